Source: an optimization exercise on an open RTL-to-GDS flow (aim: small area and a short achievable clock period). Production flows keep margins and buffers that such runs may drop.
At most, simulation tests tie the RTL to the original design; equivalence was not proved.
Runs are listed by start time; runs that overlapped did not see each other's results, and the first one shown may already differ from the original design.
The series may have gaps, and a smaller design here may also do less where the tests do not look.
Function not checked in runs 2 to 6 and 8: the RTL went through the layout flow alone.
Power and IR drop assume default switching activity.

==> flow/config.mk <==
export PLATFORM = sky130hd
export DESIGN_NAME = top
export DESIGN_NICKNAME = top
export VERILOG_FILES = /design/flow/design.v
export SDC_FILE = /design/flow/constraint.sdc
export NUM_CORES = 4
export LEC_CHECK = 0
export CAP_MARGIN = 20
export CORE_MARGIN = 2
export CORE_UTILIZATION = 30
export PLACE_DENSITY = 0.5
export SLEW_MARGIN = 20
==> flow/constraint.sdc <==
create_clock -name core_clock -period 12.0 [get_ports {CLK}]
set_input_delay 2.4000 -clock core_clock [delete_from_list [all_inputs] [get_ports {CLK}]]
set_output_delay 2.4000 -clock core_clock [all_outputs]
set_load 0.01 [all_outputs]
==> flow/design.v <==
module regPC(CLK, RST_n, IN, OUT);
input CLK, RST_n;
input [31 : 0] IN;
output [31 : 0] OUT;
reg [31 : 0] aux;
assign OUT = aux;
always_ff @(posedge CLK or negedge RST_n) 
begin
	if(!RST_n)
		aux = 0;
	else 
		aux = IN;
end
endmodule 
module ALU(Op, Zero, sol, Op1, Op2);
input [3:0] Op;
input [31:0] Op1, Op2;
output Zero;
output [31:0] sol;
reg [31:0] res;
assign Zero = (res == 0) ? 1'b1 : 1'b0;
assign sol = res;
always_comb
begin
	case(Op)
		4'b0000 : res = Op1 + Op2;	 
		4'b1000 : res = Op1 - Op2;  
		4'b0001 : res = Op1 << Op2;  
		4'b0010 : res = (Op1 < Op2) ? 1 : 0;  
		4'b0011 : res = (Op1 < Op2) ? 1 : 0;  
		4'b0100 : res = Op1 ^ Op2;	 
		4'b0101 : res = Op1 >> Op2;  
		4'b1101 : res = Op1 >> Op2;  
		4'b0110 : res = Op1 | Op2;	 
		4'b0111 : res = Op1 & Op2;  
		4'b1001 : res = (Op1 == Op2) ? 1 : 0;  
		4'b1111 : res = Op2;  
		default : res = 0;
	endcase
end
endmodule 
module ALUControl(ALUOP, IN, OUT);
input [1 : 0] ALUOP;
input [3 : 0] IN;
output reg [3 : 0] OUT;
always_comb
begin
	case(ALUOP)
		2'b00 : OUT = IN;
		2'b01 : OUT = 4'b1000;
		2'b10 : OUT = 4'b0000;
		2'b11 : OUT = 4'b1111;  
		default : OUT = 0;			
	endcase
end
endmodule 
module ImmGen (IN, OUT);
input [31 : 0] IN;
output [31 : 0] OUT;
logic [31:0] OUT_a;
assign OUT = OUT_a;
always_comb
begin
	case(IN[6:2])
		5'b00100 : OUT_a = {{20{IN[31]}},IN[31:20]};  
		5'b01000 : OUT_a = {{20{IN[31]}},IN[31:25],IN[11:7]};  
		5'b11000 : OUT_a = {{20{IN[31]}},IN[7],IN[30:25],IN[11:8],1'b0};  
		5'b01101 : OUT_a = {IN[31:12],12'b0};  
		5'b00101 : OUT_a = {{12{IN[31]}},IN[31:12]};  
		5'b11011 : OUT_a = {{12{IN[31]}},IN[19:12],IN[20],IN[30:21],1'b0};  
		5'b11001 : OUT_a = {{19{IN[31]}},IN[31:20],1'b0};  
		5'b00000 : OUT_a = {{20{IN[31]}},IN[31:20]};  
		default : OUT_a = 0;
	endcase
end
endmodule 
module registers(CLK, RST_N, Rreg1, Rreg2, Wreg, Wdata, RegWrite, Read1, Read2);
input [4:0] Rreg1, Rreg2, Wreg;
input [31:0] Wdata;
input RegWrite, CLK, RST_N;
output [31:0] Read1, Read2;
reg [31:0] regis [31:0];
integer i;
assign Read1 = regis[Rreg1][31:0];
assign Read2 = regis[Rreg2][31:0];
always_ff @(posedge CLK, negedge RST_N)
begin
	if(!RST_N)
		begin
			for (i=0;i<=31;i=i+1)
				regis[i][31:0] = 0;
		end
	else
		if(RegWrite)
			if(Wreg != 0)  
				regis[Wreg][31:0] = Wdata;			
end
endmodule 
module adder(Op1, Op2, Sol);
input [31 : 0] Op1, Op2;
output logic [31 : 0] Sol;
always_comb
begin
	Sol = Op1 + Op2;
end
endmodule 
module MUX(in1, in2, ctr, out);
input [31 : 0] in1, in2;
input ctr;
output [31 : 0] out;
assign out = (ctr == 1) ? in2 : in1;
endmodule 
module control(IN, Brach, PCRead, MemtoReg, ALUOP, MemWrite, ALUSrc, RegWrite, AddPC);
input [6:0] IN;
output reg Brach, PCRead, MemtoReg, MemWrite, ALUSrc, RegWrite, AddPC;
output reg [1:0] ALUOP;
always_comb
begin
	case(IN[6:2])
		5'b00000 : 	 
			begin
				ALUOP =  2'b10;
				Brach = 1'b0;
				PCRead = 1'b0;
				MemtoReg = 1'b1;
				MemWrite = 1'b0;
				ALUSrc = 1'b1;
				RegWrite = 1'b1;
				AddPC = 1'b0;
			end
		5'b00100 : 	 
			begin
				ALUOP =  2'b00;
				Brach = 1'b0;
				PCRead = 1'b0;
				MemtoReg = 1'b0;
				MemWrite = 1'b0;
				ALUSrc = 1'b1;
				RegWrite = 1'b1;
				AddPC = 1'b0;
			end
		5'b01000 : 	 
			begin
				ALUOP =  2'b10;
				Brach = 1'b0;
				PCRead = 1'b0;
				MemtoReg = 1'b0;
				MemWrite = 1'b1;
				ALUSrc = 1'b1;
				RegWrite = 1'b0;
				AddPC = 1'b0;
			end
		5'b01100 : 	 
			begin
				ALUOP =  2'b00;
				Brach = 1'b0;
				PCRead = 1'b0;
				MemtoReg = 1'b0;
				MemWrite = 1'b0;
				ALUSrc = 1'b0;
				RegWrite = 1'b1;
				AddPC = 1'b0;
			end
		5'b11000 : 	 
			begin
				ALUOP =  2'b00;
				Brach = 1'b1;
				PCRead = 1'b0;
				MemtoReg = 1'b0;
				MemWrite = 1'b0;
				ALUSrc = 1'b0;
				RegWrite = 1'b0;
				AddPC = 1'b0;
			end
		5'b11001 : 	 
			begin
				ALUOP =  2'b10;
				Brach = 1'b0;
				PCRead = 1'b1;
				MemtoReg = 1'b0;
				MemWrite = 1'b0;
				ALUSrc = 1'b0;
				RegWrite = 1'b1;
				AddPC = 1'b1;
			end
		5'b11011	:  
			begin
				ALUOP =  2'b10;
				Brach = 1'b0;
				PCRead = 1'b1;
				MemtoReg = 1'b0;
				MemWrite = 1'b0;
				ALUSrc = 1'b1;
				RegWrite = 1'b1;
				AddPC = 1'b1;
			end
		5'b01101 :  
			begin
				ALUOP =  2'b11;
				Brach = 1'b0;
				PCRead = 1'b0;
				MemtoReg = 1'b0;
				MemWrite = 1'b0;
				ALUSrc = 1'b1;
				RegWrite = 1'b1;
				AddPC = 1'b0;
			end
		5'b00101 :  
			begin
				ALUOP =  2'b00;
				Brach = 1'b0;
				PCRead = 1'b1;
				MemtoReg = 1'b0;
				MemWrite = 1'b0;
				ALUSrc = 1'b1;
				RegWrite = 1'b1;
				AddPC = 1'b1;
			end
		default :
			begin
				ALUOP =  2'b00;
				Brach = 1'b0;
				PCRead = 1'b0;
				MemtoReg = 1'b0;
				MemWrite = 1'b0;
				ALUSrc = 1'b0;
				RegWrite = 1'b0;
				AddPC = 1'b0;
			end
	endcase
end
endmodule 
module top(CLK, RST_N, idata, ddata_r, iaddr, daddr, ddata_w, WRam);
parameter N = 1024;
localparam n = $clog2(N);
input CLK, RST_N;
input [31 : 0] idata;
input [31 : 0] ddata_r;
output [n-1 : 0] iaddr, daddr;
output [31 : 0] ddata_w;
output WRam;
wire Zero, RegWrite;
wire [3 : 0] OP;
wire [31 : 0] AluRes, AluIn1, AluIn2;
wire [31 : 0] NeoPC;
wire [31 : 0] ADRESS;
wire [31 : 0] Add1, Add2;
wire [31 : 0] OutImm;
wire [31 : 0] Reg1, Reg2, WData;
wire [1:0] AluOP;
wire ctrAddSum, ctrReg1, ctrReg2, ctrRam, ctrAddSum_aux, AddPC;
assign ctrAddSum = (AddPC || (Zero && ctrAddSum_aux)) ? 1'b1 : 1'b0;
assign daddr = AluRes;
assign ddata_w = Reg2;
assign iaddr = ADRESS[n+1 : 2];
regPC PC_a(
	.CLK(CLK), 
	.RST_n(RST_N), 
	.IN(NeoPC), 
	.OUT(ADRESS));
ALU ALU(
	.Op(OP), 
	.Zero(Zero), 
	.sol(AluRes), 
	.Op1(AluIn1), 
	.Op2(AluIn2));
registers Registers(
	.CLK(CLK), 
	.RST_N(RST_N), 
	.Rreg1(idata[19:15]), 
	.Rreg2(idata[24:20]), 
	.Wreg(idata[11:7]), 
	.Wdata(WData), 
	.RegWrite(RegWrite), 
	.Read1(Reg1), 
	.Read2(Reg2));
ImmGen ImmGen(
	.IN(idata[31:0]), 
	.OUT(OutImm));
adder	 Add(
	.Op1(ADRESS), 
	.Op2(4), 
	.Sol(Add1));
adder	AddSum(
	.Op1(ADRESS), 
	.Op2(OutImm), 
	.Sol(Add2));
MUX MUXAddSum(
	.in1(Add1), 
	.in2(Add2), 
	.ctr(ctrAddSum), 
	.out(NeoPC));
MUX MUXReg2(
	.in1(Reg2), 
	.in2(OutImm), 
	.ctr(ctrReg2), 
	.out(AluIn2));	
MUX MUXReg1(
	.in1(Reg1), 
	.in2(Add1), 
	.ctr(ctrReg1), 
	.out(AluIn1));		
MUX MUXRam(
	.in1(AluRes), 
	.in2(ddata_r), 
	.ctr(ctrRam), 
	.out(WData));		
ALUControl	ALUControl(
	.ALUOP(AluOP), 
	.IN({idata[30],idata[14:12]}), 
	.OUT(OP));
control conrtol(
	.IN(idata[6:0]), 
	.Brach(ctrAddSum_aux), 
	.PCRead(ctrReg1), 
	.MemtoReg(ctrRam), 
	.ALUOP(AluOP), 
	.MemWrite(WRam), 
	.ALUSrc(ctrReg2), 
	.RegWrite(RegWrite),
	.AddPC(AddPC));
endmodule 
==> flow/run.sh <==
#!/bin/bash
# synth_recipe.tcl (not shown) runs the flow's synth.tcl, then flattens the netlist and writes it again
# the make line also repeats each setting of config.mk as NAME=value (left out here)
make -C /OpenROAD-flow-scripts/flow DESIGN_CONFIG=/design/flow/config.mk WORK_HOME=/design/flow/orfs CLKGATE_MAP_FILE= SYNTH_SCRIPT=/design/flow/synth_recipe.tcl finish
==> results of run 1 <==
report_power, final:
| group | internal (W) | leakage (nW) | switching (W) | total [W] |
|---|---|---|---|---|
| clock network | 0.00223 | 2.00 | 0.00171 | 0.00394 |
| registers | 0.00407 | 14.4 | 0.000545 | 0.00461 |
| logic | 0.00136 | 19.0 | 0.00283 | 0.00419 |
| total | 0.00766 | 35.4 | 0.00509 | 0.0127 |
Yosys cell counts (all sizes together) (112+ instances only):
library cell,n
dfrtp,1056
o21ai,959
a22oi,362
a21oi,240
and3,506
a2111oi,154
mux2i,126
nand2,1064
clkbuf,601
nand3,365
ha,129
buf,181
inv,112
nand4,190
nor2,345
mux2,215
routing by layer:
layer	global-route usage, %	vias to the layer above	share of wire (%)
met2	55.3	5978	41
met4	30.5	52	9.8
li1	-	28818	-
met5	0.844	-	0.13
met3	14.9	1995	13
met1	46.1	35982	36
flip-flops by register name, summed over array words and instances (netlist names):
signal and cells:
Registers.regis 1024, PC_a.aux 32
stage by stage:
stage	cells	total power (W)	instance area, µm²	hold WS [ps]	setup WS [ps]
global placement	10543	0.00864	73500	377	461
finish	10797	0.0127	77800	395	160
CTS	10761	0.0126	77600	399	487
detailed placement	10543	0.00867	73600	384	505
global route	10766	0.0131	77700	404	160
floorplan	7712	0.00652	65700	439	2290
worst max-delay path, cell delays in order:
cell and delay [ps]:
buf_2 600, nand2_1 610, nor2_4 1000, a22oi_1 250, nand4_1 120, or3_1 360
o221ai_1 240, buf_4 220, inv_1 70, ha_1 250, fa_1 240, nand2b_1 70
a21oi_1 210, o21ai_0 150, a211oi_1 450, nor2_1 120, o221ai_1 200, o31ai_1 130
nand2_1 240, nor2_1 70, o31a_1 120, a31oi_1 590, clkdlybuf4s50_1 670
kinds of logic after synthesis:
group	count (synthesis)	synth area share, %
muxes	343	5.70
buffers and inverters	895	5.64
AOI/OAI and AO/OA	2332	23.3
xor gates and xnor gates	51	0.680
and+or+nand+nor	2903	21.9
DFF	1056	40.2
adders and majority gates	132	2.55
final cells by class:
| type | count | area [µm²] |
|---|---|---|
| antenna | 34 | 85.1 |
| clock buffer | 168 | 3430 |
| clock inverter | 50 | 648 |
| fill | 22532 | 140000 |
| inverter | 113 | 424 |
| multi-input combinational | 5761 | 36500 |
| sequential | 1056 | 26400 |
| tap | 2854 | 3570 |
| timing repair buffer | 761 | 6730 |
how the worst max path moves through the flow:
stage	depth (start not counted)	from	end	slack (ps)
after floorplan	28	idata[21]	daddr[0]	2290
after global routing	19	idata[18]	daddr[1]	160
final	23	idata[18]	daddr[8]	160
after CTS	20	idata[19]	daddr[1]	490
after detailed placement	20	idata[19]	daddr[1]	500
after global placement	20	idata[19]	daddr[1]	460
cells in the final DEF (no fill, tap or decap), types with 49 or more instances in the layout:
master / count
nor2_1: 284
a21oi_1: 229
buf_12: 60
mux2i_1: 108
clkdlybuf4s50_1: 105
inv_1: 104
a2111oi_0: 152
ha_1: 129
nand2_1: 1030
dfrtp_1: 1056
o21ai_0: 944
buf_4: 589
nand4_1: 190
a221oi_1: 71
mux2_2: 210
clkbuf_16: 118
nor3_1: 96
nand3_1: 365
and3_1: 503
a22oi_1: 360
nor4_1: 49
==> report_table.html, run 1 <==
<table>
<tr><th>Metric</th><th>Value</th></tr>
<tr><th colspan="2">Status</th></tr>
<tr><td>Result of the run</td><td>no timing/DRC/antenna violations</td></tr>
<tr><th colspan="2">Timing</th></tr>
<tr><td>Max-Slew Margin vs Limit</td><td>12.7%</td></tr>
<tr><td>Time the worst path needs with I/O delays and setup</td><td>11,840 ps</td></tr>
<tr><td>RSZ-0062 raised after global routing</td><td>false</td></tr>
<tr><td>Final TNS setup</td><td>0 ps</td></tr>
<tr><td>Final Slew Violations</td><td>0</td></tr>
<tr><td>Setup-failing EPs final</td><td>0</td></tr>
<tr><td>Total count of hold-check failures in the final report</td><td>0</td></tr>
<tr><td>Worst-case clock skew</td><td>60.2 ps</td></tr>
<tr><td>Transition time at the pin with the least slew margin</td><td>1310 ps</td></tr>
<tr><td>Final cycle utilization of the critical path</td><td>98.7%</td></tr>
<tr><td>Achievable frequency</td><td>84.5 MHz</td></tr>
<tr><th colspan="2">Drt</th></tr>
<tr><td>Ratio of routed vias to standard cells</td><td>6.74</td></tr>
<tr><td>TritonRoute pass-1 iters</td><td>7</td></tr>
<tr><td>Detailed-route via count</td><td>72,825</td></tr>
<tr><td>Sum of routed wire length over all layers</td><td>444 mm</td></tr>
<tr><td>Routed len/inst</td><td>41.1 µm</td></tr>
<tr><td>DR DRC count</td><td>0</td></tr>
<tr><td>Count of nets left with antenna violations after detail routing</td><td>0</td></tr>
<tr><td>Drt first-iter violations</td><td>12,136</td></tr>
<tr><th colspan="2">Min path</th></tr>
<tr><td>Kind of path behind the tightest hold check</td><td>register to register</td></tr>
<tr><td>Origin of the worst min-delay path</td><td>Registers.regis[0][18]$_DFFE_PN0P_</td></tr>
<tr><td>Count of cells along the worst hold path</td><td>0</td></tr>
<tr><td>Capture endpoint of the worst hold path</td><td>Registers.regis[0][18]$_DFFE_PN0P_</td></tr>
<tr><th colspan="2">Logic synthesis</th></tr>
<tr><td>Average cell area after synthesis</td><td>8.52 µm²</td></tr>
<tr><td>Sequential area share after synthesis</td><td>40.2%</td></tr>
<tr><td>Gate Count Post-Synth</td><td>7,712</td></tr>
<tr><td>Ys async rst share</td><td>100%</td></tr>
<tr><td>Post-synthesis instance area</td><td>65,700 µm²</td></tr>
<tr><td>Share of the synthesized area in the top cell type</td><td>40.2%</td></tr>
<tr><td>Dominant cell type by area after synthesis</td><td>dfrtp_1</td></tr>
<tr><td>EDFF count, synth</td><td>0</td></tr>
<tr><td>Number of storage elements in the synthesis netlist</td><td>1,056</td></tr>
<tr><td>Dominant cells by area after synthesis</td><td>dfrtp_1, o21ai_0, nand2_1</td></tr>
<tr><td>Number of warnings printed during yosys synthesis</td><td>8</td></tr>
<tr><td>Most used DFF post-synth</td><td>dfrtp_1</td></tr>
<tr><td>Unique masters post-synth</td><td>108</td></tr>
<tr><th colspan="2">Final layout</th></tr>
<tr><td>Final core utilization</td><td>35.8%</td></tr>
<tr><td>Ratio of cells with drive above 1 in the final layout</td><td>16.5%</td></tr>
<tr><td>Area delta synth-&gt;final</td><td>18.4%</td></tr>
<tr><td>Number of nets in the layout</td><td>8,008</td></tr>
<tr><th colspan="2">Clock tree</th></tr>
<tr><td>Insertion delay of the later-clocked pin in the worst-skew pair</td><td>820 ps</td></tr>
<tr><td>Number of sinks on the clock net</td><td>1,056</td></tr>
<tr><td>Clock buffer count from CTS</td><td>117</td></tr>
<tr><td>Maximum clock insertion buffer count</td><td>3</td></tr>
<tr><td>Count of buffers added by post-CTS timing repair for setup</td><td>0</td></tr>
<tr><td>TritonCTS clock tree</td><td>built</td></tr>
<tr><td>Post-CTS Hold Buffers</td><td>0</td></tr>
<tr><td>Number of gates resized after CTS</td><td>0</td></tr>
<tr><td>Clock tree root buffer cell</td><td>clkbuf_16</td></tr>
<tr><td>Htree depth</td><td>3</td></tr>
<tr><td>Clock-pin slew reported for the worst setup and hold paths after clock tree synthesis</td><td>60 ps</td></tr>
<tr><th colspan="2">Global routing</th></tr>
<tr><td>Antenna violations before repair</td><td>62</td></tr>
<tr><td>Leftover overflow at the end of global routing</td><td>0</td></tr>
<tr><td>Vias in the first global route</td><td>68,053</td></tr>
<tr><td>Pin count of the biggest net entering global routing</td><td>166</td></tr>
<tr><td>Global router's overall resource usage</td><td>38.6%</td></tr>
<tr><td>First-pass GRT wire length</td><td>597 mm</td></tr>
<tr><th colspan="2">Floorplan</th></tr>
<tr><td># rows</td><td>171</td></tr>
<tr><td>Die area</td><td>223,000 µm²</td></tr>
<tr><td>I/O Pins</td><td>119</td></tr>
<tr><td>Floorplan core area</td><td>217,000 µm²</td></tr>
<tr><td>Die Ht</td><td>472 µm</td></tr>
<tr><td>Starting density of the core</td><td>30.2%</td></tr>
<tr><td>Die width</td><td>472 µm</td></tr>
<tr><th colspan="2">Setup path</th></tr>
<tr><td>Signal arrival time at the worst endpoint</td><td>9440 ps</td></tr>
<tr><td>Required time at the worst-slack endpoint</td><td>9600 ps</td></tr>
<tr><td>Register-to-register setup slack</td><td>3520 ps</td></tr>
<tr><td>Capturing element type of the critical path</td><td>output port</td></tr>
<tr><td>End of the worst register-to-register path</td><td>PC_a.aux[1]$_DFFE_PN0P_</td></tr>
<tr><td>Highest fanout seen on the critical path</td><td>22</td></tr>
<tr><td>Depth of the worst register-to-register path</td><td>29</td></tr>
<tr><td>Sort of element at the start of the critical path</td><td>input port</td></tr>
<tr><td>Startpoint of the lowest-slack register-to-register path</td><td>Registers.regis[9][0]$_DFFE_PN0P_</td></tr>
<tr><td>Critical setup path kind</td><td>input port to output port</td></tr>
<tr><th colspan="2">Placed design</th></tr>
<tr><td>Port Buf Inserts</td><td>116</td></tr>
<tr><td>Routability Congestion</td><td>1.02</td></tr>
<tr><td>Post-detail-place hpwl</td><td>303 mm</td></tr>
<tr><th colspan="2">Run</th></tr>
<tr><td>Max-cap violations</td><td>0</td></tr>
<tr><th colspan="2">Power and ir drop</th></tr>
<tr><td>Ratio of total power to cell area</td><td>164 nW/µm²</td></tr>
<tr><td>Leakage Power</td><td>35.4 nW</td></tr>
<tr><td>Maximum resistive drop on vdd</td><td>0.117 mV</td></tr>
</table>
==> run 2: changes to the inputs <==
==> flow/design.v (replaced) <==
module regPC(CLK, RST_n, IN, OUT);
input CLK, RST_n;
input [31 : 0] IN;
output reg [31 : 0] OUT;
always_ff @(posedge CLK or negedge RST_n)
	if (!RST_n)
		OUT <= 0;
	else
		OUT <= IN;
endmodule
module ALU(Op, Zero, sol, Op1, Op2);
input [3:0] Op;
input [31:0] Op1, Op2;
output Zero;
output reg [31:0] sol;
wire sub = Op[3] | Op[1];
wire [32:0] sum = {1'b0, Op1} + {1'b0, Op2 ^ {32{sub}}} + {32'b0, sub};
wire ltu = ~sum[32];
wire eq = (Op1 == Op2);
wire left = ~Op[2];
wire big = |Op2[31:5];
wire [31:0] sin, sout, srev;
genvar g;
generate
	for (g = 0; g < 32; g = g + 1) begin : rev
		assign sin[g] = left ? Op1[31-g] : Op1[g];
		assign srev[g] = sout[31-g];
	end
endgenerate
assign sout = sin >> Op2[4:0];
wire [31:0] shres = big ? 32'b0 : (left ? srev : sout);
assign Zero = (sol == 0);
always_comb
begin
	case(Op)
		4'b0000, 4'b1000 : sol = sum[31:0];
		4'b0001, 4'b0101, 4'b1101 : sol = shres;
		4'b0010, 4'b0011 : sol = {31'b0, ltu};
		4'b0100 : sol = Op1 ^ Op2;
		4'b0110 : sol = Op1 | Op2;
		4'b0111 : sol = Op1 & Op2;
		4'b1001 : sol = {31'b0, eq};
		4'b1111 : sol = Op2;
		default : sol = 0;
	endcase
end
endmodule
module ALUControl(is_add, is_lui, IN, OUT);
input is_add, is_lui;
input [3 : 0] IN;
output [3 : 0] OUT;
assign OUT = is_add ? 4'b0000 : is_lui ? 4'b1111 : IN;
endmodule
module ImmGen (IN, OUT);
input [31 : 0] IN;
output reg [31 : 0] OUT;
always_comb
begin
	case(IN[6:2])
		5'b00100 : OUT = {{20{IN[31]}},IN[31:20]};  
		5'b01000 : OUT = {{20{IN[31]}},IN[31:25],IN[11:7]};  
		5'b11000 : OUT = {{20{IN[31]}},IN[7],IN[30:25],IN[11:8],1'b0};  
		5'b01101 : OUT = {IN[31:12],12'b0};  
		5'b00101 : OUT = {{12{IN[31]}},IN[31:12]};  
		5'b11011 : OUT = {{12{IN[31]}},IN[19:12],IN[20],IN[30:21],1'b0};  
		5'b11001 : OUT = {{19{IN[31]}},IN[31:20],1'b0};  
		5'b00000 : OUT = {{20{IN[31]}},IN[31:20]};  
		default : OUT = 0;
	endcase
end
endmodule
module registers(sel, data, q);
input [31:1] sel;
input [32*31-1:0] data;
output reg [31:0] q;
integer i;
always_comb
begin
	q = 0;
	for (i = 1; i < 32; i = i + 1)
		q = q | (data[32*(i-1) +: 32] & {32{sel[i]}});
end
endmodule
module adder(Op1, Op2, Sol);
input [31 : 0] Op1, Op2;
output [31 : 0] Sol;
assign Sol = Op1 + Op2;
endmodule
module MUX(in1, in2, ctr, out);
input [31 : 0] in1, in2;
input ctr;
output [31 : 0] out;
assign out = ctr ? in2 : in1;
endmodule
module control(IN, is_load, is_store, is_br, is_addpc, is_lui, selA, selB, RegWrite);
input [4:0] IN;
output is_load, is_store, is_br, is_addpc, is_lui, selA, selB, RegWrite;
wire is_alui  = (IN == 5'b00100);
wire is_alur  = (IN == 5'b01100);
wire is_jalr  = (IN == 5'b11001);
wire is_jal   = (IN == 5'b11011);
wire is_auipc = (IN == 5'b00101);
assign is_load  = (IN == 5'b00000);
assign is_store = (IN == 5'b01000);
assign is_br    = (IN == 5'b11000);
assign is_lui   = (IN == 5'b01101);
assign is_addpc = is_jalr | is_jal | is_auipc;
assign selA = is_addpc;
assign selB = is_load | is_alui | is_store | is_jal | is_lui | is_auipc;
assign RegWrite = is_load | is_alui | is_alur | is_addpc | is_lui;
endmodule
module top(CLK, RST_N, idata, ddata_r, iaddr, daddr, ddata_w, WRam);
input CLK, RST_N;
input [31 : 0] idata;
input [31 : 0] ddata_r;
output [9 : 0] iaddr, daddr;
output [31 : 0] ddata_w;
output WRam;
wire [31:0] PC, PC4, PCIMM, NeoPC;
wire [31:0] IMM, Reg1, Reg2, A, B, RES, WData;
wire [3:0]  OP;
wire is_load, is_store, is_br, is_addpc, is_lui, selA, selB, RegWrite, taken, taken_zero;
control ctrl(
	.IN(idata[6:2]),
	.is_load(is_load),
	.is_store(is_store),
	.is_br(is_br),
	.is_addpc(is_addpc),
	.is_lui(is_lui),
	.selA(selA),
	.selB(selB),
	.RegWrite(RegWrite));
ImmGen immgen(.IN(idata), .OUT(IMM));
ALUControl aluctl(
	.is_add(is_load | is_store | (is_addpc & ~idata[4])),
	.is_lui(is_lui),
	.IN({idata[30], idata[14:12]}),
	.OUT(OP));
regPC pcreg(.CLK(CLK), .RST_n(RST_N), .IN(NeoPC), .OUT(PC));
adder add4(.Op1(PC), .Op2(32'd4), .Sol(PC4));
adder addimm(.Op1(PC), .Op2(IMM), .Sol(PCIMM));
reg [31:0] regis [1:31];
reg [31:1] valid;
wire [31:1] we, sel1, sel2;
wire [32*31-1:0] flat;
genvar g;
generate
	for (g = 1; g < 32; g = g + 1) begin : wr
		assign we[g] = RegWrite && (idata[11:7] == g);
		assign sel1[g] = valid[g] && (idata[19:15] == g);
		assign sel2[g] = valid[g] && (idata[24:20] == g);
		assign flat[32*(g-1) +: 32] = regis[g];
		always_ff @(posedge CLK)
			if (we[g])
				regis[g] <= WData;
	end
endgenerate
always_ff @(posedge CLK, negedge RST_N)
	if (!RST_N)
		valid <= 0;
	else
		valid <= valid | we;
registers rd1(.sel(sel1), .data(flat), .q(Reg1));
registers rd2(.sel(sel2), .data(flat), .q(Reg2));
MUX muxA(.in1(Reg1), .in2(PC4), .ctr(selA), .out(A));
MUX muxB(.in1(Reg2), .in2(IMM), .ctr(selB), .out(B));
ALU alu(.Op(OP), .Op1(A), .Op2(B), .sol(RES), .Zero(taken_zero));
MUX muxW(.in1(RES), .in2(ddata_r), .ctr(is_load), .out(WData));
assign taken = is_addpc | (is_br & taken_zero);
assign NeoPC = taken ? PCIMM : PC4;
wire [9:0] dimm = {idata[29:25], is_store ? idata[11:7] : idata[24:20]};
assign daddr = Reg1[9:0] + dimm;
assign ddata_w = Reg2;
assign WRam = is_store;
assign iaddr = PC[11:2];
endmodule
--- a/flow/config.mk
+++ b/flow/config.mk
@@ -11,2 +11,4 @@
 export PLACE_DENSITY = 0.5
 export SLEW_MARGIN = 20
+export SYNTH_HIERARCHICAL = 1
+export SYNTH_MINIMUM_KEEP_SIZE = 1000
==> run 2 against run 1 <==
Against the previous run: maximum frequency up 8.5%; area after synthesis is 16% lower; clock power shrank 17%; clock skew is 28 ps lower; global-route usage is 13 points lower; worst setup slack better by 930 ps; clock-buffer cell count decreased by 24; hold slack improved by 87 ps; critical path type is now input port to register; largest power group unchanged.
==> report_table.html, run 2 <==
<table>
<tr><th>Metric</th><th>Value</th></tr>
<tr><th colspan="2">Status</th></tr>
<tr><td>Result of the run</td><td>no timing/DRC/antenna violations (unchanged)</td></tr>
<tr><th colspan="2">Global routing</th></tr>
<tr><td>Leftover overflow at the end of global routing</td><td>0 (unchanged)</td></tr>
<tr><td>Pin count of the biggest net entering global routing</td><td>64 (was 166)</td></tr>
<tr><td>First-pass GRT wire length</td><td>342 mm (was 597 mm)</td></tr>
<tr><td>Vias in the first global route</td><td>42,785 (was 68,053)</td></tr>
<tr><td>Global router's overall resource usage</td><td>26.0% (was 38.6%)</td></tr>
<tr><td>Antenna violations before repair</td><td>33 (was 62)</td></tr>
<tr><th colspan="2">Drt</th></tr>
<tr><td>Detailed-route via count</td><td>45,124 (was 72,825)</td></tr>
<tr><td>Ratio of routed vias to standard cells</td><td>6.36 (was 6.74)</td></tr>
<tr><td>Routed len/inst</td><td>35.3 µm (was 41.1 µm)</td></tr>
<tr><td>Sum of routed wire length over all layers</td><td>251 mm (was 444 mm)</td></tr>
<tr><td>DR DRC count</td><td>0 (unchanged)</td></tr>
<tr><td>TritonRoute pass-1 iters</td><td>12 (was 7)</td></tr>
<tr><td>Count of nets left with antenna violations after detail routing</td><td>0 (unchanged)</td></tr>
<tr><td>Drt first-iter violations</td><td>6,542 (was 12,136)</td></tr>
<tr><th colspan="2">Timing</th></tr>
<tr><td>Time the worst path needs with I/O delays and setup</td><td>10,910 ps (was 11,840 ps)</td></tr>
<tr><td>Final cycle utilization of the critical path</td><td>90.9% (was 98.7%)</td></tr>
<tr><td>Worst-case clock skew</td><td>32.6 ps (was 60.2 ps)</td></tr>
<tr><td>Transition time at the pin with the least slew margin</td><td>1230 ps (was 1310 ps)</td></tr>
<tr><td>Max-Slew Margin vs Limit</td><td>18.3% (was 12.7%)</td></tr>
<tr><td>Total count of hold-check failures in the final report</td><td>0 (unchanged)</td></tr>
<tr><td>Final Slew Violations</td><td>0 (unchanged)</td></tr>
<tr><td>Achievable frequency</td><td>91.6 MHz (was 84.5 MHz)</td></tr>
<tr><td>Final TNS setup</td><td>0 ps (unchanged)</td></tr>
<tr><td>RSZ-0062 raised after global routing</td><td>false (unchanged)</td></tr>
<tr><td>Setup-failing EPs final</td><td>0 (unchanged)</td></tr>
<tr><th colspan="2">Logic synthesis</th></tr>
<tr><td>Dominant cell type by area after synthesis</td><td>edfxtp_1 (was dfrtp_1)</td></tr>
<tr><td>Unique masters post-synth</td><td>101 (was 108)</td></tr>
<tr><td>Dominant cells by area after synthesis</td><td>edfxtp_1, a22oi_1, ha_1 (was dfrtp_1, o21ai_0, nand2_1)</td></tr>
<tr><td>Most used DFF post-synth</td><td>edfxtp_1 (was dfrtp_1)</td></tr>
<tr><td>Synth cell count leaders</td><td>edfxtp_1, a22oi_1, clkbuf_1 (was nand2_1, dfrtp_1, o21ai_0)</td></tr>
<tr><td>Share of the synthesized area in the top cell type</td><td>53.8% (was 40.2%)</td></tr>
<tr><td>Gate Count Post-Synth</td><td>4,398 (was 7,712)</td></tr>
<tr><td>Average cell area after synthesis</td><td>12.6 µm² (was 8.52 µm²)</td></tr>
<tr><td>Sequential area share after synthesis</td><td>56.7% (was 40.2%)</td></tr>
<tr><td>Post-synthesis instance area</td><td>55,300 µm² (was 65,700 µm²)</td></tr>
<tr><td>EDFF count, synth</td><td>992 (was 0)</td></tr>
<tr><td>Number of warnings printed during yosys synthesis</td><td>12 (was 8)</td></tr>
<tr><td>Number of storage elements in the synthesis netlist</td><td>1,055 (was 1,056)</td></tr>
<tr><td>Ys async rst share</td><td>5.97% (was 100%)</td></tr>
<tr><td>Dominant cell by count in the synthesized netlist</td><td>edfxtp_1 (was nand2_1)</td></tr>
<tr><th colspan="2">Floorplan</th></tr>
<tr><td>Die width</td><td>434 µm (was 472 µm)</td></tr>
<tr><td>Die Ht</td><td>434 µm (was 472 µm)</td></tr>
<tr><td>I/O Pins</td><td>119 (unchanged)</td></tr>
<tr><td>Floorplan core area</td><td>183,000 µm² (was 217,000 µm²)</td></tr>
<tr><td>Starting density of the core</td><td>30.2% (about the same)</td></tr>
<tr><td># rows</td><td>157 (was 171)</td></tr>
<tr><td>Die area</td><td>188,000 µm² (was 223,000 µm²)</td></tr>
<tr><th colspan="2">Final layout</th></tr>
<tr><td>Area delta synth-&gt;final</td><td>15.0% (was 18.4%)</td></tr>
<tr><td>Ratio of cells with drive above 1 in the final layout</td><td>15.5% (was 16.5%)</td></tr>
<tr><td>Top library cells by usage in the layout, fill and taps aside</td><td>edfxtp_1, a22oi_1, buf_4, nand2_1, nand3_1 (was dfrtp_1, nand2_1, o21ai_0, buf_4, and3_1)</td></tr>
<tr><td>Fin area</td><td>63,700 µm² (was 77,800 µm²)</td></tr>
<tr><td>Number of nets in the layout</td><td>4,732 (was 8,008)</td></tr>
<tr><td>Max reg flops</td><td>992 (was 1,024)</td></tr>
<tr><td>Filler-free cell count of the finished design</td><td>7,093 (was 10,797)</td></tr>
<tr><td>Fill cells</td><td>17,907 (was 22,532)</td></tr>
<tr><td>Most common cell after layout, fill and taps aside</td><td>edfxtp_1 (was dfrtp_1)</td></tr>
<tr><th colspan="2">Setup path</th></tr>
<tr><td>Register-to-register setup slack</td><td>3630 ps (was 3520 ps)</td></tr>
<tr><td>Capturing element type of the critical path</td><td>register (was output port)</td></tr>
<tr><td>Required time at the worst-slack endpoint</td><td>12,630 ps (was 9600 ps)</td></tr>
<tr><td>Highest fanout seen on the critical path</td><td>18 (was 22)</td></tr>
<tr><td>Family with the most delay on the worst path</td><td>compound AO/OA/AOI/OAI gates (was simple AND/OR/NAND/NOR gates)</td></tr>
<tr><td>Critical setup path kind</td><td>input port to register (was input port to output port)</td></tr>
<tr><td>Sort of element at the start of the critical path</td><td>input port (unchanged)</td></tr>
<tr><td>Most prevalent standard cell on the critical path</td><td>buf_4</td></tr>
<tr><td>End of the worst register-to-register path</td><td>pcreg.OUT[10]$_DFF_PN0_ (was PC_a.aux[1]$_DFFE_PN0P_)</td></tr>
<tr><td>Signal arrival time at the worst endpoint</td><td>11,540 ps (was 9440 ps)</td></tr>
<tr><td>Standard cell with the maximum stage delay on the critical path</td><td>clkdlybuf4s50_1 (was nor2_4)</td></tr>
<tr><td>Peak per-stage delay on the critical path</td><td>990 ps (was 1000 ps)</td></tr>
<tr><td>Startpoint of the lowest-slack register-to-register path</td><td>valid[7]$_DFF_PN0_ (was Registers.regis[9][0]$_DFFE_PN0P_)</td></tr>
<tr><td>Count of buffering cells on the critical path with inverters included</td><td>6 (was 4)</td></tr>
<tr><td>Depth of the worst register-to-register path</td><td>26 (was 29)</td></tr>
<tr><th colspan="2">Run</th></tr>
<tr><td>Max-cap violations</td><td>0 (unchanged)</td></tr>
<tr><th colspan="2">Clock tree</th></tr>
<tr><td>Insertion delay of the later-clocked pin in the worst-skew pair</td><td>760 ps (was 820 ps)</td></tr>
<tr><td>Clock buffer count from CTS</td><td>110 (was 117)</td></tr>
<tr><td>Maximum clock insertion buffer count</td><td>3 (unchanged)</td></tr>
<tr><td>Clock tree root buffer cell</td><td>clkbuf_16 (unchanged)</td></tr>
<tr><td>Post-CTS Hold Buffers</td><td>0 (unchanged)</td></tr>
<tr><td>TritonCTS clock tree</td><td>built (unchanged)</td></tr>
<tr><td>Htree depth</td><td>3 (unchanged)</td></tr>
<tr><td>Number of gates resized after CTS</td><td>0 (unchanged)</td></tr>
<tr><td>Clock-pin slew reported for the worst setup and hold paths after clock tree synthesis</td><td>60 ps (about the same)</td></tr>
<tr><td>Number of sinks on the clock net</td><td>1,055 (was 1,056)</td></tr>
<tr><td>Count of buffers added by post-CTS timing repair for setup</td><td>0 (unchanged)</td></tr>
<tr><th colspan="2">Placed design</th></tr>
<tr><td>Post-detailed-placement cell area</td><td>60,300 µm² (was 73,600 µm²)</td></tr>
<tr><td>Number of placed instances, taps included</td><td>6,876 (was 10,543)</td></tr>
<tr><td>Post-detail-place hpwl</td><td>171 mm (was 303 mm)</td></tr>
<tr><td>Routability Congestion</td><td>1.00 (was 1.02)</td></tr>
<tr><td>Port Buf Inserts</td><td>116 (unchanged)</td></tr>
<tr><th colspan="2">Power and ir drop</th></tr>
<tr><td>Leakage Power</td><td>21.6 nW (was 35.4 nW)</td></tr>
<tr><td>Maximum resistive drop on vdd</td><td>0.139 mV (was 0.117 mV)</td></tr>
<tr><td>Ratio of total power to cell area</td><td>162 nW/µm² (was 164 nW/µm²)</td></tr>
<tr><td>Overall power of the completed layout</td><td>0.0103 W (was 0.0127 W)</td></tr>
<tr><th colspan="2">Min path</th></tr>
<tr><td>Capture endpoint of the worst hold path</td><td>valid[12]$_DFF_PN0_ (was Registers.regis[0][18]$_DFFE_PN0P_)</td></tr>
<tr><td>Count of cells along the worst hold path</td><td>1 (was 0)</td></tr>
<tr><td>Origin of the worst min-delay path</td><td>valid[12]$_DFF_PN0_ (was Registers.regis[0][18]$_DFFE_PN0P_)</td></tr>
<tr><td>Kind of path behind the tightest hold check</td><td>register to register (unchanged)</td></tr>
</table>
[run 2: cell count changes in the layout (fill, tap and decap cells not counted), moves of 174 or more]
cell | previous run | this run
a22oi_1 | 360 | 779
nand2_1 | 1030 | 186
edfxtp_1 | 0 | 992
buf_4 | 589 | 204
o21ai_0 | 944 | 101
dfrtp_1 | 1056 | 63
and3_1 | 503 | 16
nand3_1 | 365 | 181
nor2_1 | 284 | 110
[run 2: report_power, final]
| group | internal (W) | switching, W | total, W | leakage [nW] |
|---|---|---|---|---|
| Combinational | 0.000861 | 0.00173 | 0.00259 | 10.1 |
| Clock | 0.00178 | 0.00149 | 0.00327 | 1.63 |
| Sequential | 0.00432 | 0.000126 | 0.00445 | 9.88 |
| Total | 0.00696 | 0.00335 | 0.0103 | 21.6 |
[run 2: cell type report]
type                       instances  area (µm²)  share of cell area [%]
antenna                           14        35.0                  0.0550
clock buffer                     144        2890                    4.54
clock inverter                    58         458                   0.719
inverter                          94         353                   0.554
multi-input combinational       2940       22700                    35.7
sequential                      1055       31400                    49.3
tap                             2464        3080                    4.84
timing repair buffer             324        2770                    4.35
[run 2: logic make-up (layout without fill, tap and decap cells)]
group           after synthesis  count (layout)  synth area share (%)
buf+inv                     403             620                  3.12
compound gates             1486            1486                  21.0
xor+xnor                    101             101                  1.60
other cells                   0              14                     0
fa+ha+maj                   141             141                  3.23
mux                         169             169                  4.13
simple gates               1043            1043                  10.2
flops                      1055            1055                  56.7
[run 2: how the worst max path moves through the flow]
stage	start	end	depth (start not counted)	slack, ps
2_1_floorplan	idata[24]	pcreg.OUT[31]$_DFF_PN0_	32	2410
3_3_place_gp	idata[23]	pcreg.OUT[10]$_DFF_PN0_	30	750
3_5_place_dp	idata[23]	pcreg.OUT[10]$_DFF_PN0_	30	680
4_1_cts	idata[23]	pcreg.OUT[10]$_DFF_PN0_	30	1430
5_1_grt	idata[23]	pcreg.OUT[27]$_DFF_PN0_	31	830
6_report	idata[23]	pcreg.OUT[10]$_DFF_PN0_	30	1090
[run 2: stage by stage]
stage,setup WS [ps],hold slack [ps],util (%)
6_report,1090,481,34.7
5_1_grt,834,497,34.7
4_1_cts,1430,477,34.7
3_5_place_dp,681,463,32.9
3_3_place_gp,751,457,32.9
2_1_floorplan,2410,439,-
[run 2: metal layers]
layer	track usage [%]	vias up	wire, µm
met4	13.3	16	14500
li1	-	18553	-
met2	41.4	2950	115000
met5	0	-	94
met1	32.5	22915	93900
met3	6.88	690	27200
[run 2: Yosys stat by module, one instance, submodules excluded]
module | cells inside | copies in the design
registers | 733 | 2
top | 1953 | 1
ALU | 979 | 1
==> run 3: changes to the inputs <==
--- a/flow/config.mk
+++ b/flow/config.mk
@@ -10,4 +10,5 @@
 export CORE_UTILIZATION = 30
 export PLACE_DENSITY = 0.5
+export SETUP_SLACK_MARGIN = 5
 export SLEW_MARGIN = 20
 export SYNTH_HIERARCHICAL = 1
==> run 3 against run 2 <==
Against the previous run: the layout now fails its checks (capacitance limit, slew limit); utilization up 4.6 points; synthesized cell count unchanged; clock power up 1%; clock-buffer cell count down 2; non-clock buffer count up 383; critical path depth up 7; via count up 12%; maximum frequency up 20%; global-route usage up 4.9 points; critical endpoint is now regis[4][10]$_DFFE_PP_; highest routed layer unchanged.
==> report_table.html, run 3 <==
<table>
<tr><th>Metric</th><th>Value</th></tr>
<tr><th colspan="2">Timing</th></tr>
<tr><td>Final hold slack</td><td>527 ps (was 481 ps)</td></tr>
<tr><td>Final cycle utilization of the critical path</td><td>75.8% (was 90.9%)</td></tr>
<tr><td>Time the worst path needs with I/O delays and setup</td><td>9100 ps (was 10,910 ps)</td></tr>
<tr><td>Worst-case clock skew</td><td>41.8 ps (was 32.6 ps)</td></tr>
<tr><td>Transition time at the pin with the least slew margin</td><td>1560 ps (was 1230 ps)</td></tr>
<tr><td>Achievable frequency</td><td>110 MHz (was 91.6 MHz)</td></tr>
<tr><td>Final TNS setup</td><td>0 ps (unchanged)</td></tr>
<tr><td>RSZ-0062 raised after global routing</td><td>true (was false)</td></tr>
<tr><td>Setup-failing EPs final</td><td>0 (unchanged)</td></tr>
<tr><td>Max-Slew Margin vs Limit</td><td>-4.11% (was 18.3%)</td></tr>
<tr><td>Final Slew Violations</td><td>21 (was 0)</td></tr>
<tr><td>Total count of hold-check failures in the final report</td><td>0 (unchanged)</td></tr>
<tr><th colspan="2">Final layout</th></tr>
<tr><td>Most common cell after layout, fill and taps aside</td><td>edfxtp_1 (unchanged)</td></tr>
<tr><td>Max reg flops</td><td>992 (unchanged)</td></tr>
<tr><td>Number of nets in the layout</td><td>5,228 (was 4,732)</td></tr>
<tr><td>Top library cells by usage in the layout, fill and taps aside</td><td>edfxtp_1, a22oi_1, buf_4, nand3_1, nand2_1 (was edfxtp_1, a22oi_1, buf_4, nand2_1, nand3_1)</td></tr>
<tr><td>Area delta synth-&gt;final</td><td>30.2% (was 15.0%)</td></tr>
<tr><td>Ratio of cells with drive above 1 in the final layout</td><td>31.3% (was 15.5%)</td></tr>
<tr><td>Final core utilization</td><td>39.3% (was 34.7%)</td></tr>
<tr><th colspan="2">Logic synthesis</th></tr>
<tr><td>Portion of netlist area occupied by mux cells</td><td>4.13% (unchanged)</td></tr>
<tr><td>Dominant cell by count in the synthesized netlist</td><td>edfxtp_1 (unchanged)</td></tr>
<tr><td>Compound-Gate Fraction of Synth Area</td><td>21.0% (unchanged)</td></tr>
<tr><td>Post-synthesis instance area</td><td>55,300 µm² (unchanged)</td></tr>
<tr><td>Gate Count Post-Synth</td><td>4,398 (unchanged)</td></tr>
<tr><td>Number of storage elements in the synthesis netlist</td><td>1,055 (unchanged)</td></tr>
<tr><td>Number of warnings printed during yosys synthesis</td><td>12 (unchanged)</td></tr>
<tr><td>Unique masters post-synth</td><td>101 (unchanged)</td></tr>
<tr><td>EDFF count, synth</td><td>992 (unchanged)</td></tr>
<tr><td>Adder and majority cell fraction of the synthesized area</td><td>3.23% (unchanged)</td></tr>
<tr><td>Post-synthesis share of cell area spent on xor and xnor gates</td><td>1.60% (unchanged)</td></tr>
<tr><td>Ys async rst share</td><td>5.97% (unchanged)</td></tr>
<tr><td>Basic-gate share of the synthesized area counting and, or, nand and nor cells</td><td>10.2% (unchanged)</td></tr>
<tr><td>Share of the synthesized area in the top cell type</td><td>53.8% (unchanged)</td></tr>
<tr><td>Dominant cells by area after synthesis</td><td>edfxtp_1, a22oi_1, ha_1 (unchanged)</td></tr>
<tr><td>Dominant cell type by area after synthesis</td><td>edfxtp_1 (unchanged)</td></tr>
<tr><td>Most used DFF post-synth</td><td>edfxtp_1 (unchanged)</td></tr>
<tr><td>Largest family of logic cells by synthesized area</td><td>compound AO/OA/AOI/OAI gates (unchanged)</td></tr>
<tr><td>Sequential area share after synthesis</td><td>56.7% (unchanged)</td></tr>
<tr><td>Average cell area after synthesis</td><td>12.6 µm² (unchanged)</td></tr>
<tr><td>Synth cell count leaders</td><td>edfxtp_1, a22oi_1, clkbuf_1 (unchanged)</td></tr>
<tr><th colspan="2">Floorplan</th></tr>
<tr><td>Die width</td><td>434 µm (unchanged)</td></tr>
<tr><td>Floorplan core area</td><td>183,000 µm² (unchanged)</td></tr>
<tr><td>Die Ht</td><td>434 µm (unchanged)</td></tr>
<tr><td>I/O Pins</td><td>119 (unchanged)</td></tr>
<tr><td>Die area</td><td>188,000 µm² (unchanged)</td></tr>
<tr><td># rows</td><td>157 (unchanged)</td></tr>
<tr><td>Starting density of the core</td><td>30.2% (unchanged)</td></tr>
<tr><th colspan="2">Placed design</th></tr>
<tr><td>Post-detail-place hpwl</td><td>176 mm (was 171 mm)</td></tr>
<tr><td>Routability Congestion</td><td>0.971 (was 1.00)</td></tr>
<tr><td>Port Buf Inserts</td><td>116 (unchanged)</td></tr>
<tr><th colspan="2">Global routing</th></tr>
<tr><td>Global router's overall resource usage</td><td>31.0% (was 26.0%)</td></tr>
<tr><td>Pin count of the biggest net entering global routing</td><td>68 (was 64)</td></tr>
<tr><td>Antenna violations before repair</td><td>50 (was 33)</td></tr>
<tr><td>First-pass GRT wire length</td><td>398 mm (was 342 mm)</td></tr>
<tr><td>Vias in the first global route</td><td>46,147 (was 42,785)</td></tr>
<tr><td>Leftover overflow at the end of global routing</td><td>0 (unchanged)</td></tr>
<tr><th colspan="2">Clock tree</th></tr>
<tr><td>Clock-pin slew reported for the worst setup and hold paths after clock tree synthesis</td><td>60 ps (about the same)</td></tr>
<tr><td>Insertion delay of the later-clocked pin in the worst-skew pair</td><td>750 ps (was 760 ps)</td></tr>
<tr><td>Clock buffer count from CTS</td><td>107 (was 110)</td></tr>
<tr><td>Maximum clock insertion buffer count</td><td>3 (unchanged)</td></tr>
<tr><td>Number of sinks on the clock net</td><td>1,055 (unchanged)</td></tr>
<tr><td>Htree depth</td><td>3 (unchanged)</td></tr>
<tr><td>Post-CTS Hold Buffers</td><td>0 (unchanged)</td></tr>
<tr><td>TritonCTS clock tree</td><td>built (unchanged)</td></tr>
<tr><td>Clock tree root buffer cell</td><td>clkbuf_16 (unchanged)</td></tr>
<tr><th colspan="2">Drt</th></tr>
<tr><td>Sum of routed wire length over all layers</td><td>305 mm (was 251 mm)</td></tr>
<tr><td>DR DRC count</td><td>0 (unchanged)</td></tr>
<tr><td>Drt first-iter violations</td><td>8,908 (was 6,542)</td></tr>
<tr><td>Count of nets left with antenna violations after detail routing</td><td>0 (unchanged)</td></tr>
<tr><td>Detailed-route via count</td><td>50,637 (was 45,124)</td></tr>
<tr><td>Ratio of routed vias to standard cells</td><td>6.67 (was 6.36)</td></tr>
<tr><td>Routed len/inst</td><td>40.2 µm (was 35.3 µm)</td></tr>
<tr><td>TritonRoute pass-1 iters</td><td>11 (was 12)</td></tr>
<tr><th colspan="2">Power and ir drop</th></tr>
<tr><td>Leakage Power</td><td>25.2 nW (was 21.6 nW)</td></tr>
<tr><td>Maximum resistive drop on vdd</td><td>0.127 mV (was 0.139 mV)</td></tr>
<tr><td>Ratio of total power to cell area</td><td>158 nW/µm² (was 162 nW/µm²)</td></tr>
<tr><th colspan="2">Status</th></tr>
<tr><td>Failing layout criteria</td><td>capacitance limit, slew limit</td></tr>
<tr><td>Result of the run</td><td>failed layout checks (was no timing/DRC/antenna violations)</td></tr>
<tr><th colspan="2">Setup path</th></tr>
<tr><td>Required time at the worst-slack endpoint</td><td>12,420 ps (was 12,630 ps)</td></tr>
<tr><td>Standard cell with the maximum stage delay on the critical path</td><td>or4_4 (was clkdlybuf4s50_1)</td></tr>
<tr><td>Peak per-stage delay on the critical path</td><td>750 ps (was 990 ps)</td></tr>
<tr><td>Most prevalent standard cell on the critical path</td><td>buf_4 (unchanged)</td></tr>
<tr><td>Capturing element type of the critical path</td><td>register (unchanged)</td></tr>
<tr><td>Highest fanout seen on the critical path</td><td>24 (was 18)</td></tr>
<tr><td>Critical setup path kind</td><td>input port to register (unchanged)</td></tr>
<tr><td>Sort of element at the start of the critical path</td><td>input port (unchanged)</td></tr>
<tr><td>Signal arrival time at the worst endpoint</td><td>9520 ps (was 11,540 ps)</td></tr>
<tr><th colspan="2">Min path</th></tr>
<tr><td>Kind of path behind the tightest hold check</td><td>register to register (unchanged)</td></tr>
<tr><th colspan="2">Run</th></tr>
<tr><td>Max-cap violations</td><td>1 (was 0)</td></tr>
</table>
==> run 3: cell count changes in the layout (fill, tap and decap cells not counted), moves of 63 or more <==
cell / before / now
and3_4: 0 / 85
mux2_4: 0 / 115
buf_12: 4 / 67
buf_6: 0 / 139
buf_4: 204 / 392
==> run 3: Yosys stat by module, one instance, submodules excluded <==
module	cells inside	times used
ALU	979	1
top	1953	1
registers	733	2
==> run 3: where the power goes <==
part	internal, W	switching [W]
Sequential	0.00431	0.000179
Clock	0.00182	0.00149
Combinational	0.00136	0.00225
Total	0.00749	0.00392
==> run 3: timing repair <==
item,CTS,global route
gates cloned,95,29
setup endpoints to repair,1067,1066
buffers inserted,280,110
resized for setup,711,307
pin swaps,193,149
==> run 3: layout make-up <==
cell class	count	area, µm²
fill	17211	111000
clock buffer	142	2870
tap	2464	3080
antenna	24	60.1
clock inverter	50	440
multi-input combinational	3056	26700
timing repair buffer	707	7160
inverter	94	365
sequential	1055	31400
==> run 3: metal layers <==
layer  vias to the layer above  track usage [%]  wire, µm
met3                      1118             10.6     41000
met5                         -                0       219
met1                     25397             37.4    107000
met4                        26             22.7     26900
li1                      19818                -         -
met2                      4278             45.8    130000
==> run 3: stage by stage <==
stage / instances / instance area, µm² / setup slack, ps / total power (W)
global route: 7577 / 72000 / 2880 / 0.0117
finish: 7592 / 72100 / 2900 / 0.0114
detailed placement: 6860 / 60600 / 555 / 0.00715
floorplan: 4398 / 56200 / 3440 / 0.00607
global placement: 6860 / 60600 / 584 / 0.00714
CTS: 7427 / 69500 / 3160 / 0.0110
==> run 3: worst paths after layout <==
| check | start | endpoint | slack [ps] | cells past startpoint |
|---|---|---|---|---|
| max reg2reg | valid[18]$_DFF_PN0_ | regis[4][10]$_DFFE_PP_ | 4300 | 31 |
| max | idata[22] | regis[4][10]$_DFFE_PP_ | 2900 | 37 |
| min in group asynchronous | RST_N | pcreg.OUT[26]$_DFF_PN0_ | 1490 | 1 |
| min | valid[13]$_DFF_PN0_ | valid[13]$_DFF_PN0_ | 530 | 1 |
| max in group asynchronous | RST_N | valid[3]$_DFF_PN0_ | 9410 | 2 |
| min reg2reg | valid[13]$_DFF_PN0_ | valid[13]$_DFF_PN0_ | 530 | 1 |
==> run 3: critical path: cells and delay by family <==
kind / cells / cell delay (ps)
multiplexers: 2 / 700
buffers and inverters: 23 / 3020
AO/OA/AOI/OAI: 5 / 980
AND/OR/NAND/NOR: 7 / 2310
==> run 3: cells by family (layout without fill, tap and decap cells) <==
family / count (synthesis) / count (layout)
xor+xnor: 101 / 101
buf+inv: 403 / 993
fa+ha+maj: 141 / 141
flops: 1055 / 1055
simple gates: 1043 / 1073
mux: 169 / 254
compound gates: 1486 / 1487
other cells: 0 / 24
==> run 4: changes to the inputs <==
--- a/flow/design.v
+++ b/flow/design.v
@@ -12,10 +12,13 @@
 input [3:0] Op;
 input [31:0] Op1, Op2;
-output Zero;
+output reg Zero;
 output reg [31:0] sol;
 wire sub = Op[3] | Op[1];
 wire [32:0] sum = {1'b0, Op1} + {1'b0, Op2 ^ {32{sub}}} + {32'b0, sub};
 wire ltu = ~sum[32];
-wire eq = (Op1 == Op2);
+wire [31:0] x = Op1 ^ Op2;
+wire [31:0] o = Op1 | Op2;
+wire [31:0] a = Op1 & Op2;
+wire eq = ~|x;
 wire left = ~Op[2];
 wire big = |Op2[31:5];
@@ -30,5 +33,4 @@
 assign sout = sin >> Op2[4:0];
 wire [31:0] shres = big ? 32'b0 : (left ? srev : sout);
-assign Zero = (sol == 0);
 always_comb
 begin
@@ -37,10 +39,27 @@
 		4'b0001, 4'b0101, 4'b1101 : sol = shres;
 		4'b0010, 4'b0011 : sol = {31'b0, ltu};
-		4'b0100 : sol = Op1 ^ Op2;
-		4'b0110 : sol = Op1 | Op2;
-		4'b0111 : sol = Op1 & Op2;
+		4'b0100 : sol = x;
+		4'b0110 : sol = o;
+		4'b0111 : sol = a;
 		4'b1001 : sol = {31'b0, eq};
 		4'b1111 : sol = Op2;
 		default : sol = 0;
+	endcase
+end
+wire [31:0] lmask = 32'hffffffff >> Op2[4:0];	 
+wire [31:0] rmask = 32'hffffffff << Op2[4:0];	 
+always_comb
+begin
+	case(Op)
+		4'b0000 : Zero = (x == {o[30:0], 1'b0});	 
+		4'b1000, 4'b0100 : Zero = eq;
+		4'b0001 : Zero = big | ~|(Op1 & lmask);
+		4'b0101, 4'b1101 : Zero = big | ~|(Op1 & rmask);
+		4'b0010, 4'b0011 : Zero = ~ltu;
+		4'b0110 : Zero = ~|o;
+		4'b0111 : Zero = ~|a;
+		4'b1001 : Zero = ~eq;
+		4'b1111 : Zero = ~|Op2;
+		default : Zero = 1'b1;
 	endcase
 end
@@ -70,12 +89,14 @@
 end
 endmodule
-module registers(sel, data, q);
+module registers(sel, data, ext, extsel, q);
 input [31:1] sel;
 input [32*31-1:0] data;
+input [31:0] ext;
+input extsel;
 output reg [31:0] q;
 integer i;
 always_comb
 begin
-	q = 0;
+	q = ext & {32{extsel}};
 	for (i = 1; i < 32; i = i + 1)
 		q = q | (data[32*(i-1) +: 32] & {32{sel[i]}});
@@ -93,7 +114,7 @@
 assign out = ctr ? in2 : in1;
 endmodule
-module control(IN, is_load, is_store, is_br, is_addpc, is_lui, selA, selB, RegWrite);
+module control(IN, is_load, is_store, is_br, is_addpc, is_lui, foldB, RegWrite);
 input [4:0] IN;
-output is_load, is_store, is_br, is_addpc, is_lui, selA, selB, RegWrite;
+output is_load, is_store, is_br, is_addpc, is_lui, foldB, RegWrite;
 wire is_alui  = (IN == 5'b00100);
 wire is_alur  = (IN == 5'b01100);
@@ -106,6 +127,5 @@
 assign is_lui   = (IN == 5'b01101);
 assign is_addpc = is_jalr | is_jal | is_auipc;
-assign selA = is_addpc;
-assign selB = is_load | is_alui | is_store | is_jal | is_lui | is_auipc;
+assign foldB = is_alui | is_jal | is_lui | is_auipc;
 assign RegWrite = is_load | is_alui | is_alur | is_addpc | is_lui;
 endmodule
@@ -118,7 +138,7 @@
 output WRam;
 wire [31:0] PC, PC4, PCIMM, NeoPC;
-wire [31:0] IMM, Reg1, Reg2, A, B, RES, WData;
+wire [31:0] IMM, A, B, RES, WData;
 wire [3:0]  OP;
-wire is_load, is_store, is_br, is_addpc, is_lui, selA, selB, RegWrite, taken, taken_zero;
+wire is_load, is_store, is_br, is_addpc, is_lui, foldB, RegWrite, br_taken;
 control ctrl(
 	.IN(idata[6:2]),
@@ -128,6 +148,5 @@
 	.is_addpc(is_addpc),
 	.is_lui(is_lui),
-	.selA(selA),
-	.selB(selB),
+	.foldB(foldB),
 	.RegWrite(RegWrite));
 ImmGen immgen(.IN(idata), .OUT(IMM));
@@ -148,6 +167,6 @@
 	for (g = 1; g < 32; g = g + 1) begin : wr
 		assign we[g] = RegWrite && (idata[11:7] == g);
-		assign sel1[g] = valid[g] && (idata[19:15] == g);
-		assign sel2[g] = valid[g] && (idata[24:20] == g);
+		assign sel1[g] = valid[g] && !is_addpc && (idata[19:15] == g);
+		assign sel2[g] = valid[g] && !foldB && (idata[24:20] == g);
 		assign flat[32*(g-1) +: 32] = regis[g];
 		always_ff @(posedge CLK)
@@ -161,15 +180,12 @@
 	else
 		valid <= valid | we;
-registers rd1(.sel(sel1), .data(flat), .q(Reg1));
-registers rd2(.sel(sel2), .data(flat), .q(Reg2));
-MUX muxA(.in1(Reg1), .in2(PC4), .ctr(selA), .out(A));
-MUX muxB(.in1(Reg2), .in2(IMM), .ctr(selB), .out(B));
-ALU alu(.Op(OP), .Op1(A), .Op2(B), .sol(RES), .Zero(taken_zero));
+registers rdA(.sel(sel1), .data(flat), .ext(PC4), .extsel(is_addpc), .q(A));
+registers rdB(.sel(sel2), .data(flat), .ext(IMM), .extsel(foldB), .q(B));
+ALU alu(.Op(OP), .Op1(A), .Op2(B), .sol(RES), .Zero(br_taken));
 MUX muxW(.in1(RES), .in2(ddata_r), .ctr(is_load), .out(WData));
-assign taken = is_addpc | (is_br & taken_zero);
-assign NeoPC = taken ? PCIMM : PC4;
+assign NeoPC = (is_addpc | (is_br & br_taken)) ? PCIMM : PC4;
 wire [9:0] dimm = {idata[29:25], is_store ? idata[11:7] : idata[24:20]};
-assign daddr = Reg1[9:0] + dimm;
-assign ddata_w = Reg2;
+assign daddr = A[9:0] + dimm;
+assign ddata_w = B;
 assign WRam = is_store;
 assign iaddr = PC[11:2];
==> run 4 against run 3 <==
Against the previous run: first-iteration DRC count rose by 13%; critical path type is now input port to output port; cell count increased by 0.91%; non-clock buffer count increased by 50; critical endpoint is now daddr[9]; combinational power up 12%; hold slack got worse by 32 ps; die area fell by 0.82%; total power grew 4.7%; design area rose by 0.49%; the run now finishes clean; clock skew up 41 ps.
==> report_table.html, run 4 <==
<table>
<tr><th>Metric</th><th>Value</th></tr>
<tr><th colspan="2">Placed design</th></tr>
<tr><td>Post-detail-place hpwl</td><td>167 mm (was 176 mm)</td></tr>
<tr><td>Port Buf Inserts</td><td>116 (unchanged)</td></tr>
<tr><td>Routability Congestion</td><td>1.00 (was 0.971)</td></tr>
<tr><td>Worst setup slack after placement</td><td>1210 ps (was 555 ps)</td></tr>
<tr><td>Number of placed instances, taps included</td><td>6,785 (was 6,860)</td></tr>
<tr><th colspan="2">Global routing</th></tr>
<tr><td>Vias in the first global route</td><td>47,025 (was 46,147)</td></tr>
<tr><td>Pin count of the biggest net entering global routing</td><td>106 (was 68)</td></tr>
<tr><td>Antenna violations before repair</td><td>55 (was 50)</td></tr>
<tr><td>Global router's overall resource usage</td><td>32.4% (was 31.0%)</td></tr>
<tr><td>First-pass GRT wire length</td><td>414 mm (was 398 mm)</td></tr>
<tr><td>Leftover overflow at the end of global routing</td><td>0 (unchanged)</td></tr>
<tr><th colspan="2">Drt</th></tr>
<tr><td>DR DRC count</td><td>0 (unchanged)</td></tr>
<tr><td>TritonRoute pass-1 iters</td><td>9 (was 11)</td></tr>
<tr><td>Drt first-iter violations</td><td>10,072 (was 8,908)</td></tr>
<tr><td>Count of nets left with antenna violations after detail routing</td><td>0 (unchanged)</td></tr>
<tr><td>Ratio of routed vias to standard cells</td><td>6.81 (was 6.67)</td></tr>
<tr><td>Routed len/inst</td><td>41.5 µm (was 40.2 µm)</td></tr>
<tr><td>Detailed-route via count</td><td>52,158 (was 50,637)</td></tr>
<tr><td>Sum of routed wire length over all layers</td><td>318 mm (was 305 mm)</td></tr>
<tr><th colspan="2">Floorplan</th></tr>
<tr><td>I/O Pins</td><td>119 (unchanged)</td></tr>
<tr><td>Die width</td><td>432 µm (was 434 µm)</td></tr>
<tr><td># rows</td><td>156 (was 157)</td></tr>
<tr><td>Starting density of the core</td><td>30.3% (was 30.2%)</td></tr>
<tr><td>Floorplan core area</td><td>181,000 µm² (was 183,000 µm²)</td></tr>
<tr><td>Die Ht</td><td>432 µm (was 434 µm)</td></tr>
<tr><td>Die area</td><td>186,000 µm² (was 188,000 µm²)</td></tr>
<tr><th colspan="2">Clock tree</th></tr>
<tr><td>Maximum clock insertion buffer count</td><td>3 (unchanged)</td></tr>
<tr><td>Htree depth</td><td>3 (unchanged)</td></tr>
<tr><td>Number of sinks on the clock net</td><td>1,055 (unchanged)</td></tr>
<tr><td>Clock-pin slew reported for the worst setup and hold paths after clock tree synthesis</td><td>70 ps (was 60 ps)</td></tr>
<tr><td>Insertion delay of the later-clocked pin in the worst-skew pair</td><td>800 ps (was 750 ps)</td></tr>
<tr><td>TritonCTS clock tree</td><td>built (unchanged)</td></tr>
<tr><td>Clock tree root buffer cell</td><td>clkbuf_16 (unchanged)</td></tr>
<tr><td>Clock buffer count from CTS</td><td>111 (was 107)</td></tr>
<tr><th colspan="2">Logic synthesis</th></tr>
<tr><td>EDFF count, synth</td><td>992 (unchanged)</td></tr>
<tr><td>Gate Count Post-Synth</td><td>4,477 (was 4,398)</td></tr>
<tr><td>Dominant cell type by area after synthesis</td><td>edfxtp_1 (unchanged)</td></tr>
<tr><td>Ys async rst share</td><td>5.97% (unchanged)</td></tr>
<tr><td>Most used DFF post-synth</td><td>edfxtp_1 (unchanged)</td></tr>
<tr><td>Dominant cell by count in the synthesized netlist</td><td>a22oi_1 (was edfxtp_1)</td></tr>
<tr><td>Unique masters post-synth</td><td>92 (was 101)</td></tr>
<tr><td>Number of warnings printed during yosys synthesis</td><td>12 (unchanged)</td></tr>
<tr><td>Post-synthesis instance area</td><td>54,900 µm² (was 55,300 µm²)</td></tr>
<tr><td>Synth cell count leaders</td><td>a22oi_1, edfxtp_1, nand4_1 (was edfxtp_1, a22oi_1, clkbuf_1)</td></tr>
<tr><td>Number of storage elements in the synthesis netlist</td><td>1,055 (unchanged)</td></tr>
<tr><td>Dominant cells by area after synthesis</td><td>edfxtp_1, a22oi_1, nand4_1 (was edfxtp_1, a22oi_1, ha_1)</td></tr>
<tr><td>Average cell area after synthesis</td><td>12.3 µm² (was 12.6 µm²)</td></tr>
<tr><td>Share of the synthesized area in the top cell type</td><td>54.3% (was 53.8%)</td></tr>
<tr><td>Sequential area share after synthesis</td><td>57.1% (was 56.7%)</td></tr>
<tr><th colspan="2">Final layout</th></tr>
<tr><td>Number of nets in the layout</td><td>5,364 (was 5,228)</td></tr>
<tr><td>Ratio of cells with drive above 1 in the final layout</td><td>30.1% (was 31.3%)</td></tr>
<tr><td>Max reg flops</td><td>992 (unchanged)</td></tr>
<tr><td>Top library cells by usage in the layout, fill and taps aside</td><td>edfxtp_1, a22oi_1, buf_4, nand4_1, nand2_1 (was edfxtp_1, a22oi_1, buf_4, nand3_1, nand2_1)</td></tr>
<tr><td>Fill cells</td><td>16,902 (was 17,211)</td></tr>
<tr><td>Final core utilization</td><td>39.9% (was 39.3%)</td></tr>
<tr><td>Area delta synth-&gt;final</td><td>32.0% (was 30.2%)</td></tr>
<tr><td>Combined area of the multi-input logic cells</td><td>26,200 µm² (was 26,700 µm²)</td></tr>
<tr><td>Filler-free cell count of the finished design</td><td>7,661 (was 7,592)</td></tr>
<tr><td>Combined flip-flop and latch cell area</td><td>31,400 µm² (unchanged)</td></tr>
<tr><td>Most common cell after layout, fill and taps aside</td><td>edfxtp_1 (unchanged)</td></tr>
<tr><th colspan="2">Timing</th></tr>
<tr><td>Total count of hold-check failures in the final report</td><td>0 (unchanged)</td></tr>
<tr><td>Worst-case clock skew</td><td>82.9 ps (was 41.8 ps)</td></tr>
<tr><td>Transition time at the pin with the least slew margin</td><td>1170 ps (was 1560 ps)</td></tr>
<tr><td>RSZ-0062 raised after global routing</td><td>true (unchanged)</td></tr>
<tr><td>Time the worst path needs with I/O delays and setup</td><td>9190 ps (was 9100 ps)</td></tr>
<tr><td>Final cycle utilization of the critical path</td><td>76.6% (was 75.8%)</td></tr>
<tr><td>Achievable frequency</td><td>109 MHz (was 110 MHz)</td></tr>
<tr><td>Final TNS setup</td><td>0 ps (unchanged)</td></tr>
<tr><td>Max-Slew Margin vs Limit</td><td>21.6% (was -4.11%)</td></tr>
<tr><td>Final worst slack</td><td>2810 ps (was 2900 ps)</td></tr>
<tr><td>Setup-failing EPs final</td><td>0 (unchanged)</td></tr>
<tr><td>Final Slew Violations</td><td>0 (was 21)</td></tr>
<tr><th colspan="2">Power and ir drop</th></tr>
<tr><td>Ratio of total power to cell area</td><td>165 nW/µm² (was 158 nW/µm²)</td></tr>
<tr><td>Power share of the combinational group</td><td>33.9% (was 31.6%)</td></tr>
<tr><td>Internal cell power</td><td>0.00766 W (was 0.00749 W)</td></tr>
<tr><td>Sequential cell fraction of total power</td><td>37.4% (was 39.4%)</td></tr>
<tr><td>Net switching power</td><td>0.00428 W (was 0.00392 W)</td></tr>
<tr><td>Clock power share</td><td>28.7% (was 29.0%)</td></tr>
<tr><td>Sw Ratio</td><td>35.8% (was 34.3%)</td></tr>
<tr><td>Maximum resistive drop on vdd</td><td>0.150 mV (was 0.127 mV)</td></tr>
<tr><td>Leakage Power</td><td>25.1 nW (was 25.2 nW)</td></tr>
<tr><th colspan="2">Setup path</th></tr>
<tr><td>Required time at the worst-slack endpoint</td><td>9600 ps (was 12,420 ps)</td></tr>
<tr><td>Worst path cell trace</td><td>buf_12, nand2b_4, nor3_4, o21ai_4, and3_4, and3_4, buf_8, a22oi_2, nand4_1, or4_4, ha_4, a21o_1, a21oi_4, o21bai_1, a21oi_2, nor2b_1, o21a_1, o21ai_1, nand2b_1, a21oi_2, xnor2_2, buf_2</td></tr>
<tr><td>Sort of element at the start of the critical path</td><td>input port (unchanged)</td></tr>
<tr><td>Standard cell with the maximum stage delay on the critical path</td><td>or4_4 (unchanged)</td></tr>
<tr><td>Peak per-stage delay on the critical path</td><td>790 ps (was 750 ps)</td></tr>
<tr><td>Capturing element type of the critical path</td><td>output port (was register)</td></tr>
<tr><td>Critical setup path kind</td><td>input port to output port (was input port to register)</td></tr>
<tr><td>Highest fanout seen on the critical path</td><td>7 (was 24)</td></tr>
<tr><td>Depth of the worst register-to-register path</td><td>27 (was 31)</td></tr>
<tr><td>Signal arrival time at the worst endpoint</td><td>6790 ps (was 9520 ps)</td></tr>
<tr><th colspan="2">Min path</th></tr>
<tr><td>Count of cells along the worst hold path</td><td>1 (unchanged)</td></tr>
<tr><td>Kind of path behind the tightest hold check</td><td>register to register (unchanged)</td></tr>
<tr><th colspan="2">Status</th></tr>
<tr><td>Result of the run</td><td>no timing/DRC/antenna violations (was failed layout checks)</td></tr>
<tr><th colspan="2">Run</th></tr>
<tr><td>Max-cap violations</td><td>0 (was 1)</td></tr>
</table>
==> run 4: metal layers <==
layer / routed length [µm] / part of all wire (%) / global-route usage (%) / vias to the layer above
met2: 126000 / 40 / 45.1 / 4834
met1: 110000 / 35 / 40.0 / 26021
met3: 49600 / 16 / 13.6 / 1183
met5: 361 / 0.11 / 0.338 / -
met4: 31000 / 9.8 / 23.5 / 20
li1: - / - / - / 20100
==> run 4: area by class of cell <==
class	instances	area share, %
clock buffer	137	4.00
timing repair buffer	757	10.9
sequential	1055	43.3
clock inverter	74	0.867
inverter	102	0.534
multi-input combinational	3130	36.2
antenna	36	0.124
tap	2370	4.09
==> run 4: metrics by stage <==
stage                     area (µm²)  power (W)  hold slack, ps
after global routing           72400     0.0121             516
after global placement         59400    0.00718             458
after floorplan                56000    0.00606             445
final                          72400     0.0119             495
after CTS                      69900     0.0114             489
after detailed placement       59400    0.00719             466
==> run 4: cell families after synthesis <==
logic type               synth area share, %
AO/OA/AOI/OAI                           20.8
XOR/XNOR                                2.38
adder cells (fa/ha/maj)                 3.26
buffers and inverters                   3.50
flip-flops                              57.1
multiplexers                            2.77
AND/OR/NAND/NOR                         10.1
==> run 4: timing repair <==
item / CTS / global route
buffers inserted: 378 / 111
resized for setup: 754 / 279
gates cloned: 126 / 12
endpoints found under the setup margin: 1067 / 1067
hold buffers: 0 / 0
pin swaps: 193 / 170
==> run 4: path summary, 6_finish.rpt <==
path / endpoint / from / slack (ps)
worst min-delay path: pcreg.OUT[31]$_DFF_PN0_ / pcreg.OUT[31]$_DFF_PN0_ / 490
worst max-delay path: daddr[9] / idata[6] / 2810
min in group asynchronous: pcreg.OUT[19]$_DFF_PN0_ / RST_N / 1790
worst max register to register: pcreg.OUT[30]$_DFF_PN0_ / pcreg.OUT[2]$_DFF_PN0_ / 4220
worst min register to register: pcreg.OUT[31]$_DFF_PN0_ / pcreg.OUT[31]$_DFF_PN0_ / 490
max in group asynchronous: pcreg.OUT[21]$_DFF_PN0_ / RST_N / 9540
==> run 4: power by group through the flow <==
stage,Sequential (W),Clock (W),Combinational (W)
final,0.00447,0.00343,0.00405
after global routing,0.00447,0.00356,0.00408
after CTS,0.00446,0.00343,0.00353
after detailed placement,0.00451,0,0.00269
after global placement,0.00450,0,0.00268
after floorplan,0.00447,0,0.00159
==> run 4: critical path: cells and delay by family <==
family	cells	cell delay, ps
simple gates	8	2260
compound gates	9	1290
xor+xnor	1	130
fa+ha+maj	1	250
buf+inv	3	400
==> run 4: Yosys stat by module (local to each module, per instance) <==
module | flops+latches | copies in the design
ALU | 0 | 1
registers | 0 | 2
top | 1055 | 1
==> run 5: changes to the inputs <==
==> flow/design.v (replaced) <==
module regPC(CLK, RST_n, IN, OUT);
input CLK, RST_n;
input [31 : 0] IN;
output reg [31 : 0] OUT;
always_ff @(posedge CLK or negedge RST_n)
	if (!RST_n)
		OUT <= 32'hfffffffc;
	else
		OUT <= IN;
endmodule
module ALU(Op, sol, Op1, Op2);
input [3:0] Op;
input [31:0] Op1, Op2;
output reg [31:0] sol;
wire sub = Op[3] | Op[1];
wire [31:0] sum;
wire cout;
ksadd add(.a(Op1), .b(Op2 ^ {32{sub}}), .cin(sub), .s(sum), .cout(cout));
wire ltu = ~cout;
wire left = ~Op[2];
wire big = |Op2[31:5];
wire [31:0] sin, sout, srev;
genvar g;
generate
	for (g = 0; g < 32; g = g + 1) begin : rev
		assign sin[g] = left ? Op1[31-g] : Op1[g];
		assign srev[g] = sout[31-g];
	end
endgenerate
assign sout = sin >> Op2[4:0];
wire [31:0] shres = big ? 32'b0 : (left ? srev : sout);
always_comb
begin
	case(Op)
		4'b0000, 4'b1000 : sol = sum;
		4'b0001, 4'b0101, 4'b1101 : sol = shres;
		4'b0010, 4'b0011 : sol = {31'b0, ltu};
		4'b0100 : sol = Op1 ^ Op2;
		4'b0110 : sol = Op1 | Op2;
		4'b0111 : sol = Op1 & Op2;
		4'b1001 : sol = {31'b0, Op1 == Op2};
		4'b1111 : sol = Op2;
		default : sol = 0;
	endcase
end
endmodule
module Branch(Op, R1, R2, Zero);
input [3:0] Op;
input [31:0] R1, R2;
output reg Zero;
wire [31:0] x = R1 ^ R2;
wire [31:0] o = R1 | R2;
wire eq = ~|x;
wire big = |R2[31:5];
wire [31:0] lmask = 32'hffffffff >> R2[4:0];	 
wire [31:0] rmask = 32'hffffffff << R2[4:0];	 
always_comb
begin
	case(Op)
		4'b0000 : Zero = (x == {o[30:0], 1'b0});	 
		4'b1000, 4'b0100 : Zero = eq;
		4'b0001 : Zero = big | ~|(R1 & lmask);
		4'b0101, 4'b1101 : Zero = big | ~|(R1 & rmask);
		4'b0010, 4'b0011 : Zero = ~(R1 < R2);
		4'b0110 : Zero = ~|o;
		4'b0111 : Zero = ~|(R1 & R2);
		4'b1001 : Zero = ~eq;
		4'b1111 : Zero = ~|R2;
		default : Zero = 1'b1;
	endcase
end
endmodule
module ksadd(a, b, cin, s, cout);
input [31:0] a, b;
input cin;
output [31:0] s;
output cout;
wire [31:0] p = a ^ b;
wire [32:0] g0 = {a & b, cin};
wire [32:0] p0 = {p, 1'b0};
wire [32:0] g1, p1, g2, p2, g3, p3, g4, p4, g5, p5;
kslevel #(1)  k1(.gi(g0), .pi(p0), .go(g1), .po(p1));
kslevel #(2)  k2(.gi(g1), .pi(p1), .go(g2), .po(p2));
kslevel #(4)  k3(.gi(g2), .pi(p2), .go(g3), .po(p3));
kslevel #(8)  k4(.gi(g3), .pi(p3), .go(g4), .po(p4));
kslevel #(16) k5(.gi(g4), .pi(p4), .go(g5), .po(p5));
assign s = p ^ g5[31:0];
assign cout = g5[32] | (p5[32] & cin);
endmodule
module kslevel #(parameter D = 1) (gi, pi, go, po);
input [32:0] gi, pi;
output [32:0] go, po;
assign go = gi | (pi & {gi[32-D:0], {D{1'b0}}});
assign po = pi & {pi[32-D:0], {D{1'b0}}};
endmodule
module ALUControl(is_add, is_passB, IN, OUT);
input is_add, is_passB;
input [3 : 0] IN;
output [3 : 0] OUT;
assign OUT = is_add ? 4'b0000 : is_passB ? 4'b1111 : IN;
endmodule
module ImmGen (IN, OUT);
input [31 : 0] IN;
output reg [31 : 0] OUT;
always_comb
begin
	case(IN[6:2])
		5'b00100 : OUT = {{20{IN[31]}},IN[31:20]};  
		5'b01000 : OUT = {{20{IN[31]}},IN[31:25],IN[11:7]};  
		5'b11000 : OUT = {{20{IN[31]}},IN[7],IN[30:25],IN[11:8],1'b0};  
		5'b01101 : OUT = {IN[31:12],12'b0};  
		5'b00101 : OUT = {{12{IN[31]}},IN[31:12]};  
		5'b11011 : OUT = {{12{IN[31]}},IN[19:12],IN[20],IN[30:21],1'b0};  
		5'b11001 : OUT = {{19{IN[31]}},IN[31:20],1'b0};  
		5'b00000 : OUT = {{20{IN[31]}},IN[31:20]};  
		default : OUT = 0;
	endcase
end
endmodule
module registers(sel, data, ext, extsel, q);
input [31:1] sel;
input [32*31-1:0] data;
input [31:0] ext;
input extsel;
output reg [31:0] q;
integer i;
always_comb
begin
	q = ext & {32{extsel}};
	for (i = 1; i < 32; i = i + 1)
		q = q | (data[32*(i-1) +: 32] & {32{sel[i]}});
end
endmodule
module adder(Op1, Op2, Sol);
input [31 : 0] Op1, Op2;
output [31 : 0] Sol;
assign Sol = Op1 + Op2;
endmodule
module MUX(in1, in2, ctr, out);
input [31 : 0] in1, in2;
input ctr;
output [31 : 0] out;
assign out = ctr ? in2 : in1;
endmodule
module control(IN, is_load, is_store, is_br, is_addpc, is_lui, selB, RegWrite);
input [4:0] IN;
output is_load, is_store, is_br, is_addpc, is_lui, selB, RegWrite;
wire is_alui  = (IN == 5'b00100);
wire is_alur  = (IN == 5'b01100);
wire is_jalr  = (IN == 5'b11001);
wire is_jal   = (IN == 5'b11011);
wire is_auipc = (IN == 5'b00101);
assign is_load  = (IN == 5'b00000);
assign is_store = (IN == 5'b01000);
assign is_br    = (IN == 5'b11000);
assign is_lui   = (IN == 5'b01101);
assign is_addpc = is_jalr | is_jal | is_auipc;
assign selB = is_alui | is_store | is_jal | is_lui | is_auipc;
assign RegWrite = is_load | is_alui | is_alur | is_addpc | is_lui;
endmodule
module top(CLK, RST_N, idata, ddata_r, iaddr, daddr, ddata_w, WRam);
input CLK, RST_N;
input [31 : 0] idata;
input [31 : 0] ddata_r;
output [9 : 0] iaddr, daddr;
output [31 : 0] ddata_w;
output WRam;
wire [4:0] rs1 = idata[19:15];
wire [4:0] rs2 = idata[24:20];
wire [4:0] rd  = idata[11:7];
wire [31:0] PC, PC4, PCIMM, PCSEQ, PCPREV;
wire [31:0] IMM, Reg1, Reg2, A, B, RES;
wire [3:0]  OP;
wire is_load, is_store, is_br, is_addpc, is_lui, selB, RegWrite, zero;
control ctrl(
	.IN(idata[6:2]),
	.is_load(is_load),
	.is_store(is_store),
	.is_br(is_br),
	.is_addpc(is_addpc),
	.is_lui(is_lui),
	.selB(selB),
	.RegWrite(RegWrite));
ImmGen immgen(.IN(idata), .OUT(IMM));
ALUControl aluctl(
	.is_add(is_store | (is_addpc & ~idata[4])),
	.is_passB(is_lui | is_load),
	.IN({idata[30], idata[14:12]}),
	.OUT(OP));
reg [31:0] Areg, Breg, tgt;
reg [3:0]  opreg;
reg [4:0]  prd;
reg        pvalid, pjmp, pbr;
always_ff @(posedge CLK)
begin
	Areg  <= A;
	Breg  <= B;
	opreg <= OP;
	prd   <= rd;
	tgt   <= PCIMM;
end
always_ff @(posedge CLK or negedge RST_N)
	if (!RST_N) begin
		pvalid <= 1'b0;
		pjmp   <= 1'b0;
		pbr    <= 1'b0;
	end else begin
		pvalid <= RegWrite && (rd != 0);
		pjmp   <= is_addpc;
		pbr    <= is_br;
	end
regPC pcreg(.CLK(CLK), .RST_n(RST_N), .IN(PC), .OUT(PCPREV));
ALU alu(.Op(opreg), .Op1(Areg), .Op2(Breg), .sol(RES));
Branch br(.Op(opreg), .R1(Areg), .R2(Breg), .Zero(zero));
adder addseq(.Op1(PCPREV), .Op2(32'd4), .Sol(PCSEQ));
MUX muxPC(.in1(PCSEQ), .in2(tgt), .ctr(pjmp | (pbr & zero)), .out(PC));
adder add4(.Op1(PC), .Op2(32'd4), .Sol(PC4));
adder addimm(.Op1(PC), .Op2(IMM), .Sol(PCIMM));
reg [31:0] regis [1:31];
reg [31:1] valid;
wire [31:1] cap, com, sel1, sel2;
wire [32*31-1:0] flat;
genvar g;
generate
	for (g = 1; g < 32; g = g + 1) begin : rf
		assign cap[g] = RegWrite && (rd == g);
		assign com[g] = pvalid && (prd == g);
		assign sel1[g] = valid[g] && (rs1 == g);
		assign sel2[g] = valid[g] && (rs2 == g);
		assign flat[32*(g-1) +: 32] = regis[g];
		always_ff @(posedge CLK)
			if (com[g])
				regis[g] <= RES;
	end
endgenerate
always_ff @(posedge CLK, negedge RST_N)
	if (!RST_N)
		valid <= 0;
	else
		valid <= (valid | com) & ~cap;
wire byp1 = pvalid && (prd == rs1);
wire byp2 = pvalid && (prd == rs2);
registers rd1(.sel(sel1), .data(flat), .ext(RES), .extsel(byp1), .q(Reg1));
registers rd2(.sel(sel2), .data(flat), .ext(RES), .extsel(byp2), .q(Reg2));
assign A = is_addpc ? PC4 : Reg1;
assign B = is_load ? ddata_r : selB ? IMM : Reg2;
wire [9:0] dimm = {idata[29:25], is_store ? idata[11:7] : idata[24:20]};
assign daddr = Reg1[9:0] + dimm;
assign ddata_w = Reg2;
assign WRam = is_store;
assign iaddr = PC[11:2];
endmodule
==> run 5 against run 4 <==
Against the previous run: clock skew decreased by 50 ps; cell count rose by 8.1%; via count fell by 0.37%; worst setup slack improved by 260 ps; largest power group unchanged; clock-buffer cell count is 29 higher; flip-flop and latch count up 108; non-clock buffer count fell by 173; largest cell class unchanged; synthesized cell count is 14% higher; area after synthesis rose by 11%; utilization fell by 2.5 points; die area rose by 11%; sequential share of layout area up 1.2 points.
==> report_table.html, run 5 <==
<table>
<tr><th>Metric</th><th>Value</th></tr>
<tr><th colspan="2">Clock tree</th></tr>
<tr><td>TritonCTS clock tree</td><td>built (unchanged)</td></tr>
<tr><td>Insertion delay of the later-clocked pin in the worst-skew pair</td><td>790 ps (was 800 ps)</td></tr>
<tr><td>Number of sinks on the clock net</td><td>1,163 (was 1,055)</td></tr>
<tr><td>Htree depth</td><td>4 (was 3)</td></tr>
<tr><td>Clock buffer count from CTS</td><td>130 (was 111)</td></tr>
<tr><td>Clock-pin slew reported for the worst setup and hold paths after clock tree synthesis</td><td>60 ps (was 70 ps)</td></tr>
<tr><td>Maximum clock insertion buffer count</td><td>3 (unchanged)</td></tr>
<tr><td>Clock tree root buffer cell</td><td>clkbuf_16 (unchanged)</td></tr>
<tr><th colspan="2">Global routing</th></tr>
<tr><td>Pin count of the biggest net entering global routing</td><td>67 (was 106)</td></tr>
<tr><td>Leftover overflow at the end of global routing</td><td>0 (unchanged)</td></tr>
<tr><td>Antenna violations before repair</td><td>29 (was 55)</td></tr>
<tr><td>First-pass GRT wire length</td><td>388 mm (was 414 mm)</td></tr>
<tr><td>Vias in the first global route</td><td>48,241 (was 47,025)</td></tr>
<tr><td>Global router's overall resource usage</td><td>26.5% (was 32.4%)</td></tr>
<tr><th colspan="2">Placed design</th></tr>
<tr><td>Number of placed instances, taps included</td><td>7,742 (was 6,785)</td></tr>
<tr><td>Post-detail-place hpwl</td><td>179 mm (was 167 mm)</td></tr>
<tr><td>Routability Congestion</td><td>0.973 (was 1.00)</td></tr>
<tr><td>Port Buf Inserts</td><td>116 (unchanged)</td></tr>
<tr><th colspan="2">Final layout</th></tr>
<tr><td>Filler-free cell count of the finished design</td><td>8,285 (was 7,661)</td></tr>
<tr><td>Max reg flops</td><td>992 (unchanged)</td></tr>
<tr><td>Top library cells by usage in the layout, fill and taps aside</td><td>a22oi_1, edfxtp_1, buf_4, nand4_1, nand2_1 (was edfxtp_1, a22oi_1, buf_4, nand4_1, nand2_1)</td></tr>
<tr><td>Fill cells</td><td>19,556 (was 16,902)</td></tr>
<tr><td>Most common cell after layout, fill and taps aside</td><td>a22oi_1 (was edfxtp_1)</td></tr>
<tr><td>Number of nets in the layout</td><td>5,806 (was 5,364)</td></tr>
<tr><td>Ratio of cells with drive above 1 in the final layout</td><td>22.2% (was 30.1%)</td></tr>
<tr><td>Area delta synth-&gt;final</td><td>23.8% (was 32.0%)</td></tr>
<tr><th colspan="2">Power and ir drop</th></tr>
<tr><td>Ratio of total power to cell area</td><td>170 nW/µm² (was 165 nW/µm²)</td></tr>
<tr><td>Power share of the combinational group</td><td>31.1% (was 33.9%)</td></tr>
<tr><td>Maximum resistive drop on vdd</td><td>0.118 mV (was 0.150 mV)</td></tr>
<tr><td>Sw Ratio</td><td>33.9% (was 35.8%)</td></tr>
<tr><td>Net switching power</td><td>0.00436 W (was 0.00428 W)</td></tr>
<tr><td>Clock power share</td><td>29.8% (was 28.7%)</td></tr>
<tr><td>Internal cell power</td><td>0.00850 W (was 0.00766 W)</td></tr>
<tr><td>Leakage Power</td><td>25.8 nW (was 25.1 nW)</td></tr>
<tr><td>Sequential cell fraction of total power</td><td>39.0% (was 37.4%)</td></tr>
<tr><th colspan="2">Drt</th></tr>
<tr><td>Count of nets left with antenna violations after detail routing</td><td>0 (unchanged)</td></tr>
<tr><td>Ratio of routed vias to standard cells</td><td>6.27 (was 6.81)</td></tr>
<tr><td>Routed len/inst</td><td>34.7 µm (was 41.5 µm)</td></tr>
<tr><td>Sum of routed wire length over all layers</td><td>288 mm (was 318 mm)</td></tr>
<tr><td>Drt first-iter violations</td><td>7,781 (was 10,072)</td></tr>
<tr><td>TritonRoute pass-1 iters</td><td>8 (was 9)</td></tr>
<tr><td>DR DRC count</td><td>0 (unchanged)</td></tr>
<tr><td>Detailed-route via count</td><td>51,966 (was 52,158)</td></tr>
<tr><th colspan="2">Logic synthesis</th></tr>
<tr><td>Ys async rst share</td><td>5.67% (was 5.97%)</td></tr>
<tr><td>Share of the synthesized area in the top cell type</td><td>48.8% (was 54.3%)</td></tr>
<tr><td>Number of warnings printed during yosys synthesis</td><td>13 (was 12)</td></tr>
<tr><td>Dominant cells by area after synthesis</td><td>edfxtp_1, a22oi_1, ha_1 (was edfxtp_1, a22oi_1, nand4_1)</td></tr>
<tr><td>Unique masters post-synth</td><td>118 (was 92)</td></tr>
<tr><td>Most used DFF post-synth</td><td>edfxtp_1 (unchanged)</td></tr>
<tr><td>Number of storage elements in the synthesis netlist</td><td>1,163 (was 1,055)</td></tr>
<tr><td>Post-synthesis instance area</td><td>61,100 µm² (was 54,900 µm²)</td></tr>
<tr><td>Sequential area share after synthesis</td><td>55.0% (was 57.1%)</td></tr>
<tr><td>Gate Count Post-Synth</td><td>5,113 (was 4,477)</td></tr>
<tr><td>Synth cell count leaders</td><td>a22oi_1, edfxtp_1, nand4_1 (unchanged)</td></tr>
<tr><td>Dominant cell by count in the synthesized netlist</td><td>a22oi_1 (unchanged)</td></tr>
<tr><td>Dominant cell type by area after synthesis</td><td>edfxtp_1 (unchanged)</td></tr>
<tr><td>Average cell area after synthesis</td><td>12.0 µm² (was 12.3 µm²)</td></tr>
<tr><td>EDFF count, synth</td><td>992 (unchanged)</td></tr>
<tr><th colspan="2">Floorplan</th></tr>
<tr><td>I/O Pins</td><td>119 (unchanged)</td></tr>
<tr><td>Die width</td><td>455 µm (was 432 µm)</td></tr>
<tr><td>Floorplan core area</td><td>202,000 µm² (was 181,000 µm²)</td></tr>
<tr><td>Die area</td><td>207,000 µm² (was 186,000 µm²)</td></tr>
<tr><td>Starting density of the core</td><td>30.2% (was 30.3%)</td></tr>
<tr><td>Die Ht</td><td>455 µm (was 432 µm)</td></tr>
<tr><td># rows</td><td>165 (was 156)</td></tr>
<tr><th colspan="2">Timing</th></tr>
<tr><td>Max-Slew Margin vs Limit</td><td>32.3% (was 21.6%)</td></tr>
<tr><td>Final TNS setup</td><td>0 ps (unchanged)</td></tr>
<tr><td>Time the worst path needs with I/O delays and setup</td><td>8930 ps (was 9190 ps)</td></tr>
<tr><td>RSZ-0062 raised after global routing</td><td>true (unchanged)</td></tr>
<tr><td>Transition time at the pin with the least slew margin</td><td>1020 ps (was 1170 ps)</td></tr>
<tr><td>Total count of hold-check failures in the final report</td><td>0 (unchanged)</td></tr>
<tr><td>Worst-case clock skew</td><td>33.2 ps (was 82.9 ps)</td></tr>
<tr><td>Final Slew Violations</td><td>0 (unchanged)</td></tr>
<tr><td>Setup-failing EPs final</td><td>0 (unchanged)</td></tr>
<tr><td>Achievable frequency</td><td>112 MHz (was 109 MHz)</td></tr>
<tr><td>Final cycle utilization of the critical path</td><td>74.4% (was 76.6%)</td></tr>
<tr><th colspan="2">Setup path</th></tr>
<tr><td>Standard cell with the maximum stage delay on the critical path</td><td>or4_4 (unchanged)</td></tr>
<tr><td>Startpoint of the lowest-slack register-to-register path</td><td>Areg[7]$_DFF_P_ (was pcreg.OUT[2]$_DFF_PN0_)</td></tr>
<tr><td>Signal arrival time at the worst endpoint</td><td>6530 ps (was 6790 ps)</td></tr>
<tr><td>Register-to-register setup slack</td><td>5230 ps (was 4220 ps)</td></tr>
<tr><td>Depth of the worst register-to-register path</td><td>24 (was 27)</td></tr>
<tr><td>Peak per-stage delay on the critical path</td><td>580 ps (was 790 ps)</td></tr>
<tr><td>Required time at the worst-slack endpoint</td><td>9600 ps (about the same)</td></tr>
<tr><td>Sort of element at the start of the critical path</td><td>register (was input port)</td></tr>
<tr><td>Highest fanout seen on the critical path</td><td>7 (unchanged)</td></tr>
<tr><td>Critical setup path kind</td><td>register to output port (was input port to output port)</td></tr>
<tr><td>Critical path startpoint</td><td>opreg[1]$_SDFF_PP0_ (was idata[6])</td></tr>
<tr><td>Capturing element type of the critical path</td><td>output port (unchanged)</td></tr>
<tr><th colspan="2">Status</th></tr>
<tr><td>Result of the run</td><td>no timing/DRC/antenna violations (unchanged)</td></tr>
<tr><th colspan="2">Min path</th></tr>
<tr><td>Origin of the worst min-delay path</td><td>tgt[10]$_DFF_P_ (was pcreg.OUT[31]$_DFF_PN0_)</td></tr>
<tr><td>Count of cells along the worst hold path</td><td>2 (was 1)</td></tr>
<tr><td>Kind of path behind the tightest hold check</td><td>register to register (unchanged)</td></tr>
<tr><th colspan="2">Run</th></tr>
<tr><td>Max-cap violations</td><td>0 (unchanged)</td></tr>
</table>
-- run 5: changes by cell type in the layout (fill, tap and decap cells not counted), sizes merged, moves of 30 or more --
| cell | before | now |
|---|---|---|
| xnor2 | 74 | 104 |
| o21ai | 159 | 214 |
| dfstp | 0 | 30 |
| buf | 676 | 484 |
| ha | 138 | 234 |
| inv | 101 | 190 |
| nor2 | 165 | 207 |
| or2 | 37 | 5 |
| mux2 | 129 | 12 |
| clkbuf | 142 | 177 |
| dfxtp | 0 | 105 |
-- run 5: layout make-up --
| cell class | instances | area, µm² | area share (%) |
|---|---|---|---|
| Sequential cell | 1163 | 33600 | 44.5 |
| Clock inverter | 65 | 561 | 0.741 |
| Multi-Input combinational cell | 3432 | 27400 | 36.2 |
| Timing Repair Buffer | 584 | 6490 | 8.58 |
| Clock buffer | 166 | 3440 | 4.55 |
| Tap cell | 2672 | 3340 | 4.42 |
| Antenna cell | 10 | 25.0 | 0.0331 |
| Inverter | 192 | 756 | 0.999 |
| Timing Repair inverter | 1 | 5.00 | 0.00661 |
-- run 5: worst paths after layout --
kind	end
max reg2reg	tgt[28]$_DFF_P_
min reg2reg	pcreg.OUT[10]$_DFF_PN1_
max in group asynchronous	valid[25]$_DFF_PN0_
min in group asynchronous	pcreg.OUT[1]$_DFF_PN0_
max	daddr[8]
min	pcreg.OUT[10]$_DFF_PN1_
-- run 5: logic make-up after synthesis --
kind of cell,Yosys count,share of synthesized area (%)
adder cells (fa/ha/maj),237,4.87
buffers and inverters,533,4.05
XOR/XNOR,178,2.55
multiplexers,108,2.72
flip-flops,1163,55.0
AND/OR/NAND/NOR,1174,10.5
AO/OA/AOI/OAI,1720,20.3
-- run 5: layer usage --
layer / vias up / GRT usage (%) / share of wire, %
met4: 22 / 16.9 / 7.6
met5: - / 0 / 0.048
met1: 26363 / 33.9 / 38
met2: 3357 / 40.8 / 44
li1: 21524 / - / -
met3: 700 / 5.59 / 10
-- run 5: repair_timing --
action / CTS / global route
gates resized for setup: 640 / 261
pin swaps: 142 / 134
setup endpoints to repair: 64 / 56
setup buffers: 154 / 96
gates cloned: 43 / 9
endpoints found under the hold margin: 0 / 0
hold buffers: 0 / 0
-- run 5: worst max-delay path: cells and delay by family (launching register included) --
| kind | cells | cell delay [ps] |
|---|---|---|
| AOI/OAI and AO/OA | 12 | 2290 |
| and+or+nand+nor | 8 | 1360 |
| adders and majority gates | 3 | 860 |
| buffers and inverters | 4 | 620 |
| DFF | 1 | 320 |
| xor gates and xnor gates | 2 | 260 |
-- run 5: through the flow --
| stage | area [µm²] | power, W | worst slack (ps) | util [%] | hold slack [ps] |
|---|---|---|---|---|---|
| final | 75700 | 0.0129 | 3070 | 37.4 | 424 |
| after global routing | 75700 | 0.0132 | 2880 | 37.4 | 470 |
| after CTS | 73600 | 0.0124 | 3060 | 36.4 | 424 |
| after detailed placement | 65800 | 0.00807 | 1870 | 32.5 | 442 |
| after global placement | 65800 | 0.00805 | 1860 | 32.5 | 434 |
| after floorplan | 61300 | 0.00683 | 4180 | - | 436 |
-- run 5: power groups by stage --
stage	combinational (W)	clock [W]	sequential, W
floorplan	0.00180	0	0.00504
global placement	0.00298	0	0.00506
detailed placement	0.00300	0	0.00507
CTS	0.00357	0.00387	0.00501
global route	0.00418	0.00402	0.00503
finish	0.00400	0.00384	0.00501
-- run 5: modules after synthesis, one instance, submodules excluded --
module     cell area (µm²)  cells inside  copies in the design
top                  40300          2249                     1
Branch                3260           436                     1
registers             5380           768                     2
ALU                   6750           892                     1
==> run 6: changes to the inputs <==
--- a/flow/design.v
+++ b/flow/design.v
@@ -1,15 +1,13 @@
-module regPC(CLK, RST_n, IN, OUT);
-input CLK, RST_n;
-input [31 : 0] IN;
-output reg [31 : 0] OUT;
-always_ff @(posedge CLK or negedge RST_n)
-	if (!RST_n)
-		OUT <= 32'hfffffffc;
-	else
-		OUT <= IN;
-endmodule
-module ALU(Op, sol, Op1, Op2);
+module regPC(PCPREV, TGT, taken, PC);
+input [31 : 0] PCPREV, TGT;
+input taken;
+output [31 : 0] PC;
+wire [31 : 0] PCSEQ = PCPREV + 32'd4;
+assign PC = taken ? TGT : PCSEQ;
+endmodule
+module ALU(Op, Zero, sol, Op1, Op2);
 input [3:0] Op;
 input [31:0] Op1, Op2;
+output reg Zero;
 output reg [31:0] sol;
 wire sub = Op[3] | Op[1];
@@ -18,4 +16,8 @@
 ksadd add(.a(Op1), .b(Op2 ^ {32{sub}}), .cin(sub), .s(sum), .cout(cout));
 wire ltu = ~cout;
+wire [31:0] x = Op1 ^ Op2;
+wire [31:0] o = Op1 | Op2;
+wire [31:0] a = Op1 & Op2;
+wire eq = ~|x;
 wire left = ~Op[2];
 wire big = |Op2[31:5];
@@ -36,23 +38,12 @@
 		4'b0001, 4'b0101, 4'b1101 : sol = shres;
 		4'b0010, 4'b0011 : sol = {31'b0, ltu};
-		4'b0100 : sol = Op1 ^ Op2;
-		4'b0110 : sol = Op1 | Op2;
-		4'b0111 : sol = Op1 & Op2;
-		4'b1001 : sol = {31'b0, Op1 == Op2};
+		4'b0100 : sol = x;
+		4'b0110 : sol = o;
+		4'b0111 : sol = a;
+		4'b1001 : sol = {31'b0, eq};
 		4'b1111 : sol = Op2;
 		default : sol = 0;
 	endcase
 end
-endmodule
-module Branch(Op, R1, R2, Zero);
-input [3:0] Op;
-input [31:0] R1, R2;
-output reg Zero;
-wire [31:0] x = R1 ^ R2;
-wire [31:0] o = R1 | R2;
-wire eq = ~|x;
-wire big = |R2[31:5];
-wire [31:0] lmask = 32'hffffffff >> R2[4:0];	 
-wire [31:0] rmask = 32'hffffffff << R2[4:0];	 
 always_comb
 begin
@@ -60,11 +51,10 @@
 		4'b0000 : Zero = (x == {o[30:0], 1'b0});	 
 		4'b1000, 4'b0100 : Zero = eq;
-		4'b0001 : Zero = big | ~|(R1 & lmask);
-		4'b0101, 4'b1101 : Zero = big | ~|(R1 & rmask);
-		4'b0010, 4'b0011 : Zero = ~(R1 < R2);
+		4'b0001, 4'b0101, 4'b1101 : Zero = ~|shres;
+		4'b0010, 4'b0011 : Zero = ~ltu;
 		4'b0110 : Zero = ~|o;
-		4'b0111 : Zero = ~|(R1 & R2);
+		4'b0111 : Zero = ~|a;
 		4'b1001 : Zero = ~eq;
-		4'b1111 : Zero = ~|R2;
+		4'b1111 : Zero = ~|Op2;
 		default : Zero = 1'b1;
 	endcase
@@ -79,18 +69,16 @@
 wire [32:0] g0 = {a & b, cin};
 wire [32:0] p0 = {p, 1'b0};
-wire [32:0] g1, p1, g2, p2, g3, p3, g4, p4, g5, p5;
-kslevel #(1)  k1(.gi(g0), .pi(p0), .go(g1), .po(p1));
-kslevel #(2)  k2(.gi(g1), .pi(p1), .go(g2), .po(p2));
-kslevel #(4)  k3(.gi(g2), .pi(p2), .go(g3), .po(p3));
-kslevel #(8)  k4(.gi(g3), .pi(p3), .go(g4), .po(p4));
-kslevel #(16) k5(.gi(g4), .pi(p4), .go(g5), .po(p5));
+wire [32:0] g1 = g0 | (p0 & {g0[31:0], 1'b0});
+wire [32:0] p1 = p0 & {p0[31:0], 1'b0};
+wire [32:0] g2 = g1 | (p1 & {g1[30:0], 2'b0});
+wire [32:0] p2 = p1 & {p1[30:0], 2'b0};
+wire [32:0] g3 = g2 | (p2 & {g2[28:0], 4'b0});
+wire [32:0] p3 = p2 & {p2[28:0], 4'b0};
+wire [32:0] g4 = g3 | (p3 & {g3[24:0], 8'b0});
+wire [32:0] p4 = p3 & {p3[24:0], 8'b0};
+wire [32:0] g5 = g4 | (p4 & {g4[16:0], 16'b0});
+wire [32:0] p5 = p4 & {p4[16:0], 16'b0};
 assign s = p ^ g5[31:0];
 assign cout = g5[32] | (p5[32] & cin);
-endmodule
-module kslevel #(parameter D = 1) (gi, pi, go, po);
-input [32:0] gi, pi;
-output [32:0] go, po;
-assign go = gi | (pi & {gi[32-D:0], {D{1'b0}}});
-assign po = pi & {pi[32-D:0], {D{1'b0}}};
 endmodule
 module ALUControl(is_add, is_passB, IN, OUT);
@@ -136,4 +124,18 @@
 output [31 : 0] Sol;
 assign Sol = Op1 + Op2;
+endmodule
+module adder10(Op1, Op2, Sol);
+input [9:0] Op1, Op2;
+output [9:0] Sol;
+wire [9:0] p = Op1 ^ Op2;
+wire [9:0] g0 = Op1 & Op2;
+wire [9:0] g1 = g0 | (p  & {g0[8:0], 1'b0});
+wire [9:0] p1 = p  & {p[8:0], 1'b0};
+wire [9:0] g2 = g1 | (p1 & {g1[7:0], 2'b0});
+wire [9:0] p2 = p1 & {p1[7:0], 2'b0};
+wire [9:0] g3 = g2 | (p2 & {g2[5:0], 4'b0});
+wire [9:0] p3 = p2 & {p2[5:0], 4'b0};
+wire [9:0] g4 = g3 | (p3 & {g3[1:0], 8'b0});
+assign Sol = p ^ {g4[8:0], 1'b0};
 endmodule
 module MUX(in1, in2, ctr, out);
@@ -169,6 +171,6 @@
 wire [4:0] rs2 = idata[24:20];
 wire [4:0] rd  = idata[11:7];
-wire [31:0] PC, PC4, PCIMM, PCSEQ, PCPREV;
-wire [31:0] IMM, Reg1, Reg2, A, B, RES;
+wire [31:0] PC, PC4, PCIMM, PCPREV;
+wire [31:0] IMM, Reg1, Reg1a, Reg2, A, B, RES;
 wire [3:0]  OP;
 wire is_load, is_store, is_br, is_addpc, is_lui, selB, RegWrite, zero;
@@ -210,10 +212,14 @@
 		pbr    <= is_br;
 	end
-regPC pcreg(.CLK(CLK), .RST_n(RST_N), .IN(PC), .OUT(PCPREV));
-ALU alu(.Op(opreg), .Op1(Areg), .Op2(Breg), .sol(RES));
-Branch br(.Op(opreg), .R1(Areg), .R2(Breg), .Zero(zero));
-adder addseq(.Op1(PCPREV), .Op2(32'd4), .Sol(PCSEQ));
-MUX muxPC(.in1(PCSEQ), .in2(tgt), .ctr(pjmp | (pbr & zero)), .out(PC));
-adder add4(.Op1(PC), .Op2(32'd4), .Sol(PC4));
+reg [31:0] pcprev;
+always_ff @(posedge CLK or negedge RST_N)
+	if (!RST_N)
+		pcprev <= 32'hfffffffc;
+	else
+		pcprev <= PC;
+assign PCPREV = pcprev;
+ALU alu(.Op(opreg), .Op1(Areg), .Op2(Breg), .sol(RES), .Zero(zero));
+regPC pcsel(.PCPREV(PCPREV), .TGT(tgt), .taken(pjmp | (pbr & zero)), .PC(PC));
+assign PC4 = PC + 32'd4;
 adder addimm(.Op1(PC), .Op2(IMM), .Sol(PCIMM));
 reg [31:0] regis [1:31];
@@ -241,10 +247,14 @@
 wire byp1 = pvalid && (prd == rs1);
 wire byp2 = pvalid && (prd == rs2);
-registers rd1(.sel(sel1), .data(flat), .ext(RES), .extsel(byp1), .q(Reg1));
+registers rd1(.sel(sel1), .data(flat), .ext(32'b0), .extsel(1'b0), .q(Reg1a));
+assign Reg1 = Reg1a | (RES & {32{byp1}});
 registers rd2(.sel(sel2), .data(flat), .ext(RES), .extsel(byp2), .q(Reg2));
-assign A = is_addpc ? PC4 : Reg1;
+MUX muxA(.in1(Reg1), .in2(PC4), .ctr(is_addpc), .out(A));
 assign B = is_load ? ddata_r : selB ? IMM : Reg2;
 wire [9:0] dimm = {idata[29:25], is_store ? idata[11:7] : idata[24:20]};
-assign daddr = Reg1[9:0] + dimm;
+wire [9:0] daddr_rf, daddr_byp;
+adder10 adrf(.Op1(Reg1a[9:0]), .Op2(dimm), .Sol(daddr_rf));
+adder10 adbyp(.Op1(RES[9:0]), .Op2(dimm), .Sol(daddr_byp));
+assign daddr = byp1 ? daddr_byp : daddr_rf;
 assign ddata_w = Reg2;
 assign WRam = is_store;
==> flow/flow/run.sh (new file) <==
#!/bin/bash
# The standard layout, with two changes: the port buffers are buf_4
# (the default pick is a delay cell), and timing repair may resize cells
# across footprints.
set -euo pipefail
bash standard.sh MATCH_CELL_FOOTPRINT=0 "BUFFER_PORTS_ARGS=-buffer_cell sky130_fd_sc_hd__buf_4" finish > standard.log 2>&1
==> flow/standard.sh (new file) <==
#!/bin/bash
# synth_recipe.tcl (not shown) runs the flow's synth.tcl, then flattens the netlist and writes it again
# the make line also repeats each setting of config.mk as NAME=value (left out here)
make -C /OpenROAD-flow-scripts/flow DESIGN_CONFIG=/design/flow/config.mk WORK_HOME=/design/flow/orfs CLKGATE_MAP_FILE= SYNTH_SCRIPT=/design/flow/synth_recipe.tcl "${@:-finish}"
==> flow/config.mk (replaced) <==
export PLATFORM = sky130hd
export DESIGN_NAME = top
export DESIGN_NICKNAME = top
export VERILOG_FILES = /design/flow/design.v
export SDC_FILE = /design/flow/constraint.sdc
export NUM_CORES = 4
export LEC_CHECK = 0
export CAP_MARGIN = 30
export CORE_MARGIN = 2
export CORE_UTILIZATION = 50
export PLACE_DENSITY = 0.6
export SETUP_SLACK_MARGIN = 3
export SLEW_MARGIN = 30
export SYNTH_HIERARCHICAL = 1
export SYNTH_MINIMUM_KEEP_SIZE = 0
removed: flow/run.sh
==> run 6 against run 5 <==
Against the previous run: critical path depth shrank 15; clock skew up 58 ps; worst setup slack got worse by 24 ps; largest cell class unchanged; highest routed layer unchanged.
==> report_table.html, run 6 <==
<table>
<tr><th>Metric</th><th>Value</th></tr>
<tr><th colspan="2">Status</th></tr>
<tr><td>Result of the run</td><td>no timing/DRC/antenna violations (unchanged)</td></tr>
<tr><th colspan="2">Logic synthesis</th></tr>
<tr><td>Most used DFF post-synth</td><td>edfxtp_1 (unchanged)</td></tr>
<tr><td>Unique masters post-synth</td><td>103 (was 118)</td></tr>
<tr><td>Gate Count Post-Synth</td><td>4,894 (was 5,113)</td></tr>
<tr><td>Dominant cell type by area after synthesis</td><td>edfxtp_1 (unchanged)</td></tr>
<tr><td>Average cell area after synthesis</td><td>12.3 µm² (was 12.0 µm²)</td></tr>
<tr><td>Number of warnings printed during yosys synthesis</td><td>11 (was 13)</td></tr>
<tr><td>Share of the synthesized area in the top cell type</td><td>49.6% (was 48.8%)</td></tr>
<tr><td>Post-synthesis instance area</td><td>60,100 µm² (was 61,100 µm²)</td></tr>
<tr><td>Number of storage elements in the synthesis netlist</td><td>1,163 (unchanged)</td></tr>
<tr><td>Sequential area share after synthesis</td><td>55.9% (was 55.0%)</td></tr>
<tr><td>Dominant cell by count in the synthesized netlist</td><td>a22oi_1 (unchanged)</td></tr>
<tr><td>EDFF count, synth</td><td>992 (unchanged)</td></tr>
<tr><td>Synth cell count leaders</td><td>a22oi_1, edfxtp_1, nand4_1 (unchanged)</td></tr>
<tr><td>Ys async rst share</td><td>5.67% (unchanged)</td></tr>
<tr><td>Dominant cells by area after synthesis</td><td>edfxtp_1, a22oi_1, dfxtp_1 (was edfxtp_1, a22oi_1, ha_1)</td></tr>
<tr><th colspan="2">Clock tree</th></tr>
<tr><td>Insertion delay of the later-clocked pin in the worst-skew pair</td><td>810 ps (was 790 ps)</td></tr>
<tr><td>Clock-pin slew reported for the worst setup and hold paths after clock tree synthesis</td><td>60 ps (about the same)</td></tr>
<tr><td>TritonCTS clock tree</td><td>built (unchanged)</td></tr>
<tr><td>Post-CTS Hold Buffers</td><td>0 (unchanged)</td></tr>
<tr><td>Htree depth</td><td>3 (was 4)</td></tr>
<tr><td>Clock buffer count from CTS</td><td>120 (was 130)</td></tr>
<tr><td>Number of sinks on the clock net</td><td>1,163 (unchanged)</td></tr>
<tr><td>Maximum clock insertion buffer count</td><td>3 (unchanged)</td></tr>
<tr><td>Clock tree root buffer cell</td><td>clkbuf_16 (unchanged)</td></tr>
<tr><th colspan="2">Timing</th></tr>
<tr><td>Time the worst path needs with I/O delays and setup</td><td>8950 ps (was 8930 ps)</td></tr>
<tr><td>Transition time at the pin with the least slew margin</td><td>1030 ps (was 1020 ps)</td></tr>
<tr><td>Final worst slack</td><td>3050 ps (was 3070 ps)</td></tr>
<tr><td>RSZ-0062 raised after global routing</td><td>true (unchanged)</td></tr>
<tr><td>Worst-case clock skew</td><td>90.9 ps (was 33.2 ps)</td></tr>
<tr><td>Final cycle utilization of the critical path</td><td>74.6% (was 74.4%)</td></tr>
<tr><td>Max-Slew Margin vs Limit</td><td>31.1% (was 32.3%)</td></tr>
<tr><td>Achievable frequency</td><td>112 MHz (about the same)</td></tr>
<tr><td>Setup-failing EPs final</td><td>0 (unchanged)</td></tr>
<tr><td>Final TNS setup</td><td>0 ps (unchanged)</td></tr>
<tr><td>Final Slew Violations</td><td>0 (unchanged)</td></tr>
<tr><td>Total count of hold-check failures in the final report</td><td>0 (unchanged)</td></tr>
<tr><th colspan="2">Global routing</th></tr>
<tr><td>Leftover overflow at the end of global routing</td><td>0 (unchanged)</td></tr>
<tr><td>Global router's overall resource usage</td><td>42.3% (was 26.5%)</td></tr>
<tr><td>First-pass GRT wire length</td><td>361 mm (was 388 mm)</td></tr>
<tr><td>Pin count of the biggest net entering global routing</td><td>67 (unchanged)</td></tr>
<tr><td>Antenna violations before repair</td><td>21 (was 29)</td></tr>
<tr><td>Vias in the first global route</td><td>46,534 (was 48,241)</td></tr>
<tr><th colspan="2">Drt</th></tr>
<tr><td>Drt first-iter violations</td><td>8,359 (was 7,781)</td></tr>
<tr><td>Sum of routed wire length over all layers</td><td>266 mm (was 288 mm)</td></tr>
<tr><td>Count of nets left with antenna violations after detail routing</td><td>0 (unchanged)</td></tr>
<tr><td>Routed len/inst</td><td>39.3 µm (was 34.7 µm)</td></tr>
<tr><td>TritonRoute pass-1 iters</td><td>8 (unchanged)</td></tr>
<tr><td>Detailed-route via count</td><td>50,385 (was 51,966)</td></tr>
<tr><td>Ratio of routed vias to standard cells</td><td>7.46 (was 6.27)</td></tr>
<tr><td>DR DRC count</td><td>0 (unchanged)</td></tr>
<tr><th colspan="2">Setup path</th></tr>
<tr><td>Critical setup path kind</td><td>input port to output port (was register to output port)</td></tr>
<tr><td>Sort of element at the start of the critical path</td><td>input port (was register)</td></tr>
<tr><td>Worst path cell trace</td><td>buf_4, and2_1, and3_2, buf_4, a22oi_1, nand4_1, or4_4, ha_1, a21o_1, a2111oi_4, o211a_1, nor3_2, mux2_2, buf_4</td></tr>
<tr><td>Standard cell with the maximum stage delay on the critical path</td><td>or4_4 (unchanged)</td></tr>
<tr><td>Signal arrival time at the worst endpoint</td><td>6550 ps (was 6530 ps)</td></tr>
<tr><td>Family with the most delay on the worst path</td><td>simple AND/OR/NAND/NOR gates (was compound AO/OA/AOI/OAI gates)</td></tr>
<tr><td>Highest fanout seen on the critical path</td><td>20 (was 7)</td></tr>
<tr><td>Capturing element type of the critical path</td><td>output port (unchanged)</td></tr>
<tr><td>Most prevalent standard cell on the critical path</td><td>buf_4</td></tr>
<tr><td>Required time at the worst-slack endpoint</td><td>9600 ps (about the same)</td></tr>
<tr><td>Peak per-stage delay on the critical path</td><td>650 ps (was 580 ps)</td></tr>
<tr><td>Count of buffering cells on the critical path with inverters included</td><td>3 (was 4)</td></tr>
<tr><th colspan="2">Final layout</th></tr>
<tr><td>Top library cells by usage in the layout, fill and taps aside</td><td>a22oi_1, edfxtp_1, nand4_1, buf_4, nand2_1 (was a22oi_1, edfxtp_1, buf_4, nand4_1, nand2_1)</td></tr>
<tr><td>Fill cells</td><td>9,943 (was 19,556)</td></tr>
<tr><td>Fin area</td><td>67,400 µm² (was 75,700 µm²)</td></tr>
<tr><td>Most common cell after layout, fill and taps aside</td><td>a22oi_1 (unchanged)</td></tr>
<tr><td>Max reg flops</td><td>992 (unchanged)</td></tr>
<tr><td>Area delta synth-&gt;final</td><td>12.1% (was 23.8%)</td></tr>
<tr><td>Number of nets in the layout</td><td>5,238 (was 5,806)</td></tr>
<tr><td>Ratio of cells with drive above 1 in the final layout</td><td>15.0% (was 22.2%)</td></tr>
<tr><td>Final core utilization</td><td>56.3% (was 37.4%)</td></tr>
<tr><th colspan="2">Floorplan</th></tr>
<tr><td>Starting density of the core</td><td>50.2% (was 30.2%)</td></tr>
<tr><td>Die width</td><td>351 µm (was 455 µm)</td></tr>
<tr><td>Die area</td><td>123,000 µm² (was 207,000 µm²)</td></tr>
<tr><td>Die Ht</td><td>351 µm (was 455 µm)</td></tr>
<tr><td>Floorplan core area</td><td>120,000 µm² (was 202,000 µm²)</td></tr>
<tr><td># rows</td><td>127 (was 165)</td></tr>
<tr><td>I/O Pins</td><td>119 (unchanged)</td></tr>
<tr><th colspan="2">Power and ir drop</th></tr>
<tr><td>Overall power of the completed layout</td><td>0.0118 W (was 0.0129 W)</td></tr>
<tr><td>Ratio of total power to cell area</td><td>176 nW/µm² (was 170 nW/µm²)</td></tr>
<tr><td>Maximum resistive drop on vdd</td><td>0.149 mV (was 0.118 mV)</td></tr>
<tr><td>Leakage Power</td><td>23.1 nW (was 25.8 nW)</td></tr>
<tr><th colspan="2">Placed design</th></tr>
<tr><td>Post-detail-place hpwl</td><td>173 mm (was 179 mm)</td></tr>
<tr><td>Worst setup slack after placement</td><td>2750 ps (was 1870 ps)</td></tr>
<tr><td>Routability Congestion</td><td>1.05 (was 0.973)</td></tr>
<tr><td>Port Buf Inserts</td><td>116 (unchanged)</td></tr>
<tr><td>Post-detailed-placement cell area</td><td>63,000 µm² (was 65,800 µm²)</td></tr>
<tr><th colspan="2">Min path</th></tr>
<tr><td>Kind of path behind the tightest hold check</td><td>register to register (unchanged)</td></tr>
<tr><th colspan="2">Run</th></tr>
<tr><td>Max-cap violations</td><td>0 (unchanged)</td></tr>
</table>
[run 6: final timing paths]
check	to	startpoint	depth (start not counted)	slack, ps
worst max-delay path	daddr[9]	idata[18]	14	3050
worst min-delay path	pcprev[28]$_DFF_PN1_	tgt[28]$_DFF_P_	2	500
worst max register to register	tgt[28]$_DFF_P_	opreg[2]$_DFF_P_	20	3650
worst min register to register	pcprev[28]$_DFF_PN1_	tgt[28]$_DFF_P_	2	500
max in group asynchronous	valid[18]$_DFF_PN0_	RST_N	1	9810
min in group asynchronous	valid[31]$_DFF_PN0_	RST_N	1	1690
[run 6: layout make-up]
type / instances / area (µm²) / share of cell area [%]
diodes: 16 / 40.0 / 0.0594
clock buffers: 147 / 3140 / 4.65
clock inverters: 79 / 828 / 1.23
inverters: 95 / 357 / 0.529
multi-input cells: 3350 / 25200 / 37.3
flip-flops and latches: 1163 / 33600 / 49.8
well taps: 1612 / 2020 / 2.99
repair buffers: 291 / 2280 / 3.38
[run 6: routing by layer]
metal | track usage (%) | vias up | routed length [µm]
met5 | 0 | - | 107
met4 | 28.7 | 16 | 21600
met3 | 12.5 | 1002 | 35700
met2 | 61.4 | 4060 | 112000
met1 | 54.8 | 24979 | 96300
li1 | - | 20328 | -
[run 6: per-stage QoR]
stage	std cells	hold WS (ps)
floorplan	4930	440
detailed placement	6498	489
global placement	6496	484
CTS	6725	499
finish	6753	503
global route	6740	531
[run 6: repair_timing]
action                                  in CTS  in global routing
setup buffers                                0                 12
endpoints found under the setup margin      12                 16
resized for setup                           33                 32
pin swaps                                    2                 13
cloned                                       1                  0
[run 6: cells by family after synthesis]
| group | share of synthesized area [%] |
|---|---|
| simple gates | 10.5 |
| fa+ha+maj | 3.19 |
| xor+xnor | 2.74 |
| flops | 55.9 |
| other cells | 0.00624 |
| buf+inv | 3.41 |
| mux | 4.04 |
| compound gates | 20.2 |
[run 6: power breakdown]
group / total [W] / internal, W / switching [W]
clock: 0.00377 / 0.00212 / 0.00165
sequential: 0.00502 / 0.00480 / 0.000221
combinational: 0.00305 / 0.00104 / 0.00201
total: 0.0118 / 0.00796 / 0.00388
[run 6: per-module statistics from Yosys, one instance, submodules excluded]
module	cells	flops+latches	times used
adder10	52	0	2
ImmGen	86	0	1
ALU	806	0	1
control	21	0	1
ALUControl	4	0	1
registers	768	0	2
adder	248	0	1
top	1623	1163	1
ksadd	275	0	1
MUX	36	0	1
regPC	155	0	1
[run 6: worst reg2reg max path: cells and delay by family, from the launching register on]
| family | cells | cell delay, ps |
|---|---|---|
| multiplexers | 1 | 640 |
| XOR/XNOR | 1 | 160 |
| AND/OR/NAND/NOR | 4 | 850 |
| buffers and inverters | 2 | 1340 |
| AO/OA/AOI/OAI | 11 | 4250 |
| flip-flops | 1 | 640 |
| adder cells (fa/ha/maj) | 1 | 390 |
==> run 7: changes to the inputs <==
--- a/flow/design.v
+++ b/flow/design.v
@@ -1,8 +1,11 @@
-module regPC(PCPREV, TGT, taken, PC);
-input [31 : 0] PCPREV, TGT;
-input taken;
-output [31 : 0] PC;
-wire [31 : 0] PCSEQ = PCPREV + 32'd4;
-assign PC = taken ? TGT : PCSEQ;
+module regPC(CLK, RST_n, IN, OUT);
+input CLK, RST_n;
+input [31 : 0] IN;
+output reg [31 : 0] OUT;
+always_ff @(posedge CLK or negedge RST_n)
+	if (!RST_n)
+		OUT <= 32'hfffffffc;
+	else
+		OUT <= IN;
 endmodule
 module ALU(Op, Zero, sol, Op1, Op2);
@@ -69,16 +72,18 @@
 wire [32:0] g0 = {a & b, cin};
 wire [32:0] p0 = {p, 1'b0};
-wire [32:0] g1 = g0 | (p0 & {g0[31:0], 1'b0});
-wire [32:0] p1 = p0 & {p0[31:0], 1'b0};
-wire [32:0] g2 = g1 | (p1 & {g1[30:0], 2'b0});
-wire [32:0] p2 = p1 & {p1[30:0], 2'b0};
-wire [32:0] g3 = g2 | (p2 & {g2[28:0], 4'b0});
-wire [32:0] p3 = p2 & {p2[28:0], 4'b0};
-wire [32:0] g4 = g3 | (p3 & {g3[24:0], 8'b0});
-wire [32:0] p4 = p3 & {p3[24:0], 8'b0};
-wire [32:0] g5 = g4 | (p4 & {g4[16:0], 16'b0});
-wire [32:0] p5 = p4 & {p4[16:0], 16'b0};
+wire [32:0] g1, p1, g2, p2, g3, p3, g4, p4, g5, p5;
+kslevel #(1)  k1(.gi(g0), .pi(p0), .go(g1), .po(p1));
+kslevel #(2)  k2(.gi(g1), .pi(p1), .go(g2), .po(p2));
+kslevel #(4)  k3(.gi(g2), .pi(p2), .go(g3), .po(p3));
+kslevel #(8)  k4(.gi(g3), .pi(p3), .go(g4), .po(p4));
+kslevel #(16) k5(.gi(g4), .pi(p4), .go(g5), .po(p5));
 assign s = p ^ g5[31:0];
 assign cout = g5[32] | (p5[32] & cin);
+endmodule
+module kslevel #(parameter D = 1) (gi, pi, go, po);
+input [32:0] gi, pi;
+output [32:0] go, po;
+assign go = gi | (pi & {gi[32-D:0], {D{1'b0}}});
+assign po = pi & {pi[32-D:0], {D{1'b0}}};
 endmodule
 module ALUControl(is_add, is_passB, IN, OUT);
@@ -171,5 +176,5 @@
 wire [4:0] rs2 = idata[24:20];
 wire [4:0] rd  = idata[11:7];
-wire [31:0] PC, PC4, PCIMM, PCPREV;
+wire [31:0] PC, PC4, PCIMM, PCSEQ, PCPREV;
 wire [31:0] IMM, Reg1, Reg1a, Reg2, A, B, RES;
 wire [3:0]  OP;
@@ -212,14 +217,9 @@
 		pbr    <= is_br;
 	end
-reg [31:0] pcprev;
-always_ff @(posedge CLK or negedge RST_N)
-	if (!RST_N)
-		pcprev <= 32'hfffffffc;
-	else
-		pcprev <= PC;
-assign PCPREV = pcprev;
+regPC pcreg(.CLK(CLK), .RST_n(RST_N), .IN(PC), .OUT(PCPREV));
 ALU alu(.Op(opreg), .Op1(Areg), .Op2(Breg), .sol(RES), .Zero(zero));
-regPC pcsel(.PCPREV(PCPREV), .TGT(tgt), .taken(pjmp | (pbr & zero)), .PC(PC));
-assign PC4 = PC + 32'd4;
+adder addseq(.Op1(PCPREV), .Op2(32'd4), .Sol(PCSEQ));
+MUX muxPC(.in1(PCSEQ), .in2(tgt), .ctr(pjmp | (pbr & zero)), .out(PC));
+adder add4(.Op1(PC), .Op2(32'd4), .Sol(PC4));
 adder addimm(.Op1(PC), .Op2(IMM), .Sol(PCIMM));
 reg [31:0] regis [1:31];
@@ -250,5 +250,5 @@
 assign Reg1 = Reg1a | (RES & {32{byp1}});
 registers rd2(.sel(sel2), .data(flat), .ext(RES), .extsel(byp2), .q(Reg2));
-MUX muxA(.in1(Reg1), .in2(PC4), .ctr(is_addpc), .out(A));
+assign A = is_addpc ? PC4 : Reg1;
 assign B = is_load ? ddata_r : selB ? IMM : Reg2;
 wire [9:0] dimm = {idata[29:25], is_store ? idata[11:7] : idata[24:20]};
--- a/flow/config.mk
+++ b/flow/config.mk
@@ -9,7 +9,9 @@
 export CORE_MARGIN = 2
 export CORE_UTILIZATION = 50
+export CTS_BUF_LIST = sky130_fd_sc_hd__clkbuf_4 sky130_fd_sc_hd__clkbuf_8
+export CTS_CLUSTER_SIZE = 30
 export PLACE_DENSITY = 0.6
 export SETUP_SLACK_MARGIN = 3
 export SLEW_MARGIN = 30
 export SYNTH_HIERARCHICAL = 1
-export SYNTH_MINIMUM_KEEP_SIZE = 0
+export SYNTH_MINIMUM_KEEP_SIZE = 1000
==> run 7 against run 6 <==
Against the previous run: combinational power is 6.9% lower; total power is 3.4% lower; still clean on timing, DRC and antenna; critical path depth is 5 higher; critical endpoint unchanged; first-iteration DRC count is 4.1% higher.
==> report_table.html, run 7 <==
<table>
<tr><th>Metric</th><th>Value</th></tr>
<tr><th colspan="2">Logic synthesis</th></tr>
<tr><td>Number of warnings printed during yosys synthesis</td><td>12 (was 11)</td></tr>
<tr><td>Average cell area after synthesis</td><td>12.1 µm² (was 12.3 µm²)</td></tr>
<tr><td>Share of the synthesized area in the top cell type</td><td>50.4% (was 49.6%)</td></tr>
<tr><td>EDFF count, synth</td><td>992 (unchanged)</td></tr>
<tr><td>Gate Count Post-Synth</td><td>4,876 (was 4,894)</td></tr>
<tr><td>Unique masters post-synth</td><td>99 (was 103)</td></tr>
<tr><td>Most used DFF post-synth</td><td>edfxtp_1 (unchanged)</td></tr>
<tr><td>Dominant cells by area after synthesis</td><td>edfxtp_1, a22oi_1, dfxtp_1 (unchanged)</td></tr>
<tr><td>Synth cell count leaders</td><td>a22oi_1, edfxtp_1, nand4_1 (unchanged)</td></tr>
<tr><td>Dominant cell type by area after synthesis</td><td>edfxtp_1 (unchanged)</td></tr>
<tr><td>Post-synthesis instance area</td><td>59,100 µm² (was 60,100 µm²)</td></tr>
<tr><td>Dominant cell by count in the synthesized netlist</td><td>a22oi_1 (unchanged)</td></tr>
<tr><td>Ys async rst share</td><td>5.67% (unchanged)</td></tr>
<tr><td>Sequential area share after synthesis</td><td>56.8% (was 55.9%)</td></tr>
<tr><td>Number of storage elements in the synthesis netlist</td><td>1,163 (unchanged)</td></tr>
<tr><th colspan="2">Timing</th></tr>
<tr><td>Setup-failing EPs final</td><td>0 (unchanged)</td></tr>
<tr><td>Final cycle utilization of the critical path</td><td>76.9% (was 74.6%)</td></tr>
<tr><td>Final TNS setup</td><td>0 ps (unchanged)</td></tr>
<tr><td>Time the worst path needs with I/O delays and setup</td><td>9230 ps (was 8950 ps)</td></tr>
<tr><td>Total count of hold-check failures in the final report</td><td>0 (unchanged)</td></tr>
<tr><td>Max-Slew Margin vs Limit</td><td>27.2% (was 31.1%)</td></tr>
<tr><td>Achievable frequency</td><td>108 MHz (was 112 MHz)</td></tr>
<tr><td>Final Slew Violations</td><td>0 (unchanged)</td></tr>
<tr><td>RSZ-0062 raised after global routing</td><td>true (unchanged)</td></tr>
<tr><td>Transition time at the pin with the least slew margin</td><td>1090 ps (was 1030 ps)</td></tr>
<tr><td>Worst-case clock skew</td><td>80.0 ps (was 90.9 ps)</td></tr>
<tr><th colspan="2">Global routing</th></tr>
<tr><td>Leftover overflow at the end of global routing</td><td>0 (unchanged)</td></tr>
<tr><td>Vias in the first global route</td><td>47,186 (was 46,534)</td></tr>
<tr><td>Global Route met1 Usage</td><td>51.8% (was 54.8%)</td></tr>
<tr><td>Met3 GRT Util</td><td>12.6% (was 12.5%)</td></tr>
<tr><td>First-pass GRT wire length</td><td>351 mm (was 361 mm)</td></tr>
<tr><td>Layer with the highest usage</td><td>met2 (unchanged)</td></tr>
<tr><td>Antenna violations before repair</td><td>23 (was 21)</td></tr>
<tr><td>Met2 Use GR</td><td>61.5% (was 61.4%)</td></tr>
<tr><td>Pin count of the biggest net entering global routing</td><td>67 (unchanged)</td></tr>
<tr><td>Global router's overall resource usage</td><td>41.4% (was 42.3%)</td></tr>
<tr><th colspan="2">Clock tree</th></tr>
<tr><td>Number of sinks on the clock net</td><td>1,163 (unchanged)</td></tr>
<tr><td>Insertion delay of the later-clocked pin in the worst-skew pair</td><td>970 ps (was 810 ps)</td></tr>
<tr><td>Clock buffer count from CTS</td><td>190 (was 120)</td></tr>
<tr><td>TritonCTS clock tree</td><td>built (unchanged)</td></tr>
<tr><td>Post-CTS Hold Buffers</td><td>0 (unchanged)</td></tr>
<tr><td>Maximum clock insertion buffer count</td><td>3 (unchanged)</td></tr>
<tr><td>Clock tree root buffer cell</td><td>clkbuf_8 (was clkbuf_16)</td></tr>
<tr><td>Htree depth</td><td>4 (was 3)</td></tr>
<tr><td>Clock-pin slew reported for the worst setup and hold paths after clock tree synthesis</td><td>60 ps (about the same)</td></tr>
<tr><th colspan="2">Power and ir drop</th></tr>
<tr><td>Leakage Power</td><td>22.8 nW (was 23.1 nW)</td></tr>
<tr><td>Internal cell power</td><td>0.00759 W (was 0.00796 W)</td></tr>
<tr><td>Sw Ratio</td><td>33.7% (was 32.8%)</td></tr>
<tr><td>Maximum resistive drop on vdd</td><td>0.119 mV (was 0.149 mV)</td></tr>
<tr><td>Clock power share</td><td>31.2% (was 31.9%)</td></tr>
<tr><td>Sequential cell fraction of total power</td><td>43.9% (was 42.4%)</td></tr>
<tr><td>Power share of the combinational group</td><td>24.9% (was 25.7%)</td></tr>
<tr><td>Overall power of the completed layout</td><td>0.0114 W (was 0.0118 W)</td></tr>
<tr><td>Ratio of total power to cell area</td><td>171 nW/µm² (was 176 nW/µm²)</td></tr>
<tr><td>Net switching power</td><td>0.00385 W (was 0.00388 W)</td></tr>
<tr><th colspan="2">Setup path</th></tr>
<tr><td>Highest fanout seen on the critical path</td><td>32 (was 20)</td></tr>
<tr><td>Register-to-register setup slack</td><td>3770 ps (was 3650 ps)</td></tr>
<tr><td>Sort of element at the start of the critical path</td><td>input port (unchanged)</td></tr>
<tr><td>Required time at the worst-slack endpoint</td><td>9600 ps (about the same)</td></tr>
<tr><td>End of the worst register-to-register path</td><td>tgt[31]$_DFF_P_ (was tgt[28]$_DFF_P_)</td></tr>
<tr><td>Depth of the worst register-to-register path</td><td>26 (was 20)</td></tr>
<tr><td>Critical setup path kind</td><td>input port to output port (unchanged)</td></tr>
<tr><td>Startpoint of the lowest-slack register-to-register path</td><td>Breg[0]$_DFF_P_ (was opreg[2]$_DFF_P_)</td></tr>
<tr><td>Capturing element type of the critical path</td><td>output port (unchanged)</td></tr>
<tr><td>Signal arrival time at the worst endpoint</td><td>6830 ps (was 6550 ps)</td></tr>
<tr><th colspan="2">Final layout</th></tr>
<tr><td>Top library cells by usage in the layout, fill and taps aside</td><td>a22oi_1, edfxtp_1, nand4_1, buf_4, clkbuf_8 (was a22oi_1, edfxtp_1, nand4_1, buf_4, nand2_1)</td></tr>
<tr><td>Most common cell after layout, fill and taps aside</td><td>a22oi_1 (unchanged)</td></tr>
<tr><td>Number of nets in the layout</td><td>5,320 (was 5,238)</td></tr>
<tr><td>Area delta synth-&gt;final</td><td>13.4% (was 12.1%)</td></tr>
<tr><td>Ratio of cells with drive above 1 in the final layout</td><td>17.9% (was 15.0%)</td></tr>
<tr><td>Max reg flops</td><td>992 (unchanged)</td></tr>
<tr><td>Filler-free cell count of the finished design</td><td>6,812 (was 6,753)</td></tr>
<tr><th colspan="2">Min path</th></tr>
<tr><td>Origin of the worst min-delay path</td><td>tgt[0]$_DFF_P_ (was tgt[28]$_DFF_P_)</td></tr>
<tr><td>Capture endpoint of the worst hold path</td><td>pcreg.OUT[0]$_DFF_PN0_ (was pcprev[28]$_DFF_PN1_)</td></tr>
<tr><td>Count of cells along the worst hold path</td><td>2 (unchanged)</td></tr>
<tr><td>Kind of path behind the tightest hold check</td><td>register to register (unchanged)</td></tr>
<tr><th colspan="2">Floorplan</th></tr>
<tr><td>Starting density of the core</td><td>50.2% (about the same)</td></tr>
<tr><td>Die area</td><td>121,000 µm² (was 123,000 µm²)</td></tr>
<tr><td>Die Ht</td><td>348 µm (was 351 µm)</td></tr>
<tr><td>I/O Pins</td><td>119 (unchanged)</td></tr>
<tr><td>Die width</td><td>348 µm (was 351 µm)</td></tr>
<tr><td># rows</td><td>126 (was 127)</td></tr>
<tr><td>Floorplan core area</td><td>118,000 µm² (was 120,000 µm²)</td></tr>
<tr><th colspan="2">Drt</th></tr>
<tr><td>DR DRC count</td><td>0 (unchanged)</td></tr>
<tr><td>Drt first-iter violations</td><td>8,701 (was 8,359)</td></tr>
<tr><td>Sum of routed wire length over all layers</td><td>260 mm (was 266 mm)</td></tr>
<tr><td>Ratio of routed vias to standard cells</td><td>7.40 (was 7.46)</td></tr>
<tr><td>Routed len/inst</td><td>38.1 µm (was 39.3 µm)</td></tr>
<tr><td>TritonRoute pass-1 iters</td><td>14 (was 8)</td></tr>
<tr><td>Detailed-route via count</td><td>50,415 (was 50,385)</td></tr>
<tr><td>Count of nets left with antenna violations after detail routing</td><td>0 (unchanged)</td></tr>
<tr><th colspan="2">Placed design</th></tr>
<tr><td>Number of placed instances, taps included</td><td>6,389 (was 6,498)</td></tr>
<tr><td>Port Buf Inserts</td><td>116 (unchanged)</td></tr>
<tr><td>Post-detail-place hpwl</td><td>159 mm (was 173 mm)</td></tr>
<tr><td>Routability Congestion</td><td>1.05 (about the same)</td></tr>
<tr><th colspan="2">Run</th></tr>
<tr><td>Max-cap violations</td><td>0 (unchanged)</td></tr>
<tr><th colspan="2">Status</th></tr>
<tr><td>Result of the run</td><td>no timing/DRC/antenna violations (unchanged)</td></tr>
</table>
-- run 7: cell types whose count changed in the layout (fill, tap and decap cells not counted), moves of 23 or more --
cell,change
nand3_1,-30
o21ai_0,+47
clkbuf_1,-25
a221oi_1,-29
a21oi_1,+66
a22oi_1,-26
clkbuf_4,+58
clkbuf_16,-121
a222oi_1,+24
o211ai_1,-23
mux2_4,-37
clkbuf_8,+199
a21o_1,-40
-- run 7: final cells by class --
cell class	instances	area, µm²
tap	1536	1920
multi-input combinational	3310	24500
inverter	109	413
sequential	1163	33600
clock inverter	93	688
fill	9761	50700
timing repair buffer	330	2740
clock buffer	256	3170
antenna	15	37.5
-- run 7: how the worst max path moves through the flow --
stage               cells past startpoint       from  endpoint
CTS                                    18  idata[17]  daddr[9]
global placement                       20  idata[18]  daddr[9]
global route                           20  idata[19]  daddr[9]
finish                                 19  idata[18]  daddr[9]
floorplan                              15   idata[5]  daddr[9]
detailed placement                     20  idata[17]  daddr[9]
-- run 7: metal layers --
metal / vias up / part of all wire (%)
met1: 24812 / 35
met2: 4178 / 43
met3: 1043 / 14
li1: 20365 / -
met4: 17 / 8.6
met5: - / 0.065
-- run 7: worst max-delay path, stage by stage --
cell,delay [ps]
buf_4,170
nor2b_1,210
and3_2,260
buf_12,220
a22oi_1,210
nand4_1,420
or4_4,720
ha_4,200
a21o_1,180
a21oi_2,150
nor2b_1,60
o21a_1,210
nor4_4,370
o41ai_2,110
xnor2_1,200
nor2_1,70
a21oi_2,330
xnor2_1,170
buf_4,150
-- run 7: per-module statistics from Yosys (local to each module, per instance) --
module,copies in the design,flops+latches,area [µm²],cells inside
ALU,1,0,7730,1060
registers,2,0,5380,768
top,1,1163,40700,2280
-- run 7: power groups by stage --
stage	Sequential [W]	Clock [W]	Combinational (W)
2_1_floorplan	0.00500	0	0.00168
3_3_place_gp	0.00510	0	0.00263
3_5_place_dp	0.00510	0	0.00265
4_1_cts	0.00501	0.00357	0.00269
5_1_grt	0.00504	0.00376	0.00298
6_report	0.00502	0.00357	0.00284
-- run 7: timing repair --
| item | 4_1_cts | 5_1_grt |
|---|---|---|
| setup buffers | 14 | 38 |
| endpoints found under the setup margin | 34 | 12 |
| cloned | 1 | 5 |
| pin swaps | 7 | 24 |
| gates resized for setup | 56 | 73 |
-- run 7: cells by family after synthesis --
kind of cell             count (synthesis)  share of synthesized area, %
other                                    1                       0.00634
flip-flops                            1163                          56.8
AO/OA/AOI/OAI                         1705                          20.5
XOR/XNOR                               189                          2.80
adder cells (fa/ha/maj)                150                          3.21
multiplexers                           132                          3.08
buffers and inverters                  443                          3.44
AND/OR/NAND/NOR                       1093                          10.2
-- run 7: stage by stage --
stage / instance area [µm²] / hold slack [ps] / utilization, % / setup slack [ps]
floorplan: 59300 / 445 / - / 3440
global placement: 62100 / 474 / 52.7 / 2300
detailed placement: 62100 / 473 / 52.7 / 2290
CTS: 66300 / 481 / 56.3 / 2960
global route: 67100 / 519 / 56.9 / 2770
finish: 67100 / 478 / 57.0 / 2770
==> run 8: changes to the inputs <==
==> flow/design.v: back to that of run 6 <==
==> flow/config.mk (replaced) <==
export PLATFORM = sky130hd
export DESIGN_NAME = top
export DESIGN_NICKNAME = top
export VERILOG_FILES = /design/flow/design.v
export SDC_FILE = /design/flow/constraint.sdc
export NUM_CORES = 4
export LEC_CHECK = 0
export CAP_MARGIN = 30
export CORE_MARGIN = 2
export CORE_UTILIZATION = 50
export PLACE_DENSITY = 0.6
export SETUP_SLACK_MARGIN = 4
export SLEW_MARGIN = 30
export SYNTH_HIERARCHICAL = 1
export SYNTH_MINIMUM_KEEP_SIZE = 0
==> run 8 against run 7 <==
Against the previous run: sequential share of layout area down 2.7 points; largest cell class unchanged; die area up 1.6%; worst setup slack better by 860 ps.
==> report_table.html, run 8 <==
<table>
<tr><th>Metric</th><th>Value</th></tr>
<tr><th colspan="2">Clock tree</th></tr>
<tr><td>Post-CTS Hold Buffers</td><td>0 (unchanged)</td></tr>
<tr><td>Number of sinks on the clock net</td><td>1,163 (unchanged)</td></tr>
<tr><td>Maximum clock insertion buffer count</td><td>3 (unchanged)</td></tr>
<tr><td>Clock buffer count from CTS</td><td>119 (was 190)</td></tr>
<tr><td>Clock tree root buffer cell</td><td>clkbuf_16 (was clkbuf_8)</td></tr>
<tr><td>Htree depth</td><td>3 (was 4)</td></tr>
<tr><td>Clock-pin slew reported for the worst setup and hold paths after clock tree synthesis</td><td>60 ps (about the same)</td></tr>
<tr><td>TritonCTS clock tree</td><td>built (unchanged)</td></tr>
<tr><td>Insertion delay of the later-clocked pin in the worst-skew pair</td><td>740 ps (was 970 ps)</td></tr>
<tr><th colspan="2">Logic synthesis</th></tr>
<tr><td>Sequential area share after synthesis</td><td>55.9% (was 56.8%)</td></tr>
<tr><td>Largest family of logic cells by synthesized area</td><td>compound AO/OA/AOI/OAI gates (unchanged)</td></tr>
<tr><td>Unique masters post-synth</td><td>103 (was 99)</td></tr>
<tr><td>Gate Count Post-Synth</td><td>4,894 (was 4,876)</td></tr>
<tr><td>EDFF count, synth</td><td>992 (unchanged)</td></tr>
<tr><td>Most used DFF post-synth</td><td>edfxtp_1 (unchanged)</td></tr>
<tr><td>Post-synthesis share of cell area spent on xor and xnor gates</td><td>2.74% (was 2.80%)</td></tr>
<tr><td>Ys async rst share</td><td>5.67% (unchanged)</td></tr>
<tr><td>Average cell area after synthesis</td><td>12.3 µm² (was 12.1 µm²)</td></tr>
<tr><td>Dominant cell type by area after synthesis</td><td>edfxtp_1 (unchanged)</td></tr>
<tr><td>Synth cell count leaders</td><td>a22oi_1, edfxtp_1, nand4_1 (unchanged)</td></tr>
<tr><td>Number of warnings printed during yosys synthesis</td><td>11 (was 12)</td></tr>
<tr><td>Compound-Gate Fraction of Synth Area</td><td>20.2% (was 20.5%)</td></tr>
<tr><td>Dominant cells by area after synthesis</td><td>edfxtp_1, a22oi_1, dfxtp_1 (unchanged)</td></tr>
<tr><td>Portion of netlist area occupied by mux cells</td><td>4.04% (was 3.08%)</td></tr>
<tr><td>Number of storage elements in the synthesis netlist</td><td>1,163 (unchanged)</td></tr>
<tr><td>Post-synthesis instance area</td><td>60,100 µm² (was 59,100 µm²)</td></tr>
<tr><td>Dominant cell by count in the synthesized netlist</td><td>a22oi_1 (unchanged)</td></tr>
<tr><td>Basic-gate share of the synthesized area counting and, or, nand and nor cells</td><td>10.5% (was 10.2%)</td></tr>
<tr><td>Adder and majority cell fraction of the synthesized area</td><td>3.19% (was 3.21%)</td></tr>
<tr><td>Share of the synthesized area in the top cell type</td><td>49.6% (was 50.4%)</td></tr>
<tr><th colspan="2">Final layout</th></tr>
<tr><td>Max reg flops</td><td>992 (unchanged)</td></tr>
<tr><td>Combined area of the multi-input logic cells</td><td>26,300 µm² (was 24,500 µm²)</td></tr>
<tr><td>Most common cell after layout, fill and taps aside</td><td>a22oi_1 (unchanged)</td></tr>
<tr><td>Area delta synth-&gt;final</td><td>17.9% (was 13.4%)</td></tr>
<tr><td>Top library cells by usage in the layout, fill and taps aside</td><td>a22oi_1, edfxtp_1, buf_4, nand4_1, nand2_1 (was a22oi_1, edfxtp_1, nand4_1, buf_4, clkbuf_8)</td></tr>
<tr><td>Combined flip-flop and latch cell area</td><td>33,600 µm² (about the same)</td></tr>
<tr><td>Ratio of cells with drive above 1 in the final layout</td><td>21.4% (was 17.9%)</td></tr>
<tr><td>Fill cells</td><td>9,719 (was 9,761)</td></tr>
<tr><td>Number of nets in the layout</td><td>5,448 (was 5,320)</td></tr>
<tr><td>Final core utilization</td><td>59.2% (was 57.0%)</td></tr>
<tr><th colspan="2">Global routing</th></tr>
<tr><td>Pin count of the biggest net entering global routing</td><td>67 (unchanged)</td></tr>
<tr><td>Leftover overflow at the end of global routing</td><td>0 (unchanged)</td></tr>
<tr><td>First-pass GRT wire length</td><td>374 mm (was 351 mm)</td></tr>
<tr><td>Global router's overall resource usage</td><td>43.6% (was 41.4%)</td></tr>
<tr><td>Antenna violations before repair</td><td>21 (was 23)</td></tr>
<tr><td>Vias in the first global route</td><td>48,350 (was 47,186)</td></tr>
<tr><th colspan="2">Floorplan</th></tr>
<tr><td>Die Ht</td><td>351 µm (was 348 µm)</td></tr>
<tr><td>I/O Pins</td><td>119 (unchanged)</td></tr>
<tr><td>Die width</td><td>351 µm (was 348 µm)</td></tr>
<tr><td>Floorplan core area</td><td>120,000 µm² (was 118,000 µm²)</td></tr>
<tr><td>Starting density of the core</td><td>50.2% (about the same)</td></tr>
<tr><td># rows</td><td>127 (was 126)</td></tr>
<tr><td>Die area</td><td>123,000 µm² (was 121,000 µm²)</td></tr>
<tr><th colspan="2">Drt</th></tr>
<tr><td>Drt first-iter violations</td><td>8,388 (was 8,701)</td></tr>
<tr><td>Detailed-route via count</td><td>51,811 (was 50,415)</td></tr>
<tr><td>Ratio of routed vias to standard cells</td><td>7.45 (was 7.40)</td></tr>
<tr><td>Routed len/inst</td><td>39.6 µm (was 38.1 µm)</td></tr>
<tr><td>DR DRC count</td><td>0 (unchanged)</td></tr>
<tr><td>TritonRoute pass-1 iters</td><td>10 (was 14)</td></tr>
<tr><td>Sum of routed wire length over all layers</td><td>275 mm (was 260 mm)</td></tr>
<tr><td>Count of nets left with antenna violations after detail routing</td><td>0 (unchanged)</td></tr>
<tr><th colspan="2">Timing</th></tr>
<tr><td>Achievable frequency</td><td>120 MHz (was 108 MHz)</td></tr>
<tr><td>Final Slew Violations</td><td>0 (unchanged)</td></tr>
<tr><td>Time the worst path needs with I/O delays and setup</td><td>8360 ps (was 9230 ps)</td></tr>
<tr><td>Final hold slack</td><td>503 ps (was 478 ps)</td></tr>
<tr><td>RSZ-0062 raised after global routing</td><td>true (unchanged)</td></tr>
<tr><td>Transition time at the pin with the least slew margin</td><td>909 ps (was 1090 ps)</td></tr>
<tr><td>Max-Slew Margin vs Limit</td><td>38.7% (was 27.2%)</td></tr>
<tr><td>Final cycle utilization of the critical path</td><td>69.7% (was 76.9%)</td></tr>
<tr><td>Worst-case clock skew</td><td>33.4 ps (was 80.0 ps)</td></tr>
<tr><td>Total count of hold-check failures in the final report</td><td>0 (unchanged)</td></tr>
<tr><td>Final TNS setup</td><td>0 ps (unchanged)</td></tr>
<tr><td>Setup-failing EPs final</td><td>0 (unchanged)</td></tr>
<tr><th colspan="2">Setup path</th></tr>
<tr><td>End of the worst register-to-register path</td><td>tgt[31]$_DFF_P_ (unchanged)</td></tr>
<tr><td>Highest fanout seen on the critical path</td><td>18 (was 32)</td></tr>
<tr><td>Register-to-register setup slack</td><td>4120 ps (was 3770 ps)</td></tr>
<tr><td>Depth of the worst register-to-register path</td><td>20 (was 26)</td></tr>
<tr><td>Sort of element at the start of the critical path</td><td>input port (unchanged)</td></tr>
<tr><td>Peak per-stage delay on the critical path</td><td>520 ps (was 720 ps)</td></tr>
<tr><td>Startpoint of the lowest-slack register-to-register path</td><td>Areg[30]$_DFF_P_ (was Breg[0]$_DFF_P_)</td></tr>
<tr><td>Critical setup path kind</td><td>input port to output port (unchanged)</td></tr>
<tr><td>Required time at the worst-slack endpoint</td><td>9600 ps (about the same)</td></tr>
<tr><td>Signal arrival time at the worst endpoint</td><td>5960 ps (was 6830 ps)</td></tr>
<tr><td>Standard cell with the maximum stage delay on the critical path</td><td>or4_4 (unchanged)</td></tr>
<tr><td>Capturing element type of the critical path</td><td>output port (unchanged)</td></tr>
<tr><td>Worst path cell trace</td><td>buf_8, nor2_4, and2_4, and3_4, a22oi_1, nand4_1, or4_4, ha_4, fa_2, a21oi_4, o211ai_1, o41ai_2, xnor2_1, mux2_4, buf_4 (was buf_4, nor2b_1, and3_2, buf_12, a22oi_1, nand4_1, or4_4, ha_4, a21o_1, a21oi_2, nor2b_1, o21a_1, nor4_4, o41ai_2, xnor2_1, nor2_1, a21oi_2, xnor2_1, buf_4)</td></tr>
<tr><th colspan="2">Placed design</th></tr>
<tr><td>Post-detail-place hpwl</td><td>173 mm (was 159 mm)</td></tr>
<tr><td>Routability Congestion</td><td>1.11 (was 1.05)</td></tr>
<tr><td>Port Buf Inserts</td><td>116 (unchanged)</td></tr>
<tr><th colspan="2">Min path</th></tr>
<tr><td>Capture endpoint of the worst hold path</td><td>pcprev[29]$_DFF_PN1_ (was pcreg.OUT[0]$_DFF_PN0_)</td></tr>
<tr><td>Kind of path behind the tightest hold check</td><td>register to register (unchanged)</td></tr>
<tr><td>Count of cells along the worst hold path</td><td>2 (unchanged)</td></tr>
<tr><td>Origin of the worst min-delay path</td><td>tgt[29]$_DFF_P_ (was tgt[0]$_DFF_P_)</td></tr>
<tr><th colspan="2">Power and ir drop</th></tr>
<tr><td>Ratio of total power to cell area</td><td>177 nW/µm² (was 171 nW/µm²)</td></tr>
<tr><td>Overall power of the completed layout</td><td>0.0125 W (was 0.0114 W)</td></tr>
<tr><td>Leakage Power</td><td>24.6 nW (was 22.8 nW)</td></tr>
<tr><td>Maximum resistive drop on vdd</td><td>0.128 mV (was 0.119 mV)</td></tr>
<tr><th colspan="2">Status</th></tr>
<tr><td>Result of the run</td><td>no timing/DRC/antenna violations (unchanged)</td></tr>
<tr><th colspan="2">Run</th></tr>
<tr><td>Max-cap violations</td><td>0 (unchanged)</td></tr>
</table>
run 8: cell count changes after synthesis, sizes merged, moves of 29 or more:
| cell | before | now |
|---|---|---|
| a21o | 31 | 73 |
| a21oi | 172 | 98 |
| a221oi | 8 | 38 |
| mux2 | 30 | 72 |
| nand3 | 53 | 82 |
| o21ai | 197 | 135 |
run 8: modules after synthesis, one instance, submodules excluded:
| module | cell area [µm²] | copies in the design | flops+latches |
|---|---|---|---|
| ksadd | 1870 | 1 | 0 |
| ImmGen | 651 | 1 | 0 |
| control | 113 | 1 | 0 |
| registers | 5380 | 2 | 0 |
| ALU | 5970 | 1 | 0 |
| top | 36600 | 1 | 1163 |
| ALUControl | 40.0 | 1 | 0 |
| adder10 | 437 | 2 | 0 |
| regPC | 938 | 1 | 0 |
| MUX | 544 | 1 | 0 |
| adder | 1740 | 1 | 0 |
run 8: worst max-delay path by stage:
stage                     start  endpoint  depth (start not counted)
3_3_place_gp   opreg[1]$_DFF_P_  daddr[8]                         22
6_report              idata[17]  daddr[8]                         15
3_5_place_dp          idata[16]  daddr[8]                         16
4_1_cts        opreg[3]$_DFF_P_  daddr[8]                         23
2_1_floorplan  opreg[1]$_DFF_P_  daddr[8]                         23
5_1_grt        opreg[1]$_DFF_P_  daddr[8]                         23
run 8: per-layer routing:
metal | vias up | GRT usage (%) | routed length (µm)
met5 | - | 2.35 | 761
met4 | 32 | 31.5 | 24500
met3 | 1197 | 15.5 | 38000
met2 | 4296 | 64.6 | 118000
met1 | 25535 | 52.6 | 94200
li1 | 20751 | - | -
run 8: area by class of cell:
type,count,area share (%)
Antenna cell,12,0.0424
Clock buffer,140,4.53
Clock inverter,78,1.30
Inverter,95,0.509
Multi-Input combinational cell,3354,37.1
Sequential cell,1163,47.4
Tap cell,1612,2.85
Timing Repair Buffer,498,6.31
run 8: logic make-up after synthesis:
kind of cell,after synthesis
buf+inv,417
compound gates,1657
simple gates,1144
flops,1163
xor+xnor,188
fa+ha+maj,151
other cells,1
mux,173
run 8: report_power, final:
part / switching (W) / internal [W] / total, W
Sequential: 0.000237 / 0.00480 / 0.00503
Combinational: 0.00226 / 0.00128 / 0.00354
Clock: 0.00161 / 0.00233 / 0.00394
run 8: critical path: cells and delay by family:
family                   cells  cell delay [ps]
multiplexers                 1              270
buffers and inverters        2              280
adder cells (fa/ha/maj)      2              590
AO/OA/AOI/OAI                4              940
XOR/XNOR                     1              100
AND/OR/NAND/NOR              5             1370
run 8: through the flow:
| stage | instance area, µm² | setup slack, ps | cells |
|---|---|---|---|
| CTS | 69800 | 3650 | 6886 |
| global route | 70800 | 3600 | 6946 |
| floorplan | 60300 | 4060 | 4930 |
| detailed placement | 63100 | 2920 | 6500 |
| global placement | 63000 | 2660 | 6497 |
| finish | 70900 | 3640 | 6952 |
run 8: timing repair:
action / CTS / global route
pin swaps: 93 / 49
setup buffers: 155 / 47
endpoints found under the setup margin: 73 / 44
gates cloned: 13 / 5
resized for setup: 243 / 116
==> run 9: changes to the inputs <==
--- a/flow/design.v
+++ b/flow/design.v
@@ -6,20 +6,24 @@
 assign PC = taken ? TGT : PCSEQ;
 endmodule
-module ALU(Op, Zero, sol, Op1, Op2);
-input [3:0] Op;
+module ALU(ctl, big, Zero, sol, Op1, Op2);
+input [19:0] ctl;
+input big;
 input [31:0] Op1, Op2;
-output reg Zero;
-output reg [31:0] sol;
-wire sub = Op[3] | Op[1];
+output Zero;
+output [31:0] sol;
+wire sub   = ctl[0];
+wire left  = ctl[1];
+wire r_sum = ctl[2], r_sh = ctl[3], r_ltu = ctl[4], r_x = ctl[5];
+wire r_o   = ctl[6], r_a  = ctl[7], r_eq  = ctl[8], r_b = ctl[9];
+wire z_add = ctl[10], z_eqs = ctl[11], z_eqx = ctl[12], z_sh = ctl[13];
+wire z_ltu = ctl[14], z_o = ctl[15], z_a = ctl[16], z_ne = ctl[17];
+wire z_b   = ctl[18], z_one = ctl[19];
 wire [31:0] sum;
 wire cout;
-ksadd add(.a(Op1), .b(Op2 ^ {32{sub}}), .cin(sub), .s(sum), .cout(cout));
-wire ltu = ~cout;
+ksadd add(.a(Op1), .b(Op2), .cin(sub), .s(sum), .cout(cout));
 wire [31:0] x = Op1 ^ Op2;
 wire [31:0] o = Op1 | Op2;
 wire [31:0] a = Op1 & Op2;
 wire eq = ~|x;
-wire left = ~Op[2];
-wire big = |Op2[31:5];
 wire [31:0] sin, sout, srev;
 genvar g;
@@ -32,32 +36,22 @@
 assign sout = sin >> Op2[4:0];
 wire [31:0] shres = big ? 32'b0 : (left ? srev : sout);
-always_comb
-begin
-	case(Op)
-		4'b0000, 4'b1000 : sol = sum;
-		4'b0001, 4'b0101, 4'b1101 : sol = shres;
-		4'b0010, 4'b0011 : sol = {31'b0, ltu};
-		4'b0100 : sol = x;
-		4'b0110 : sol = o;
-		4'b0111 : sol = a;
-		4'b1001 : sol = {31'b0, eq};
-		4'b1111 : sol = Op2;
-		default : sol = 0;
-	endcase
-end
-always_comb
-begin
-	case(Op)
-		4'b0000 : Zero = (x == {o[30:0], 1'b0});	 
-		4'b1000, 4'b0100 : Zero = eq;
-		4'b0001, 4'b0101, 4'b1101 : Zero = ~|shres;
-		4'b0010, 4'b0011 : Zero = ~ltu;
-		4'b0110 : Zero = ~|o;
-		4'b0111 : Zero = ~|a;
-		4'b1001 : Zero = ~eq;
-		4'b1111 : Zero = ~|Op2;
-		default : Zero = 1'b1;
-	endcase
-end
+assign sol = ({32{r_sum}} & sum)
+           | ({32{r_sh}} & shres)
+           | {31'b0, r_ltu & ~cout}
+           | ({32{r_x}} & x)
+           | ({32{r_o}} & o)
+           | ({32{r_a}} & a)
+           | {31'b0, r_eq & eq}
+           | ({32{r_b}} & Op2);
+assign Zero = z_one
+            | (z_add & (x == {o[30:0], 1'b0}))	 
+            | (z_eqs & (&x))			 
+            | (z_eqx & eq)
+            | (z_sh & ~|shres)
+            | (z_ltu & cout)
+            | (z_o & ~|o)
+            | (z_a & ~|a)
+            | (z_ne & ~eq)
+            | (z_b & ~|Op2);
 endmodule
 module ksadd(a, b, cin, s, cout);
@@ -87,4 +81,32 @@
 output [3 : 0] OUT;
 assign OUT = is_add ? 4'b0000 : is_passB ? 4'b1111 : IN;
+endmodule
+module ALUDecode(Op, ctl);
+input [3:0] Op;
+output [19:0] ctl;
+wire sub = (Op == 4'b1000) | (Op == 4'b0010) | (Op == 4'b0011);
+wire sh  = (Op == 4'b0001) | (Op == 4'b0101) | (Op == 4'b1101);
+wire known = (Op == 4'b0000) | sub | sh | (Op == 4'b0100) | (Op == 4'b0110)
+           | (Op == 4'b0111) | (Op == 4'b1001) | (Op == 4'b1111);
+assign ctl[0]  = sub;
+assign ctl[1]  = (Op == 4'b0001);			 
+assign ctl[2]  = (Op == 4'b0000) | (Op == 4'b1000);	 
+assign ctl[3]  = sh;
+assign ctl[4]  = (Op == 4'b0010) | (Op == 4'b0011);	 
+assign ctl[5]  = (Op == 4'b0100);
+assign ctl[6]  = (Op == 4'b0110);
+assign ctl[7]  = (Op == 4'b0111);
+assign ctl[8]  = (Op == 4'b1001);
+assign ctl[9]  = (Op == 4'b1111);
+assign ctl[10] = (Op == 4'b0000);			 
+assign ctl[11] = (Op == 4'b1000);			 
+assign ctl[12] = (Op == 4'b0100);
+assign ctl[13] = sh;
+assign ctl[14] = (Op == 4'b0010) | (Op == 4'b0011);
+assign ctl[15] = (Op == 4'b0110);
+assign ctl[16] = (Op == 4'b0111);
+assign ctl[17] = (Op == 4'b1001);
+assign ctl[18] = (Op == 4'b1111);
+assign ctl[19] = ~known;				 
 endmodule
 module ImmGen (IN, OUT);
@@ -191,5 +213,8 @@
 	.OUT(OP));
 reg [31:0] Areg, Breg, tgt;
-reg [3:0]  opreg;
+reg [19:0] ctlreg;
+reg        bigreg;
+wire [19:0] CTL;
+ALUDecode aludec(.Op(OP), .ctl(CTL));
 reg [4:0]  prd;
 reg        pvalid, pjmp, pbr;
@@ -197,6 +222,7 @@
 begin
 	Areg  <= A;
-	Breg  <= B;
-	opreg <= OP;
+	Breg  <= B ^ {32{CTL[0]}};
+	ctlreg <= CTL;
+	bigreg <= |B[31:5];
 	prd   <= rd;
 	tgt   <= PCIMM;
@@ -219,5 +245,5 @@
 		pcprev <= PC;
 assign PCPREV = pcprev;
-ALU alu(.Op(opreg), .Op1(Areg), .Op2(Breg), .sol(RES), .Zero(zero));
+ALU alu(.ctl(ctlreg), .big(bigreg), .Op1(Areg), .Op2(Breg), .sol(RES), .Zero(zero));
 regPC pcsel(.PCPREV(PCPREV), .TGT(tgt), .taken(pjmp | (pbr & zero)), .PC(PC));
 assign PC4 = PC + 32'd4;
--- a/flow/config.mk
+++ b/flow/config.mk
@@ -10,5 +10,5 @@
 export CORE_UTILIZATION = 50
 export PLACE_DENSITY = 0.6
-export SETUP_SLACK_MARGIN = 4
+export SETUP_SLACK_MARGIN = 3
 export SLEW_MARGIN = 30
 export SYNTH_HIERARCHICAL = 1
==> run 9 against run 8 <==
Against the previous run: worst setup slack got worse by 570 ps; sequential power increased by 2%; combinational power decreased by 7.1%; register-to-register slack got worse by 180 ps; clock power decreased by 2%; non-clock buffer count decreased by 215; routed wire length decreased by 9.4%; design area decreased by 4.6%; critical path type unchanged; largest cell class unchanged.
==> report_table.html, run 9 <==
<table>
<tr><th>Metric</th><th>Value</th></tr>
<tr><th colspan="2">Global routing</th></tr>
<tr><td>Leftover overflow at the end of global routing</td><td>0 (unchanged)</td></tr>
<tr><td>First-pass GRT wire length</td><td>346 mm (was 374 mm)</td></tr>
<tr><td>Pin count of the biggest net entering global routing</td><td>51 (was 67)</td></tr>
<tr><td>Global router's overall resource usage</td><td>39.7% (was 43.6%)</td></tr>
<tr><td>Antenna violations before repair</td><td>12 (was 21)</td></tr>
<tr><td>Vias in the first global route</td><td>47,072 (was 48,350)</td></tr>
<tr><th colspan="2">Clock tree</th></tr>
<tr><td>Maximum clock insertion buffer count</td><td>3 (unchanged)</td></tr>
<tr><td>Count of buffers added by post-CTS timing repair for setup</td><td>0 (was 155)</td></tr>
<tr><td>Post-CTS Hold Buffers</td><td>0 (unchanged)</td></tr>
<tr><td>Htree depth</td><td>4 (was 3)</td></tr>
<tr><td>Clock-pin slew reported for the worst setup and hold paths after clock tree synthesis</td><td>50 ps (was 60 ps)</td></tr>
<tr><td>Clock tree root buffer cell</td><td>clkbuf_16 (unchanged)</td></tr>
<tr><td>TritonCTS clock tree</td><td>built (unchanged)</td></tr>
<tr><td>Number of sinks on the clock net</td><td>1,180 (was 1,163)</td></tr>
<tr><td>Number of gates resized after CTS</td><td>21 (was 243)</td></tr>
<tr><td>Clock buffer count from CTS</td><td>131 (was 119)</td></tr>
<tr><td>Insertion delay of the later-clocked pin in the worst-skew pair</td><td>770 ps (was 740 ps)</td></tr>
<tr><th colspan="2">Timing</th></tr>
<tr><td>RSZ-0062 raised after global routing</td><td>false (was true)</td></tr>
<tr><td>Max-Slew Margin vs Limit</td><td>21.6% (was 38.7%)</td></tr>
<tr><td>Achievable frequency</td><td>112 MHz (was 120 MHz)</td></tr>
<tr><td>Final cycle utilization of the critical path</td><td>74.5% (was 69.7%)</td></tr>
<tr><td>Setup-failing EPs final</td><td>0 (unchanged)</td></tr>
<tr><td>Final Slew Violations</td><td>0 (unchanged)</td></tr>
<tr><td>Worst-case clock skew</td><td>38.8 ps (was 33.4 ps)</td></tr>
<tr><td>Transition time at the pin with the least slew margin</td><td>1170 ps (was 909 ps)</td></tr>
<tr><td>Total count of hold-check failures in the final report</td><td>0 (unchanged)</td></tr>
<tr><td>Time the worst path needs with I/O delays and setup</td><td>8930 ps (was 8360 ps)</td></tr>
<tr><td>Final worst slack</td><td>3070 ps (was 3640 ps)</td></tr>
<tr><td>Final TNS setup</td><td>0 ps (unchanged)</td></tr>
<tr><th colspan="2">Final layout</th></tr>
<tr><td>Top library cells by usage in the layout, fill and taps aside</td><td>a22oi_1, edfxtp_1, nand4_1, buf_4, nand2_1 (was a22oi_1, edfxtp_1, buf_4, nand4_1, nand2_1)</td></tr>
<tr><td>Area delta synth-&gt;final</td><td>11.9% (was 17.9%)</td></tr>
<tr><td>Number of nets in the layout</td><td>5,206 (was 5,448)</td></tr>
<tr><td>Max reg flops</td><td>992 (unchanged)</td></tr>
<tr><td>Fill cells</td><td>10,052 (was 9,719)</td></tr>
<tr><td>Ratio of cells with drive above 1 in the final layout</td><td>14.9% (was 21.4%)</td></tr>
<tr><td>Final core utilization</td><td>56.4% (was 59.2%)</td></tr>
<tr><td>Number of antenna diodes</td><td>0 (was 12)</td></tr>
<tr><td>Most common cell after layout, fill and taps aside</td><td>a22oi_1 (unchanged)</td></tr>
<tr><th colspan="2">Setup path</th></tr>
<tr><td>Critical path startpoint</td><td>idata[16] (was idata[17])</td></tr>
<tr><td>Family with the most delay on the worst path</td><td>simple AND/OR/NAND/NOR gates (unchanged)</td></tr>
<tr><td>Number of gates on the worst path with buffers counted</td><td>16 (was 15)</td></tr>
<tr><td>Register-to-register setup slack</td><td>3940 ps (was 4120 ps)</td></tr>
<tr><td>Count of buffering cells on the critical path with inverters included</td><td>3 (was 2)</td></tr>
<tr><td>Startpoint of the lowest-slack register-to-register path</td><td>Breg[3]$_DFF_P_ (was Areg[30]$_DFF_P_)</td></tr>
<tr><td>CP endpoint</td><td>daddr[8] (unchanged)</td></tr>
<tr><td>Highest fanout seen on the critical path</td><td>22 (was 18)</td></tr>
<tr><td>Required time at the worst-slack endpoint</td><td>9600 ps (about the same)</td></tr>
<tr><td>Capturing element type of the critical path</td><td>output port (unchanged)</td></tr>
<tr><td>End of the worst register-to-register path</td><td>tgt[30]$_DFF_P_ (was tgt[31]$_DFF_P_)</td></tr>
<tr><td>Signal arrival time at the worst endpoint</td><td>6530 ps (was 5960 ps)</td></tr>
<tr><td>Sort of element at the start of the critical path</td><td>input port (unchanged)</td></tr>
<tr><td>Worst path cell trace</td><td>buf_4, nor2b_1, nor2b_1, and3_2, buf_6, a22oi_1, nand4_1, or4_4, ha_1, fa_1, a21oi_1, o211ai_1, o41ai_2, xnor2_1, mux2_1, buf_4 (was buf_8, nor2_4, and2_4, and3_4, a22oi_1, nand4_1, or4_4, ha_4, fa_2, a21oi_4, o211ai_1, o41ai_2, xnor2_1, mux2_4, buf_4)</td></tr>
<tr><td>Critical setup path kind</td><td>input port to output port (unchanged)</td></tr>
<tr><td>Peak per-stage delay on the critical path</td><td>610 ps (was 520 ps)</td></tr>
<tr><td>Standard cell with the maximum stage delay on the critical path</td><td>or4_4 (unchanged)</td></tr>
<tr><td>Depth of the worst register-to-register path</td><td>23 (was 20)</td></tr>
<tr><th colspan="2">Power and ir drop</th></tr>
<tr><td>Overall power of the completed layout</td><td>0.0123 W (was 0.0125 W)</td></tr>
<tr><td>Maximum resistive drop on vdd</td><td>0.139 mV (was 0.128 mV)</td></tr>
<tr><td>Ratio of total power to cell area</td><td>182 nW/µm² (was 177 nW/µm²)</td></tr>
<tr><td>Leakage Power</td><td>23.4 nW (was 24.6 nW)</td></tr>
<tr><th colspan="2">Logic synthesis</th></tr>
<tr><td>Synth cell count leaders</td><td>a22oi_1, edfxtp_1, nand4_1 (unchanged)</td></tr>
<tr><td>Sequential area share after synthesis</td><td>56.2% (was 55.9%)</td></tr>
<tr><td>Share of the synthesized area in the top cell type</td><td>49.3% (was 49.6%)</td></tr>
<tr><td>Gate Count Post-Synth</td><td>4,855 (was 4,894)</td></tr>
<tr><td>Ys async rst share</td><td>5.59% (was 5.67%)</td></tr>
<tr><td>Number of storage elements in the synthesis netlist</td><td>1,180 (was 1,163)</td></tr>
<tr><td>Post-synthesis instance area</td><td>60,400 µm² (was 60,100 µm²)</td></tr>
<tr><td>Number of warnings printed during yosys synthesis</td><td>10 (was 11)</td></tr>
<tr><td>Average cell area after synthesis</td><td>12.4 µm² (was 12.3 µm²)</td></tr>
<tr><td>Dominant cell type by area after synthesis</td><td>edfxtp_1 (unchanged)</td></tr>
<tr><td>Most used DFF post-synth</td><td>edfxtp_1 (unchanged)</td></tr>
<tr><td>Unique masters post-synth</td><td>108 (was 103)</td></tr>
<tr><td>Dominant cells by area after synthesis</td><td>edfxtp_1, a22oi_1, dfxtp_1 (unchanged)</td></tr>
<tr><td>Dominant cell by count in the synthesized netlist</td><td>a22oi_1 (unchanged)</td></tr>
<tr><td>EDFF count, synth</td><td>992 (unchanged)</td></tr>
<tr><th colspan="2">Run</th></tr>
<tr><td>Max-cap violations</td><td>0 (unchanged)</td></tr>
<tr><th colspan="2">Drt</th></tr>
<tr><td>Drt first-iter violations</td><td>7,503 (was 8,388)</td></tr>
<tr><td>Ratio of routed vias to standard cells</td><td>7.39 (was 7.45)</td></tr>
<tr><td>Sum of routed wire length over all layers</td><td>249 mm (was 275 mm)</td></tr>
<tr><td>DR DRC count</td><td>0 (unchanged)</td></tr>
<tr><td>Detailed-route via count</td><td>49,471 (was 51,811)</td></tr>
<tr><td>Routed len/inst</td><td>37.2 µm (was 39.6 µm)</td></tr>
<tr><td>TritonRoute pass-1 iters</td><td>9 (was 10)</td></tr>
<tr><td>Count of nets left with antenna violations after detail routing</td><td>0 (unchanged)</td></tr>
<tr><th colspan="2">Placed design</th></tr>
<tr><td>Post-detail-place hpwl</td><td>156 mm (was 173 mm)</td></tr>
<tr><td>Worst setup slack after placement</td><td>2660 ps (was 2920 ps)</td></tr>
<tr><td>Port Buf Inserts</td><td>116 (unchanged)</td></tr>
<tr><td>Routability Congestion</td><td>1.01 (was 1.11)</td></tr>
<tr><th colspan="2">Floorplan</th></tr>
<tr><td>Die area</td><td>124,000 µm² (was 123,000 µm²)</td></tr>
<tr><td>Die width</td><td>352 µm (was 351 µm)</td></tr>
<tr><td>Die Ht</td><td>352 µm (was 351 µm)</td></tr>
<tr><td>Floorplan core area</td><td>120,000 µm² (about the same)</td></tr>
<tr><td>I/O Pins</td><td>119 (unchanged)</td></tr>
<tr><td># rows</td><td>127 (unchanged)</td></tr>
<tr><td>Starting density of the core</td><td>50.4% (was 50.2%)</td></tr>
<tr><th colspan="2">Status</th></tr>
<tr><td>Result of the run</td><td>no timing/DRC/antenna violations (unchanged)</td></tr>
<tr><th colspan="2">Min path</th></tr>
<tr><td>Kind of path behind the tightest hold check</td><td>register to register (unchanged)</td></tr>
</table>
-- run 9: layout make-up --
type,count,area [µm²],share of cell area [%]
flip-flops and latches,1180,33900,50.2
inverters,127,477,0.705
repair buffers,283,2160,3.19
clock inverters,50,534,0.790
multi-input cells,3266,25000,36.9
clock buffers,178,3520,5.20
well taps,1612,2020,2.98
-- run 9: how the worst min path moves through the flow --
stage | cells after the start | from | slack [ps] | to
floorplan | 2 | tgt[29]$_DFF_P_ | 440 | pcprev[29]$_DFF_PN1_
global placement | 2 | tgt[4]$_DFF_P_ | 440 | pcprev[4]$_DFF_PN1_
detailed placement | 2 | tgt[4]$_DFF_P_ | 470 | pcprev[4]$_DFF_PN1_
CTS | 2 | tgt[4]$_DFF_P_ | 460 | pcprev[4]$_DFF_PN1_
global route | 2 | tgt[4]$_DFF_P_ | 520 | pcprev[4]$_DFF_PN1_
finish | 2 | tgt[4]$_DFF_P_ | 460 | pcprev[4]$_DFF_PN1_
-- run 9: per-module statistics from Yosys, one instance, submodules excluded, a selection --
module	cells inside	times used
ALU	731	1
ALUControl	4	1
ALUDecode	30	1
MUX	36	1
adder	202	1
control	21	1
ksadd	275	1
top	1675	1
-- run 9: metal layers --
metal  vias to the layer above  global-route usage [%]  share of wire (%)
met2                      3856                    60.3                 44
met3                      1035                    11.7                 13
li1                      20166                       -                  -
met4                        14                    27.4                8.3
met1                     24400                    48.9                 35
met5                         -                       0              0.032
-- run 9: worst register-to-register path, delay by kind of cell (launching register included) --
| kind | cells | cell delay, ps |
|---|---|---|
| AO/OA/AOI/OAI | 9 | 2580 |
| XOR/XNOR | 1 | 160 |
| adder cells (fa/ha/maj) | 3 | 1380 |
| buffers and inverters | 3 | 1240 |
| flip-flops | 1 | 310 |
| multiplexers | 2 | 680 |
| AND/OR/NAND/NOR | 5 | 1650 |
-- run 9: kinds of logic after synthesis --
logic type	synth area share, %
other	0.00621
AOI/OAI and AO/OA	19.8
muxes	4.29
buffers and inverters	3.60
DFF	56.2
xor gates and xnor gates	2.74
and+or+nand+nor	10.2
adders and majority gates	3.18
-- run 9: power by group --
group | internal, W | switching (W) | total, W
clock network | 0.00218 | 0.00169 | 0.00387
logic | 0.00115 | 0.00214 | 0.00329
registers | 0.00490 | 0.000235 | 0.00513
-- run 9: metrics by stage --
stage	area [µm²]	hold WS, ps	instances
floorplan	60500	439	4891
global placement	63300	439	6467
detailed placement	63400	465	6468
CTS	67500	465	6696
global route	67600	521	6696
finish	67600	461	6696
==> run 10: changes to the inputs <==
--- a/flow/config.mk
+++ b/flow/config.mk
@@ -10,5 +10,5 @@
 export CORE_UTILIZATION = 50
 export PLACE_DENSITY = 0.6
-export SETUP_SLACK_MARGIN = 3
+export SETUP_SLACK_MARGIN = 4
 export SLEW_MARGIN = 30
 export SYNTH_HIERARCHICAL = 1
==> run 10 against run 9 <==
Against the previous run: first-iteration DRC count rose by 8.8%; combinational power rose by 6%; hold slack got worse by 34 ps; critical path type unchanged; routed wire length increased by 7.0%; synthesized cell count is the same; non-clock buffer count grew 153; largest cell class unchanged; via count grew 3.8%.
==> report_table.html, run 10 <==
<table>
<tr><th>Metric</th><th>Value</th></tr>
<tr><th colspan="2">Status</th></tr>
<tr><td>Result of the run</td><td>no timing/DRC/antenna violations (unchanged)</td></tr>
<tr><th colspan="2">Placed design</th></tr>
<tr><td>Port Buf Inserts</td><td>116 (unchanged)</td></tr>
<tr><td>Post-detailed-placement cell area</td><td>63,400 µm² (unchanged)</td></tr>
<tr><td>Post-detail-place hpwl</td><td>156 mm (unchanged)</td></tr>
<tr><td>Routability Congestion</td><td>1.01 (unchanged)</td></tr>
<tr><td>Number of placed instances, taps included</td><td>6,468 (unchanged)</td></tr>
<tr><th colspan="2">Logic synthesis</th></tr>
<tr><td>Share of the synthesized area in the top cell type</td><td>49.3% (unchanged)</td></tr>
<tr><td>EDFF count, synth</td><td>992 (unchanged)</td></tr>
<tr><td>Dominant cells by area after synthesis</td><td>edfxtp_1, a22oi_1, dfxtp_1 (unchanged)</td></tr>
<tr><td>Dominant cell type by area after synthesis</td><td>edfxtp_1 (unchanged)</td></tr>
<tr><td>Dominant cell by count in the synthesized netlist</td><td>a22oi_1 (unchanged)</td></tr>
<tr><td>Average cell area after synthesis</td><td>12.4 µm² (unchanged)</td></tr>
<tr><td>Number of warnings printed during yosys synthesis</td><td>10 (unchanged)</td></tr>
<tr><td>Gate Count Post-Synth</td><td>4,855 (unchanged)</td></tr>
<tr><td>Ys async rst share</td><td>5.59% (unchanged)</td></tr>
<tr><td>Post-synthesis instance area</td><td>60,400 µm² (unchanged)</td></tr>
<tr><td>Sequential area share after synthesis</td><td>56.2% (unchanged)</td></tr>
<tr><td>Unique masters post-synth</td><td>108 (unchanged)</td></tr>
<tr><td>Most used DFF post-synth</td><td>edfxtp_1 (unchanged)</td></tr>
<tr><td>Number of storage elements in the synthesis netlist</td><td>1,180 (unchanged)</td></tr>
<tr><td>Synth cell count leaders</td><td>a22oi_1, edfxtp_1, nand4_1 (unchanged)</td></tr>
<tr><th colspan="2">Setup path</th></tr>
<tr><td>Standard cell with the maximum stage delay on the critical path</td><td>or4_4 (unchanged)</td></tr>
<tr><td>Peak per-stage delay on the critical path</td><td>590 ps (was 610 ps)</td></tr>
<tr><td>Startpoint of the lowest-slack register-to-register path</td><td>ctlreg[1]$_DFF_P_ (was Breg[3]$_DFF_P_)</td></tr>
<tr><td>Count of buffering cells on the critical path with inverters included</td><td>4 (was 3)</td></tr>
<tr><td>Most prevalent standard cell on the critical path</td><td>buf_12</td></tr>
<tr><td>Sort of element at the start of the critical path</td><td>input port (unchanged)</td></tr>
<tr><td>Number of gates on the worst path with buffers counted</td><td>17 (was 16)</td></tr>
<tr><td>Register-to-register setup slack</td><td>4600 ps (was 3940 ps)</td></tr>
<tr><td>Critical setup path kind</td><td>input port to output port (unchanged)</td></tr>
<tr><td>Highest fanout seen on the critical path</td><td>7 (was 22)</td></tr>
<tr><td>End of the worst register-to-register path</td><td>tgt[31]$_DFF_P_ (was tgt[30]$_DFF_P_)</td></tr>
<tr><td>Depth of the worst register-to-register path</td><td>23 (unchanged)</td></tr>
<tr><td>Critical path startpoint</td><td>idata[18] (was idata[16])</td></tr>
<tr><td>Family with the most delay on the worst path</td><td>simple AND/OR/NAND/NOR gates (unchanged)</td></tr>
<tr><td>Worst path cell trace</td><td>buf_12, nor2b_4, and2_4, and3_4, buf_12, buf_12, a22oi_2, nand4_1, or4_4, ha_4, fa_2, a21oi_2, o211ai_1, o41ai_2, xnor2_1, mux2_1, buf_4 (was buf_4, nor2b_1, nor2b_1, and3_2, buf_6, a22oi_1, nand4_1, or4_4, ha_1, fa_1, a21oi_1, o211ai_1, o41ai_2, xnor2_1, mux2_1, buf_4)</td></tr>
<tr><td>Signal arrival time at the worst endpoint</td><td>5900 ps (was 6530 ps)</td></tr>
<tr><td>Capturing element type of the critical path</td><td>output port (unchanged)</td></tr>
<tr><td>Required time at the worst-slack endpoint</td><td>9600 ps (about the same)</td></tr>
<tr><th colspan="2">Floorplan</th></tr>
<tr><td>Die width</td><td>352 µm (unchanged)</td></tr>
<tr><td>Die area</td><td>124,000 µm² (unchanged)</td></tr>
<tr><td>Die Ht</td><td>352 µm (unchanged)</td></tr>
<tr><td>Starting density of the core</td><td>50.4% (unchanged)</td></tr>
<tr><td># rows</td><td>127 (unchanged)</td></tr>
<tr><td>I/O Pins</td><td>119 (unchanged)</td></tr>
<tr><td>Floorplan core area</td><td>120,000 µm² (unchanged)</td></tr>
<tr><th colspan="2">Final layout</th></tr>
<tr><td>Top library cells by usage in the layout, fill and taps aside</td><td>a22oi_1, edfxtp_1, buf_4, nand4_1, clkbuf_16 (was a22oi_1, edfxtp_1, nand4_1, buf_4, nand2_1)</td></tr>
<tr><td>Most common cell after layout, fill and taps aside</td><td>a22oi_1 (unchanged)</td></tr>
<tr><td>Ratio of cells with drive above 1 in the final layout</td><td>19.5% (was 14.9%)</td></tr>
<tr><td>Combined flip-flop and latch cell area</td><td>34,000 µm² (was 33,900 µm²)</td></tr>
<tr><td>Filler-free cell count of the finished design</td><td>6,854 (was 6,696)</td></tr>
<tr><td>Max reg flops</td><td>992 (unchanged)</td></tr>
<tr><td>Fin area</td><td>70,600 µm² (was 67,600 µm²)</td></tr>
<tr><td>Number of nets in the layout</td><td>5,359 (was 5,206)</td></tr>
<tr><td>Fill cells</td><td>9,761 (was 10,052)</td></tr>
<tr><td>Area delta synth-&gt;final</td><td>16.9% (was 11.9%)</td></tr>
<tr><td>Combined area of the multi-input logic cells</td><td>25,700 µm² (was 25,000 µm²)</td></tr>
<tr><th colspan="2">Min path</th></tr>
<tr><td>Origin of the worst min-delay path</td><td>tgt[4]$_DFF_P_ (unchanged)</td></tr>
<tr><td>Count of cells along the worst hold path</td><td>2 (unchanged)</td></tr>
<tr><td>Kind of path behind the tightest hold check</td><td>register to register (unchanged)</td></tr>
<tr><td>Capture endpoint of the worst hold path</td><td>pcprev[4]$_DFF_PN1_ (unchanged)</td></tr>
<tr><th colspan="2">Clock tree</th></tr>
<tr><td>Clock-pin slew reported for the worst setup and hold paths after clock tree synthesis</td><td>50 ps (about the same)</td></tr>
<tr><td>TritonCTS clock tree</td><td>built (unchanged)</td></tr>
<tr><td>Clock buffer count from CTS</td><td>131 (unchanged)</td></tr>
<tr><td>Maximum clock insertion buffer count</td><td>3 (unchanged)</td></tr>
<tr><td>Insertion delay of the later-clocked pin in the worst-skew pair</td><td>780 ps (was 770 ps)</td></tr>
<tr><td>Htree depth</td><td>4 (unchanged)</td></tr>
<tr><td>Number of sinks on the clock net</td><td>1,180 (unchanged)</td></tr>
<tr><td>Clock tree root buffer cell</td><td>clkbuf_16 (unchanged)</td></tr>
<tr><th colspan="2">Run</th></tr>
<tr><td>Max-cap violations</td><td>0 (unchanged)</td></tr>
<tr><th colspan="2">Timing</th></tr>
<tr><td>Achievable frequency</td><td>121 MHz (was 112 MHz)</td></tr>
<tr><td>Final hold slack</td><td>427 ps (was 461 ps)</td></tr>
<tr><td>Setup-failing EPs final</td><td>0 (unchanged)</td></tr>
<tr><td>Time the worst path needs with I/O delays and setup</td><td>8300 ps (was 8930 ps)</td></tr>
<tr><td>Total count of hold-check failures in the final report</td><td>0 (unchanged)</td></tr>
<tr><td>RSZ-0062 raised after global routing</td><td>true (was false)</td></tr>
<tr><td>Transition time at the pin with the least slew margin</td><td>1020 ps (was 1170 ps)</td></tr>
<tr><td>Final cycle utilization of the critical path</td><td>69.1% (was 74.5%)</td></tr>
<tr><td>Max-Slew Margin vs Limit</td><td>32.0% (was 21.6%)</td></tr>
<tr><td>Final Slew Violations</td><td>0 (unchanged)</td></tr>
<tr><td>Worst-case clock skew</td><td>45.2 ps (was 38.8 ps)</td></tr>
<tr><td>Final TNS setup</td><td>0 ps (unchanged)</td></tr>
<tr><th colspan="2">Power and ir drop</th></tr>
<tr><td>Maximum resistive drop on vdd</td><td>0.143 mV (was 0.139 mV)</td></tr>
<tr><td>Ratio of total power to cell area</td><td>177 nW/µm² (was 182 nW/µm²)</td></tr>
<tr><td>Leakage Power</td><td>24.6 nW (was 23.4 nW)</td></tr>
<tr><th colspan="2">Drt</th></tr>
<tr><td>Drt first-iter violations</td><td>8,165 (was 7,503)</td></tr>
<tr><td>TritonRoute pass-1 iters</td><td>9 (unchanged)</td></tr>
<tr><td>Count of nets left with antenna violations after detail routing</td><td>0 (unchanged)</td></tr>
<tr><td>DR DRC count</td><td>0 (unchanged)</td></tr>
<tr><td>Ratio of routed vias to standard cells</td><td>7.49 (was 7.39)</td></tr>
<tr><td>Sum of routed wire length over all layers</td><td>267 mm (was 249 mm)</td></tr>
<tr><td>Detailed-route via count</td><td>51,331 (was 49,471)</td></tr>
<tr><td>Routed len/inst</td><td>38.9 µm (was 37.2 µm)</td></tr>
<tr><th colspan="2">Global routing</th></tr>
<tr><td>First-pass GRT wire length</td><td>365 mm (was 346 mm)</td></tr>
<tr><td>Layer with the highest usage</td><td>met2 (unchanged)</td></tr>
<tr><td>Met2 Use GR</td><td>62.7% (was 60.3%)</td></tr>
<tr><td>Pin count of the biggest net entering global routing</td><td>51 (unchanged)</td></tr>
<tr><td>Global Route met1 Usage</td><td>50.4% (was 48.9%)</td></tr>
<tr><td>Leftover overflow at the end of global routing</td><td>0 (unchanged)</td></tr>
<tr><td>Vias in the first global route</td><td>48,309 (was 47,072)</td></tr>
<tr><td>Antenna violations before repair</td><td>21 (was 12)</td></tr>
<tr><td>Global router's overall resource usage</td><td>42.5% (was 39.7%)</td></tr>
<tr><td>Met3 GRT Util</td><td>15.9% (was 11.7%)</td></tr>
</table>
==> run 10: cell type report <==
cell class | instances | area share, %
multi-input combinational | 3266 | 36.4
inverter | 127 | 0.686
tap | 1612 | 2.86
clock buffer | 178 | 4.98
sequential | 1180 | 48.1
timing repair buffer | 436 | 6.20
antenna | 5 | 0.0177
clock inverter | 50 | 0.757
==> run 10: modules after synthesis, one instance, submodules excluded, a selection <==
module / copies in the design / cell area [µm²] / cells inside / flip-flops and latches
top: 1 / 37400 / 1675 / 1180
registers: 2 / 5380 / 768 / 0
regPC: 1 / 938 / 155 / 0
ImmGen: 1 / 651 / 86 / 0
adder10: 2 / 437 / 52 / 0
ALUControl: 1 / 40.0 / 4 / 0
==> run 10: stage by stage <==
stage	setup WS [ps]	util, %	power [W]
2_1_floorplan	4140	-	0.00711
3_3_place_gp	2490	52.9	0.00833
3_5_place_dp	2660	52.9	0.00834
4_1_cts	3770	58.6	0.0123
5_1_grt	3650	58.9	0.0129
6_report	3700	58.9	0.0125
==> run 10: kinds of logic after synthesis <==
logic type,after synthesis,synth area share (%)
DFF,1180,56.2
AOI/OAI and AO/OA,1614,19.8
adders and majority gates,151,3.18
buffers and inverters,445,3.60
muxes,196,4.29
xor gates and xnor gates,189,2.74
and+or+nand+nor,1079,10.2
other,1,0.00621
==> run 10: worst max path at each step <==
stage                     endpoint
after global routing      daddr[8]
after global placement    daddr[8]
after floorplan           daddr[8]
after detailed placement  daddr[9]
final                     daddr[8]
after CTS                 daddr[8]
==> run 10: power breakdown <==
group          leakage [nW]  switching, W  internal (W)
registers              10.9      0.000246       0.00490
clock network          1.96       0.00171       0.00218
logic                  11.7       0.00221       0.00128
total                  24.6       0.00416       0.00836
==> run 10: per-layer routing <==
metal | up-vias | wire (µm)
met5 | - | 181
li1 | 20487 | -
met3 | 1208 | 38400
met1 | 25380 | 90200
met4 | 30 | 25200
met2 | 4226 | 113000
==> run 10: worst register-to-register path, cell delays in order, from the launching register on <==
cell       delay (ps)
dfxtp_4           400
buf_12            160
mux2_4            360
mux2_2            300
a32oi_1           610
mux2_2            290
nor2_1             80
a2111oi_0         460
and4b_1           270
a31oi_1            90
o21ai_1           350
a21o_1            170
buf_4             300
clkinv_1          700
mux2_2            640
ha_1              470
a21oi_1           110
o21ai_1           280
o211ai_1          150
a31oi_1           340
nand2_1           180
a21oi_1           260
o41a_1            250
xnor2_1           130
==> run 10: repair_timing <==
item	CTS	global route
setup buffers	106	20
gates cloned	27	0
endpoints found under the setup margin	38	26
pin swaps	68	28
gates resized for setup	324	49
hold buffers	0	0
==> run 11: changes to the inputs <==
--- a/flow/config.mk
+++ b/flow/config.mk
@@ -14,2 +14,3 @@
 export SYNTH_HIERARCHICAL = 1
 export SYNTH_MINIMUM_KEEP_SIZE = 0
+export TNS_END_PERCENT = 5
==> run 11 against run 10 <==
Against the previous run: maximum frequency decreased by 2.2%; synthesized cell count unchanged; utilization decreased by 0.81 points; still clean.
==> report_table.html, run 11 <==
<table>
<tr><th>Metric</th><th>Value</th></tr>
<tr><th colspan="2">Power and ir drop</th></tr>
<tr><td>Internal cell power</td><td>0.00830 W (was 0.00836 W)</td></tr>
<tr><td>Sequential cell fraction of total power</td><td>41.5% (was 41.1%)</td></tr>
<tr><td>Power share of the combinational group</td><td>27.3% (was 27.8%)</td></tr>
<tr><td>Net switching power</td><td>0.00410 W (was 0.00416 W)</td></tr>
<tr><td>Ratio of total power to cell area</td><td>178 nW/µm² (was 177 nW/µm²)</td></tr>
<tr><td>Clock power share</td><td>31.2% (was 31.1%)</td></tr>
<tr><td>Sw Ratio</td><td>33.1% (was 33.3%)</td></tr>
<tr><td>Leakage Power</td><td>24.1 nW (was 24.6 nW)</td></tr>
<tr><td>Maximum resistive drop on vdd</td><td>0.133 mV (was 0.143 mV)</td></tr>
<tr><th colspan="2">Timing</th></tr>
<tr><td>Total count of hold-check failures in the final report</td><td>0 (unchanged)</td></tr>
<tr><td>Max-Slew Margin vs Limit</td><td>28.5% (was 32.0%)</td></tr>
<tr><td>Time the worst path needs with I/O delays and setup</td><td>8490 ps (was 8300 ps)</td></tr>
<tr><td>Achievable frequency</td><td>118 MHz (was 121 MHz)</td></tr>
<tr><td>Transition time at the pin with the least slew margin</td><td>1070 ps (was 1020 ps)</td></tr>
<tr><td>Final Slew Violations</td><td>0 (unchanged)</td></tr>
<tr><td>Final cycle utilization of the critical path</td><td>70.7% (was 69.1%)</td></tr>
<tr><td>Worst-case clock skew</td><td>48.9 ps (was 45.2 ps)</td></tr>
<tr><td>Final TNS setup</td><td>0 ps (unchanged)</td></tr>
<tr><td>RSZ-0062 raised after global routing</td><td>true (unchanged)</td></tr>
<tr><td>Setup-failing EPs final</td><td>0 (unchanged)</td></tr>
<tr><th colspan="2">Floorplan</th></tr>
<tr><td>Die width</td><td>352 µm (unchanged)</td></tr>
<tr><td>Die Ht</td><td>352 µm (unchanged)</td></tr>
<tr><td>Die area</td><td>124,000 µm² (unchanged)</td></tr>
<tr><td># rows</td><td>127 (unchanged)</td></tr>
<tr><td>Floorplan core area</td><td>120,000 µm² (unchanged)</td></tr>
<tr><td>Starting density of the core</td><td>50.4% (unchanged)</td></tr>
<tr><td>I/O Pins</td><td>119 (unchanged)</td></tr>
<tr><th colspan="2">Setup path</th></tr>
<tr><td>Sort of element at the start of the critical path</td><td>input port (unchanged)</td></tr>
<tr><td>Startpoint of the lowest-slack register-to-register path</td><td>Breg[4]$_DFF_P_ (was ctlreg[1]$_DFF_P_)</td></tr>
<tr><td>Worst path cell trace</td><td>buf_6, and3_4, and3_4, buf_12, a22oi_2, nand4_1, or4_4, ha_4, fa_2, a21oi_2, o211ai_1, o41ai_2, xnor2_1, mux2_4, buf_6 (was buf_12, nor2b_4, and2_4, and3_4, buf_12, buf_12, a22oi_2, nand4_1, or4_4, ha_4, fa_2, a21oi_2, o211ai_1, o41ai_2, xnor2_1, mux2_1, buf_4)</td></tr>
<tr><td>Family with the most delay on the worst path</td><td>simple AND/OR/NAND/NOR gates (unchanged)</td></tr>
<tr><td>Register-to-register setup slack</td><td>4530 ps (was 4600 ps)</td></tr>
<tr><td>End of the worst register-to-register path</td><td>tgt[30]$_DFF_P_ (was tgt[31]$_DFF_P_)</td></tr>
<tr><td>Capturing element type of the critical path</td><td>output port (unchanged)</td></tr>
<tr><td>Count of buffering cells on the critical path with inverters included</td><td>3 (was 4)</td></tr>
<tr><td>Critical setup path kind</td><td>input port to output port (unchanged)</td></tr>
<tr><td>Highest fanout seen on the critical path</td><td>16 (was 7)</td></tr>
<tr><td>Depth of the worst register-to-register path</td><td>23 (unchanged)</td></tr>
<tr><td>Required time at the worst-slack endpoint</td><td>9600 ps (about the same)</td></tr>
<tr><td>Peak per-stage delay on the critical path</td><td>580 ps (was 590 ps)</td></tr>
<tr><td>Standard cell with the maximum stage delay on the critical path</td><td>or4_4 (unchanged)</td></tr>
<tr><td>Signal arrival time at the worst endpoint</td><td>6090 ps (was 5900 ps)</td></tr>
<tr><th colspan="2">Clock tree</th></tr>
<tr><td>Number of sinks on the clock net</td><td>1,180 (unchanged)</td></tr>
<tr><td>Maximum clock insertion buffer count</td><td>3 (unchanged)</td></tr>
<tr><td>Clock tree root buffer cell</td><td>clkbuf_16 (unchanged)</td></tr>
<tr><td>Clock buffer count from CTS</td><td>131 (unchanged)</td></tr>
<tr><td>Clock-pin slew reported for the worst setup and hold paths after clock tree synthesis</td><td>50 ps (about the same)</td></tr>
<tr><td>Htree depth</td><td>4 (unchanged)</td></tr>
<tr><td>Insertion delay of the later-clocked pin in the worst-skew pair</td><td>760 ps (was 780 ps)</td></tr>
<tr><td>TritonCTS clock tree</td><td>built (unchanged)</td></tr>
<tr><th colspan="2">Logic synthesis</th></tr>
<tr><td>Unique masters post-synth</td><td>108 (unchanged)</td></tr>
<tr><td>Dominant cell by count in the synthesized netlist</td><td>a22oi_1 (unchanged)</td></tr>
<tr><td>Dominant cells by area after synthesis</td><td>edfxtp_1, a22oi_1, dfxtp_1 (unchanged)</td></tr>
<tr><td>Synth cell count leaders</td><td>a22oi_1, edfxtp_1, nand4_1 (unchanged)</td></tr>
<tr><td>Ys async rst share</td><td>5.59% (unchanged)</td></tr>
<tr><td>Average cell area after synthesis</td><td>12.4 µm² (unchanged)</td></tr>
<tr><td>Sequential area share after synthesis</td><td>56.2% (unchanged)</td></tr>
<tr><td>Number of warnings printed during yosys synthesis</td><td>10 (unchanged)</td></tr>
<tr><td>Share of the synthesized area in the top cell type</td><td>49.3% (unchanged)</td></tr>
<tr><td>Gate Count Post-Synth</td><td>4,855 (unchanged)</td></tr>
<tr><td>Dominant cell type by area after synthesis</td><td>edfxtp_1 (unchanged)</td></tr>
<tr><td>Number of storage elements in the synthesis netlist</td><td>1,180 (unchanged)</td></tr>
<tr><td>Post-synthesis instance area</td><td>60,400 µm² (unchanged)</td></tr>
<tr><td>EDFF count, synth</td><td>992 (unchanged)</td></tr>
<tr><td>Most used DFF post-synth</td><td>edfxtp_1 (unchanged)</td></tr>
<tr><th colspan="2">Final layout</th></tr>
<tr><td>Number of nets in the layout</td><td>5,294 (was 5,359)</td></tr>
<tr><td>Final core utilization</td><td>58.1% (was 58.9%)</td></tr>
<tr><td>Fill cells</td><td>9,857 (was 9,761)</td></tr>
<tr><td>Max reg flops</td><td>992 (unchanged)</td></tr>
<tr><td>Area delta synth-&gt;final</td><td>15.3% (was 16.9%)</td></tr>
<tr><td>Most common cell after layout, fill and taps aside</td><td>a22oi_1 (unchanged)</td></tr>
<tr><td>Ratio of cells with drive above 1 in the final layout</td><td>17.7% (was 19.5%)</td></tr>
<tr><td>Top library cells by usage in the layout, fill and taps aside</td><td>a22oi_1, edfxtp_1, nand4_1, buf_4, clkbuf_16 (was a22oi_1, edfxtp_1, buf_4, nand4_1, clkbuf_16)</td></tr>
<tr><th colspan="2">Run</th></tr>
<tr><td>Max-cap violations</td><td>0 (unchanged)</td></tr>
<tr><th colspan="2">Drt</th></tr>
<tr><td>Detail Route met2 WL</td><td>111 mm (was 113 mm)</td></tr>
<tr><td>Count of nets left with antenna violations after detail routing</td><td>0 (unchanged)</td></tr>
<tr><td>Detailed-route via count</td><td>50,507 (was 51,331)</td></tr>
<tr><td>Wl on met1</td><td>88.7 mm (was 90.2 mm)</td></tr>
<tr><td>DR DRC count</td><td>0 (unchanged)</td></tr>
<tr><td>Sum of routed wire length over all layers</td><td>261 mm (was 267 mm)</td></tr>
<tr><td>TritonRoute pass-1 iters</td><td>10 (was 9)</td></tr>
<tr><td>Top Layer Used</td><td>met5 (unchanged)</td></tr>
<tr><td>Ratio of routed vias to standard cells</td><td>7.44 (was 7.49)</td></tr>
<tr><td>Drt first-iter violations</td><td>7,793 (was 8,165)</td></tr>
<tr><td>Routed length on met3</td><td>36.7 mm (was 38.4 mm)</td></tr>
<tr><td>Routed len/inst</td><td>38.5 µm (was 38.9 µm)</td></tr>
<tr><th colspan="2">Placed design</th></tr>
<tr><td>Post-detail-place hpwl</td><td>156 mm (unchanged)</td></tr>
<tr><td>Routability Congestion</td><td>1.01 (unchanged)</td></tr>
<tr><td>Port Buf Inserts</td><td>116 (unchanged)</td></tr>
<tr><th colspan="2">Global routing</th></tr>
<tr><td>First-pass GRT wire length</td><td>348 mm (was 365 mm)</td></tr>
<tr><td>Pin count of the biggest net entering global routing</td><td>51 (unchanged)</td></tr>
<tr><td>Leftover overflow at the end of global routing</td><td>0 (unchanged)</td></tr>
<tr><td>Antenna violations before repair</td><td>19 (was 21)</td></tr>
<tr><td>Vias in the first global route</td><td>47,276 (was 48,309)</td></tr>
<tr><td>Global router's overall resource usage</td><td>40.0% (was 42.5%)</td></tr>
<tr><th colspan="2">Status</th></tr>
<tr><td>Result of the run</td><td>no timing/DRC/antenna violations (unchanged)</td></tr>
<tr><th colspan="2">Min path</th></tr>
<tr><td>Kind of path behind the tightest hold check</td><td>register to register (unchanged)</td></tr>
<tr><td>Count of cells along the worst hold path</td><td>2 (unchanged)</td></tr>
<tr><td>Capture endpoint of the worst hold path</td><td>pcprev[4]$_DFF_PN1_ (unchanged)</td></tr>
<tr><td>Origin of the worst min-delay path</td><td>tgt[4]$_DFF_P_ (unchanged)</td></tr>
</table>
run 11: per-stage QoR:
step	worst slack, ps	cells	hold slack (ps)	power, W	cell area, µm²
final	3510	6788	461	0.0124	69600
after global routing	3500	6784	521	0.0128	69600
after CTS	3350	6706	465	0.0122	67900
after detailed placement	2660	6468	465	0.00834	63400
after global placement	2490	6467	439	0.00833	63300
after floorplan	4140	4891	439	0.00711	60500
run 11: worst min-delay path, delay by kind of cell, from the launching register on:
| family | cells | cell delay (ps) |
|---|---|---|
| AND/OR/NAND/NOR | 1 | 50 |
| AO/OA/AOI/OAI | 1 | 100 |
| flip-flops | 1 | 290 |
run 11: cells by family (layout without fill, tap and decap cells):
| family | Yosys count | in the layout | share of synthesized area, % |
|---|---|---|---|
| AOI/OAI and AO/OA | 1614 | 1614 | 19.8 |
| DFF | 1180 | 1180 | 56.2 |
| and+or+nand+nor | 1079 | 1079 | 10.2 |
| buffers and inverters | 445 | 726 | 3.60 |
| muxes | 196 | 196 | 4.29 |
| xor gates and xnor gates | 189 | 189 | 2.74 |
| adders and majority gates | 151 | 151 | 3.18 |
| other | 1 | 41 | 0.00621 |
run 11: per-module statistics from Yosys, one instance, submodules excluded, a selection:
module      cell area (µm²)  cells inside  times used  flops+latches
top                   37400          1675           1           1180
adder                  1500           202           1              0
MUX                     544            36           1              0
ksadd                  1870           275           1              0
ALUControl             40.0             4           1              0
ImmGen                  651            86           1              0
regPC                   938           155           1              0
ALUDecode               214            30           1              0
run 11: layout make-up:
type                    count  area, µm²  area share (%)
multi-input cells        3266      25500            36.6
diodes                      4       10.0          0.0144
clock buffers             178       3520            5.05
inverters                 127        484           0.695
repair buffers            371       3650            5.24
well taps                1612       2020            2.90
clock inverters            50        534           0.767
flip-flops and latches   1180      33900            48.8
run 11: worst max-delay path by stage:
stage / start / end / slack [ps] / depth (start not counted)
finish: idata[19] / daddr[8] / 3510 / 15
CTS: idata[17] / daddr[8] / 3350 / 16
detailed placement: idata[16] / daddr[9] / 2660 / 15
floorplan: idata[15] / daddr[8] / 4140 / 14
global placement: idata[16] / daddr[8] / 2490 / 16
global route: idata[19] / daddr[8] / 3500 / 15
run 11: what timing repair did:
item,in CTS,in global routing
cloned,0,20
setup buffers,10,58
resized for setup,99,183
pin swaps,10,57
hold buffers,0,0
hold endpoints to repair,0,0
endpoints found under the setup margin,38,48
run 11: layer usage:
| metal | global-route usage, % | vias to the layer above |
|---|---|---|
| met5 | 0 | - |
| met4 | 28.2 | 26 |
| met3 | 12.4 | 1155 |
| met2 | 60.1 | 4196 |
| met1 | 49.0 | 24776 |
| li1 | - | 20354 |
run 11: power by group through the flow:
| stage | clock [W] | sequential (W) | combinational [W] |
|---|---|---|---|
| after CTS | 0.00389 | 0.00512 | 0.00320 |
| after global routing | 0.00405 | 0.00515 | 0.00357 |
| after floorplan | 0 | 0.00511 | 0.00200 |
| after detailed placement | 0 | 0.00520 | 0.00315 |
| final | 0.00387 | 0.00514 | 0.00339 |
| after global placement | 0 | 0.00520 | 0.00314 |
==> run 12: changes to the inputs <==
--- a/flow/config.mk
+++ b/flow/config.mk
@@ -8,9 +8,8 @@
 export CAP_MARGIN = 30
 export CORE_MARGIN = 2
-export CORE_UTILIZATION = 50
-export PLACE_DENSITY = 0.6
+export CORE_UTILIZATION = 60
+export PLACE_DENSITY = 0.7
 export SETUP_SLACK_MARGIN = 4
 export SLEW_MARGIN = 30
 export SYNTH_HIERARCHICAL = 1
 export SYNTH_MINIMUM_KEEP_SIZE = 0
-export TNS_END_PERCENT = 5
==> run 12 against run 11 <==
Against the previous run: highest routed layer unchanged; combinational power is 4% higher; utilization is 12 points higher; clock-buffer cell count is 29 lower; flip-flop and latch count is the same; largest power group unchanged; worst setup slack better by 170 ps; global-route usage is 9.9 points higher.
==> report_table.html, run 12 <==
<table>
<tr><th>Metric</th><th>Value</th></tr>
<tr><th colspan="2">Status</th></tr>
<tr><td>Result of the run</td><td>no timing/DRC/antenna violations (unchanged)</td></tr>
<tr><th colspan="2">Timing</th></tr>
<tr><td>RSZ-0062 raised after global routing</td><td>true (unchanged)</td></tr>
<tr><td>Final Slew Violations</td><td>0 (unchanged)</td></tr>
<tr><td>Final cycle utilization of the critical path</td><td>69.3% (was 70.7%)</td></tr>
<tr><td>Transition time at the pin with the least slew margin</td><td>969 ps (was 1070 ps)</td></tr>
<tr><td>Time the worst path needs with I/O delays and setup</td><td>8320 ps (was 8490 ps)</td></tr>
<tr><td>Achievable frequency</td><td>120 MHz (was 118 MHz)</td></tr>
<tr><td>Final TNS setup</td><td>0 ps (unchanged)</td></tr>
<tr><td>Final hold slack</td><td>510 ps (was 461 ps)</td></tr>
<tr><td>Setup-failing EPs final</td><td>0 (unchanged)</td></tr>
<tr><td>Max-Slew Margin vs Limit</td><td>35.4% (was 28.5%)</td></tr>
<tr><td>Worst-case clock skew</td><td>46.7 ps (was 48.9 ps)</td></tr>
<tr><td>Total count of hold-check failures in the final report</td><td>0 (unchanged)</td></tr>
<tr><th colspan="2">Setup path</th></tr>
<tr><td>Register-to-register setup slack</td><td>4380 ps (was 4530 ps)</td></tr>
<tr><td>Highest fanout seen on the critical path</td><td>9 (was 16)</td></tr>
<tr><td>Standard cell with the maximum stage delay on the critical path</td><td>or4_4 (unchanged)</td></tr>
<tr><td>Most prevalent standard cell on the critical path</td><td>buf_12</td></tr>
<tr><td>Sort of element at the start of the critical path</td><td>input port (unchanged)</td></tr>
<tr><td>Family with the most delay on the worst path</td><td>simple AND/OR/NAND/NOR gates (unchanged)</td></tr>
<tr><td>Count of buffering cells on the critical path with inverters included</td><td>4 (was 3)</td></tr>
<tr><td>Number of gates on the worst path with buffers counted</td><td>16 (was 15)</td></tr>
<tr><td>Peak per-stage delay on the critical path</td><td>660 ps (was 580 ps)</td></tr>
<tr><td>Critical setup path kind</td><td>input port to output port (unchanged)</td></tr>
<tr><td>Worst path cell trace</td><td>buf_12, and2_4, nor2b_4, and3_4, buf_12, buf_12, a22oi_2, nand4_1, or4_4, fa_2, a21oi_4, o211ai_1, o41ai_2, xnor2_1, mux2_4, buf_6 (was buf_6, and3_4, and3_4, buf_12, a22oi_2, nand4_1, or4_4, ha_4, fa_2, a21oi_2, o211ai_1, o41ai_2, xnor2_1, mux2_4, buf_6)</td></tr>
<tr><td>CP endpoint</td><td>daddr[8] (unchanged)</td></tr>
<tr><td>Capturing element type of the critical path</td><td>output port (unchanged)</td></tr>
<tr><td>Startpoint of the lowest-slack register-to-register path</td><td>Breg[2]$_DFF_P_ (was Breg[4]$_DFF_P_)</td></tr>
<tr><td>Required time at the worst-slack endpoint</td><td>9600 ps (about the same)</td></tr>
<tr><td>Signal arrival time at the worst endpoint</td><td>5920 ps (was 6090 ps)</td></tr>
<tr><td>End of the worst register-to-register path</td><td>tgt[31]$_DFF_P_ (was tgt[30]$_DFF_P_)</td></tr>
<tr><td>Depth of the worst register-to-register path</td><td>23 (unchanged)</td></tr>
<tr><td>Critical path startpoint</td><td>idata[15] (was idata[19])</td></tr>
<tr><th colspan="2">Min path</th></tr>
<tr><td>Kind of path behind the tightest hold check</td><td>register to register (unchanged)</td></tr>
<tr><th colspan="2">Floorplan</th></tr>
<tr><td># rows</td><td>116 (was 127)</td></tr>
<tr><td>Floorplan core area</td><td>100,000 µm² (was 120,000 µm²)</td></tr>
<tr><td>Die width</td><td>321 µm (was 352 µm)</td></tr>
<tr><td>I/O Pins</td><td>119 (unchanged)</td></tr>
<tr><td>Die area</td><td>103,000 µm² (was 124,000 µm²)</td></tr>
<tr><td>Starting density of the core</td><td>60.4% (was 50.4%)</td></tr>
<tr><td>Die Ht</td><td>321 µm (was 352 µm)</td></tr>
<tr><th colspan="2">Logic synthesis</th></tr>
<tr><td>Number of warnings printed during yosys synthesis</td><td>10 (unchanged)</td></tr>
<tr><td>Average cell area after synthesis</td><td>12.4 µm² (unchanged)</td></tr>
<tr><td>EDFF count, synth</td><td>992 (unchanged)</td></tr>
<tr><td>Share of the synthesized area in the top cell type</td><td>49.3% (unchanged)</td></tr>
<tr><td>Number of storage elements in the synthesis netlist</td><td>1,180 (unchanged)</td></tr>
<tr><td>Post-synthesis instance area</td><td>60,400 µm² (unchanged)</td></tr>
<tr><td>Ys async rst share</td><td>5.59% (unchanged)</td></tr>
<tr><td>Dominant cell type by area after synthesis</td><td>edfxtp_1 (unchanged)</td></tr>
<tr><td>Gate Count Post-Synth</td><td>4,855 (unchanged)</td></tr>
<tr><td>Sequential area share after synthesis</td><td>56.2% (unchanged)</td></tr>
<tr><td>Most used DFF post-synth</td><td>edfxtp_1 (unchanged)</td></tr>
<tr><td>Synth cell count leaders</td><td>a22oi_1, edfxtp_1, nand4_1 (unchanged)</td></tr>
<tr><td>Dominant cell by count in the synthesized netlist</td><td>a22oi_1 (unchanged)</td></tr>
<tr><td>Dominant cells by area after synthesis</td><td>edfxtp_1, a22oi_1, dfxtp_1 (unchanged)</td></tr>
<tr><td>Unique masters post-synth</td><td>108 (unchanged)</td></tr>
<tr><th colspan="2">Clock tree</th></tr>
<tr><td>Htree depth</td><td>3 (was 4)</td></tr>
<tr><td>Number of sinks on the clock net</td><td>1,180 (unchanged)</td></tr>
<tr><td>TritonCTS clock tree</td><td>built (unchanged)</td></tr>
<tr><td>Maximum clock insertion buffer count</td><td>3 (unchanged)</td></tr>
<tr><td>Clock tree root buffer cell</td><td>clkbuf_16 (unchanged)</td></tr>
<tr><td>Clock buffer count from CTS</td><td>115 (was 131)</td></tr>
<tr><td>Post-CTS Hold Buffers</td><td>0 (unchanged)</td></tr>
<tr><td>Clock-pin slew reported for the worst setup and hold paths after clock tree synthesis</td><td>70 ps (was 50 ps)</td></tr>
<tr><td>Insertion delay of the later-clocked pin in the worst-skew pair</td><td>770 ps (was 760 ps)</td></tr>
<tr><th colspan="2">Global routing</th></tr>
<tr><td>Met2 Use GR</td><td>69.3% (was 60.1%)</td></tr>
<tr><td>Antenna violations before repair</td><td>14 (was 19)</td></tr>
<tr><td>Vias in the first global route</td><td>48,648 (was 47,276)</td></tr>
<tr><td>Met3 GRT Util</td><td>23.0% (was 12.4%)</td></tr>
<tr><td>Global router's overall resource usage</td><td>49.8% (was 40.0%)</td></tr>
<tr><td>Pin count of the biggest net entering global routing</td><td>67 (was 51)</td></tr>
<tr><td>Leftover overflow at the end of global routing</td><td>0 (unchanged)</td></tr>
<tr><td>First-pass GRT wire length</td><td>358 mm (was 348 mm)</td></tr>
<tr><td>Global Route met1 Usage</td><td>59.3% (was 49.0%)</td></tr>
<tr><td>Layer with the highest usage</td><td>met2 (unchanged)</td></tr>
<tr><th colspan="2">Drt</th></tr>
<tr><td>TritonRoute pass-1 iters</td><td>8 (was 10)</td></tr>
<tr><td>Routed len/inst</td><td>40.1 µm (was 38.5 µm)</td></tr>
<tr><td>DR DRC count</td><td>0 (unchanged)</td></tr>
<tr><td>Sum of routed wire length over all layers</td><td>263 mm (was 261 mm)</td></tr>
<tr><td>Count of nets left with antenna violations after detail routing</td><td>0 (unchanged)</td></tr>
<tr><td>Ratio of routed vias to standard cells</td><td>8.02 (was 7.44)</td></tr>
<tr><td>Drt first-iter violations</td><td>9,744 (was 7,793)</td></tr>
<tr><td>Detailed-route via count</td><td>52,554 (was 50,507)</td></tr>
<tr><th colspan="2">Power and ir drop</th></tr>
<tr><td>Ratio of total power to cell area</td><td>175 nW/µm² (was 178 nW/µm²)</td></tr>
<tr><td>Leakage Power</td><td>24.6 nW (was 24.1 nW)</td></tr>
<tr><td>Maximum resistive drop on vdd</td><td>0.138 mV (was 0.133 mV)</td></tr>
<tr><th colspan="2">Placed design</th></tr>
<tr><td>Port Buf Inserts</td><td>116 (unchanged)</td></tr>
<tr><td>Post-detail-place hpwl</td><td>150 mm (was 156 mm)</td></tr>
<tr><td>Routability Congestion</td><td>1.03 (was 1.01)</td></tr>
<tr><th colspan="2">Final layout</th></tr>
<tr><td>Number of nets in the layout</td><td>5,363 (was 5,294)</td></tr>
<tr><td>Ratio of cells with drive above 1 in the final layout</td><td>19.2% (was 17.7%)</td></tr>
<tr><td>Most common cell after layout, fill and taps aside</td><td>a22oi_1 (unchanged)</td></tr>
<tr><td>Area delta synth-&gt;final</td><td>16.2% (was 15.3%)</td></tr>
<tr><td>Max reg flops</td><td>992 (unchanged)</td></tr>
<tr><td>Top library cells by usage in the layout, fill and taps aside</td><td>a22oi_1, edfxtp_1, buf_4, nand4_1, clkbuf_16 (was a22oi_1, edfxtp_1, nand4_1, buf_4, clkbuf_16)</td></tr>
<tr><th colspan="2">Run</th></tr>
<tr><td>Max-cap violations</td><td>0 (unchanged)</td></tr>
</table>
[run 12: cell count changes in the layout (fill, tap and decap cells not counted), sizes merged]
cell / delta
buf: +78
bufinv: +5
clkbuf: -22
clkinv: +15
clkinvlp: -3
diode: +9
inv: -3
[run 12: metal layers]
layer,up-vias,wire length (µm)
li1,20524,-
met5,-,370
met2,5264,106000
met3,1507,45500
met1,25240,83800
met4,19,27400
[run 12: layout make-up]
type                       instances  area [µm²]
multi-input combinational       3266       25700
timing repair buffer             456        4700
clock buffer                     149        3110
inverter                         127         480
fill                            6804       29800
sequential                      1180       33900
clock inverter                    64         643
tap                             1298        1620
antenna                           13        32.5
[run 12: tightest hold or removal path, delay by kind of cell, from the launching register on]
| family | cells | cell delay, ps |
|---|---|---|
| AOI/OAI and AO/OA | 1 | 110 |
| DFF | 1 | 300 |
| and+or+nand+nor | 1 | 80 |
[run 12: worst min path at each step]
stage | depth (start not counted) | to | from
final | 2 | pcprev[29]$_DFF_PN1_ | tgt[29]$_DFF_P_
after global routing | 2 | pcprev[27]$_DFF_PN1_ | tgt[27]$_DFF_P_
after CTS | 2 | pcprev[27]$_DFF_PN1_ | tgt[27]$_DFF_P_
after detailed placement | 2 | pcprev[27]$_DFF_PN1_ | tgt[27]$_DFF_P_
after global placement | 1 | valid[24]$_DFF_PN0_ | valid[24]$_DFF_PN0_
after floorplan | 2 | pcprev[29]$_DFF_PN1_ | tgt[29]$_DFF_P_
[run 12: per-stage QoR]
step / power (W) / cell area [µm²] / worst slack [ps] / utilization, % / std cells
finish: 0.0123 / 70200 / 3680 / 70.2 / 6553
global route: 0.0126 / 70200 / 3670 / 70.2 / 6541
CTS: 0.0120 / 69700 / 3740 / 69.7 / 6524
detailed placement: 0.00830 / 63000 / 2650 / 63.0 / 6168
global placement: 0.00829 / 63000 / 2710 / 63.0 / 6168
floorplan: 0.00711 / 60500 / 4140 / - / 4891
[run 12: repair_timing]
action,CTS,global route
pin swaps,77,44
setup buffers,119,13
hold endpoints to repair,0,0
gates resized for setup,299,49
setup endpoints to repair,28,37
gates cloned,24,3
[run 12: cells by family after synthesis]
group	synth area share (%)
DFF	56.2
adders and majority gates	3.18
buffers and inverters	3.60
xor gates and xnor gates	2.74
AOI/OAI and AO/OA	19.8
muxes	4.29
and+or+nand+nor	10.2
other	0.00621
[run 12: power by group]
| part | internal [W] | switching (W) | total (W) | leakage, nW |
|---|---|---|---|---|
| Combinational | 0.00127 | 0.00223 | 0.00351 | 11.9 |
| Clock | 0.00204 | 0.00161 | 0.00366 | 1.83 |
| Sequential | 0.00489 | 0.000211 | 0.00511 | 10.9 |
| Total | 0.00821 | 0.00406 | 0.0123 | 24.6 |
[run 12: per-module statistics from Yosys (local to each module, per instance), excerpt]
module,area (µm²),times used,cells
top,37400,1,1675
ALU,5540,1,731
adder,1500,1,202
regPC,938,1,155
adder10,437,2,52
ALUDecode,214,1,30
ALUControl,40.0,1,4
==> run 13: changes to the inputs <==
--- a/flow/config.mk
+++ b/flow/config.mk
@@ -8,7 +8,7 @@
 export CAP_MARGIN = 30
 export CORE_MARGIN = 2
-export CORE_UTILIZATION = 60
-export PLACE_DENSITY = 0.7
-export SETUP_SLACK_MARGIN = 4
+export CORE_UTILIZATION = 50
+export PLACE_DENSITY = 0.6
+export SETUP_SLACK_MARGIN = 3.5
 export SLEW_MARGIN = 30
 export SYNTH_HIERARCHICAL = 1
==> run 13 against run 12 <==
Against the previous run: still clean; maximum frequency fell by 3.2%; area after synthesis did not move; clock power rose by 6.0%; sequential share of layout area rose by 0.51 points; critical endpoint unchanged; largest cell class unchanged.
==> report_table.html, run 13 <==
<table>
<tr><th>Metric</th><th>Value</th></tr>
<tr><th colspan="2">Status</th></tr>
<tr><td>Result of the run</td><td>no timing/DRC/antenna violations (unchanged)</td></tr>
<tr><th colspan="2">Clock tree</th></tr>
<tr><td>TritonCTS clock tree</td><td>built (unchanged)</td></tr>
<tr><td>Clock-pin slew reported for the worst setup and hold paths after clock tree synthesis</td><td>50 ps (was 70 ps)</td></tr>
<tr><td>Clock tree root buffer cell</td><td>clkbuf_16 (unchanged)</td></tr>
<tr><td>Number of sinks on the clock net</td><td>1,180 (unchanged)</td></tr>
<tr><td>Post-CTS Hold Buffers</td><td>0 (unchanged)</td></tr>
<tr><td>Htree depth</td><td>4 (was 3)</td></tr>
<tr><td>Maximum clock insertion buffer count</td><td>3 (unchanged)</td></tr>
<tr><td>Insertion delay of the later-clocked pin in the worst-skew pair</td><td>780 ps (was 770 ps)</td></tr>
<tr><td>Clock buffer count from CTS</td><td>131 (was 115)</td></tr>
<tr><th colspan="2">Setup path</th></tr>
<tr><td>Sort of element at the start of the critical path</td><td>input port (unchanged)</td></tr>
<tr><td>Depth of the worst register-to-register path</td><td>27 (was 23)</td></tr>
<tr><td>Family with the most delay on the worst path</td><td>simple AND/OR/NAND/NOR gates (unchanged)</td></tr>
<tr><td>Highest fanout seen on the critical path</td><td>32 (was 9)</td></tr>
<tr><td>Count of buffering cells on the critical path with inverters included</td><td>3 (was 4)</td></tr>
<tr><td>Signal arrival time at the worst endpoint</td><td>6190 ps (was 5920 ps)</td></tr>
<tr><td>Worst path cell trace</td><td>buf_4, and3_4, and3_2, buf_12, a22oi_2, nand4_1, or4_4, ha_4, fa_2, a21oi_2, o211ai_1, o41ai_2, xnor2_1, mux2_1, buf_4 (was buf_12, and2_4, nor2b_4, and3_4, buf_12, buf_12, a22oi_2, nand4_1, or4_4, fa_2, a21oi_4, o211ai_1, o41ai_2, xnor2_1, mux2_4, buf_6)</td></tr>
<tr><td>Capturing element type of the critical path</td><td>output port (unchanged)</td></tr>
<tr><td>Most prevalent standard cell on the critical path</td><td>buf_4 (was buf_12)</td></tr>
<tr><td>Critical path startpoint</td><td>idata[19] (was idata[15])</td></tr>
<tr><td>Register-to-register setup slack</td><td>4410 ps (was 4380 ps)</td></tr>
<tr><td>Standard cell with the maximum stage delay on the critical path</td><td>or4_4 (unchanged)</td></tr>
<tr><td>Peak per-stage delay on the critical path</td><td>590 ps (was 660 ps)</td></tr>
<tr><td>Required time at the worst-slack endpoint</td><td>9600 ps (about the same)</td></tr>
<tr><td>Critical setup path kind</td><td>input port to output port (unchanged)</td></tr>
<tr><td>End of the worst register-to-register path</td><td>tgt[30]$_DFF_P_ (was tgt[31]$_DFF_P_)</td></tr>
<tr><td>Startpoint of the lowest-slack register-to-register path</td><td>Breg[0]$_DFF_P_ (was Breg[2]$_DFF_P_)</td></tr>
<tr><th colspan="2">Drt</th></tr>
<tr><td>Detailed-route via count</td><td>50,283 (was 52,554)</td></tr>
<tr><td>Drt first-iter violations</td><td>8,275 (was 9,744)</td></tr>
<tr><td>Sum of routed wire length over all layers</td><td>260 mm (was 263 mm)</td></tr>
<tr><td>TritonRoute pass-1 iters</td><td>12 (was 8)</td></tr>
<tr><td>Count of nets left with antenna violations after detail routing</td><td>0 (unchanged)</td></tr>
<tr><td>Ratio of routed vias to standard cells</td><td>7.42 (was 8.02)</td></tr>
<tr><td>DR DRC count</td><td>0 (unchanged)</td></tr>
<tr><td>Routed len/inst</td><td>38.4 µm (was 40.1 µm)</td></tr>
<tr><th colspan="2">Timing</th></tr>
<tr><td>Achievable frequency</td><td>116 MHz (was 120 MHz)</td></tr>
<tr><td>RSZ-0062 raised after global routing</td><td>true (unchanged)</td></tr>
<tr><td>Final hold slack</td><td>461 ps (was 510 ps)</td></tr>
<tr><td>Worst-case clock skew</td><td>45.6 ps (was 46.7 ps)</td></tr>
<tr><td>Max-Slew Margin vs Limit</td><td>26.1% (was 35.4%)</td></tr>
<tr><td>Final cycle utilization of the critical path</td><td>71.6% (was 69.3%)</td></tr>
<tr><td>Total count of hold-check failures in the final report</td><td>0 (unchanged)</td></tr>
<tr><td>Final Slew Violations</td><td>0 (unchanged)</td></tr>
<tr><td>Final TNS setup</td><td>0 ps (unchanged)</td></tr>
<tr><td>Setup-failing EPs final</td><td>0 (unchanged)</td></tr>
<tr><td>Time the worst path needs with I/O delays and setup</td><td>8590 ps (was 8320 ps)</td></tr>
<tr><td>Transition time at the pin with the least slew margin</td><td>1100 ps (was 969 ps)</td></tr>
<tr><th colspan="2">Logic synthesis</th></tr>
<tr><td>Adder and majority cell fraction of the synthesized area</td><td>3.18% (unchanged)</td></tr>
<tr><td>Post-synthesis share of cell area spent on xor and xnor gates</td><td>2.74% (unchanged)</td></tr>
<tr><td>Compound-Gate Fraction of Synth Area</td><td>19.8% (unchanged)</td></tr>
<tr><td>Average cell area after synthesis</td><td>12.4 µm² (unchanged)</td></tr>
<tr><td>Dominant cell type by area after synthesis</td><td>edfxtp_1 (unchanged)</td></tr>
<tr><td>Number of storage elements in the synthesis netlist</td><td>1,180 (unchanged)</td></tr>
<tr><td>EDFF count, synth</td><td>992 (unchanged)</td></tr>
<tr><td>Portion of netlist area occupied by mux cells</td><td>4.29% (unchanged)</td></tr>
<tr><td>Number of warnings printed during yosys synthesis</td><td>10 (unchanged)</td></tr>
<tr><td>Dominant cell by count in the synthesized netlist</td><td>a22oi_1 (unchanged)</td></tr>
<tr><td>Share of the synthesized area in the top cell type</td><td>49.3% (unchanged)</td></tr>
<tr><td>Ys async rst share</td><td>5.59% (unchanged)</td></tr>
<tr><td>Sequential area share after synthesis</td><td>56.2% (unchanged)</td></tr>
<tr><td>Post-synthesis instance area</td><td>60,400 µm² (unchanged)</td></tr>
<tr><td>Basic-gate share of the synthesized area counting and, or, nand and nor cells</td><td>10.2% (unchanged)</td></tr>
<tr><td>Gate Count Post-Synth</td><td>4,855 (unchanged)</td></tr>
<tr><td>Unique masters post-synth</td><td>108 (unchanged)</td></tr>
<tr><td>Synth cell count leaders</td><td>a22oi_1, edfxtp_1, nand4_1 (unchanged)</td></tr>
<tr><td>Dominant cells by area after synthesis</td><td>edfxtp_1, a22oi_1, dfxtp_1 (unchanged)</td></tr>
<tr><td>Most used DFF post-synth</td><td>edfxtp_1 (unchanged)</td></tr>
<tr><td>Largest family of logic cells by synthesized area</td><td>compound AO/OA/AOI/OAI gates (unchanged)</td></tr>
<tr><th colspan="2">Min path</th></tr>
<tr><td>Count of cells along the worst hold path</td><td>2 (unchanged)</td></tr>
<tr><td>Origin of the worst min-delay path</td><td>tgt[4]$_DFF_P_ (was tgt[29]$_DFF_P_)</td></tr>
<tr><td>Capture endpoint of the worst hold path</td><td>pcprev[4]$_DFF_PN1_ (was pcprev[29]$_DFF_PN1_)</td></tr>
<tr><td>Kind of path behind the tightest hold check</td><td>register to register (unchanged)</td></tr>
<tr><th colspan="2">Final layout</th></tr>
<tr><td>Most common cell after layout, fill and taps aside</td><td>a22oi_1 (unchanged)</td></tr>
<tr><td>Top library cells by usage in the layout, fill and taps aside</td><td>a22oi_1, edfxtp_1, nand4_1, buf_4, clkbuf_16 (was a22oi_1, edfxtp_1, buf_4, nand4_1, clkbuf_16)</td></tr>
<tr><td>Ratio of cells with drive above 1 in the final layout</td><td>17.6% (was 19.2%)</td></tr>
<tr><td>Max reg flops</td><td>992 (unchanged)</td></tr>
<tr><td>Number of nets in the layout</td><td>5,282 (was 5,363)</td></tr>
<tr><td>Area delta synth-&gt;final</td><td>15.0% (was 16.2%)</td></tr>
<tr><th colspan="2">Global routing</th></tr>
<tr><td>Antenna violations before repair</td><td>14 (unchanged)</td></tr>
<tr><td>First-pass GRT wire length</td><td>351 mm (was 358 mm)</td></tr>
<tr><td>Pin count of the biggest net entering global routing</td><td>51 (was 67)</td></tr>
<tr><td>Leftover overflow at the end of global routing</td><td>0 (unchanged)</td></tr>
<tr><td>Vias in the first global route</td><td>47,350 (was 48,648)</td></tr>
<tr><td>Global router's overall resource usage</td><td>40.5% (was 49.8%)</td></tr>
<tr><th colspan="2">Placed design</th></tr>
<tr><td>Port Buf Inserts</td><td>116 (unchanged)</td></tr>
<tr><td>Routability Congestion</td><td>1.01 (was 1.03)</td></tr>
<tr><td>Post-detail-place hpwl</td><td>156 mm (was 150 mm)</td></tr>
<tr><th colspan="2">Floorplan</th></tr>
<tr><td># rows</td><td>127 (was 116)</td></tr>
<tr><td>Die area</td><td>124,000 µm² (was 103,000 µm²)</td></tr>
<tr><td>I/O Pins</td><td>119 (unchanged)</td></tr>
<tr><td>Die width</td><td>352 µm (was 321 µm)</td></tr>
<tr><td>Die Ht</td><td>352 µm (was 321 µm)</td></tr>
<tr><td>Starting density of the core</td><td>50.4% (was 60.4%)</td></tr>
<tr><td>Floorplan core area</td><td>120,000 µm² (was 100,000 µm²)</td></tr>
<tr><th colspan="2">Power and ir drop</th></tr>
<tr><td>Internal cell power</td><td>0.00830 W (was 0.00821 W)</td></tr>
<tr><td>Leakage Power</td><td>24.0 nW (was 24.6 nW)</td></tr>
<tr><td>Power share of the combinational group</td><td>27.3% (was 28.6%)</td></tr>
<tr><td>Ratio of total power to cell area</td><td>179 nW/µm² (was 175 nW/µm²)</td></tr>
<tr><td>Net switching power</td><td>0.00412 W (was 0.00406 W)</td></tr>
<tr><td>Sequential cell fraction of total power</td><td>41.4% (was 41.6%)</td></tr>
<tr><td>Maximum resistive drop on vdd</td><td>0.141 mV (was 0.138 mV)</td></tr>
<tr><td>Clock power share</td><td>31.3% (was 29.8%)</td></tr>
<tr><td>Sw Ratio</td><td>33.2% (was 33.1%)</td></tr>
<tr><th colspan="2">Run</th></tr>
<tr><td>Max-cap violations</td><td>0 (unchanged)</td></tr>
</table>
## run 13: cell types whose count changed in the layout (fill, tap and decap cells not counted), moves of 9 or more
cell,before,now
buf_6,24,9
dfxtp_2,8,18
buf_4,348,297
clkinv_1,29,17
clkbuf_1,28,43
buf_12,55,30
dfxtp_1,112,103
## run 13: metal layers
metal  wire length [µm]  share of wire, %  global-route usage [%]  vias up
met4              22500               8.6                    27.9       16
met3              35700                14                    13.2     1063
met5                110             0.042                       0        -
li1                   -                 -                       -    20341
met2             112000                43                    61.0     4081
met1              90200                35                    49.3    24782
## run 13: power groups by stage
stage	Combinational, W	Sequential (W)	Clock [W]
final	0.00339	0.00514	0.00388
after global routing	0.00357	0.00515	0.00405
after CTS	0.00321	0.00513	0.00389
after detailed placement	0.00315	0.00520	0
after global placement	0.00314	0.00520	0
after floorplan	0.00200	0.00511	0
## run 13: worst max-delay path by stage
stage,to,slack [ps],cells past startpoint
floorplan,daddr[8],4140,14
global placement,daddr[8],2490,16
detailed placement,daddr[9],2660,15
CTS,daddr[9],3490,15
global route,ddata_w[14],3410,15
finish,daddr[8],3410,15
## run 13: kinds of logic (layout without fill, tap and decap cells)
family	count (synthesis)	count (layout)
DFF	1180	1180
adders and majority gates	151	151
muxes	196	196
and+or+nand+nor	1079	1079
xor gates and xnor gates	189	189
AOI/OAI and AO/OA	1614	1614
other	1	45
buffers and inverters	445	714
## run 13: worst reg2reg max path: cells and delay by family, from the launching register on
family / cells / cell delay [ps]
adder cells (fa/ha/maj): 3 / 1140
XOR/XNOR: 1 / 160
buffers and inverters: 3 / 870
AND/OR/NAND/NOR: 3 / 860
multiplexers: 1 / 340
AO/OA/AOI/OAI: 16 / 3850
flip-flops: 1 / 310
## run 13: per-stage QoR
step / util, % / instance area [µm²] / power (W) / setup WS, ps / instances
after floorplan: - / 60500 / 0.00711 / 4140 / 4891
after global placement: 52.9 / 63300 / 0.00833 / 2490 / 6467
after detailed placement: 52.9 / 63400 / 0.00834 / 2660 / 6468
after CTS: 57.0 / 68200 / 0.0122 / 3490 / 6717
after global routing: 58.0 / 69400 / 0.0128 / 3410 / 6772
final: 58.0 / 69500 / 0.0124 / 3410 / 6780
## run 13: modules after synthesis (local to each module, per instance), excerpt
module | cells inside | times used | area, µm² | flops+latches
ksadd | 275 | 1 | 1870 | 0
ImmGen | 86 | 1 | 651 | 0
adder | 202 | 1 | 1500 | 0
adder10 | 52 | 2 | 437 | 0
ALUControl | 4 | 1 | 40.0 | 0
ALUDecode | 30 | 1 | 214 | 0
top | 1675 | 1 | 37400 | 1180
regPC | 155 | 1 | 938 | 0
ALU | 731 | 1 | 5540 | 0
## run 13: area by class of cell
type / count / area (µm²)
fill: 9874 / 50300
sequential: 1180 / 33900
multi-input combinational: 3266 / 25500
clock buffer: 178 / 3520
timing repair buffer: 359 / 3470
tap: 1612 / 2020
clock inverter: 50 / 534
inverter: 127 / 484
antenna: 8 / 20.0
## run 13: repair_timing
| action | CTS | global route |
|---|---|---|
| pin swaps | 18 | 50 |
| endpoints found under the setup margin | 8 | 20 |
| setup buffers | 15 | 43 |
| resized for setup | 145 | 129 |
| cloned | 6 | 12 |

-- static timing again, ports no longer ideal --
The flow's constraints put no driver on any port. The routed layouts listed below were extracted and timed again, unchanged, in two steps.
Step 1 (the two cells are an assumption about what drives the block):
set clk [get_ports {CLK}]
set_driving_cell -lib_cell sky130_fd_sc_hd__clkbuf_16 $clk
set_driving_cell -lib_cell sky130_fd_sc_hd__buf_2 [delete_from_list [all_inputs] $clk]
Step 2 moves the port delays by t, midway between the first and last clock arrival at a register: inputs arrive t later, outputs are due t later. That takes back most of the time a late clock gives input paths.
Slacks: ideal / step 1 / step 2; pairs: ideal / step 1.
run | shift t [ns] | slack for setup (ns) | slew at the worst register clock pin (ns)
run 1 | 0.872 | 0.160 / 0.137 / 0.002 | 0.07 / 0.07
run 2 | 0.821 | 1.088 / 0.978 / 0.158 | 0.07 / 0.07
run 3 | 0.808 | 2.902 / 2.861 / 2.053 | 0.07 / 0.07
run 4 | 0.837 | 2.813 / 2.750 / 2.328 | 0.07 / 0.07
run 5 | 0.859 | 3.073 / 2.992 / 3.111 | 0.08 / 0.08
run 6 | 0.837 | 3.049 / 2.999 / 3.005 | 0.07 / 0.07
run 7 | 1.003 | 2.773 / 2.749 / 2.749 | 0.07 / 0.07
run 8 | 0.790 | 3.635 / 3.545 / 3.545 | 0.07 / 0.07
run 9 | 0.821 | 3.066 / 3.041 / 3.041 | 0.07 / 0.07
run 10 | 0.833 | 3.703 / 3.633 / 3.633 | 0.07 / 0.07
run 11 | 0.804 | 3.512 / 3.447 / 3.447 | 0.07 / 0.07
run 12 | 0.821 | 3.683 / 3.633 / 3.633 | 0.07 / 0.07
run 13 | 0.836 | 3.411 / 3.388 / 3.388 | 0.07 / 0.07
The setup slack of run 2, which loses most, moves by -0.110 ns with the drivers and by -0.930 ns with both steps.
